This is an optimization exercise on Yosys and OpenROAD, whose aim is small area, not a production implementation. Where RTL was checked, it was by simulation tests only, not by an equivalence proof against the original. Order is by start time. A run may have started before the one above it ended, and the first run may already hold edits. Not every run is shown, and edits may drop behaviour that the tests do not exercise. For runs 18 to 21, only the layout was checked, not whether the RTL still works. Power is estimated from default activity; no workload was simulated.

==> flow/design.v <==
module uart_rx #(parameter CLKS_PER_BIT = 2813)
                (input clock,
                 input i_rst,
                 input i_rx,
                 output [7:0] o_data_byte,
                 output o_data_avail);
    localparam IDLE_STATE    = 2'b00;
    localparam START_STATE   = 2'b01;
    localparam GET_BIT_STATE = 2'b10;
    localparam STOP_STATE    = 2'b11;
    reg rx_buffer;
    reg rx;
    reg [1:0] state;
    reg [15:0] counter;
    reg [2:0] bit_index;
    reg [7:0] data_byte;
    reg data_avail;
    assign o_data_avail = data_avail;
    assign o_data_byte  = data_byte;
    always @(posedge clock)
    begin
        if (i_rst)
        begin
            rx_buffer <= 1'b1;
            rx        <= 1'b1;
        end
        else
        begin
            rx_buffer <= i_rx;
            rx        <= rx_buffer;
        end
    end
    always @(posedge clock)
    begin
        if (i_rst)
        begin
            state      <= IDLE_STATE;
            counter    <= 0;
            bit_index  <= 0;
            data_byte  <= 0;
            data_avail <= 0;
        end
        else
        case (state)
            IDLE_STATE:
            begin
                data_avail <= 0;
                counter    <= 0;
                bit_index  <= 0;
                if (rx == 0)  
                    state <= START_STATE;
                else
                    state <= IDLE_STATE;
            end
            START_STATE:
            begin
                if (counter == (CLKS_PER_BIT - 1) / 2)
                begin
                    if (rx == 0)  
                    begin
                        counter <= 0;
                        state   <= GET_BIT_STATE;
                    end
                    else
                    begin
                        state <= IDLE_STATE;
                    end
                end
                else
                begin
                    counter <= counter + 16'b1;
                    state   <= START_STATE;
                end
            end
            GET_BIT_STATE:
            begin
                if (counter < CLKS_PER_BIT - 1)
                begin
                    counter <= counter + 16'b1;
                    state   <= GET_BIT_STATE;
                end
                else
                begin
                    counter              <= 0;
                    data_byte[bit_index] <= rx;
                    if (bit_index < 7)
                    begin
                        bit_index <= bit_index + 3'b1;
                        state     <= GET_BIT_STATE;
                    end
                    else
                    begin
                        bit_index <= 0;
                        state     <= STOP_STATE;
                    end
                end
            end
            STOP_STATE:
            begin
                if (counter < CLKS_PER_BIT - 1)
                begin
                    counter <= counter + 16'b1;
                    state   <= STOP_STATE;
                end
                else
                begin
                    data_avail <= 1;
                    counter    <= 0;
                    state      <= IDLE_STATE;
                end
            end
            default:
            state <= IDLE_STATE;
        endcase
    end
endmodule
module filter (input wire clock,
               input wire i_rst,
               input wire i_data_avail,
               input wire [7:0] i_data_byte,
               output reg [7:0] o_data_byte,
               output reg o_data_avail);
    parameter N = 50;
    reg [7:0] shift_reg [0:N-1];   
    reg [15:0] sum;                
    integer i;
    always @(posedge clock) begin
        if (i_rst) begin
            sum = 16'd0;
            for (i = 0; i < N; i = i + 1) begin
                shift_reg[i] <= 8'd0;
            end
            o_data_byte  <= 8'd0;
            o_data_avail <= 1'b0;
        end else if (i_data_avail) begin
            sum = sum - shift_reg[N-1] + i_data_byte;
            for (i = N-1; i > 0; i = i - 1) begin
                shift_reg[i] <= shift_reg[i-1];
            end
            shift_reg[0] <= i_data_byte;
            o_data_byte <= sum / N;
            o_data_avail <= 1'b1;
            end else begin
            o_data_avail <= 1'b0;
        end
    end
endmodule
module uart_tx #(parameter CLKS_PER_BIT = 2813)
                (input clock,
                 input i_rst,
                 input i_data_avail,
                 input [7:0] i_data_byte,
                 output reg o_active,
                 output reg o_tx,
                 output reg o_done);
    localparam IDLE_STATE     = 2'b00;
    localparam START_STATE    = 2'b01;
    localparam SEND_BIT_STATE = 2'b10;
    localparam STOP_STATE     = 2'b11;
    reg [1:0] state;
    reg [15:0] counter;
    reg [2:0] bit_index;
    reg [7:0] data_byte;
	 reg tx;
    always @(posedge clock)
    begin
        if (i_rst)
        begin
            state     <= IDLE_STATE;
            counter   <= 0;
            bit_index <= 0;
            data_byte <= 0;
            o_tx      <= 1;
            o_done    <= 0;
            o_active  <= 0;
        end
        else
        case(state)
            IDLE_STATE:
            begin
                o_tx      <= 1;
                o_done    <= 0;
                counter   <= 0;
                bit_index <= 0;
                if (i_data_avail == 1)
                begin
                    o_active  <= 1;
                    data_byte <= i_data_byte;
                    state     <= START_STATE;
                end
                else
                begin
                    state    <= IDLE_STATE;
                    o_active <= 0;
                end
            end
            START_STATE:
            begin
                o_tx <= 0;
                if (counter < CLKS_PER_BIT - 1)
                begin
                    counter <= counter + 16'b1;
                    state   <= START_STATE;
                end
                else
                begin
                    counter <= 0;
                    state   <= SEND_BIT_STATE;
                end
            end
            SEND_BIT_STATE:
            begin
                o_tx <= data_byte[bit_index];
                if (counter < CLKS_PER_BIT - 1)
                begin
                    counter <= counter + 16'b1;
                    state   <= SEND_BIT_STATE;
                end
                else
                begin
                    counter <= 0;
                    if (bit_index < 7)
                    begin
                        bit_index <= bit_index + 3'b1;
                        state     <= SEND_BIT_STATE;
                    end
                    else
                    begin
                        bit_index <= 0;
                        state     <= STOP_STATE;
                    end
                end
            end
            STOP_STATE:
            begin
                o_tx <= 1;
                if (counter < CLKS_PER_BIT - 1)
                begin
                    counter <= counter + 16'b1;
                    state   <= STOP_STATE;
                end
                else
                begin
                    o_done   <= 1;
                    state    <= IDLE_STATE;
                    o_active <= 0;
                end
            end
            default: state <= IDLE_STATE;
        endcase
    end
endmodule
module uart_top(
	input clk,
	input wire rst,
	input wire uart_rx,
	output wire uart_tx,
	output wire[3:0] led
    );
wire [7:0] data8;
wire data8_avail;
wire filter_data_avail;
reg [7:0] led_reg;
wire [7:0] filter_data; 
wire active;
wire done;
uart_rx#(.CLKS_PER_BIT(2813))  UART_RX (
	.clock (clk),
	.i_rst (rst),
	.i_rx (uart_rx),
	.o_data_byte (data8),
	.o_data_avail(data8_avail)
	);
filter LPF (
 .clock(clk),
 .i_rst(rst),
 .i_data_avail(data8_avail),
 .i_data_byte(data8),
 .o_data_byte(filter_data),
 .o_data_avail(filter_data_avail)
);
uart_tx# (.CLKS_PER_BIT(2813)) UART_TX (
	.clock(clk),
	.i_rst(rst),
	.i_data_avail(filter_data_avail),
	.i_data_byte(filter_data),
	.o_active (active),
	.o_tx (uart_tx),
	.o_done (done)
);
assign led = led_reg;
always @ (posedge clk)
begin
if (rst)
 led_reg <= 8'd0;
else if (filter_data_avail)
 led_reg <= filter_data[3:0];
 end
endmodule
==> flow/run.sh <==
#!/bin/bash
# synth_recipe.tcl (not shown) runs the flow's synth.tcl, then flattens the netlist and writes it again
# the make line also repeats each setting of config.mk as NAME=value (left out here)
make -C /OpenROAD-flow-scripts/flow DESIGN_CONFIG=/design/flow/config.mk WORK_HOME=/design/flow/orfs CLKGATE_MAP_FILE= SYNTH_SCRIPT=/design/flow/synth_recipe.tcl finish
==> flow/config.mk <==
export PLATFORM = sky130hd
export DESIGN_NAME = uart_top
export DESIGN_NICKNAME = uart_top
export VERILOG_FILES = /design/flow/design.v
export SDC_FILE = /design/flow/constraint.sdc
export NUM_CORES = 4
export LEC_CHECK = 0
export CAP_MARGIN = 20
export CORE_MARGIN = 2
export CORE_UTILIZATION = 40
export SLEW_MARGIN = 20
==> flow/constraint.sdc <==
create_clock -name core_clock -period 20.0 [get_ports {clk}]
set_input_delay 4.0000 -clock core_clock [delete_from_list [all_inputs] [get_ports {clk}]]
set_output_delay 4.0000 -clock core_clock [all_outputs]
set_load 0.01 [all_outputs]
==> results.txt, run 1 <==
Synthesized Nets = 2278
Area grow syn2layout = 10.6%
Vias = 14742
Util after Layout = 44.8%
Max Slew Vio Count = 0
Mapped Area = 0.0213 mm²
Post-DP Area = 0.0219 mm²
Max FO, Critical Path = 13
Slowest cell delay on critical path = 630 ps
Clk slew on worst S/H paths = 60 ps
Initial Utilization = 40.5%
Number of synthesized flops with an enable pin = 0
Clock Path Buffers = 3
CP endpoint kind = flop
Worst skew pair latency = 580 ps
Worst Setup SP = UART_RX.data_byte[4]
# nets final = 2220
Antenna cell count = 0
Main synth FF type = dfxtp_1
Final Worst Setup Slack = 9860 ps
Max reg flops = 400
Share of layout cells above drive strength 1 = 7.12%
Tightest Pin Transition = 1210 ps
Seq/Total Area, Yosys = 46.1%
GRT Overall Usage = 13.5%
Routed len/inst = 13.0 µm
Routed vias/inst = 5.07
Fin. Hold Viols = 0
Pin count of the biggest net entering global routing = 252
Seq cells post-synth = 491
Final wirelength = 37800 µm
Crit Path Category = flop to flop
H-tree Lvls = 2
Final setup viols = 0
Synth unique cells = 106
Slowest CP cell = xor2_1
Tmin final = 10140 ps
DRT iter0 DRCs = 899
CTS tree = done
Layout Skew = 14.1 ps
Most common cell after layout, fill and taps aside = nor2_1
RSZ-0062 raised after global routing = no
HPWL Detailed = 23900 µm
First-pass GRT wire length = 66100 µm
# clock sinks = 491
Ys async rst share = 0%
Max-slew headroom = 19.0%
Chip height = 235 µm
Final cycle utilization of the critical path = 50.7%
Most frequent cells in the layout = nor2_1, dfxtp_1, mux2i_1, nand2_1, a21oi_1
Req. time, crit path = 20490 ps
Syn Area/Cell = 9.54 µm²
Cells after Synth = 2236
R2R Path Start = UART_RX.data_byte[4]
Root buffer cell = clkbuf_16
Crit path DAT = 10640 ps
Critical path's top delay family = compound AO/OA/AOI/OAI gates
Routability cong. = 0.815
Core Region = 0.0527 mm²
Number of routed nets with antenna violations = 0
Overflow left after global routing = 0
Max cap viols = 0
Yosys warning total = 5
Dpl ws = 9960 ps
Fill count = 4992
Most area-hungry cell type in the Yosys netlist = dfxtp_1
Buffers & Inverters on Critical Path = 2
Antenna violations before repair = 0
Input/output buffers = 7
Setup Fix Bufs, Post-CTS = 0
Drt first pass iters = 6
CTS Hold Buffers Added = 0
Die ar. = 0.0552 mm²
Vias in the first global route = 14050
Post-route cell area = 0.0236 mm²
Achievable frequency = 98.6 MHz
Area contributors post-synth = dfxtp_1, mux2i_1, nor2_1
Num ports = 8
Critical path launch point type = flop
Post-CTS Resized = 0
CTS Buf Count = 51
Hold Path Class = flop to flop
Status = complete, no violations
R2R setup slack = 9860 ps
TNS Setup = 0 ps
Worst Min Path Start = UART_RX.rx_buffer
Top-area cell type share of the netlist area = 46.1%
DRC = 0
Die width = 235 µm
# rows = 84
Yosys cell counts, drive strengths merged, types with 7 or more instances:
library cell	instances
nand2	79
a21oi	66
a211oi	21
nand4	13
dfxtp	491
xor2	28
nor2	526
o21ai	43
a21o	8
buf	58
nor4	9
and3	7
and2	16
and4	7
or3	8
o211ai	11
nand2b	10
mux2i	431
nand3	34
xnor2	31
a31oi	21
inv	53
ha	31
clkbuf	71
or2	16
fa	8
nor3	23
path summary, 6_finish.rpt:
kind / cells past startpoint / end
worst min-delay path: 1 / UART_RX.rx
worst max register to register: 33 / LPF.o_data_byte[0]
worst max-delay path: 33 / LPF.o_data_byte[0]
worst min register to register: 1 / UART_RX.rx
cell type report:
| type | instances | area [µm²] | area share (%) |
|---|---|---|---|
| Tap cell | 688 | 861 | 3.65 |
| Sequential cell | 491 | 9830 | 41.7 |
| Multi-Input combinational cell | 1563 | 10800 | 45.8 |
| Inverter | 53 | 199 | 0.843 |
| Clock buffer | 73 | 1450 | 6.14 |
| Timing Repair Buffer | 18 | 183 | 0.774 |
| Clock inverter | 21 | 268 | 1.13 |
cells by family (layout without fill, tap and decap cells):
group,after synthesis,in the layout,synth area share (%)
and+or+nand+nor,771,771,15.7
DFF,491,491,46.1
muxes,439,439,20.8
AOI/OAI and AO/OA,249,249,8.63
buffers and inverters,182,165,3.29
xor gates and xnor gates,59,59,2.60
adders and majority gates,45,45,2.86
metrics by stage:
stage	hold slack [ps]	cells
after global routing	449	2907
after global placement	398	2813
after detailed placement	401	2813
final	416	2907
after CTS	416	2907
after floorplan	389	2236
layer usage:
metal  share of wire [%]  track usage [%]  vias up
met5                   0                0        -
met4                 2.4             4.28        0
met3                 3.6             2.57       75
met2                  45             22.1      185
met1                  49             18.0     6875
li1                    -                -     7607
worst reg2reg max path, delay by kind of cell, from the launching register on:
family | cells | cell delay, ps
buf+inv | 2 | 100
fa+ha+maj | 5 | 1930
xor+xnor | 3 | 1190
mux | 2 | 880
flops | 1 | 350
compound gates | 15 | 3800
simple gates | 6 | 1790
Power of run 1 is not shown: the default activity estimate is doubtful for this run.
==> inputs of run 2 (changes only) <==
==> flow/design.v (replaced) <==
module uart_rx (input clock,
                input i_rst,
                input i_rx,
                output reg [11:0] o_cnt,
                output reg [4:0] o_rc,
                output o_sample,
                output o_txstart);
    wire tick0 = (o_cnt == 12'd0);
    wire tick  = tick0 | (o_cnt == 12'd1407);
    always @(posedge clock)
        if (i_rst | (o_cnt == 12'd2812))
            o_cnt <= 12'd0;
        else
            o_cnt <= o_cnt + 12'd1;
    always @(posedge clock)
        if (i_rst)
            o_rc <= 5'd0;
        else if (o_rc == 5'd0) begin
            if (!i_rx)
                o_rc <= tick ? 5'd2 : 5'd1;
        end
        else if (o_rc <= 5'd2 && i_rx)
            o_rc <= 5'd0;
        else if (tick)
            o_rc <= (o_rc == 5'd20) ? 5'd0 : o_rc + 5'd1;
    assign o_sample  = tick & ~o_rc[0] & (o_rc >= 5'd4) & (o_rc <= 5'd18);
    assign o_txstart = tick0 & (o_rc == 5'd19 || o_rc == 5'd20);
endmodule
module filter (input wire clock,
               input wire i_rst,
               input wire i_rx,
               input wire [11:0] i_cnt,
               input wire [4:0] i_rc,
               input wire i_sample,
               output reg [7:0] o_q);
    reg [399:0] ring;
    reg [8:0]   x;
    reg         clr;
    reg         pend;
    reg         nb;         
    reg         ob;         
    reg [5:0]   r;
    wire wr   = pend & (x == 9'd0);
    wire act  = (i_rc >= 5'd5) & (i_rc <= 5'd20);    
    wire win  = act & (i_cnt[11:7] == 5'b10000);
    wire [2:0] bi = (i_rc - 5'd5) >> 1;
    wire step = win & ((i_cnt[6:0] >> bi) == 7'd0);
    wire up   = step & nb & ~ob;
    wire dn   = step & ob & ~nb;
    wire hold = win & (i_cnt[6:0] < 7'd13);
    always @(posedge clock)
        ring <= {ring[398:0], clr ? 1'b0 : (wr ? nb : ring[399])};
    always @(posedge clock) begin
        if (i_rst)
            clr <= 1'b1;
        else if (i_cnt[9])
            clr <= 1'b0;
        if (i_rst | (!hold & x == 9'd399))
            x <= 9'd0;
        else if (!hold)
            x <= x + 9'd1;
        if (i_rst)
            pend <= 1'b0;
        else if (i_sample)
            pend <= 1'b1;
        else if (wr)
            pend <= 1'b0;
        if (i_sample)
            nb <= i_rx;
        if (wr)
            ob <= ring[399];
        if (i_rst) begin
            o_q <= 8'd0;
            r   <= 6'd0;
        end
        else if (up) begin
            if (r == 6'd49) begin
                r   <= 6'd0;
                o_q <= o_q + 8'd1;
            end
            else
                r <= r + 6'd1;
        end
        else if (dn) begin
            if (r == 6'd0) begin
                r   <= 6'd49;
                o_q <= o_q - 8'd1;
            end
            else
                r <= r - 6'd1;
        end
    end
endmodule
module uart_tx (input clock,
                input i_rst,
                input i_tick,
                input i_start,
                input [7:0] i_data,
                output o_tx,
                output [3:0] o_led);
    reg [3:0] s;
    reg [7:0] data;
    always @(posedge clock)
        if (i_rst) begin
            s    <= 4'd0;
            data <= 8'd0;
        end
        else if (i_start) begin
            s    <= 4'd1;
            data <= i_data;
        end
        else if (i_tick && s != 4'd0)
            s <= (s == 4'd9) ? 4'd0 : s + 4'd1;
    wire [2:0] bi = s[2:0] - 3'd2;
    assign o_tx  = (s == 4'd0) | (s != 4'd1 && data[bi]);
    assign o_led = data[3:0];
endmodule
module uart_top(
	input clk,
	input wire rst,
	input wire uart_rx,
	output wire uart_tx,
	output wire[3:0] led
    );
wire [11:0] cnt;
wire [4:0]  rc;
wire        sample;
wire        txstart;
wire [7:0]  q;
uart_rx UART_RX (
	.clock   (clk),
	.i_rst   (rst),
	.i_rx    (uart_rx),
	.o_cnt   (cnt),
	.o_rc    (rc),
	.o_sample(sample),
	.o_txstart(txstart)
	);
filter LPF (
	.clock   (clk),
	.i_rst   (rst),
	.i_rx    (uart_rx),
	.i_cnt   (cnt),
	.i_rc    (rc),
	.i_sample(sample),
	.o_q     (q)
	);
uart_tx UART_TX (
	.clock    (clk),
	.i_rst    (rst),
	.i_tick   (cnt == 12'd0),
	.i_start  (txstart),
	.i_data   (q),
	.o_tx     (uart_tx),
	.o_led    (led)
	);
endmodule
==> results.txt, run 2 <==
CTS Buf Count = 42 (was 51)
Layout Skew = 32.6 ps (was 14.1 ps)
Most frequent cells in the layout = dfxtp_1, nor2_1, clkbuf_16, o21ai_0, nand2_1 (was nor2_1, dfxtp_1, mux2i_1, nand2_1, a21oi_1)
Mux share of post-synthesis cell area = 1.71% (was 20.8%)
Fin. Hold Viols = 0 (unchanged)
Setup Fix Bufs, Post-CTS = 0 (unchanged)
Seq/Total Area, Yosys = 80.2% (was 46.1%)
Root buffer cell = clkbuf_16 (unchanged)
Clock Path Buffers = 3 (unchanged)
Worst Min Path Start = LPF.ring[78] (was UART_RX.rx_buffer)
DRT iter0 DRCs = 276 (was 899)
Chip height = 173 µm (was 235 µm)
XOR/XNOR Fraction of Synth Area = 2.23% (was 2.60%)
Area contributors post-synth = dfxtp_1, ha_1, nor2_1 (was dfxtp_1, mux2i_1, nor2_1)
WHS Path Cells = 0 (was 1)
Antenna cell count = 0 (unchanged)
Worst flop-to-flop path endpoint = LPF.o_q[7] (was LPF.o_data_byte[0])
CP endpoint kind = primary output (was flop)
R2R depth = 14 (was 33)
# clock sinks = 456 (was 491)
Peak VDD IR = 0.0000577 V
Number of synthesized flops with an enable pin = 2 (was 0)
Routed vias/inst = 4.27 (was 5.07)
Dpl ws = 14110 ps (was 9960 ps)
Post-Synth Simple-Gate Area = 6.92% (was 15.7%)
Top-area cell type share of the netlist area = 79.6% (was 46.1%)
Yosys warning total = 3 (was 5)
Top-count cell post-synth = dfxtp_1 (was nor2_1)
Achievable frequency = 156 MHz (was 98.6 MHz)
Routability cong. = 0.763 (was 0.815)
Mapped Area = 0.0114 mm² (was 0.0213 mm²)
Num ports = 8 (unchanged)
Most area-hungry cell type in the Yosys netlist = dfxtp_1 (unchanged)
RSZ-0062 raised after global routing = no (unchanged)
Crit path DAT = 2410 ps (was 10640 ps)
Synthesized Nets = 825 (was 2278)
GRT Overall Usage = 9.98% (was 13.5%)
Hold Path Class = flop to flop (unchanged)
Adder-Cell Fraction of Synth Area = 2.48% (was 2.86%)
Max cap viols = 0 (unchanged)
Final cycle utilization of the critical path = 32.0% (was 50.7%)
Syn Area/Cell = 14.3 µm² (was 9.54 µm²)
Hold endpoint = LPF.ring[79] (was UART_RX.rx)
Tmin final = 6410 ps (was 10140 ps)
Die ar. = 0.0299 mm² (was 0.0552 mm²)
Largest family of logic cells by synthesized area = simple AND/OR/NAND/NOR gates (was multiplexers)
H-tree Lvls = 2 (unchanged)
Most common cell after layout, fill and taps aside = dfxtp_1 (was nor2_1)
Status = complete, no violations (unchanged)
HPWL Detailed = 7600 µm (was 23900 µm)
Synth unique cells = 61 (was 106)
Cells after Synth = 800 (was 2236)
DRC = 0 (unchanged)
# nets final = 854 (was 2220)
Clk slew on worst S/H paths = 60 ps (about the same)
First-pass GRT wire length = 25100 µm (was 66100 µm)
Tightest Pin Transition = 689 ps (was 1210 ps)
Ys async rst share = 0% (unchanged)
Synth top cells by count = dfxtp_1, nor2_1, o21ai_0 (was nor2_1, dfxtp_1, mux2i_1)
Post-CTS Resized = 0 (unchanged)
Antenna violations before repair = 0 (unchanged)
Max-slew headroom = 53.8% (was 19.0%)
Input/output buffers = 7 (unchanged)
Req. time, crit path = 16000 ps (was 20490 ps)
Critical path launch point type = flop (unchanged)
Number of routed nets with antenna violations = 0 (unchanged)
Final setup viols = 0 (unchanged)
Crit Path Category = flop to primary output (was flop to flop)
Largest regs = LPF.ring x400, UART_RX.o_cnt x12, LPF.x x9
R2R setup slack = 15940 ps (was 9860 ps)
R2R Path Start = UART_RX.o_rc[1] (was UART_RX.data_byte[4])
Main synth FF type = dfxtp_1 (unchanged)
Share of layout cells above drive strength 1 = 9.33% (was 7.12%)
Max Slew Vio Count = 0 (unchanged)
Util after Layout = 47.4% (was 44.8%)
CTS tree = done (unchanged)
Final wirelength = 14700 µm (was 37800 µm)
Compound-gate portion of the synthesized area = 4.67% (was 8.63%)
# rows = 61 (was 84)
Initial Utilization = 40.8% (was 40.5%)
Vias = 5274 (was 14742)
Final Worst Setup Slack = 13590 ps (was 9860 ps)
Post-route cell area = 0.0132 mm² (was 0.0236 mm²)
TNS Setup = 0 ps (unchanged)
Die width = 173 µm (was 235 µm)
Worst skew pair latency = 540 ps (was 580 ps)
Max reg flops = 400 (unchanged)
Overflow left after global routing = 0 (unchanged)
Area grow syn2layout = 16.0% (was 10.6%)
Pin count of the biggest net entering global routing = 32 (was 252)
Seq cells post-synth = 456 (was 491)
Drt first pass iters = 4 (was 6)
Core Region = 0.0279 mm² (was 0.0527 mm²)
CTS Hold Buffers Added = 0 (unchanged)
Post-DP Area = 0.0118 mm² (was 0.0219 mm²)
PwrDens = 132 mW/mm²
Vias in the first global route = 5115 (was 14050)
Routed len/inst = 11.9 µm (was 13.0 µm)
Max FO, Critical Path = 8 (was 13)
Leakage = 0.00518 µW
[run 2: cell families (layout without fill, tap and decap cells)]
group	count (synthesis)	in the layout
muxes	17	17
AOI/OAI and AO/OA	81	81
buffers and inverters	41	98
and+or+nand+nor	154	154
adders and majority gates	22	22
xor gates and xnor gates	29	29
DFF	456	456
[run 2: worst max-delay path, cell delays in order, from the launching register on]
cell and delay [ps]:
dfxtp_1 480, mux4_2 530, nor2b_1 140, a211oi_1 190
a21oi_1 60, clkdlybuf4s50_1 490
[run 2: through the flow]
step                std cells  hold slack [ps]  power (µW)
global placement         1163              311         974
global route             1235              295        1810
floorplan                 800              310         967
detailed placement       1163              312         974
CTS                      1235              290        1770
finish                   1235              300        1750
[run 2: worst max path at each step]
stage	startpoint	endpoint	slack [ps]	cells after the start
after global placement	UART_TX.s[1]	uart_tx	14070	5
after CTS	UART_TX.s[1]	uart_tx	13560	5
after detailed placement	UART_TX.s[1]	uart_tx	14110	5
after global routing	UART_TX.s[1]	uart_tx	13470	5
after floorplan	UART_TX.s[1]	uart_tx	14520	5
final	UART_TX.s[1]	uart_tx	13590	5
[run 2: per-layer routing]
layer / vias up / wire (µm) / global-route usage [%]
li1: 2705 / - / -
met1: 2465 / 7970 / 14.9
met2: 72 / 5760 / 13.4
met3: 32 / 621 / 2.88
met4: 0 / 319 / 4.06
met5: - / 0 / 0
[run 2: report_power, final]
group	internal [µW]	total [µW]	leakage (µW)	switching (µW)
clock network	470	793	0.000685	323
registers	912	920	0.00367	7.61
logic	14.1	35.0	0.000823	20.9
[run 2: cell type report]
type	instances	area, µm²
clock buffer	61	1190
clock inverter	11	210
fill	2433	14700
inverter	17	63.8
multi-input combinational	303	2070
sequential	456	9150
tap	378	473
timing repair buffer	9	85.1
==> inputs of run 3 (changes only) <==
--- a/flow/config.mk
+++ b/flow/config.mk
@@ -8,4 +8,6 @@
 export CAP_MARGIN = 20
 export CORE_MARGIN = 2
 export CORE_UTILIZATION = 40
+export CTS_BUF_LIST = sky130_fd_sc_hd__clkbuf_2 sky130_fd_sc_hd__clkbuf_4 sky130_fd_sc_hd__clkbuf_8
+export CTS_CLUSTER_SIZE = 30
 export SLEW_MARGIN = 20
==> results.txt, run 3 <==
Hold Path Class = flop to flop (unchanged)
CTS Hold Buffers Added = 0 (unchanged)
Critical path's top delay family = multiplexers (unchanged)
Vias = 5449 (was 5274)
Max reg flops = 400 (unchanged)
Pin count of the biggest net entering global routing = 32 (unchanged)
DRT iter0 DRCs = 248 (was 276)
Critical path launch point type = flop (unchanged)
Ys async rst share = 0% (unchanged)
Post-route cell area = 0.0134 mm² (was 0.0132 mm²)
TNS Setup = 0 ps (unchanged)
PwrDens = 131 mW/mm² (was 132 mW/mm²)
Layout Skew = 17.2 ps (was 32.6 ps)
Initial Utilization = 40.8% (unchanged)
H-tree Lvls = 3 (was 2)
Mapped Area = 0.0114 mm² (unchanged)
Tightest Pin Transition = 692 ps (was 689 ps)
Post-DP Area = 0.0118 mm² (unchanged)
Top-area cell type share of the netlist area = 79.6% (unchanged)
Peak VDD IR = 0.0000608 V (was 0.0000577 V)
Synth unique cells = 61 (unchanged)
Post-CTS Resized = 0 (unchanged)
Status = complete, no violations (unchanged)
Routability cong. = 0.763 (unchanged)
DRC = 0 (unchanged)
Most frequent cells in the layout = dfxtp_1, clkbuf_8, nor2_1, o21ai_0, nand2_1 (was dfxtp_1, nor2_1, clkbuf_16, o21ai_0, nand2_1)
Crit Path Category = flop to primary output (unchanged)
Routed len/inst = 11.5 µm (was 11.9 µm)
Cells after Synth = 800 (unchanged)
Leakage = 0.00530 µW (was 0.00518 µW)
Post-Layout Cell Count = 1288 (was 1235)
# rows = 61 (unchanged)
Chip height = 173 µm (unchanged)
Number of synthesized flops with an enable pin = 2 (unchanged)
CTS tree = done (unchanged)
Drt first pass iters = 5 (was 4)
Synth top cells by count = dfxtp_1, nor2_1, o21ai_0 (unchanged)
Placed cells = 1163 (unchanged)
HPWL Detailed = 7600 µm (unchanged)
Syn Area/Cell = 14.3 µm² (unchanged)
First-pass GRT wire length = 25600 µm (was 25100 µm)
Core Region = 0.0279 mm² (unchanged)
Main synth FF type = dfxtp_1 (unchanged)
Final setup viols = 0 (unchanged)
Seq cells post-synth = 456 (unchanged)
Root buffer cell = clkbuf_8 (was clkbuf_16)
Overflow left after global routing = 0 (unchanged)
GRT Overall Usage = 10.3% (was 9.98%)
Clk slew on worst S/H paths = 60 ps (about the same)
Largest regs = LPF.ring x400, UART_RX.o_cnt x12, LPF.x x9 (unchanged)
Max-slew headroom = 53.6% (was 53.8%)
Routed vias/inst = 4.23 (was 4.27)
Crit path cell chain = mux4_2 -> nor2b_1 -> a211oi_1 -> a21oi_1 -> clkdlybuf4s50_1 (unchanged)
RSZ-0062 raised after global routing = no (unchanged)
Area contributors post-synth = dfxtp_1, ha_1, nor2_1 (unchanged)
Antenna violations before repair = 0 (unchanged)
Buffers & Inverters on Critical Path = 1 (unchanged)
Crit path DAT = 2460 ps (was 2410 ps)
Most area-hungry cell type in the Yosys netlist = dfxtp_1 (unchanged)
Synthesized Nets = 825 (unchanged)
# nets final = 882 (was 854)
Area grow syn2layout = 17.1% (was 16.0%)
Final cycle utilization of the critical path = 32.3% (was 32.0%)
CP endpoint kind = primary output (unchanged)
Seq/Total Area, Yosys = 80.2% (unchanged)
Die ar. = 0.0299 mm² (unchanged)
Tmin final = 6460 ps (was 6410 ps)
Most common cell after layout, fill and taps aside = dfxtp_1 (unchanged)
Setup Fix Bufs, Post-CTS = 0 (unchanged)
Vias in the first global route = 5361 (was 5115)
CTS Buf Count = 70 (was 42)
Slowest CP cell = mux4_2 (unchanged)
Clock Path Buffers = 3 (unchanged)
Max FO, Critical Path = 8 (unchanged)
Yosys warning total = 3 (unchanged)
Worst skew pair latency = 570 ps (was 540 ps)
# clock sinks = 456 (unchanged)
Num ports = 8 (unchanged)
Max cap viols = 0 (unchanged)
Fin. Hold Viols = 0 (unchanged)
Number of routed nets with antenna violations = 0 (unchanged)
Max Slew Vio Count = 0 (unchanged)
Req. time, crit path = 16000 ps (about the same)
Achievable frequency = 155 MHz (was 156 MHz)
Slowest cell delay on critical path = 530 ps (about the same)
Top-count cell post-synth = dfxtp_1 (unchanged)
Die width = 173 µm (unchanged)
Final wirelength = 14800 µm (was 14700 µm)
Antenna cell count = 0 (unchanged)
Share of layout cells above drive strength 1 = 15.9% (was 9.33%)
Input/output buffers = 7 (unchanged)
[run 3: cell counts after synthesis]
Identical to the previous run, type by type.
[run 3: metrics by stage]
stage	hold slack, ps	util, %	worst slack [ps]	power [µW]
after floorplan	310	-	14520	967
after global placement	311	42.4	14070	974
after detailed placement	312	42.4	14110	974
after CTS	311	47.8	13470	1780
after global routing	308	47.9	13390	1830
final	314	47.9	13540	1750
[run 3: final timing paths]
check / startpoint / to / slack (ps) / depth (start not counted)
worst max-delay path: UART_TX.s[1] / uart_tx / 13540 / 5
worst min-delay path: LPF.ring[213] / LPF.ring[214] / 310 / 0
worst max register to register: UART_RX.o_rc[1] / LPF.o_q[7] / 15930 / 14
worst min register to register: LPF.ring[213] / LPF.ring[214] / 310 / 0
[run 3: where the power goes]
part	internal [µW]	switching, µW	leakage (µW)
clock	457	339	0.000801
combinational	14.1	20.9	0.000823
sequential	912	7.50	0.00367
total	1380	368	0.00530
[run 3: cell families after synthesis]
family / share of synthesized area [%]
AO/OA/AOI/OAI: 4.67
XOR/XNOR: 2.23
adder cells (fa/ha/maj): 2.48
buffers and inverters: 1.82
flip-flops: 80.2
multiplexers: 1.71
AND/OR/NAND/NOR: 6.92
[run 3: final cells by class]
type,count,area [µm²]
Inverter,17,63.8
Timing Repair Buffer,9,85.1
Clock buffer,106,1370
Fill cell,2445,14600
Sequential cell,456,9150
Multi-Input combinational cell,303,2070
Tap cell,378,473
Clock inverter,19,159
[run 3: metal layers]
layer | share of wire [%] | up-vias | GRT usage [%] | wire length [µm]
li1 | - | 2772 | - | -
met1 | 53 | 2538 | 14.7 | 7900
met2 | 39 | 94 | 13.3 | 5710
met3 | 4.7 | 45 | 3.96 | 687
met4 | 3.2 | 0 | 5.76 | 466
met5 | 0 | - | 0 | 0
==> inputs of run 4 (changes only) <==
--- a/flow/config.mk
+++ b/flow/config.mk
@@ -8,6 +8,5 @@
 export CAP_MARGIN = 20
 export CORE_MARGIN = 2
 export CORE_UTILIZATION = 40
-export CTS_BUF_LIST = sky130_fd_sc_hd__clkbuf_2 sky130_fd_sc_hd__clkbuf_4 sky130_fd_sc_hd__clkbuf_8
-export CTS_CLUSTER_SIZE = 30
+export CTS_BUF_LIST = sky130_fd_sc_hd__clkbuf_4
 export SLEW_MARGIN = 20
==> results.txt, run 4 <==
Antenna violations before repair = 1 (was 0)
Clk slew on worst S/H paths = 70 ps (was 60 ps)
Post-Layout Cell Count = 1347 (was 1288)
Ys async rst share = 0% (unchanged)
CTS tree = done (unchanged)
Status = complete, no violations (unchanged)
Most frequent cells in the layout = dfxtp_1, clkbuf_4, nor2_1, o21ai_0, nand2_1 (was dfxtp_1, clkbuf_8, nor2_1, o21ai_0, nand2_1)
Main synth FF type = dfxtp_1 (unchanged)
# nets final = 914 (was 882)
Vias in the first global route = 5659 (was 5361)
DRC = 0 (unchanged)
Syn Area/Cell = 14.3 µm² (unchanged)
Cells after Synth = 800 (unchanged)
PwrDens = 127 mW/mm² (was 131 mW/mm²)
# rows = 61 (unchanged)
CTS Hold Buffers Added = 0 (unchanged)
Req. time, crit path = 16000 ps (about the same)
Mapped Area = 0.0114 mm² (unchanged)
Power share of the sequential group = 54.9% (was 52.5%)
Overflow left after global routing = 0 (unchanged)
Fin. Hold Viols = 0 (unchanged)
Max Slew Vio Count = 0 (unchanged)
Most common cell after layout, fill and taps aside = dfxtp_1 (unchanged)
P_int = 1320 µW (was 1380 µW)
Max FO, Critical Path = 8 (unchanged)
Routability cong. = 0.763 (unchanged)
Share of layout cells above drive strength 1 = 18.7% (was 15.9%)
Number of routed nets with antenna violations = 0 (unchanged)
Tightest Pin Transition = 715 ps (was 692 ps)
Die width = 173 µm (unchanged)
Synthesized Nets = 825 (unchanged)
Final Worst Setup Slack = 13430 ps (was 13540 ps)
Most area-hungry cell type in the Yosys netlist = dfxtp_1 (unchanged)
Worst skew pair latency = 690 ps (was 570 ps)
H-tree Lvls = 3 (unchanged)
Clock Path Buffers = 3 (unchanged)
HPWL Detailed = 7600 µm (unchanged)
Logic pwr share = 2.1% (was 2.0%)
Dpl ws = 14110 ps (unchanged)
Crit path DAT = 2570 ps (was 2460 ps)
Area grow syn2layout = 15.8% (was 17.1%)
Initial Utilization = 40.8% (unchanged)
RSZ-0062 raised after global routing = no (unchanged)
Root buffer cell = clkbuf_4 (was clkbuf_8)
Tmin final = 6570 ps (was 6460 ps)
TNS Setup = 0 ps (unchanged)
Vias = 5633 (was 5449)
Max-slew headroom = 52.0% (was 53.6%)
Top-area cell type share of the netlist area = 79.6% (unchanged)
Routed len/inst = 11.0 µm (was 11.5 µm)
CP endpoint kind = primary output (unchanged)
Leakage = 0.00530 µW (about the same)
Final hold slack = 304 ps (was 314 ps)
Achievable frequency = 152 MHz (was 155 MHz)
Final cycle utilization of the critical path = 32.8% (was 32.3%)
Drt first pass iters = 4 (was 5)
Final setup viols = 0 (unchanged)
Post-CTS Resized = 0 (unchanged)
CTS Buf Count = 102 (was 70)
# clock sinks = 456 (unchanged)
Synth top cells by count = dfxtp_1, nor2_1, o21ai_0 (unchanged)
Chip height = 173 µm (unchanged)
Final wirelength = 14800 µm (about the same)
Seq/Total Area, Yosys = 80.2% (unchanged)
Routed vias/inst = 4.18 (was 4.23)
First-pass GRT wire length = 26000 µm (was 25600 µm)
Switching part of the total power = 21.0% (about the same)
Layout Skew = 23.3 ps (was 17.2 ps)
Placed cells = 1163 (unchanged)
Critical path launch point type = flop (unchanged)
Yosys warning total = 3 (unchanged)
Crit Path Category = flop to primary output (unchanged)
Input/output buffers = 7 (unchanged)
Tot Pwr = 1680 µW (was 1750 µW)
Pin count of the biggest net entering global routing = 32 (unchanged)
Seq cells post-synth = 456 (unchanged)
Number of synthesized flops with an enable pin = 2 (unchanged)
DRT iter0 DRCs = 203 (was 248)
Core Region = 0.0279 mm² (unchanged)
Switch Pwr = 352 µW (was 368 µW)
Clock share of power = 43.0% (was 45.5%)
Hold Path Class = flop to flop (unchanged)
Largest regs = LPF.ring x400, UART_RX.o_cnt x12, LPF.x x9 (unchanged)
Area contributors post-synth = dfxtp_1, ha_1, nor2_1 (unchanged)
Top-count cell post-synth = dfxtp_1 (unchanged)
Peak VDD IR = 0.0000507 V (was 0.0000608 V)
Setup Fix Bufs, Post-CTS = 0 (unchanged)
Num ports = 8 (unchanged)
Max reg flops = 400 (unchanged)
Synth unique cells = 61 (unchanged)
Max cap viols = 0 (unchanged)
GRT Overall Usage = 10.4% (was 10.3%)
Die ar. = 0.0299 mm² (unchanged)
==> run 4: cell types whose count changed in the layout (fill, tap and decap cells not counted), sizes merged <==
cell and change:
bufinv +3, clkbuf +44, clkinv +18, clkinvlp -3, diode +2, inv -5
==> run 4: final timing paths <==
check / start / end / slack [ps] / cells past startpoint
hold / removal: LPF.ring[190] / LPF.ring[191] / 300 / 0
setup / recovery: UART_TX.s[1] / uart_tx / 13430 / 5
setup reg to reg: UART_RX.o_rc[1] / LPF.o_q[7] / 15910 / 14
hold reg to reg: LPF.ring[190] / LPF.ring[191] / 300 / 0
==> run 4: metal layers <==
| layer | up-vias | global-route usage (%) | part of all wire, % | wire length (µm) |
|---|---|---|---|---|
| met5 | - | 0 | 0 | 0 |
| met4 | 0 | 6.39 | 3.1 | 461 |
| met3 | 43 | 3.67 | 3.4 | 501 |
| met2 | 85 | 13.5 | 40 | 5930 |
| met1 | 2621 | 14.6 | 54 | 7950 |
| li1 | 2884 | - | - | - |
==> run 4: cells by family (layout without fill, tap and decap cells) <==
kind of cell	count (synthesis)	in the layout	synth area share, %
flip-flops	456	456	80.2
AND/OR/NAND/NOR	154	154	6.92
AO/OA/AOI/OAI	81	81	4.67
buffers and inverters	41	208	1.82
XOR/XNOR	29	29	2.23
adder cells (fa/ha/maj)	22	22	2.48
multiplexers	17	17	1.71
other	0	2	0
==> run 4: layout make-up <==
type	count	area (µm²)
flip-flops and latches	456	9150
fillers	2530	14700
diodes	2	5.00
well taps	378	473
clock buffers	150	1130
multi-input cells	303	2070
repair buffers	9	85.1
inverters	17	63.8
clock inverters	32	244
==> run 4: stage by stage <==
step / instance area, µm² / util (%)
floorplan: 11400 / -
global placement: 11800 / 42.4
detailed placement: 11800 / 42.4
CTS: 13200 / 47.3
global route: 13200 / 47.3
finish: 13200 / 47.3
==> run 4: power by group through the flow <==
| stage | Combinational (µW) | Clock [µW] | Sequential [µW] |
|---|---|---|---|
| after CTS | 34.8 | 755 | 919 |
| after global routing | 39.8 | 804 | 919 |
| after global placement | 34.2 | 0 | 940 |
| after floorplan | 32.9 | 0 | 935 |
| after detailed placement | 34.5 | 0 | 940 |
| final | 35.0 | 721 | 919 |
==> run 4: worst max-delay path: stages, from the launching register on <==
cell	delay, ps
dfxtp_1	480
mux4_2	530
nor2b_1	140
a211oi_1	190
a21oi_1	60
clkdlybuf4s50_1	490
==> inputs of run 5 (changes only) <==
==> flow/config.mk (replaced) <==
export PLATFORM = sky130hd
export DESIGN_NAME = uart_top
export DESIGN_NICKNAME = uart_top
export VERILOG_FILES = /design/flow/design.v
export SDC_FILE = /design/flow/constraint.sdc
export NUM_CORES = 4
export LEC_CHECK = 0
export ABC_AREA = 1
export CAP_MARGIN = 20
export CORE_MARGIN = 2
export CORE_UTILIZATION = 65
export CTS_CLUSTER_DIAMETER = 100
export CTS_CLUSTER_SIZE = 30
export SLEW_MARGIN = 20
==> results.txt, run 5 <==
Routed vias/inst = 4.92 (was 4.18)
Worst skew pair latency = 530 ps (was 690 ps)
Fin. Hold Viols = 0 (unchanged)
R2R Path Start = UART_RX.o_rc[0] (was UART_RX.o_rc[1])
# rows = 48 (was 61)
CTS Hold Buffers Added = 0 (unchanged)
CP endpoint kind = primary output (unchanged)
Die width = 138 µm (was 173 µm)
GRT Overall Usage = 19.3% (was 10.4%)
Synthesized Nets = 922 (was 825)
Synth unique cells = 48 (was 61)
Vias in the first global route = 5702 (was 5659)
Mux share of post-synthesis cell area = 0% (was 1.71%)
# clock sinks = 456 (unchanged)
R2R setup slack = 16480 ps (was 15910 ps)
Fill count = 1082 (was 2530)
Clock Path Buffers = 3 (unchanged)
Power share of the sequential group = 65.4% (was 54.9%)
Critical Path End = uart_tx (unchanged)
PwrDens = 113 mW/mm² (was 127 mW/mm²)
Req. time, crit path = 16000 ps (about the same)
Max FO, Critical Path = 6 (was 8)
Status = complete, no violations (unchanged)
Max reg flops = 400 (unchanged)
Buffers & Inverters on Critical Path = 2 (was 1)
Number of synthesized flops with an enable pin = 2 (unchanged)
Top-count cell post-synth = dfxtp_1 (unchanged)
Worst flop-to-flop path endpoint = LPF.o_q[7] (unchanged)
CTS tree = done (unchanged)
Top Metal Used = met4 (unchanged)
Num ports = 8 (unchanged)
Number of routed nets with antenna violations = 0 (unchanged)
Routability cong. = 0.772 (was 0.763)
HPWL Detailed = 9740 µm (was 7600 µm)
Antenna cell count = 0 (was 2)
Overflow left after global routing = 0 (unchanged)
Seq cells post-synth = 456 (unchanged)
P_int = 1100 µW (was 1320 µW)
CTS Buf Count = 19 (was 102)
# nets final = 939 (was 914)
Achievable frequency = 161 MHz (was 152 MHz)
Final wirelength = 17700 µm (was 14800 µm)
Crit Path Category = flop to primary output (unchanged)
Slowest CP cell = clkdlybuf4s50_1 (was mux4_2)
Most area-hungry cell type in the Yosys netlist = dfxtp_1 (unchanged)
H-tree Lvls = 1 (was 3)
Die ar. = 0.0189 mm² (was 0.0299 mm²)
Post-route cell area = 0.0124 mm² (was 0.0132 mm²)
Setup Fix Bufs, Post-CTS = 0 (unchanged)
Main synth FF type = dfxtp_1 (unchanged)
Compound-gate portion of the synthesized area = 4.91% (was 4.67%)
Post-Synth Simple-Gate Area = 9.10% (was 6.92%)
Critical path launch point type = flop (unchanged)
Tmin final = 6190 ps (was 6570 ps)
Initial Utilization = 66.9% (was 40.8%)
Input/output buffers = 7 (unchanged)
Met1 wire length = 8640 µm (was 7950 µm)
Hold Path Class = flop to flop (unchanged)
Chip height = 138 µm (was 173 µm)
Largest regs = LPF.ring x400, UART_RX.o_cnt x12, LPF.x x9 (unchanged)
Core Region = 0.0174 mm² (was 0.0279 mm²)
Logic pwr share = 3.2% (was 2.1%)
Slowest cell delay on critical path = 520 ps (was 530 ps)
Ys async rst share = 0% (unchanged)
Met2 wire len = 8200 µm (was 5930 µm)
XOR/XNOR Fraction of Synth Area = 1.51% (was 2.23%)
Max Slew Vio Count = 0 (unchanged)
Leakage = 0.00499 µW (was 0.00530 µW)
First-pass GRT wire length = 28600 µm (was 26000 µm)
Switching part of the total power = 21.2% (was 21.0%)
Drt first pass iters = 5 (was 4)
DRT iter0 DRCs = 312 (was 203)
Clk slew on worst S/H paths = 110 ps (was 70 ps)
Seq/Total Area, Yosys = 78.8% (was 80.2%)
Layout Skew = 24.7 ps (was 23.3 ps)
Area grow syn2layout = 6.89% (was 15.8%)
Area contributors post-synth = dfxtp_1, nand2_1, inv_1 (was dfxtp_1, ha_1, nor2_1)
Syn Area/Cell = 12.9 µm² (was 14.3 µm²)
Adder-Cell Fraction of Synth Area = 2.44% (was 2.48%)
Worst Setup SP = UART_TX.s[0] (was UART_TX.s[1])
Routed wl met3 = 478 µm (was 501 µm)
Vias = 5619 (was 5633)
Pin count of the biggest net entering global routing = 32 (unchanged)
Crit path depth = 5 (unchanged)
Share of layout cells above drive strength 1 = 6.11% (was 18.7%)
RSZ-0062 raised after global routing = no (unchanged)
Most frequent cells in the layout = dfxtp_1, nand2_1, inv_1, nor2_1, a21oi_1 (was dfxtp_1, clkbuf_4, nor2_1, o21ai_0, nand2_1)
Critical path's top delay family = buffers and inverters (was multiplexers)
Max cap viols = 0 (unchanged)
Synth top cells by count = dfxtp_1, nand2_1, inv_1 (was dfxtp_1, nor2_1, o21ai_0)
Final setup viols = 0 (unchanged)
Antenna violations before repair = 0 (was 1)
Cells after Synth = 897 (was 800)
Final cycle utilization of the critical path = 31.0% (was 32.8%)
Post-CTS Resized = 0 (unchanged)
Crit path DAT = 2190 ps (was 2570 ps)
Top-area cell type share of the netlist area = 78.3% (was 79.6%)
Final hold slack = 323 ps (was 304 ps)
Tightest Pin Transition = 809 ps (was 715 ps)
Routed len/inst = 15.5 µm (was 11.0 µm)
Peak VDD IR = 0.000104 V (was 0.0000507 V)
Yosys warning total = 3 (unchanged)
Max-slew headroom = 46.0% (was 52.0%)
Post-DP Area = 0.0119 mm² (was 0.0118 mm²)
R2R depth = 17 (was 14)
Switch Pwr = 296 µW (was 352 µW)
TNS Setup = 0 ps (unchanged)
DRC = 0 (unchanged)
Root buffer cell = clkbuf_16 (was clkbuf_4)
Largest family of logic cells by synthesized area = simple AND/OR/NAND/NOR gates (unchanged)
Mapped Area = 0.0116 mm² (was 0.0114 mm²)
Crit path cell chain = nor2_1 -> inv_1 -> nor3_1 -> a31o_2 -> clkdlybuf4s50_1 (was mux4_2 -> nor2b_1 -> a211oi_1 -> a21oi_1 -> clkdlybuf4s50_1)
Clock share of power = 31.3% (was 43.0%)
Most common cell after layout, fill and taps aside = dfxtp_1 (unchanged)
run 5: cell count changes after synthesis, sizes merged, moves of 6 or more:
| cell | previous run | this run |
|---|---|---|
| o21ai | 23 | 37 |
| a21oi | 19 | 46 |
| mux2i | 15 | 0 |
| nand4 | 7 | 17 |
| and3 | 6 | 0 |
| buf | 13 | 7 |
| xnor2 | 15 | 9 |
| clkbuf | 11 | 4 |
| inv | 17 | 79 |
| nand2 | 22 | 79 |
| nand3 | 16 | 32 |
run 5: kinds of logic (layout without fill, tap and decap cells):
logic type | Yosys count | in the layout
AOI/OAI and AO/OA | 100 | 100
xor gates and xnor gates | 20 | 20
adders and majority gates | 22 | 22
buffers and inverters | 91 | 110
DFF | 456 | 456
and+or+nand+nor | 208 | 208
run 5: worst reg2reg max path, cell delays in order, from the launching register on:
cell,delay (ps)
dfxtp_1,430
inv_1,170
ha_1,400
nand2_1,100
inv_1,40
o21ai_1,140
inv_1,70
a21oi_2,210
nand3_4,290
ha_1,450
a21oi_1,160
nand2_1,130
a31oi_1,400
inv_1,100
nand2_1,100
nand4_1,120
nand2_1,90
nor2_1,50
run 5: how the worst min path moves through the flow:
stage	slack [ps]	cells past startpoint	start	to
2_1_floorplan	310	0	LPF.ring[99]	LPF.ring[100]
3_3_place_gp	310	0	LPF.ring[370]	LPF.ring[371]
3_5_place_dp	310	0	LPF.ring[129]	LPF.ring[130]
4_1_cts	320	0	LPF.ring[396]	LPF.ring[397]
5_1_grt	330	0	LPF.ring[23]	LPF.ring[24]
6_report	320	0	LPF.ring[23]	LPF.ring[24]
run 5: per-layer routing:
metal / up-vias / global-route usage, %
met2: 89 / 32.1
met1: 2628 / 26.9
met5: - / 0
met3: 25 / 2.69
met4: 0 / 5.21
li1: 2877 / -
run 5: cell type report:
class | count | area, µm² | share of cell area, %
Clock buffer | 20 | 479 | 3.86
Clock inverter | 3 | 41.3 | 0.333
Inverter | 80 | 303 | 2.44
Multi-Input combinational cell | 350 | 2080 | 16.8
Sequential cell | 456 | 9150 | 73.7
Tap cell | 225 | 282 | 2.27
Timing Repair Buffer | 7 | 70.1 | 0.565
run 5: metrics by stage:
step	std cells	setup WS, ps	power, µW	util (%)
after global routing	1141	13600	1440	71.5
after floorplan	897	14930	971	-
after global placement	1118	13850	979	68.5
final	1141	13810	1400	71.5
after detailed placement	1118	13810	982	68.5
after CTS	1141	13800	1410	71.5
run 5: power groups by stage:
stage,Clock (µW),Sequential [µW],Combinational [µW]
after floorplan,0,936,35.2
after global placement,0,937,42.2
after detailed placement,0,937,44.5
after CTS,447,916,45.1
after global routing,471,917,51.2
final,438,916,45.5
==> inputs of run 6 (changes only) <==
--- a/flow/config.mk
+++ b/flow/config.mk
@@ -5,7 +5,6 @@
 export SDC_FILE = /design/flow/constraint.sdc
 export NUM_CORES = 4
 export LEC_CHECK = 0
-export ABC_AREA = 1
 export CAP_MARGIN = 20
 export CORE_MARGIN = 2
 export CORE_UTILIZATION = 65
==> results.txt, run 6 <==
GRT Overall Usage = 18.5% (was 19.3%)
Cells after Synth = 800 (was 897)
Layout Skew = 26.2 ps (was 24.7 ps)
Util after Layout = 70.6% (was 71.5%)
Leakage = 0.00475 µW (was 0.00499 µW)
Yosys warning total = 3 (unchanged)
Worst skew pair latency = 540 ps (was 530 ps)
Logic pwr share = 2.6% (was 3.2%)
Main synth FF type = dfxtp_1 (unchanged)
Area contributors post-synth = dfxtp_1, ha_1, nor2_1 (was dfxtp_1, nand2_1, inv_1)
P_int = 1100 µW (about the same)
Power share of the sequential group = 66.0% (was 65.4%)
Slowest cell delay on critical path = 550 ps (was 520 ps)
Most frequent cells in the layout = dfxtp_1, nor2_1, o21ai_0, nand2_1, ha_1 (was dfxtp_1, nand2_1, inv_1, nor2_1, a21oi_1)
Overflow left after global routing = 0 (unchanged)
RSZ-0062 raised after global routing = no (unchanged)
Most area-hungry cell type in the Yosys netlist = dfxtp_1 (unchanged)
Num ports = 8 (unchanged)
HPWL Detailed = 9030 µm (was 9740 µm)
Crit Path Category = flop to primary output (unchanged)
Number of synthesized flops with an enable pin = 2 (unchanged)
# nets final = 831 (was 939)
Root buffer cell = clkbuf_16 (unchanged)
Die width = 136 µm (was 138 µm)
Status = complete, no violations (unchanged)
CTS tree = done (unchanged)
Tmin final = 6520 ps (was 6190 ps)
Chip height = 136 µm (was 138 µm)
Clock Path Buffers = 3 (unchanged)
Number of routed nets with antenna violations = 0 (unchanged)
Clk slew on worst S/H paths = 120 ps (was 110 ps)
Final cycle utilization of the critical path = 32.6% (was 31.0%)
Top-area cell type share of the netlist area = 79.6% (was 78.3%)
Fin. Hold Viols = 0 (unchanged)
CP endpoint kind = primary output (unchanged)
Vias in the first global route = 5324 (was 5702)
# clock sinks = 456 (unchanged)
Seq cells post-synth = 456 (unchanged)
CTS Buf Count = 19 (unchanged)
DRC = 0 (unchanged)
Routability cong. = 0.772 (about the same)
Syn Area/Cell = 14.3 µm² (was 12.9 µm²)
Max reg flops = 400 (unchanged)
Drt first pass iters = 4 (was 5)
Final setup viols = 0 (unchanged)
Final wirelength = 16400 µm (was 17700 µm)
Synthesized Nets = 825 (was 922)
Largest regs = LPF.ring x400, UART_RX.o_cnt x12, LPF.x x9 (unchanged)
Critical path launch point type = flop (unchanged)
Input/output buffers = 7 (unchanged)
Switching part of the total power = 20.8% (was 21.2%)
Max-slew headroom = 53.2% (was 46.0%)
Tightest Pin Transition = 697 ps (was 809 ps)
Area grow syn2layout = 6.59% (was 6.89%)
Routed vias/inst = 5.01 (was 4.92)
Switch Pwr = 290 µW (was 296 µW)
Setup Fix Bufs, Post-CTS = 0 (unchanged)
Clock share of power = 31.4% (was 31.3%)
# rows = 48 (unchanged)
Post-CTS Resized = 0 (unchanged)
First-pass GRT wire length = 27200 µm (was 28600 µm)
Antenna violations before repair = 0 (unchanged)
Achievable frequency = 153 MHz (was 161 MHz)
Req. time, crit path = 16000 ps (about the same)
Antenna cell count = 0 (unchanged)
Share of layout cells above drive strength 1 = 5.08% (was 6.11%)
Synth top cells by count = dfxtp_1, nor2_1, o21ai_0 (was dfxtp_1, nand2_1, inv_1)
Die ar. = 0.0186 mm² (was 0.0189 mm²)
Core Region = 0.0172 mm² (was 0.0174 mm²)
Seq/Total Area, Yosys = 80.2% (was 78.8%)
DRT iter0 DRCs = 237 (was 312)
PwrDens = 114 mW/mm² (was 113 mW/mm²)
Ys async rst share = 0% (unchanged)
TNS Setup = 0 ps (unchanged)
Top-count cell post-synth = dfxtp_1 (unchanged)
Met1 wire length = 8180 µm (was 8640 µm)
Most common cell after layout, fill and taps aside = dfxtp_1 (unchanged)
Crit path cell chain = mux4_2 -> nor2b_1 -> a211oi_1 -> a21oi_1 -> clkdlybuf4s50_1 (was nor2_1 -> inv_1 -> nor3_1 -> a31o_2 -> clkdlybuf4s50_1)
Routed wl met3 = 452 µm (was 478 µm)
Hold Path Class = flop to flop (unchanged)
Max cap viols = 0 (unchanged)
Routed len/inst = 15.9 µm (was 15.5 µm)
Vias = 5167 (was 5619)
Synth unique cells = 61 (was 48)
Crit path DAT = 2520 ps (was 2190 ps)
Initial Utilization = 66.2% (was 66.9%)
Pin count of the biggest net entering global routing = 32 (unchanged)
Mapped Area = 0.0114 mm² (was 0.0116 mm²)
CTS Hold Buffers Added = 0 (unchanged)
Peak VDD IR = 0.000121 V (was 0.000104 V)
Max FO, Critical Path = 8 (was 6)
Slowest CP cell = mux4_2 (was clkdlybuf4s50_1)
Met2 wire len = 7430 µm (was 8200 µm)
Top Metal Used = met4 (unchanged)
Max Slew Vio Count = 0 (unchanged)
H-tree Lvls = 1 (unchanged)
-- run 6: changes by cell type after synthesis, moves of 9 or more --
| cell | previous run | this run |
|---|---|---|
| a21oi_1 | 45 | 17 |
| o21ai_1 | 9 | 0 |
| nand3_1 | 26 | 16 |
| mux2i_1 | 0 | 15 |
| nand2_1 | 75 | 22 |
| nand4_1 | 17 | 7 |
| inv_1 | 73 | 17 |
-- run 6: cells by family (layout without fill, tap and decap cells) --
| family | Yosys count | count (layout) | synth area share [%] |
|---|---|---|---|
| multiplexers | 17 | 17 | 1.71 |
| AND/OR/NAND/NOR | 154 | 154 | 6.92 |
| AO/OA/AOI/OAI | 81 | 81 | 4.67 |
| XOR/XNOR | 29 | 29 | 2.23 |
| flip-flops | 456 | 456 | 80.2 |
| buffers and inverters | 41 | 48 | 1.82 |
| adder cells (fa/ha/maj) | 22 | 22 | 2.48 |
-- run 6: power groups by stage --
stage | Clock, µW | Combinational, µW | Sequential [µW]
6_report | 437 | 36.5 | 919
3_5_place_dp | 0 | 35.4 | 940
5_1_grt | 474 | 40.5 | 921
3_3_place_gp | 0 | 33.3 | 939
4_1_cts | 446 | 35.6 | 919
2_1_floorplan | 0 | 32.9 | 935
-- run 6: path summary, 6_finish.rpt --
path / start / end / slack (ps) / cells after the start
max: UART_TX.s[1] / uart_tx / 13480 / 5
min: LPF.ring[103] / LPF.ring[104] / 310 / 0
max reg2reg: UART_RX.o_rc[0] / LPF.o_q[7] / 15670 / 14
min reg2reg: LPF.ring[103] / LPF.ring[104] / 310 / 0
-- run 6: per-layer routing --
| layer | track usage (%) | up-vias |
|---|---|---|
| met2 | 30.0 | 64 |
| met4 | 4.98 | 0 |
| met1 | 26.0 | 2455 |
| met5 | 0 | - |
| li1 | - | 2629 |
| met3 | 2.96 | 19 |
-- run 6: metrics by stage --
stage / setup slack, ps / hold WS [ps] / power (µW) / cell area [µm²] / cells
2_1_floorplan: 14520 / 310 / 967 / 11400 / 800
3_3_place_gp: 14070 / 311 / 973 / 11600 / 1010
3_5_place_dp: 14050 / 312 / 975 / 11600 / 1010
4_1_cts: 13450 / 315 / 1400 / 12200 / 1032
5_1_grt: 13380 / 321 / 1440 / 12200 / 1032
6_report: 13480 / 306 / 1390 / 12200 / 1032
-- run 6: critical path, delay by kind of cell, from the launching register on --
family / cells / cell delay [ps]
and+or+nand+nor: 1 / 140
AOI/OAI and AO/OA: 2 / 290
buffers and inverters: 1 / 500
DFF: 1 / 500
muxes: 1 / 550
-- run 6: final cells by class --
cell class / count / area (µm²)
Clock inverter: 2 / 38.8
Timing Repair Buffer: 9 / 85.1
Tap cell: 225 / 282
Fill cell: 1088 / 5070
Multi-Input combinational cell: 303 / 2070
Inverter: 17 / 63.8
Sequential cell: 456 / 9150
Clock buffer: 20 / 479
==> inputs of run 7 (changes only) <==
==> flow/design.v (replaced) <==
module uart_rx (input clock,
                input i_rst,
                input i_rx,
                output reg [11:0] o_cnt,
                output o_tick,
                output o_tick0,
                output reg [4:0] o_u,
                output o_sample,
                output o_txstart);
    wire [12:0] c;
    assign c[0] = 1'b1;
    genvar k;
    generate for (k = 0; k < 12; k = k + 1) begin : g_inc
        assign c[k+1] = c[k] & o_cnt[k];
    end endgenerate
    assign o_tick  = c[11];
    assign o_tick0 = c[12];
    always @(posedge clock)
        if (i_rst | c[12])
            o_cnt <= 12'd1283;
        else
            o_cnt <= o_cnt ^ c[11:0];
    wire idle  = ~o_u[4] & ~o_u[3];
    wire check = ~o_u[4] & o_u[3] & ~o_u[1];
    always @(posedge clock)
        if (i_rst)
            o_u <= 5'd0;
        else if (idle) begin
            if (!i_rx)
                o_u <= {4'b0110, o_tick};
        end
        else if (check & i_rx)
            o_u <= 5'd0;
        else
            o_u <= o_u + {4'd0, o_tick};
    assign o_sample  = o_tick & o_u[0] & (o_u[4] ^ (o_u[3] & o_u[2] & o_u[1]));
    assign o_txstart = o_tick0 & (&o_u[4:1]);
endmodule
module filter (input wire clock,
               input wire i_rst,
               input wire i_rx,
               input wire i_clr,
               input wire [11:0] i_cnt,
               input wire [4:0] i_u,
               input wire i_sample,
               output reg [7:0] o_q);
    reg [399:0] ring;
    reg [8:0]   x;
    reg         pend;
    reg         nb;         
    reg         ob;         
    reg [5:0]   r;
    wire wr   = pend & (x == 9'd0);
    wire win  = i_u[4] & (i_cnt[11:7] == 5'b11000);
    wire [2:0] bi = i_u[3:1];
    wire step = win & ((i_cnt[6:0] >> bi) == 7'd0);
    wire up   = step & nb & ~ob;
    wire dn   = step & ob & ~nb;
    wire hold = win & (i_cnt[6:0] < 7'd13);
    always @(posedge clock)
        ring <= {ring[398:0], ~i_clr & (wr ? nb : ring[399])};
    wire [9:0] xc;
    assign xc[0] = ~hold;
    genvar k;
    generate for (k = 0; k < 9; k = k + 1) begin : g_x
        assign xc[k+1] = xc[k] & x[k];
    end endgenerate
    wire xwrap = xc[4] & x[7] & x[8];      
    always @(posedge clock) begin
        if (i_rst | xwrap)
            x <= 9'd0;
        else
            x <= x ^ xc[8:0];
        if (i_rst)
            pend <= 1'b0;
        else if (i_sample)
            pend <= 1'b1;
        else if (wr)
            pend <= 1'b0;
        if (i_sample)
            nb <= i_rx;
        if (wr)
            ob <= ring[399];
    end
    wire [6:0] rt;
    wire [8:0] qt;
    assign rt[0] = up | dn;
    generate for (k = 0; k < 6; k = k + 1) begin : g_r
        assign rt[k+1] = rt[k] & (r[k] ^ dn);
    end endgenerate
    wire r49 = r[5] & r[4] & r[0] & ~r[3] & ~r[2] & ~r[1];
    assign qt[0] = (up & r49) | (dn & rt[6]);
    generate for (k = 0; k < 8; k = k + 1) begin : g_q
        assign qt[k+1] = qt[k] & (o_q[k] ^ dn);
    end endgenerate
    always @(posedge clock)
        if (i_rst) begin
            o_q <= 8'd0;
            r   <= 6'd0;
        end
        else begin
            o_q <= o_q ^ qt[7:0];
            if (qt[0])
                r <= {dn, dn, 3'b000, dn};
            else
                r <= r ^ rt[5:0];
        end
endmodule
module uart_tx (input clock,
                input i_rst,
                input i_tick,
                input i_tick0,
                input i_start,
                input [7:0] i_data,
                output o_tx,
                output [3:0] o_led,
                output o_clr);
    reg [3:0] s;
    reg [7:0] data;
    assign o_clr = ~s[3] & ~s[1] & s[0];
    always @(posedge clock)
        if (i_rst)
            s <= 4'd1;
        else if (i_start)
            s <= 4'd7;
        else if (o_clr)
            s <= {3'd0, ~i_tick};
        else
            s <= s + {3'd0, i_tick0 & (s[3] | s[0])};
    always @(posedge clock)
        if (i_rst)
            data <= 8'd0;
        else if (i_start)
            data <= i_data;
    assign o_tx  = s[3] ? data[s[2:0]] : ~(s[1] & s[0]);
    assign o_led = data[3:0];
endmodule
module uart_top(
	input clk,
	input wire rst,
	input wire uart_rx,
	output wire uart_tx,
	output wire[3:0] led
    );
wire [11:0] cnt;
wire        tick;
wire        tick0;
wire [4:0]  u;
wire        sample;
wire        txstart;
wire        clr;
wire [7:0]  q;
uart_rx UART_RX (
	.clock    (clk),
	.i_rst    (rst),
	.i_rx     (uart_rx),
	.o_cnt    (cnt),
	.o_tick   (tick),
	.o_tick0  (tick0),
	.o_u      (u),
	.o_sample (sample),
	.o_txstart(txstart)
	);
filter LPF (
	.clock   (clk),
	.i_rst   (rst),
	.i_rx    (uart_rx),
	.i_clr   (clr),
	.i_cnt   (cnt),
	.i_u     (u),
	.i_sample(sample),
	.o_q     (q)
	);
uart_tx UART_TX (
	.clock    (clk),
	.i_rst    (rst),
	.i_tick   (tick),
	.i_tick0  (tick0),
	.i_start  (txstart),
	.i_data   (q),
	.o_tx     (uart_tx),
	.o_led    (led),
	.o_clr    (clr)
	);
endmodule
--- a/flow/config.mk
+++ b/flow/config.mk
@@ -8,6 +8,7 @@
 export CAP_MARGIN = 20
 export CORE_MARGIN = 2
 export CORE_UTILIZATION = 65
-export CTS_CLUSTER_DIAMETER = 100
-export CTS_CLUSTER_SIZE = 30
+export CTS_BUF_LIST = sky130_fd_sc_hd__clkbuf_8
+export CTS_CLUSTER_DIAMETER = 60
+export CTS_CLUSTER_SIZE = 20
 export SLEW_MARGIN = 20
==> results.txt, run 7 <==
Area contributors post-synth = dfxtp_1, ha_1, and2_1 (was dfxtp_1, ha_1, nor2_1)
# clock sinks = 455 (was 456)
Final cycle utilization of the critical path = 31.4% (was 32.6%)
Max-slew headroom = 61.4% (was 53.2%)
Die ar. = 0.0177 mm² (was 0.0186 mm²)
Post-Layout Cell Count = 947 (was 1032)
Core Region = 0.0164 mm² (was 0.0172 mm²)
CTS Buf Count = 27 (was 19)
Routed len/inst = 13.2 µm (was 15.9 µm)
Share of layout cells above drive strength 1 = 5.78% (was 5.08%)
Syn Area/Cell = 15.4 µm² (was 14.3 µm²)
Top-count cell post-synth = dfxtp_1 (unchanged)
Root buffer cell = clkbuf_8 (was clkbuf_16)
Final hold slack = 324 ps (was 306 ps)
TNS Setup = 0 ps (unchanged)
Post-CTS Resized = 0 (unchanged)
Tightest Pin Transition = 576 ps (was 697 ps)
Max cap viols = 0 (unchanged)
Area grow syn2layout = 6.32% (was 6.59%)
Tot Pwr = 1290 µW (was 1390 µW)
Antenna violations before repair = 0 (unchanged)
PwrDens = 113 mW/mm² (was 114 mW/mm²)
Initial Utilization = 65.9% (was 66.2%)
WHS Path Cells = 0 (unchanged)
Seq cells post-synth = 455 (was 456)
Routed vias/inst = 4.70 (was 5.01)
Top-area cell type share of the netlist area = 83.8% (was 79.6%)
Tmin final = 6270 ps (was 6520 ps)
Overflow left after global routing = 0 (unchanged)
DRT iter0 DRCs = 176 (was 237)
Status = complete, no violations (unchanged)
Clock Path Buffers = 3 (unchanged)
Max reg flops = 400 (unchanged)
Routability cong. = 0.749 (was 0.772)
CP endpoint kind = primary output (unchanged)
Input/output buffers = 7 (unchanged)
Crit path DAT = 2270 ps (was 2520 ps)
Antenna cell count = 0 (unchanged)
Num ports = 8 (unchanged)
Most frequent cells in the layout = dfxtp_1, nor2_1, clkbuf_8, nand2_1, ha_1 (was dfxtp_1, nor2_1, o21ai_0, nand2_1, ha_1)
Seq/Total Area, Yosys = 84.4% (was 80.2%)
Die width = 133 µm (was 136 µm)
Leakage = 0.00457 µW (was 0.00475 µW)
Fin. Hold Viols = 0 (unchanged)
Critical path launch point type = flop (unchanged)
Synth top cells by count = dfxtp_1, nor2_1, nand2_1 (was dfxtp_1, nor2_1, o21ai_0)
Number of routed nets with antenna violations = 0 (unchanged)
Req. time, crit path = 16000 ps (about the same)
Setup Fix Bufs, Post-CTS = 0 (unchanged)
Clk slew on worst S/H paths = 120 ps (about the same)
Chip height = 133 µm (was 136 µm)
Peak VDD IR = 0.0000900 V (was 0.000121 V)
Yosys warning total = 3 (unchanged)
Number of synthesized flops with an enable pin = 2 (unchanged)
HPWL Detailed = 7030 µm (was 9030 µm)
# rows = 47 (was 48)
Synth unique cells = 50 (was 61)
Worst skew pair latency = 580 ps (was 540 ps)
Final setup viols = 0 (unchanged)
GRT Overall Usage = 14.8% (was 18.5%)
Vias = 4448 (was 5167)
Achievable frequency = 159 MHz (was 153 MHz)
Largest regs = LPF.ring x400, UART_RX.o_cnt x12, LPF.x x9 (unchanged)
Most common cell after layout, fill and taps aside = dfxtp_1 (unchanged)
Max Slew Vio Count = 0 (unchanged)
Crit Path Category = flop to primary output (unchanged)
H-tree Lvls = 1 (unchanged)
Max FO, Critical Path = 6 (was 8)
CTS tree = done (unchanged)
Ys async rst share = 0% (unchanged)
# nets final = 750 (was 831)
Mapped Area = 0.0108 mm² (was 0.0114 mm²)
Hold Path Class = flop to flop (unchanged)
CTS Hold Buffers Added = 0 (unchanged)
Drt first pass iters = 4 (unchanged)
Vias in the first global route = 4547 (was 5324)
Util after Layout = 70.1% (was 70.6%)
DRC = 0 (unchanged)
Placed cells = 915 (was 1010)
Main synth FF type = dfxtp_1 (unchanged)
Most area-hungry cell type in the Yosys netlist = dfxtp_1 (unchanged)
Synthesized Nets = 729 (was 825)
R2R depth = 17 (was 14)
First-pass GRT wire length = 21600 µm (was 27200 µm)
Final wirelength = 12500 µm (was 16400 µm)
Fill count = 1057 (was 1088)
Layout Skew = 26.2 ps (about the same)
Pin count of the biggest net entering global routing = 38 (was 32)
RSZ-0062 raised after global routing = no (unchanged)
Cells after Synth = 703 (was 800)
-- run 7: cell types whose count changed after synthesis, sizes merged, moves of 5 or more --
cell / previous run / this run
mux2i: 15 / 10
and2: 3 / 19
a21o: 5 / 0
inv: 17 / 4
o21ai: 23 / 8
or3: 2 / 7
nand3: 16 / 5
nor2: 56 / 28
xnor2: 15 / 4
xor2: 14 / 7
-- run 7: cell type report --
class	instances	area (µm²)	area share, %
multi-input cells	228	1590	13.8
repair buffers	8	77.6	0.675
inverters	4	15.0	0.131
clock buffers	27	372	3.23
well taps	220	275	2.39
flip-flops and latches	455	9130	79.4
clock inverters	5	46.3	0.403
-- run 7: metrics by stage --
stage / setup slack (ps) / instance area [µm²]
after CTS: 13700 / 11500
after global routing: 13630 / 11500
final: 13730 / 11500
after floorplan: 14870 / 10800
after detailed placement: 14310 / 11100
after global placement: 14360 / 11100
-- run 7: cells by family (layout without fill, tap and decap cells) --
group | count (synthesis) | count (layout) | share of synthesized area [%]
buf+inv | 20 | 44 | 0.949
compound gates | 51 | 51 | 3.03
mux | 12 | 12 | 1.24
xor+xnor | 11 | 11 | 0.891
flops | 455 | 455 | 84.4
simple gates | 131 | 131 | 6.84
fa+ha+maj | 23 | 23 | 2.66
-- run 7: metal layers --
layer / wire (µm) / GRT usage, % / vias up / share of wire (%)
met2: 5080 / 21.7 / 37 / 41
met5: 0 / 0 / - / 0
met3: 406 / 3.10 / 19 / 3.3
met1: 6750 / 22.4 / 2074 / 54
li1: - / - / 2318 / -
met4: 251 / 4.30 / 0 / 2.0
-- run 7: worst paths after layout --
kind,slack [ps],endpoint,from
max,13730,uart_tx,UART_TX.s[0]
min,320,LPF.ring[186],LPF.ring[185]
max reg2reg,16440,UART_TX.s[2],UART_RX.o_cnt[0]
min reg2reg,320,LPF.ring[186],LPF.ring[185]
-- run 7: power by group --
group	switching (µW)	leakage [µW]	internal (µW)
Combinational	4.62	0.000678	4.36
Clock	247	0.000222	127
Sequential	2.32	0.00367	908
Total	254	0.00457	1040
-- run 7: critical path, stage by stage, from the launching register on --
cell and delay (ps):
dfxtp_1 460, mux4_2 540, o21ai_0 170, a32oi_1 70, clkdlybuf4s50_1 490
==> inputs of run 8 (changes only) <==
--- a/flow/config.mk
+++ b/flow/config.mk
@@ -8,7 +8,6 @@
 export CAP_MARGIN = 20
 export CORE_MARGIN = 2
 export CORE_UTILIZATION = 65
-export CTS_BUF_LIST = sky130_fd_sc_hd__clkbuf_8
-export CTS_CLUSTER_DIAMETER = 60
-export CTS_CLUSTER_SIZE = 20
+export CTS_CLUSTER_DIAMETER = 100
+export CTS_CLUSTER_SIZE = 30
 export SLEW_MARGIN = 20
==> results.txt, run 8 <==
Synth unique cells = 50 (unchanged)
HPWL Detailed = 7030 µm (unchanged)
TNS Setup = 0 ps (unchanged)
Seq cells post-synth = 455 (unchanged)
Drt first pass iters = 4 (unchanged)
Max reg flops = 400 (unchanged)
Top-area cell type share of the netlist area = 83.8% (unchanged)
PwrDens = 116 mW/mm² (was 113 mW/mm²)
Ys async rst share = 0% (unchanged)
Post-CTS Resized = 0 (unchanged)
Most common cell after layout, fill and taps aside = dfxtp_1 (unchanged)
Synthesized Nets = 729 (unchanged)
Seq/Total Area, Yosys = 84.4% (unchanged)
Dpl ws = 14310 ps (unchanged)
Post-route cell area = 0.0116 mm² (was 0.0115 mm²)
Largest regs = LPF.ring x400, UART_RX.o_cnt x12, LPF.x x9 (unchanged)
Vias in the first global route = 4525 (was 4547)
Routed len/inst = 13.8 µm (was 13.2 µm)
Critical path's top delay family = multiplexers (unchanged)
Final cycle utilization of the critical path = 31.2% (was 31.4%)
Core Region = 0.0164 mm² (unchanged)
Overflow left after global routing = 0 (unchanged)
Most frequent cells in the layout = dfxtp_1, nor2_1, nand2_1, ha_1, a21oi_1 (was dfxtp_1, nor2_1, clkbuf_8, nand2_1, ha_1)
Post-Synth Simple-Gate Area = 6.84% (unchanged)
Num ports = 8 (unchanged)
Main synth FF type = dfxtp_1 (unchanged)
Root buffer cell = clkbuf_16 (was clkbuf_8)
First-pass GRT wire length = 22100 µm (was 21600 µm)
Fin. Hold Viols = 0 (unchanged)
Slowest CP cell = mux4_2 (unchanged)
Number of routed nets with antenna violations = 0 (unchanged)
Adder-Cell Fraction of Synth Area = 2.66% (unchanged)
CTS tree = done (unchanged)
Critical path launch point type = flop (unchanged)
Yosys warning total = 3 (unchanged)
Cells after Synth = 703 (unchanged)
Max FO, Critical Path = 6 (unchanged)
Antenna violations before repair = 0 (unchanged)
Post-DP Area = 0.0111 mm² (unchanged)
Max Slew Vio Count = 0 (unchanged)
H-tree Lvls = 1 (unchanged)
# clock sinks = 455 (unchanged)
Antenna cell count = 0 (unchanged)
Area grow syn2layout = 7.24% (was 6.32%)
Mapped Area = 0.0108 mm² (unchanged)
Syn Area/Cell = 15.4 µm² (unchanged)
Hold Path Class = flop to flop (unchanged)
Max cap viols = 0 (unchanged)
RSZ-0062 raised after global routing = no (unchanged)
Crit path depth = 4 (unchanged)
CTS Buf Count = 19 (was 27)
DRT iter0 DRCs = 179 (was 176)
Top-count cell post-synth = dfxtp_1 (unchanged)
Chip height = 133 µm (unchanged)
Share of layout cells above drive strength 1 = 4.46% (was 5.78%)
Tmin final = 6250 ps (was 6270 ps)
CP endpoint kind = primary output (unchanged)
Crit Path Category = flop to primary output (unchanged)
Req. time, crit path = 16000 ps (about the same)
Final wirelength = 13000 µm (was 12500 µm)
Leakage = 0.00460 µW (was 0.00457 µW)
Area contributors post-synth = dfxtp_1, ha_1, and2_1 (unchanged)
WHS Path Cells = 0 (unchanged)
Die ar. = 0.0177 mm² (unchanged)
Pin count of the biggest net entering global routing = 38 (unchanged)
CTS Hold Buffers Added = 0 (unchanged)
Compound-gate portion of the synthesized area = 3.03% (unchanged)
# nets final = 742 (was 750)
Input/output buffers = 7 (unchanged)
Slowest cell delay on critical path = 540 ps (about the same)
Synth top cells by count = dfxtp_1, nor2_1, nand2_1 (unchanged)
Buffers & Inverters on Critical Path = 1 (unchanged)
Final Worst Setup Slack = 13750 ps (was 13730 ps)
DRC = 0 (unchanged)
XOR/XNOR Fraction of Synth Area = 0.891% (unchanged)
Peak VDD IR = 0.0000838 V (was 0.0000900 V)
Tightest Pin Transition = 577 ps (was 576 ps)
Status = complete, no violations (unchanged)
Max-slew headroom = 61.4% (about the same)
Clk slew on worst S/H paths = 120 ps (about the same)
Layout Skew = 22.0 ps (was 26.2 ps)
Final setup viols = 0 (unchanged)
Crit path cell chain = mux4_2 -> o21ai_0 -> a32oi_1 -> clkdlybuf4s50_1 (unchanged)
Most area-hungry cell type in the Yosys netlist = dfxtp_1 (unchanged)
Die width = 133 µm (unchanged)
Crit path DAT = 2250 ps (was 2270 ps)
Routed vias/inst = 4.69 (was 4.70)
R2R depth = 17 (unchanged)
GRT Overall Usage = 15.3% (was 14.8%)
Worst skew pair latency = 510 ps (was 580 ps)
Clock Path Buffers = 3 (unchanged)
Final hold slack = 307 ps (was 324 ps)
Mux share of post-synthesis cell area = 1.24% (unchanged)
Vias = 4392 (was 4448)
Initial Utilization = 65.9% (unchanged)
Achievable frequency = 160 MHz (was 159 MHz)
Routability cong. = 0.749 (unchanged)
Largest family of logic cells by synthesized area = simple AND/OR/NAND/NOR gates (unchanged)
# rows = 47 (unchanged)
Number of synthesized flops with an enable pin = 2 (unchanged)
Setup Fix Bufs, Post-CTS = 0 (unchanged)
-- run 8: worst paths after layout --
path / slack (ps) / startpoint / to
setup / recovery: 13750 / UART_TX.s[0] / uart_tx
hold / removal: 310 / LPF.ring[200] / LPF.ring[201]
setup reg to reg: 16460 / UART_RX.o_cnt[0] / UART_TX.s[2]
hold reg to reg: 310 / LPF.ring[200] / LPF.ring[201]
-- run 8: kinds of logic after synthesis --
logic type      after synthesis
compound gates               51
xor+xnor                     11
fa+ha+maj                    23
buf+inv                      20
flops                       455
mux                          12
simple gates                131
-- run 8: metal layers --
metal	GRT usage (%)	up-vias	share of wire, %
met3	2.53	23	2.9
li1	-	2301	-
met4	4.60	0	1.9
met5	0	-	0
met2	23.1	37	42
met1	23.0	2031	54
-- run 8: area by class of cell --
| class | instances | area (µm²) |
|---|---|---|
| flip-flops and latches | 455 | 9130 |
| inverters | 4 | 15.0 |
| clock buffers | 20 | 479 |
| repair buffers | 8 | 77.6 |
| fillers | 1031 | 4810 |
| multi-input cells | 228 | 1590 |
| clock inverters | 2 | 38.8 |
| well taps | 220 | 275 |
-- run 8: worst register-to-register path, stage by stage, from the launching register on --
cell	delay (ps)
dfxtp_1	360
ha_1	200
ha_1	180
ha_1	170
ha_1	170
ha_1	180
ha_1	180
ha_1	180
ha_1	190
ha_1	200
ha_1	260
ha_1	310
o21a_1	150
ha_1	210
ha_1	190
xor2_1	140
nand2_1	70
a21oi_1	140
-- run 8: stage by stage --
stage,total power [µW],utilization (%),instances
4_1_cts,1360,70.7,937
3_5_place_dp,940,67.5,915
2_1_floorplan,938,-,703
6_report,1350,70.7,937
3_3_place_gp,940,67.5,915
5_1_grt,1390,70.7,937
-- run 8: power by group --
part	internal (µW)	switching (µW)
clock	177	252
sequential	908	2.31
combinational	4.36	4.57
total	1090	259
==> inputs of run 9 (changes only) <==
--- a/flow/config.mk
+++ b/flow/config.mk
@@ -8,6 +8,7 @@
 export CAP_MARGIN = 20
 export CORE_MARGIN = 2
 export CORE_UTILIZATION = 65
-export CTS_CLUSTER_DIAMETER = 100
-export CTS_CLUSTER_SIZE = 30
+export CTS_BUF_LIST = sky130_fd_sc_hd__clkbuf_4
+export CTS_CLUSTER_DIAMETER = 40
+export CTS_CLUSTER_SIZE = 12
 export SLEW_MARGIN = 20
==> results.txt, run 9 <==
Status = complete, no violations (unchanged)
Crit path DAT = 2360 ps (was 2250 ps)
TNS Setup = 0 ps (unchanged)
Req. time, crit path = 16000 ps (about the same)
Max Slew Vio Count = 0 (unchanged)
Mapped Area = 0.0108 mm² (unchanged)
Routed len/inst = 13.0 µm (was 13.8 µm)
Achievable frequency = 157 MHz (was 160 MHz)
Switch Pwr = 262 µW (was 259 µW)
Final cycle utilization of the critical path = 31.8% (was 31.2%)
Routed vias/inst = 4.71 (was 4.69)
Main synth FF type = dfxtp_1 (unchanged)
Setup Fix Bufs, Post-CTS = 0 (unchanged)
Slowest CP cell = mux4_2 (unchanged)
Seq/Total Area, Yosys = 84.4% (unchanged)
Peak VDD IR = 0.0000744 V (was 0.0000838 V)
Antenna violations before repair = 1 (was 0)
Routability cong. = 0.749 (unchanged)
Seq cells post-synth = 455 (unchanged)
Num ports = 8 (unchanged)
Root buffer cell = clkbuf_4 (was clkbuf_16)
Final wirelength = 12700 µm (was 13000 µm)
Number of synthesized flops with an enable pin = 2 (unchanged)
Crit Path Category = flop to primary output (unchanged)
Leakage = 0.00461 µW (was 0.00460 µW)
Syn Area/Cell = 15.4 µm² (unchanged)
Initial Utilization = 65.9% (unchanged)
# nets final = 769 (was 742)
Worst skew pair latency = 630 ps (was 510 ps)
Most common cell after layout, fill and taps aside = dfxtp_1 (unchanged)
Area grow syn2layout = 6.51% (was 7.24%)
Power share of the sequential group = 70.2% (was 67.5%)
Dpl ws = 14310 ps (unchanged)
Most area-hungry cell type in the Yosys netlist = dfxtp_1 (unchanged)
Ys async rst share = 0% (unchanged)
Crit path cell chain = mux4_2 -> o21ai_0 -> a32oi_1 -> clkdlybuf4s50_1 (unchanged)
Number of routed nets with antenna violations = 0 (unchanged)
Tightest Pin Transition = 544 ps (was 577 ps)
Cells after Synth = 703 (unchanged)
Synth top cells by count = dfxtp_1, nor2_1, nand2_1 (unchanged)
Overflow left after global routing = 0 (unchanged)
Layout Skew = 19.2 ps (was 22.0 ps)
Input/output buffers = 7 (unchanged)
H-tree Lvls = 2 (was 1)
Largest regs = LPF.ring x400, UART_RX.o_cnt x12, LPF.x x9 (unchanged)
DRC = 0 (unchanged)
Yosys warning total = 3 (unchanged)
Vias in the first global route = 4750 (was 4525)
Critical path launch point type = flop (unchanged)
Logic pwr share = 0.7% (about the same)
CP endpoint kind = primary output (unchanged)
PwrDens = 113 mW/mm² (was 116 mW/mm²)
First-pass GRT wire length = 22100 µm (about the same)
Area contributors post-synth = dfxtp_1, ha_1, and2_1 (unchanged)
CTS tree = done (unchanged)
Max-slew headroom = 63.5% (was 61.4%)
Synth unique cells = 50 (unchanged)
Max FO, Critical Path = 6 (unchanged)
# rows = 47 (unchanged)
RSZ-0062 raised after global routing = no (unchanged)
CTS Hold Buffers Added = 0 (unchanged)
Share of layout cells above drive strength 1 = 9.02% (was 4.46%)
Max reg flops = 400 (unchanged)
P_int = 1040 µW (was 1090 µW)
R2R setup slack = 16470 ps (was 16460 ps)
Tmin final = 6360 ps (was 6250 ps)
Core Region = 0.0164 mm² (unchanged)
Clock share of power = 29.1% (was 31.8%)
HPWL Detailed = 7030 µm (unchanged)
Top-count cell post-synth = dfxtp_1 (unchanged)
DRT iter0 DRCs = 156 (was 179)
GRT Overall Usage = 15.3% (about the same)
Die width = 133 µm (unchanged)
Die ar. = 0.0177 mm² (unchanged)
Hold Path Class = flop to flop (unchanged)
Fin. Hold Viols = 0 (unchanged)
Slowest cell delay on critical path = 540 ps (about the same)
Tot Pwr = 1300 µW (was 1350 µW)
Post-CTS Resized = 0 (unchanged)
Final Worst Setup Slack = 13640 ps (was 13750 ps)
Drt first pass iters = 4 (unchanged)
Vias = 4591 (was 4392)
Pin count of the biggest net entering global routing = 38 (unchanged)
# clock sinks = 455 (unchanged)
Clock Path Buffers = 3 (unchanged)
Max cap viols = 0 (unchanged)
Chip height = 133 µm (unchanged)
Final setup viols = 0 (unchanged)
Clk slew on worst S/H paths = 110 ps (was 120 ps)
CTS Buf Count = 46 (was 19)
Switching part of the total power = 20.2% (was 19.2%)
Most frequent cells in the layout = dfxtp_1, clkbuf_4, nor2_1, nand2_1, ha_1 (was dfxtp_1, nor2_1, nand2_1, ha_1, a21oi_1)
Top-area cell type share of the netlist area = 83.8% (unchanged)
Synthesized Nets = 729 (unchanged)
-- run 9: cell types whose count changed in the layout (fill, tap and decap cells not counted), sizes merged --
cell      previous run  this run
diode                0         1
inv                  5         8
clkinvlp             0         1
clkinv               1         3
clkbuf              20        51
-- run 9: cell families (layout without fill, tap and decap cells) --
group / count (synthesis) / after routing / share of synthesized area, %
xor+xnor: 11 / 11 / 0.891
buf+inv: 20 / 71 / 0.949
mux: 12 / 12 / 1.24
other cells: 0 / 1 / 0
fa+ha+maj: 23 / 23 / 2.66
compound gates: 51 / 51 / 3.03
simple gates: 131 / 131 / 6.84
flops: 455 / 455 / 84.4
-- run 9: through the flow --
step | cell area [µm²] | hold WS (ps) | utilization [%] | instances
after detailed placement | 11100 | 312 | 67.5 | 915
final | 11500 | 325 | 70.2 | 975
after global placement | 11100 | 313 | 67.5 | 915
after global routing | 11500 | 336 | 70.2 | 975
after CTS | 11500 | 332 | 70.2 | 974
after floorplan | 10800 | 310 | - | 703
-- run 9: power groups by stage --
stage / registers [µW] / clock network, µW / logic [µW]
2_1_floorplan: 930 / 0 / 7.59
4_1_cts: 911 / 394 / 9.06
5_1_grt: 911 / 426 / 10.2
3_5_place_dp: 931 / 0 / 8.99
6_report: 911 / 378 / 8.99
3_3_place_gp: 931 / 0 / 8.59
-- run 9: critical path: cells and delay by family, from the launching register on --
family,cells,cell delay (ps)
multiplexers,1,540
buffers and inverters,1,490
AO/OA/AOI/OAI,2,240
flip-flops,1,460
-- run 9: final timing paths --
kind                    startpoint             to  cells past startpoint
setup reg to reg  UART_RX.o_cnt[0]   UART_TX.s[2]                     17
setup / recovery      UART_TX.s[0]        uart_tx                      4
hold / removal       LPF.ring[209]  LPF.ring[210]                      0
hold reg to reg      LPF.ring[209]  LPF.ring[210]                      0
-- run 9: final cells by class --
type / instances / area [µm²]
fill: 1093 / 4890
multi-input combinational: 228 / 1590
timing repair buffer: 8 / 77.6
inverter: 4 / 15.0
sequential: 455 / 9130
clock buffer: 51 / 383
clock inverter: 8 / 53.8
tap: 220 / 275
antenna: 1 / 2.50
-- run 9: routing by layer --
metal  GRT usage (%)  vias to the layer above  part of all wire (%)
li1                -                     2384                     -
met1            22.2                     2122                    53
met2            21.8                       59                    41
met3            4.37                       26                   4.1
met4            6.09                        0                   1.8
met5               0                        -                     0
==> inputs of run 10 (changes only) <==
==> flow/flow/run.sh (new file) <==
#!/bin/bash
# The standard layout with two changes:
#  - synthesis is the standard synthesis script with ABC mapping for area
#    (flow/abc_area.tcl); registers are mapped before ABC and are unchanged;
#  - clock tree synthesis adds no dummy loads.
# Each tool's log is under orfs/logs/; this script's own output goes to
# standard.log.
set -euo pipefail
{ head -n 1 synth_recipe.tcl; cat flow/abc_area.tcl; tail -n +2 synth_recipe.tcl; } > flow_synth.tcl
sed "s#SYNTH_SCRIPT=[^ ]*synth_recipe.tcl#SYNTH_SCRIPT=$PWD/flow_synth.tcl#" standard.sh > flow_standard.sh
grep -q "SYNTH_SCRIPT=$PWD/flow_synth.tcl" flow_standard.sh
export CTS_ARGS="-sink_clustering_enable -repair_clock_nets -dont_use_dummy_load -buf_list sky130_fd_sc_hd__clkbuf_8 -sink_clustering_size 20 -sink_clustering_max_diameter 60"
bash flow_standard.sh > standard.log 2>&1
==> flow/flow/abc_area.tcl (new file) <==
# Map with ABC's own default script for the library instead of ORFS's
# delay-driven script (and without its -D target), which trades area for depth.
proc abc {args} {
  set out {}
  set skip 0
  foreach a $args {
    if {$skip} { set skip 0; continue }
    if {$a eq "-script" || $a eq "-D"} { set skip 1; continue }
    lappend out $a
  }
  yosys abc {*}$out
}
==> flow/standard.sh (new file) <==
#!/bin/bash
# synth_recipe.tcl (not shown) runs the flow's synth.tcl, then flattens the netlist and writes it again
# the make line also repeats each setting of config.mk as NAME=value (left out here)
make -C /OpenROAD-flow-scripts/flow DESIGN_CONFIG=/design/flow/config.mk WORK_HOME=/design/flow/orfs CLKGATE_MAP_FILE= SYNTH_SCRIPT=/design/flow/synth_recipe.tcl "${@:-finish}"
--- a/flow/config.mk
+++ b/flow/config.mk
@@ -8,7 +8,7 @@
 export CAP_MARGIN = 20
 export CORE_MARGIN = 2
 export CORE_UTILIZATION = 65
-export CTS_BUF_LIST = sky130_fd_sc_hd__clkbuf_4
-export CTS_CLUSTER_DIAMETER = 40
-export CTS_CLUSTER_SIZE = 12
+export CTS_BUF_LIST = sky130_fd_sc_hd__clkbuf_8
+export CTS_CLUSTER_DIAMETER = 60
+export CTS_CLUSTER_SIZE = 20
 export SLEW_MARGIN = 20
removed: flow/run.sh
==> results.txt, run 10 <==
Number of routed nets with antenna violations = 0 (unchanged)
Req. time, crit path = 16000 ps (about the same)
Root buffer cell = clkbuf_8 (was clkbuf_4)
Layout Skew = 54.8 ps (was 19.2 ps)
Ys async rst share = 0% (unchanged)
Mux share of post-synthesis cell area = 0.580% (was 1.24%)
Final setup viols = 0 (unchanged)
Post-Synth Simple-Gate Area = 6.82% (was 6.84%)
Tightest Pin Transition = 485 ps (was 544 ps)
# nets final = 747 (was 769)
Most area-hungry cell type in the Yosys netlist = dfxtp_1 (unchanged)
Routed vias/inst = 4.71 (about the same)
Syn Area/Cell = 15.4 µm² (about the same)
Number of synthesized flops with an enable pin = 2 (unchanged)
Main synth FF type = dfxtp_1 (unchanged)
GRT Overall Usage = 14.7% (was 15.3%)
Chip height = 133 µm (about the same)
Seq cells post-synth = 455 (unchanged)
Mapped Area = 0.0108 mm² (about the same)
Fin. Hold Viols = 0 (unchanged)
Die width = 133 µm (about the same)
First-pass GRT wire length = 21100 µm (was 22100 µm)
Most common cell after layout, fill and taps aside = dfxtp_1 (unchanged)
HPWL Detailed = 6820 µm (was 7030 µm)
Synth unique cells = 54 (was 50)
H-tree Lvls = 1 (was 2)
DRC = 0 (unchanged)
Hold Path Class = flop to flop (unchanged)
Pin count of the biggest net entering global routing = 38 (unchanged)
PwrDens = 112 mW/mm² (was 113 mW/mm²)
# clock sinks = 455 (unchanged)
Placed cells = 912 (was 915)
Antenna cell count = 0 (was 1)
Share of layout cells above drive strength 1 = 5.84% (was 9.02%)
Post-CTS Resized = 0 (unchanged)
CTS Hold Buffers Added = 0 (unchanged)
Max Slew Vio Count = 0 (unchanged)
Power share of the sequential group = 71.2% (was 70.2%)
Tmin final = 6280 ps (was 6360 ps)
Area grow syn2layout = 6.03% (was 6.51%)
Final wirelength = 12200 µm (was 12700 µm)
RSZ-0062 raised after global routing = no (unchanged)
Max FO, Critical Path = 7 (was 6)
Worst skew pair latency = 570 ps (was 630 ps)
Seq/Total Area, Yosys = 84.7% (was 84.4%)
Crit path DAT = 2280 ps (was 2360 ps)
Vias = 4426 (was 4591)
CP endpoint kind = primary output (unchanged)
P_int = 1030 µW (was 1040 µW)
Critical path launch point type = flop (unchanged)
Largest regs = LPF.ring x400, UART_RX.o_cnt x12, LPF.x x9 (unchanged)
Status = complete, no violations (unchanged)
Max cap viols = 0 (unchanged)
Fill count = 1082 (was 1093)
DRT iter0 DRCs = 127 (was 156)
Leakage = 0.00452 µW (was 0.00461 µW)
Initial Utilization = 65.7% (was 65.9%)
Logic pwr share = 0.8% (was 0.7%)
Post-Layout Cell Count = 939 (was 975)
Synthesized Nets = 724 (was 729)
Synth top cells by count = dfxtp_1, nand2_1, ha_1 (was dfxtp_1, nor2_1, nand2_1)
Switch Pwr = 244 µW (was 262 µW)
Antenna violations before repair = 0 (was 1)
Cells after Synth = 698 (was 703)
XOR/XNOR Fraction of Synth Area = 1.38% (was 0.891%)
Top-area cell type share of the netlist area = 84.1% (was 83.8%)
Routability cong. = 0.761 (was 0.749)
Clock share of power = 27.9% (was 29.1%)
# rows = 47 (unchanged)
Peak VDD IR = 0.000102 V (was 0.0000744 V)
Achievable frequency = 159 MHz (was 157 MHz)
Area contributors post-synth = dfxtp_1, ha_1, and2_1 (unchanged)
Max-slew headroom = 66.7% (was 63.5%)
Clock Path Buffers = 3 (unchanged)
Compound-gate portion of the synthesized area = 3.10% (was 3.03%)
Num ports = 8 (unchanged)
Die ar. = 0.0176 mm² (was 0.0177 mm²)
Overflow left after global routing = 0 (unchanged)
Core Region = 0.0164 mm² (unchanged)
Routed len/inst = 13.0 µm (about the same)
Vias in the first global route = 4351 (was 4750)
Adder-Cell Fraction of Synth Area = 2.67% (was 2.66%)
Clk slew on worst S/H paths = 120 ps (was 110 ps)
Yosys warning total = 3 (unchanged)
Input/output buffers = 7 (unchanged)
Crit Path Category = flop to primary output (unchanged)
TNS Setup = 0 ps (unchanged)
Max reg flops = 400 (unchanged)
CTS tree = done (unchanged)
Drt first pass iters = 4 (unchanged)
Switching part of the total power = 19.1% (was 20.2%)
CTS Buf Count = 27 (was 46)
Largest family of logic cells by synthesized area = simple AND/OR/NAND/NOR gates (unchanged)
Setup Fix Bufs, Post-CTS = 0 (unchanged)
Top-count cell post-synth = dfxtp_1 (unchanged)
Most frequent cells in the layout = dfxtp_1, clkbuf_8, nand2_1, ha_1, a21oi_1 (was dfxtp_1, clkbuf_4, nor2_1, nand2_1, ha_1)
Final cycle utilization of the critical path = 31.4% (was 31.8%)
run 10: critical path: stages, from the launching register on:
cell,delay [ps]
dfxtp_1,480
mux4_2,530
o21ai_0,160
a32oi_1,70
clkdlybuf4s50_1,490
run 10: stage by stage:
step / hold WS, ps / instance area [µm²] / utilization [%] / total power [µW] / setup WS [ps]
floorplan: 310 / 10800 / - / 939 / 14850
global placement: 312 / 11100 / 67.4 / 941 / 14340
detailed placement: 312 / 11100 / 67.4 / 942 / 14330
CTS: 291 / 11400 / 69.7 / 1290 / 13670
global route: 288 / 11400 / 69.7 / 1330 / 13570
finish: 288 / 11400 / 69.7 / 1280 / 13720
run 10: power by group through the flow:
stage	combinational, µW	clock (µW)	sequential (µW)
floorplan	8.86	0	930
global placement	9.74	0	931
detailed placement	10.5	0	932
CTS	10.6	371	911
global route	12.3	402	912
finish	10.6	357	911
run 10: path summary, 6_finish.rpt:
kind / cells after the start / end / from / slack, ps
max: 4 / uart_tx / UART_TX.s[1] / 13720
min: 0 / LPF.ring[44] / LPF.ring[43] / 290
max reg2reg: 17 / UART_TX.s[2] / UART_RX.o_cnt[0] / 16450
min reg2reg: 0 / LPF.ring[44] / LPF.ring[43] / 290
run 10: area by class of cell:
cell class | count | area [µm²] | area share (%)
Inverter | 3 | 11.3 | 0.0985
Tap cell | 220 | 275 | 2.41
Clock buffer | 27 | 372 | 3.25
Timing Repair Buffer | 8 | 77.6 | 0.678
Multi-Input combinational cell | 226 | 1570 | 13.7
Sequential cell | 455 | 9130 | 79.8
run 10: cells by family (layout without fill, tap and decap cells):
family	Yosys count	in the layout
xor gates and xnor gates	17	17
muxes	5	5
DFF	455	455
AOI/OAI and AO/OA	51	51
adders and majority gates	23	23
and+or+nand+nor	130	130
buffers and inverters	17	38
run 10: metal layers:
metal	GRT usage, %	wire [µm]	part of all wire, %	up-vias
met2	20.9	4840	40	46
li1	-	-	-	2302
met4	5.32	295	2.4	0
met3	3.07	451	3.7	22
met5	0	0	0	-
met1	22.4	6660	54	2056
==> inputs of run 11 (changes only) <==
==> flow/flow/run.sh (replaced) <==
#!/bin/bash
# Standard layout, with clock tree synthesis told not to add dummy loads.
set -euo pipefail
export CTS_ARGS="-sink_clustering_enable -repair_clock_nets -dont_use_dummy_load -buf_list sky130_fd_sc_hd__clkbuf_8 -sink_clustering_size 20 -sink_clustering_max_diameter 60"
bash standard.sh > standard.log 2>&1
removed: flow/flow/abc_area.tcl
==> results.txt, run 11 <==
Mapped Area = 0.0108 mm² (about the same)
# rows = 47 (unchanged)
Most area-hungry cell type in the Yosys netlist = dfxtp_1 (unchanged)
HPWL Detailed = 7030 µm (was 6820 µm)
CTS tree = done (unchanged)
Setup Fix Bufs, Post-CTS = 0 (unchanged)
Max cap viols = 0 (unchanged)
Most frequent cells in the layout = dfxtp_1, nor2_1, clkbuf_8, nand2_1, ha_1 (was dfxtp_1, clkbuf_8, nand2_1, ha_1, a21oi_1)
Core Region = 0.0164 mm² (unchanged)
Crit path DAT = 2210 ps (was 2280 ps)
Worst skew pair latency = 570 ps (about the same)
Pin count of the biggest net entering global routing = 38 (unchanged)
Switching part of the total power = 19.0% (was 19.1%)
CP endpoint kind = primary output (unchanged)
Syn Area/Cell = 15.4 µm² (about the same)
Status = complete, no violations (unchanged)
Placed cells = 915 (was 912)
Dpl ws = 14310 ps (was 14330 ps)
Antenna violations before repair = 0 (unchanged)
# clock sinks = 455 (unchanged)
Root buffer cell = clkbuf_8 (unchanged)
Max Slew Vio Count = 0 (unchanged)
Max-slew headroom = 63.6% (was 66.7%)
Top-count cell post-synth = dfxtp_1 (unchanged)
Clk slew on worst S/H paths = 110 ps (was 120 ps)
Max FO, Critical Path = 6 (was 7)
Achievable frequency = 161 MHz (was 159 MHz)
Yosys warning total = 3 (unchanged)
Layout Skew = 75.9 ps (was 54.8 ps)
Area grow syn2layout = 5.89% (was 6.03%)
Num ports = 8 (unchanged)
Util after Layout = 69.8% (was 69.7%)
H-tree Lvls = 1 (unchanged)
# nets final = 750 (was 747)
Top-area cell type share of the netlist area = 83.8% (was 84.1%)
R2R depth = 17 (unchanged)
Ys async rst share = 0% (unchanged)
Final Worst Setup Slack = 13790 ps (was 13720 ps)
Fin. Hold Viols = 0 (unchanged)
Final cycle utilization of the critical path = 31.0% (was 31.4%)
Synthesized Nets = 729 (was 724)
First-pass GRT wire length = 21500 µm (was 21100 µm)
Synth top cells by count = dfxtp_1, nor2_1, nand2_1 (was dfxtp_1, nand2_1, ha_1)
Share of layout cells above drive strength 1 = 5.26% (was 5.84%)
Seq cells post-synth = 455 (unchanged)
Vias in the first global route = 4542 (was 4351)
R2R setup slack = 16450 ps (about the same)
Overflow left after global routing = 0 (unchanged)
CTS Buf Count = 27 (unchanged)
Worst flop-to-flop path endpoint = UART_TX.s[2] (unchanged)
Routed vias/inst = 4.70 (was 4.71)
Routability cong. = 0.749 (was 0.761)
Power share of the sequential group = 71.3% (was 71.2%)
Clock Path Buffers = 3 (unchanged)
Crit Path Category = flop to primary output (unchanged)
Critical path launch point type = flop (unchanged)
Tmin final = 6210 ps (was 6280 ps)
Max reg flops = 400 (unchanged)
DRC = 0 (unchanged)
Hold Path Class = flop to flop (unchanged)
R2R Path Start = UART_RX.o_cnt[0] (unchanged)
Final wirelength = 12500 µm (was 12200 µm)
Leakage = 0.00454 µW (was 0.00452 µW)
Post-Layout Cell Count = 942 (was 939)
Cells after Synth = 703 (was 698)
Synth unique cells = 50 (was 54)
Drt first pass iters = 4 (unchanged)
Peak VDD IR = 0.0000900 V (was 0.000102 V)
Fill count = 1062 (was 1082)
TNS Setup = 0 ps (unchanged)
Number of routed nets with antenna violations = 0 (unchanged)
Tightest Pin Transition = 544 ps (was 485 ps)
PwrDens = 112 mW/mm² (about the same)
P_int = 1030 µW (about the same)
Worst Setup SP = UART_TX.s[0] (was UART_TX.s[1])
Initial Utilization = 65.9% (was 65.7%)
Input/output buffers = 7 (unchanged)
Largest regs = LPF.ring x400, UART_RX.o_cnt x12, LPF.x x9 (unchanged)
Chip height = 133 µm (about the same)
Die width = 133 µm (about the same)
Number of synthesized flops with an enable pin = 2 (unchanged)
Area contributors post-synth = dfxtp_1, ha_1, and2_1 (unchanged)
Main synth FF type = dfxtp_1 (unchanged)
Logic pwr share = 0.7% (was 0.8%)
Critical Path End = uart_tx (unchanged)
Die ar. = 0.0177 mm² (was 0.0176 mm²)
CTS Hold Buffers Added = 0 (unchanged)
Final hold slack = 307 ps (was 288 ps)
Vias = 4426 (unchanged)
Routed len/inst = 13.2 µm (was 13.0 µm)
Post-CTS Resized = 0 (unchanged)
Antenna cell count = 0 (unchanged)
Most common cell after layout, fill and taps aside = dfxtp_1 (unchanged)
DRT iter0 DRCs = 205 (was 127)
Req. time, crit path = 16000 ps (about the same)
Seq/Total Area, Yosys = 84.4% (was 84.7%)
GRT Overall Usage = 14.8% (was 14.7%)
Switch Pwr = 243 µW (was 244 µW)
Clock share of power = 28.0% (was 27.9%)
RSZ-0062 raised after global routing = no (unchanged)
Final setup viols = 0 (unchanged)
[run 11: changes by cell type after synthesis, sizes merged, moves of 3 or more]
cell	before	now
nand3b	1	4
nor2	20	28
mux2i	4	10
nand3	16	5
o21ba	1	4
xnor2	10	4
nor3b	4	1
or4	0	4
[run 11: metal layers]
layer,part of all wire (%),vias up,track usage [%]
li1,-,2311,-
met1,54,2053,22.5
met2,40,44,21.6
met3,3.2,18,3.10
met4,2.1,0,4.30
met5,0,-,0
[run 11: critical path: stages, from the launching register on]
cell	delay (ps)
dfxtp_1	450
mux4_2	530
o21ai_0	170
a32oi_1	70
clkdlybuf4s50_1	490
[run 11: final cells by class]
| cell class | count | area [µm²] | area share, % |
|---|---|---|---|
| clock buffers | 27 | 372 | 3.24 |
| multi-input cells | 228 | 1590 | 13.8 |
| flip-flops and latches | 455 | 9130 | 79.7 |
| well taps | 220 | 275 | 2.40 |
| inverters | 4 | 15.0 | 0.131 |
| repair buffers | 8 | 77.6 | 0.677 |
[run 11: cell families after synthesis]
group | count (synthesis) | synth area share, %
XOR/XNOR | 11 | 0.891
flip-flops | 455 | 84.4
buffers and inverters | 20 | 0.949
AO/OA/AOI/OAI | 51 | 3.03
AND/OR/NAND/NOR | 131 | 6.84
adder cells (fa/ha/maj) | 23 | 2.66
multiplexers | 12 | 1.24
[run 11: how the worst min path moves through the flow]
stage                              from       endpoint  depth (start not counted)
after global routing      LPF.ring[240]  LPF.ring[241]                          0
after floorplan            LPF.ring[99]  LPF.ring[100]                          0
final                      LPF.ring[35]   LPF.ring[36]                          0
after CTS                 LPF.ring[103]  LPF.ring[104]                          0
after global placement    LPF.ring[370]  LPF.ring[371]                          0
after detailed placement  LPF.ring[140]  LPF.ring[141]                          0
[run 11: through the flow]
stage	cell area (µm²)	total power, µW
floorplan	10800	938
global placement	11100	940
detailed placement	11100	940
CTS	11500	1290
global route	11500	1320
finish	11500	1280
[run 11: power groups by stage]
stage / clock (µW) / sequential [µW] / combinational (µW)
6_report: 358 / 910 / 8.99
5_1_grt: 398 / 911 / 10.2
4_1_cts: 370 / 910 / 9.06
3_5_place_dp: 0 / 931 / 8.99
3_3_place_gp: 0 / 931 / 8.59
2_1_floorplan: 0 / 930 / 7.59
==> inputs of run 12 (changes only) <==
--- a/flow/design.v
+++ b/flow/design.v
@@ -5,7 +5,6 @@
                 output o_tick,
                 output o_tick0,
                 output reg [4:0] o_u,
-                output o_sample,
                 output o_txstart);
     wire [12:0] c;
     assign c[0] = 1'b1;
@@ -33,7 +32,6 @@
             o_u <= 5'd0;
         else
             o_u <= o_u + {4'd0, o_tick};
-    assign o_sample  = o_tick & o_u[0] & (o_u[4] ^ (o_u[3] & o_u[2] & o_u[1]));
     assign o_txstart = o_tick0 & (&o_u[4:1]);
 endmodule
 module filter (input wire clock,
@@ -42,23 +40,20 @@
                input wire i_clr,
                input wire [11:0] i_cnt,
                input wire [4:0] i_u,
-               input wire i_sample,
                output reg [7:0] o_q);
     reg [399:0] ring;
     reg [8:0]   x;
-    reg         pend;
-    reg         nb;         
-    reg         ob;         
+    reg         up;         
+    reg         dn;         
     reg [5:0]   r;
-    wire wr   = pend & (x == 9'd0);
-    wire win  = i_u[4] & (i_cnt[11:7] == 5'b11000);
+    wire rdbit = i_u[0] & (i_u[4] ^ (i_u[3] & i_u[2] & i_u[1]));
+    wire wr    = rdbit & i_cnt[10] & i_cnt[9] & (x == 9'd0);
+    wire win   = i_u[4] & (i_cnt[11:7] == 5'b11000);
     wire [2:0] bi = i_u[3:1];
-    wire step = win & ((i_cnt[6:0] >> bi) == 7'd0);
-    wire up   = step & nb & ~ob;
-    wire dn   = step & ob & ~nb;
-    wire hold = win & (i_cnt[6:0] < 7'd13);
+    wire step  = win & ((i_cnt[6:0] >> bi) == 7'd0);
+    wire hold  = win & (i_cnt[6:0] < 7'd13);
     always @(posedge clock)
-        ring <= {ring[398:0], ~i_clr & (wr ? nb : ring[399])};
+        ring <= {ring[398:0], ~i_clr & (wr ? i_rx : ring[399])};
     wire [9:0] xc;
     assign xc[0] = ~hold;
     genvar k;
@@ -67,31 +62,31 @@
     end endgenerate
     wire xwrap = xc[4] & x[7] & x[8];      
     always @(posedge clock) begin
-        if (i_rst | xwrap)
+        if (xwrap)
             x <= 9'd0;
         else
             x <= x ^ xc[8:0];
-        if (i_rst)
-            pend <= 1'b0;
-        else if (i_sample)
-            pend <= 1'b1;
-        else if (wr)
-            pend <= 1'b0;
-        if (i_sample)
-            nb <= i_rx;
-        if (wr)
-            ob <= ring[399];
+        if (i_cnt[11:7] == 5'b11001) begin
+            up <= 1'b0;
+            dn <= 1'b0;
+        end
+        else if (wr) begin
+            up <= up | (i_rx & ~ring[399]);
+            dn <= dn | (~i_rx & ring[399]);
+        end
     end
     wire [6:0] rt;
     wire [8:0] qt;
-    assign rt[0] = up | dn;
+    wire sup = step & up;
+    wire sdn = step & dn;
+    assign rt[0] = sup | sdn;
     generate for (k = 0; k < 6; k = k + 1) begin : g_r
-        assign rt[k+1] = rt[k] & (r[k] ^ dn);
+        assign rt[k+1] = rt[k] & (r[k] ^ sdn);
     end endgenerate
     wire r49 = r[5] & r[4] & r[0] & ~r[3] & ~r[2] & ~r[1];
-    assign qt[0] = (up & r49) | (dn & rt[6]);
+    assign qt[0] = (sup & r49) | (sdn & rt[6]);
     generate for (k = 0; k < 8; k = k + 1) begin : g_q
-        assign qt[k+1] = qt[k] & (o_q[k] ^ dn);
+        assign qt[k+1] = qt[k] & (o_q[k] ^ sdn);
     end endgenerate
     always @(posedge clock)
         if (i_rst) begin
@@ -101,7 +96,7 @@
         else begin
             o_q <= o_q ^ qt[7:0];
             if (qt[0])
-                r <= {dn, dn, 3'b000, dn};
+                r <= {sdn, sdn, 3'b000, sdn};
             else
                 r <= r ^ rt[5:0];
         end
@@ -129,9 +124,12 @@
             s <= s + {3'd0, i_tick0 & (s[3] | s[0])};
     always @(posedge clock)
         if (i_rst)
-            data <= 8'd0;
+            data[3:0] <= 4'd0;
         else if (i_start)
-            data <= i_data;
+            data[3:0] <= i_data[3:0];
+    always @(posedge clock)
+        if (i_start)
+            data[7:4] <= i_data[7:4];
     assign o_tx  = s[3] ? data[s[2:0]] : ~(s[1] & s[0]);
     assign o_led = data[3:0];
 endmodule
@@ -146,7 +144,6 @@
 wire        tick;
 wire        tick0;
 wire [4:0]  u;
-wire        sample;
 wire        txstart;
 wire        clr;
 wire [7:0]  q;
@@ -158,7 +155,6 @@
 	.o_tick   (tick),
 	.o_tick0  (tick0),
 	.o_u      (u),
-	.o_sample (sample),
 	.o_txstart(txstart)
 	);
 filter LPF (
@@ -168,7 +164,6 @@
 	.i_clr   (clr),
 	.i_cnt   (cnt),
 	.i_u     (u),
-	.i_sample(sample),
 	.o_q     (q)
 	);
 uart_tx UART_TX (
==> flow/flow/run.sh (replaced) <==
#!/bin/bash
# The standard layout with two changes:
#  - synthesis is the standard synthesis script with ABC mapping for area
#    (flow/abc_area.tcl); registers are mapped before ABC and are unchanged;
#  - clock tree synthesis adds no dummy loads.
# Each tool's log is under orfs/logs/; this script's own output goes to
# standard.log.
set -euo pipefail
{ head -n 1 synth_recipe.tcl; cat flow/abc_area.tcl; tail -n +2 synth_recipe.tcl; } > flow_synth.tcl
sed "s#SYNTH_SCRIPT=[^ ]*synth_recipe.tcl#SYNTH_SCRIPT=$PWD/flow_synth.tcl#" standard.sh > flow_standard.sh
grep -q "SYNTH_SCRIPT=$PWD/flow_synth.tcl" flow_standard.sh
export CTS_ARGS="-sink_clustering_enable -repair_clock_nets -dont_use_dummy_load -buf_list sky130_fd_sc_hd__clkbuf_8 -sink_clustering_size 24 -sink_clustering_max_diameter 50"
bash flow_standard.sh > standard.log 2>&1
==> flow/flow/abc_area.tcl (new file) <==
# Map with ABC's own default script for the library instead of ORFS's
# delay-driven script (and without its -D target), which trades area for depth.
proc abc {args} {
  set out {}
  set skip 0
  foreach a $args {
    if {$skip} { set skip 0; continue }
    if {$a eq "-script" || $a eq "-D"} { set skip 1; continue }
    lappend out $a
  }
  yosys abc {*}$out
}
--- a/flow/config.mk
+++ b/flow/config.mk
@@ -8,7 +8,4 @@
 export CAP_MARGIN = 20
 export CORE_MARGIN = 2
 export CORE_UTILIZATION = 65
-export CTS_BUF_LIST = sky130_fd_sc_hd__clkbuf_8
-export CTS_CLUSTER_DIAMETER = 60
-export CTS_CLUSTER_SIZE = 20
 export SLEW_MARGIN = 20
==> results.txt, run 12 <==
Status = complete, no violations (unchanged)
Yosys warning total = 3 (unchanged)
Seq/Total Area, Yosys = 85.5% (was 84.4%)
Peak VDD IR = 0.0000845 V (was 0.0000900 V)
Clock share of power = 28.5% (was 28.0%)
Die ar. = 0.0175 mm² (was 0.0177 mm²)
DRC = 0 (unchanged)
Final cycle utilization of the critical path = 31.1% (was 31.0%)
RSZ-0062 raised after global routing = no (unchanged)
Mapped Area = 0.0107 mm² (was 0.0108 mm²)
Crit path DAT = 2220 ps (was 2210 ps)
Final setup viols = 0 (unchanged)
Max FO, Critical Path = 5 (was 6)
Routed vias/inst = 4.84 (was 4.70)
Hold Path Class = flop to flop (unchanged)
Synthesized Nets = 699 (was 729)
Switch Pwr = 242 µW (was 243 µW)
Post-route cell area = 0.0114 mm² (was 0.0115 mm²)
CTS Hold Buffers Added = 0 (unchanged)
Syn Area/Cell = 15.9 µm² (was 15.4 µm²)
Tot Pwr = 1280 µW (about the same)
Main synth FF type = dfxtp_1 (unchanged)
Post-Layout Cell Count = 917 (was 942)
Root buffer cell = clkbuf_8 (unchanged)
CP endpoint kind = primary output (unchanged)
Largest regs = LPF.ring x400, UART_RX.o_cnt x12, LPF.x x9 (unchanged)
Leakage = 0.00449 µW (was 0.00454 µW)
P_int = 1040 µW (was 1030 µW)
Layout Skew = 55.4 ps (was 75.9 ps)
Switching part of the total power = 18.9% (was 19.0%)
Overflow left after global routing = 0 (unchanged)
Vias = 4438 (was 4426)
Most area-hungry cell type in the Yosys netlist = dfxtp_1 (unchanged)
Power share of the sequential group = 70.9% (was 71.3%)
GRT Overall Usage = 14.9% (was 14.8%)
Input/output buffers = 7 (unchanged)
CTS tree = done (unchanged)
Logic pwr share = 0.6% (was 0.7%)
Cells after Synth = 673 (was 703)
First-pass GRT wire length = 21600 µm (was 21500 µm)
# clock sinks = 454 (was 455)
Synth unique cells = 51 (was 50)
# rows = 46 (was 47)
Synth top cells by count = dfxtp_1, a21oi_1, ha_1 (was dfxtp_1, nor2_1, nand2_1)
Chip height = 132 µm (was 133 µm)
Worst skew pair latency = 570 ps (about the same)
Reg area = 0.00913 mm² (unchanged)
H-tree Lvls = 1 (unchanged)
Area of the multi-input gates = 0.00149 mm² (was 0.00159 mm²)
Tmin final = 6220 ps (was 6210 ps)
Most common cell after layout, fill and taps aside = dfxtp_1 (unchanged)
DRT iter0 DRCs = 145 (was 205)
Max cap viols = 0 (unchanged)
Area contributors post-synth = dfxtp_1, ha_1, a21oi_1 (was dfxtp_1, ha_1, and2_1)
# nets final = 729 (was 750)
Ys async rst share = 0% (unchanged)
Critical path launch point type = flop (unchanged)
Util after Layout = 71.1% (was 69.8%)
Die width = 132 µm (was 133 µm)
Post-CTS Resized = 0 (unchanged)
Area grow syn2layout = 6.46% (was 5.89%)
Drt first pass iters = 4 (unchanged)
Share of layout cells above drive strength 1 = 7.13% (was 5.26%)
Routed len/inst = 13.6 µm (was 13.2 µm)
Vias in the first global route = 4539 (was 4542)
Max reg flops = 400 (unchanged)
Top-count cell post-synth = dfxtp_1 (unchanged)
Max Slew Vio Count = 0 (unchanged)
Post-DP Area = 0.0110 mm² (was 0.0111 mm²)
Placed cells = 888 (was 915)
Top-area cell type share of the netlist area = 84.3% (was 83.8%)
Most frequent cells in the layout = dfxtp_1, clkbuf_8, a21oi_1, ha_1, nand2_1 (was dfxtp_1, nor2_1, clkbuf_8, nand2_1, ha_1)
TNS Setup = 0 ps (unchanged)
Crit Path Category = flop to primary output (unchanged)
Fill count = 1058 (was 1062)
Antenna cell count = 0 (unchanged)
HPWL Detailed = 7330 µm (was 7030 µm)
Initial Utilization = 66.8% (was 65.9%)
Clock Path Buffers = 3 (unchanged)
Req. time, crit path = 16000 ps (about the same)
Clk slew on worst S/H paths = 120 ps (was 110 ps)
Achievable frequency = 161 MHz (about the same)
Fin. Hold Viols = 0 (unchanged)
Tightest Pin Transition = 589 ps (was 544 ps)
Setup Fix Bufs, Post-CTS = 0 (unchanged)
Seq cells post-synth = 454 (was 455)
Number of routed nets with antenna violations = 0 (unchanged)
Core Region = 0.0160 mm² (was 0.0164 mm²)
PwrDens = 113 mW/mm² (was 112 mW/mm²)
Antenna violations before repair = 0 (unchanged)
Final wirelength = 12500 µm (about the same)
Number of synthesized flops with an enable pin = 4 (was 2)
Pin count of the biggest net entering global routing = 33 (was 38)
Num ports = 8 (unchanged)
CTS Buf Count = 29 (was 27)
Max-slew headroom = 60.8% (was 63.6%)
Routability cong. = 0.759 (was 0.749)
run 12: worst paths after layout:
kind | start | end | slack [ps] | cells after the start
setup / recovery | UART_TX.s[1] | uart_tx | 13780 | 4
hold / removal | LPF.ring[244] | LPF.ring[245] | 290 | 0
setup reg to reg | UART_RX.o_cnt[0] | UART_TX.s[2] | 16340 | 17
hold reg to reg | LPF.ring[244] | LPF.ring[245] | 290 | 0
run 12: kinds of logic after synthesis:
kind of cell	synth area share (%)
DFF	85.5
muxes	0.715
xor gates and xnor gates	1.07
buffers and inverters	0.597
and+or+nand+nor	5.59
adders and majority gates	2.69
AOI/OAI and AO/OA	3.87
run 12: layer usage:
metal,vias to the layer above,track usage [%],part of all wire (%)
met4,0,4.60,2.6
met3,33,3.00,3.3
met5,-,0,0
li1,2246,-,-
met2,74,22.5,42
met1,2085,22.0,52
run 12: power by group through the flow:
stage / clock (µW) / combinational (µW) / sequential (µW)
final: 365 / 7.50 / 908
after global routing: 411 / 8.48 / 909
after CTS: 379 / 7.61 / 908
after detailed placement: 0 / 7.53 / 929
after global placement: 0 / 7.18 / 929
after floorplan: 0 / 5.50 / 928
run 12: critical path: stages (launching register included):
cell and delay (ps):
dfxtp_1 430, mux4_2 510, o22ai_1 160, a32oi_1 70, clkdlybuf4s50_1 490
run 12: layout make-up:
class | count | share of cell area [%]
multi-input cells | 206 | 13.1
well taps | 216 | 2.38
clock buffers | 29 | 3.51
flip-flops and latches | 454 | 80.3
inverters | 5 | 0.165
repair buffers | 7 | 0.572
run 12: per-stage QoR:
stage | setup WS (ps) | hold slack [ps]
floorplan | 14880 | 310
global placement | 14140 | 313
detailed placement | 14050 | 312
CTS | 13750 | 294
global route | 13630 | 295
finish | 13780 | 288
==> inputs of run 13 (changes only) <==
--- a/flow/flow/run.sh
+++ b/flow/flow/run.sh
@@ -9,5 +9,5 @@
 { head -n 1 synth_recipe.tcl; cat flow/abc_area.tcl; tail -n +2 synth_recipe.tcl; } > flow_synth.tcl
 sed "s#SYNTH_SCRIPT=[^ ]*synth_recipe.tcl#SYNTH_SCRIPT=$PWD/flow_synth.tcl#" standard.sh > flow_standard.sh
 grep -q "SYNTH_SCRIPT=$PWD/flow_synth.tcl" flow_standard.sh
-export CTS_ARGS="-sink_clustering_enable -repair_clock_nets -dont_use_dummy_load -buf_list sky130_fd_sc_hd__clkbuf_8 -sink_clustering_size 24 -sink_clustering_max_diameter 50"
+export CTS_ARGS="-sink_clustering_enable -repair_clock_nets -dont_use_dummy_load -buf_list sky130_fd_sc_hd__clkbuf_4 -sink_clustering_size 12 -sink_clustering_max_diameter 40"
 bash flow_standard.sh > standard.log 2>&1
==> results.txt, run 13 <==
Status = complete, no violations (unchanged)
CTS tree = done (unchanged)
Post-Synth Simple-Gate Area = 5.59% (unchanged)
Yosys warning total = 3 (unchanged)
Largest family of logic cells by synthesized area = simple AND/OR/NAND/NOR gates (unchanged)
Fill count = 1064 (was 1058)
Clock Path Buffers = 3 (unchanged)
Drt first pass iters = 4 (unchanged)
XOR/XNOR Fraction of Synth Area = 1.07% (unchanged)
Buffers & Inverters on Critical Path = 1 (unchanged)
Critical path's top delay family = multiplexers (unchanged)
Share of layout cells above drive strength 1 = 9.46% (was 7.13%)
Num ports = 8 (unchanged)
Hold Path Class = flop to flop (unchanged)
DRT iter0 DRCs = 176 (was 145)
PwrDens = 112 mW/mm² (was 113 mW/mm²)
Peak VDD IR = 0.0000769 V (was 0.0000845 V)
Chip height = 132 µm (unchanged)
Crit Path Category = flop to primary output (unchanged)
Final cycle utilization of the critical path = 31.5% (was 31.1%)
Vias = 4487 (was 4438)
Core Region = 0.0160 mm² (unchanged)
Achievable frequency = 159 MHz (was 161 MHz)
Synth top cells by count = dfxtp_1, a21oi_1, ha_1 (unchanged)
Final wirelength = 12800 µm (was 12500 µm)
Main synth FF type = dfxtp_1 (unchanged)
Antenna violations before repair = 1 (was 0)
Max-slew headroom = 60.6% (was 60.8%)
Setup Fix Bufs, Post-CTS = 0 (unchanged)
Most common cell after layout, fill and taps aside = dfxtp_1 (unchanged)
Area grow syn2layout = 6.05% (was 6.46%)
Initial Utilization = 66.8% (unchanged)
Tmin final = 6310 ps (was 6220 ps)
Adder-Cell Fraction of Synth Area = 2.69% (unchanged)
Root buffer cell = clkbuf_4 (was clkbuf_8)
Seq cells post-synth = 454 (unchanged)
Dpl ws = 14050 ps (unchanged)
Clk slew on worst S/H paths = 110 ps (was 120 ps)
Top-area cell type share of the netlist area = 84.3% (unchanged)
HPWL Detailed = 7330 µm (unchanged)
Area of the multi-input gates = 0.00149 mm² (unchanged)
Max cap viols = 0 (unchanged)
Most area-hungry cell type in the Yosys netlist = dfxtp_1 (unchanged)
Post-route cell area = 0.0113 mm² (was 0.0114 mm²)
Number of routed nets with antenna violations = 0 (unchanged)
Syn Area/Cell = 15.9 µm² (unchanged)
Top-count cell post-synth = dfxtp_1 (unchanged)
CTS Hold Buffers Added = 0 (unchanged)
Seq/Total Area, Yosys = 85.5% (unchanged)
Largest regs = LPF.ring x400, UART_RX.o_cnt x12, LPF.x x9 (unchanged)
Fin. Hold Viols = 0 (unchanged)
Synth unique cells = 51 (unchanged)
Tightest Pin Transition = 591 ps (was 589 ps)
Crit path cell chain = mux4_2 -> o22ai_1 -> a32oi_1 -> clkdlybuf4s50_1 (unchanged)
Die width = 132 µm (unchanged)
Crit path DAT = 2310 ps (was 2220 ps)
Routed len/inst = 13.7 µm (was 13.6 µm)
Ys async rst share = 0% (unchanged)
H-tree Lvls = 2 (was 1)
Leakage = 0.00450 µW (was 0.00449 µW)
Slowest cell delay on critical path = 510 ps (about the same)
Layout Skew = 53.3 ps (was 55.4 ps)
# clock sinks = 454 (unchanged)
Worst skew pair latency = 640 ps (was 570 ps)
Number of synthesized flops with an enable pin = 4 (unchanged)
Mux share of post-synthesis cell area = 0.715% (unchanged)
Compound-gate portion of the synthesized area = 3.87% (unchanged)
Max reg flops = 400 (unchanged)
CTS Buf Count = 47 (was 29)
Vias in the first global route = 4738 (was 4539)
Die ar. = 0.0175 mm² (unchanged)
Input/output buffers = 7 (unchanged)
First-pass GRT wire length = 22100 µm (was 21600 µm)
Post-CTS Resized = 0 (unchanged)
Req. time, crit path = 16000 ps (about the same)
TNS Setup = 0 ps (unchanged)
Reg area = 0.00913 mm² (unchanged)
Area contributors post-synth = dfxtp_1, ha_1, a21oi_1 (unchanged)
GRT Overall Usage = 15.6% (was 14.9%)
# nets final = 747 (was 729)
Mapped Area = 0.0107 mm² (unchanged)
Most frequent cells in the layout = dfxtp_1, clkbuf_4, a21oi_1, ha_1, nand2_1 (was dfxtp_1, clkbuf_8, a21oi_1, ha_1, nand2_1)
Routability cong. = 0.759 (unchanged)
Final Worst Setup Slack = 13690 ps (was 13780 ps)
Cells after Synth = 673 (unchanged)
Final setup viols = 0 (unchanged)
Max Slew Vio Count = 0 (unchanged)
DRC = 0 (unchanged)
# rows = 46 (unchanged)
Overflow left after global routing = 0 (unchanged)
Pin count of the biggest net entering global routing = 33 (unchanged)
Critical path launch point type = flop (unchanged)
Final hold slack = 261 ps (was 288 ps)
Max FO, Critical Path = 5 (unchanged)
CP endpoint kind = primary output (unchanged)
Synthesized Nets = 699 (unchanged)
RSZ-0062 raised after global routing = no (unchanged)
Slowest CP cell = mux4_2 (unchanged)
Post-DP Area = 0.0110 mm² (unchanged)
Routed vias/inst = 4.79 (was 4.84)
run 13: cell counts after synthesis:
Identical to the previous run, type by type.
run 13: final cells by class:
type,instances,area share [%]
Sequential cell,454,80.6
Multi-Input combinational cell,206,13.1
Clock buffer,47,3.12
Tap cell,216,2.39
Timing Repair Buffer,7,0.574
Inverter,5,0.166
Antenna cell,1,0.0221
run 13: report_power, final:
group          switching (µW)  internal (µW)
Sequential               2.02            906
Combinational            4.68           2.86
Clock                     242            109
Total                     248           1020
run 13: worst reg2reg max path, delay by kind of cell, from the launching register on:
kind	cells	cell delay (ps)
DFF	1	370
adders and majority gates	13	2640
AOI/OAI and AO/OA	4	600
run 13: metrics by stage:
stage | power (µW) | cells | utilization, %
after detailed placement | 936 | 888 | 68.6
after floorplan | 934 | 673 | -
after global routing | 1320 | 936 | 70.8
final | 1270 | 936 | 70.8
after global placement | 936 | 888 | 68.6
after CTS | 1280 | 935 | 70.8
run 13: metal layers:
metal / track usage, % / vias up / wire [µm]
met4: 8.18 / 0 / 392
met5: 0 / - / 0
met2: 22.5 / 87 / 5370
met3: 4.15 / 36 / 543
li1: - / 2295 / -
met1: 21.7 / 2069 / 6480
run 13: cells by family after synthesis:
logic type,after synthesis
xor+xnor,13
flops,454
fa+ha+maj,23
mux,6
simple gates,108
buf+inv,13
compound gates,56
run 13: final timing paths:
| kind | from | endpoint | slack [ps] | cells after the start |
|---|---|---|---|---|
| worst max-delay path | UART_TX.s[1] | uart_tx | 13690 | 4 |
| worst min-delay path | LPF.ring[48] | LPF.ring[49] | 260 | 0 |
| worst max register to register | UART_RX.o_cnt[0] | UART_TX.s[2] | 16300 | 17 |
| worst min register to register | LPF.ring[48] | LPF.ring[49] | 260 | 0 |
==> inputs of run 14 (changes only) <==
--- a/flow/flow/run.sh
+++ b/flow/flow/run.sh
@@ -10,4 +10,5 @@
 sed "s#SYNTH_SCRIPT=[^ ]*synth_recipe.tcl#SYNTH_SCRIPT=$PWD/flow_synth.tcl#" standard.sh > flow_standard.sh
 grep -q "SYNTH_SCRIPT=$PWD/flow_synth.tcl" flow_standard.sh
 export CTS_ARGS="-sink_clustering_enable -repair_clock_nets -dont_use_dummy_load -buf_list sky130_fd_sc_hd__clkbuf_4 -sink_clustering_size 12 -sink_clustering_max_diameter 40"
+export BUFFER_PORTS_ARGS="-buffer_cell sky130_fd_sc_hd__buf_1"
 bash flow_standard.sh > standard.log 2>&1
==> results.txt, run 14 <==
Status = complete, no violations (unchanged)
Clock Path Buffers = 3 (unchanged)
First-pass GRT wire length = 21000 µm (was 22100 µm)
Share of layout cells above drive strength 1 = 9.44% (was 9.46%)
Overflow left after global routing = 0 (unchanged)
Logic pwr share = 0.6% (about the same)
Crit Path Category = flop to primary output (unchanged)
Root buffer cell = clkbuf_4 (unchanged)
Syn Area/Cell = 15.9 µm² (unchanged)
Fin. Hold Viols = 0 (unchanged)
Crit path DAT = 1980 ps (was 2310 ps)
Post-route cell area = 0.0113 mm² (about the same)
Final hold slack = 307 ps (was 261 ps)
Leakage = 0.00448 µW (was 0.00450 µW)
Layout Skew = 38.6 ps (was 53.3 ps)
Max reg flops = 400 (unchanged)
Worst skew pair latency = 640 ps (about the same)
Critical path launch point type = flop (unchanged)
Seq cells post-synth = 454 (unchanged)
Switching part of the total power = 19.6% (about the same)
Crit path cell chain = mux4_2 -> o22ai_1 -> a32oi_1 -> buf_1 (was mux4_2 -> o22ai_1 -> a32oi_1 -> clkdlybuf4s50_1)
H-tree Lvls = 2 (unchanged)
PwrDens = 112 mW/mm² (about the same)
Clock share of power = 27.7% (about the same)
Most frequent cells in the layout = dfxtp_1, clkbuf_4, a21oi_1, ha_1, nand2_1 (unchanged)
GRT Overall Usage = 14.8% (was 15.6%)
Vias = 4522 (was 4487)
Area grow syn2layout = 5.75% (was 6.05%)
Routability cong. = 0.751 (was 0.759)
Drt first pass iters = 4 (unchanged)
DRC = 0 (unchanged)
Req. time, crit path = 16000 ps (about the same)
Post-DP Area = 0.0109 mm² (was 0.0110 mm²)
Setup Fix Bufs, Post-CTS = 0 (unchanged)
Top-count cell post-synth = dfxtp_1 (unchanged)
Number of synthesized flops with an enable pin = 4 (unchanged)
Power share of the sequential group = 71.8% (was 71.7%)
Seq/Total Area, Yosys = 85.5% (unchanged)
Max cap viols = 0 (unchanged)
Slowest CP cell = mux4_2 (unchanged)
HPWL Detailed = 6940 µm (was 7330 µm)
Die width = 132 µm (unchanged)
Vias in the first global route = 4510 (was 4738)
Max Slew Vio Count = 0 (unchanged)
CTS Hold Buffers Added = 0 (unchanged)
Max FO, Critical Path = 5 (unchanged)
R2R depth = 17 (unchanged)
Most common cell after layout, fill and taps aside = dfxtp_1 (unchanged)
RSZ-0062 raised after global routing = no (unchanged)
Ys async rst share = 0% (unchanged)
Peak VDD IR = 0.0000722 V (was 0.0000769 V)
CP endpoint kind = primary output (unchanged)
Mapped Area = 0.0107 mm² (unchanged)
Clk slew on worst S/H paths = 110 ps (about the same)
Synthesized Nets = 699 (unchanged)
Final cycle utilization of the critical path = 29.9% (was 31.5%)
Cells after Synth = 673 (unchanged)
Area contributors post-synth = dfxtp_1, ha_1, a21oi_1 (unchanged)
# clock sinks = 454 (unchanged)
TNS Setup = 0 ps (unchanged)
Tmin final = 5980 ps (was 6310 ps)
DRT iter0 DRCs = 149 (was 176)
Num ports = 8 (unchanged)
# nets final = 748 (was 747)
Final setup viols = 0 (unchanged)
Synth unique cells = 51 (unchanged)
Routed vias/inst = 4.83 (was 4.79)
Antenna violations before repair = 1 (unchanged)
Slowest cell delay on critical path = 510 ps (about the same)
CTS tree = done (unchanged)
Fill count = 1120 (was 1064)
Most area-hungry cell type in the Yosys netlist = dfxtp_1 (unchanged)
Pin count of the biggest net entering global routing = 33 (unchanged)
WHS Path Cells = 0 (unchanged)
Number of routed nets with antenna violations = 0 (unchanged)
Top-area cell type share of the netlist area = 84.3% (unchanged)
Initial Utilization = 66.8% (unchanged)
Final wirelength = 12300 µm (was 12800 µm)
Achievable frequency = 167 MHz (was 159 MHz)
Main synth FF type = dfxtp_1 (unchanged)
CTS Buf Count = 47 (unchanged)
Tightest Pin Transition = 579 ps (was 591 ps)
Max-slew headroom = 61.0% (was 60.6%)
Switch Pwr = 247 µW (was 248 µW)
Routed len/inst = 13.2 µm (was 13.7 µm)
P_int = 1020 µW (about the same)
Synth top cells by count = dfxtp_1, a21oi_1, ha_1 (unchanged)
Largest regs = LPF.ring x400, UART_RX.o_cnt x12, LPF.x x9 (unchanged)
Yosys warning total = 3 (unchanged)
Core Region = 0.0160 mm² (unchanged)
Hold Path Class = flop to flop (unchanged)
Chip height = 132 µm (unchanged)
Die ar. = 0.0175 mm² (unchanged)
Post-CTS Resized = 0 (unchanged)
# rows = 46 (unchanged)
Input/output buffers = 7 (unchanged)
## run 14: cells by family after synthesis
family,after synthesis,synth area share [%]
compound gates,56,3.87
simple gates,108,5.59
xor+xnor,13,1.07
mux,6,0.715
fa+ha+maj,23,2.69
flops,454,85.5
buf+inv,13,0.597
## run 14: layout make-up
type                            count  area, µm²  area share (%)
Sequential cell                   454       9130            80.8
Multi-Input combinational cell    206       1490            13.2
Clock buffer                       47        353            3.12
Tap cell                          216        270            2.39
Timing Repair Buffer                8       33.8           0.299
Inverter                            5       18.8           0.166
Antenna cell                        1       2.50          0.0222
## run 14: final timing paths
| kind | from | end | slack, ps |
|---|---|---|---|
| worst max-delay path | UART_TX.s[1] | uart_tx | 14020 |
| worst min-delay path | LPF.ring[153] | LPF.ring[154] | 310 |
| worst max register to register | UART_RX.o_cnt[0] | UART_TX.s[2] | 16450 |
| worst min register to register | LPF.ring[153] | LPF.ring[154] | 310 |
## run 14: worst max-delay path, delay by kind of cell, from the launching register on
kind / cells / cell delay, ps
DFF: 1 / 430
buffers and inverters: 1 / 150
muxes: 1 / 510
AOI/OAI and AO/OA: 2 / 250
## run 14: per-layer routing
layer  vias up  wire [µm]  GRT usage, %
met3        34        449          3.77
met1      2117       6430          21.0
met2        69       5120          21.4
li1       2302          -             -
met4         0        341          7.29
met5         -          0             0
## run 14: power by group through the flow
stage               clock network, µW  registers [µW]  logic [µW]
finish                            350             908        7.47
global placement                    0             929        6.98
global route                      397             909        8.45
CTS                               365             908        7.46
detailed placement                  0             929        7.34
floorplan                           0             928        5.50
## run 14: through the flow
step / instances / utilization, % / power, µW / worst slack (ps)
detailed placement: 889 / 68.4 / 936 / 14690
CTS: 936 / 70.6 / 1280 / 13990
global placement: 889 / 68.4 / 936 / 14730
floorplan: 673 / - / 934 / 14880
global route: 937 / 70.6 / 1310 / 13910
finish: 937 / 70.6 / 1270 / 14020
==> inputs of run 15 (changes only) <==
--- a/flow/flow/run.sh
+++ b/flow/flow/run.sh
@@ -9,6 +9,6 @@
 { head -n 1 synth_recipe.tcl; cat flow/abc_area.tcl; tail -n +2 synth_recipe.tcl; } > flow_synth.tcl
 sed "s#SYNTH_SCRIPT=[^ ]*synth_recipe.tcl#SYNTH_SCRIPT=$PWD/flow_synth.tcl#" standard.sh > flow_standard.sh
 grep -q "SYNTH_SCRIPT=$PWD/flow_synth.tcl" flow_standard.sh
-export CTS_ARGS="-sink_clustering_enable -repair_clock_nets -dont_use_dummy_load -buf_list sky130_fd_sc_hd__clkbuf_4 -sink_clustering_size 12 -sink_clustering_max_diameter 40"
+export CTS_ARGS="-sink_clustering_enable -repair_clock_nets -dont_use_dummy_load -buf_list {sky130_fd_sc_hd__clkbuf_4 sky130_fd_sc_hd__clkbuf_8} -root_buf sky130_fd_sc_hd__clkbuf_8 -sink_clustering_buffer sky130_fd_sc_hd__clkbuf_4 -sink_clustering_size 14 -sink_clustering_max_diameter 40"
 export BUFFER_PORTS_ARGS="-buffer_cell sky130_fd_sc_hd__buf_1"
 bash flow_standard.sh > standard.log 2>&1
==> results.txt, run 15 <==
PwrDens = 112 mW/mm² (about the same)
Syn Area/Cell = 15.9 µm² (unchanged)
Final cycle utilization of the critical path = 29.3% (was 29.9%)
Most frequent cells in the layout = dfxtp_1, clkbuf_4, a21oi_1, ha_1, nand2_1 (unchanged)
Overflow left after global routing = 0 (unchanged)
Antenna cell count = 0 (was 1)
Hold Path Class = flop to flop (unchanged)
Main synth FF type = dfxtp_1 (unchanged)
Die width = 132 µm (unchanged)
Req. time, crit path = 16000 ps (about the same)
CP endpoint kind = primary output (unchanged)
Number of routed nets with antenna violations = 0 (unchanged)
Cells after Synth = 673 (unchanged)
Tightest Pin Transition = 584 ps (was 579 ps)
Synth top cells by count = dfxtp_1, a21oi_1, ha_1 (unchanged)
Placed cells = 889 (unchanged)
DRC = 0 (unchanged)
# nets final = 744 (was 748)
Hold endpoint = LPF.ring[40] (was LPF.ring[154])
Crit Path Category = flop to primary output (unchanged)
Area of the multi-input gates = 0.00149 mm² (unchanged)
Clk slew on worst S/H paths = 120 ps (was 110 ps)
Chip height = 132 µm (unchanged)
Critical path launch point type = flop (unchanged)
Seq/Total Area, Yosys = 85.5% (unchanged)
Routed len/inst = 13.2 µm (about the same)
Synthesized Nets = 699 (unchanged)
Drt first pass iters = 4 (unchanged)
Peak VDD IR = 0.0000686 V (was 0.0000722 V)
Post-CTS Resized = 0 (unchanged)
Root buffer cell = clkbuf_8 (was clkbuf_4)
Area grow syn2layout = 5.74% (was 5.75%)
Crit path DAT = 1860 ps (was 1980 ps)
Num ports = 8 (unchanged)
Die ar. = 0.0175 mm² (unchanged)
Seq cells post-synth = 454 (unchanged)
Top-count cell post-synth = dfxtp_1 (unchanged)
Clock Path Buffers = 3 (unchanged)
HPWL Detailed = 6940 µm (unchanged)
Max FO, Critical Path = 5 (unchanged)
Initial Utilization = 66.8% (unchanged)
Number of synthesized flops with an enable pin = 4 (unchanged)
Layout Skew = 48.2 ps (was 38.6 ps)
Vias in the first global route = 4537 (was 4510)
Setup Fix Bufs, Post-CTS = 0 (unchanged)
Area contributors post-synth = dfxtp_1, ha_1, a21oi_1 (unchanged)
Max cap viols = 0 (unchanged)
R2R depth = 17 (unchanged)
GRT Overall Usage = 14.8% (about the same)
Share of layout cells above drive strength 1 = 8.94% (was 9.44%)
H-tree Lvls = 2 (unchanged)
Most area-hungry cell type in the Yosys netlist = dfxtp_1 (unchanged)
Max reg flops = 400 (unchanged)
Reg area = 0.00913 mm² (unchanged)
DRT iter0 DRCs = 190 (was 149)
R2R setup slack = 16450 ps (about the same)
Fin. Hold Viols = 0 (unchanged)
Routed vias/inst = 4.82 (was 4.83)
Worst skew pair latency = 520 ps (was 640 ps)
Worst Min Path Start = LPF.ring[39] (was LPF.ring[153])
Routability cong. = 0.751 (unchanged)
Yosys warning total = 3 (unchanged)
Final hold slack = 300 ps (was 307 ps)
Synth unique cells = 51 (unchanged)
First-pass GRT wire length = 21100 µm (was 21000 µm)
CTS Hold Buffers Added = 0 (unchanged)
Top-area cell type share of the netlist area = 84.3% (unchanged)
Input/output buffers = 7 (unchanged)
Core Region = 0.0160 mm² (unchanged)
WHS Path Cells = 0 (unchanged)
Post-Layout Cell Count = 932 (was 937)
Mapped Area = 0.0107 mm² (unchanged)
Largest regs = LPF.ring x400, UART_RX.o_cnt x12, LPF.x x9 (unchanged)
Max-slew headroom = 60.7% (was 61.0%)
Ys async rst share = 0% (unchanged)
RSZ-0062 raised after global routing = no (unchanged)
Pin count of the biggest net entering global routing = 33 (unchanged)
Vias = 4496 (was 4522)
Achievable frequency = 171 MHz (was 167 MHz)
Antenna violations before repair = 0 (was 1)
TNS Setup = 0 ps (unchanged)
CTS tree = done (unchanged)
Final wirelength = 12300 µm (about the same)
# rows = 46 (unchanged)
# clock sinks = 454 (unchanged)
Tmin final = 5860 ps (was 5980 ps)
Fill count = 1103 (was 1120)
CTS Buf Count = 43 (was 47)
Worst flop-to-flop path endpoint = UART_TX.s[2] (unchanged)
Most common cell after layout, fill and taps aside = dfxtp_1 (unchanged)
Leakage = 0.00448 µW (about the same)
R2R Path Start = UART_RX.o_cnt[0] (unchanged)
Final setup viols = 0 (unchanged)
Max Slew Vio Count = 0 (unchanged)
Status = complete, no violations (unchanged)
==> run 15: cell counts after synthesis <==
Identical to the previous run, type by type.
==> run 15: how the worst max path moves through the flow <==
stage                             from      end  slack, ps  cells after the start
after global routing      UART_TX.s[1]  uart_tx      14050                      4
after detailed placement  UART_TX.s[1]  uart_tx      14690                      4
after CTS                 UART_TX.s[1]  uart_tx      14120                      4
final                     UART_TX.s[1]  uart_tx      14140                      4
after global placement    UART_TX.s[1]  uart_tx      14730                      4
after floorplan           UART_TX.s[1]  uart_tx      14880                      3
==> run 15: power by group <==
part / switching (µW) / total (µW) / internal [µW]
registers: 1.82 / 908 / 906
clock network: 240 / 352 / 112
logic: 4.63 / 7.47 / 2.84
total: 246 / 1270 / 1020
==> run 15: cell type report <==
class | count | share of cell area (%)
multi-input cells | 206 | 13.2
clock buffers | 43 | 3.14
repair buffers | 8 | 0.299
flip-flops and latches | 454 | 80.8
well taps | 216 | 2.39
inverters | 5 | 0.166
==> run 15: metrics by stage <==
stage          total power (µW)  util [%]  area (µm²)  setup slack, ps
2_1_floorplan               934         -       10700            14880
3_5_place_dp                936      68.4       10900            14690
6_report                   1270      70.6       11300            14140
3_3_place_gp                936      68.4       10900            14730
4_1_cts                    1280      70.6       11300            14120
5_1_grt                    1320      70.6       11300            14050
==> run 15: kinds of logic (layout without fill, tap and decap cells) <==
logic type	count (synthesis)	in the layout	synth area share (%)
fa+ha+maj	23	23	2.69
mux	6	6	0.715
simple gates	108	108	5.59
buf+inv	13	56	0.597
flops	454	454	85.5
xor+xnor	13	13	1.07
compound gates	56	56	3.87
==> run 15: layer usage <==
metal,vias up,track usage (%),part of all wire (%)
met2,64,21.6,42
met3,21,4.04,4.0
met4,0,6.51,2.0
met5,-,0,0
met1,2122,21.0,52
li1,2289,-,-
==> run 15: critical path, stage by stage, from the launching register on <==
cell     delay, ps
dfxtp_1        430
mux4_2         510
o22ai_1        170
a32oi_1         80
buf_1          150
==> inputs of run 16 (changes only) <==
==> flow/flow/run.sh (replaced) <==
#!/bin/bash
# The standard layout with two changes:
#  - synthesis is the standard synthesis script with ABC mapping for area
#    (flow/abc_area.tcl); registers are mapped before ABC and are unchanged;
#  - clock tree synthesis adds no dummy loads.
# Each tool's log is under orfs/logs/; this script's own output goes to
# standard.log.
set -euo pipefail
{ head -n 1 synth_recipe.tcl; cat flow/abc_area.tcl; tail -n +2 synth_recipe.tcl; } > flow_synth.tcl
sed "s#SYNTH_SCRIPT=[^ ]*synth_recipe.tcl#SYNTH_SCRIPT=$PWD/flow_synth.tcl#" standard.sh > flow_standard.sh
grep -q "SYNTH_SCRIPT=$PWD/flow_synth.tcl" flow_standard.sh
export CTS_ARGS="-sink_clustering_enable -repair_clock_nets -dont_use_dummy_load -buf_list sky130_fd_sc_hd__clkbuf_4 -sink_clustering_size 13 -sink_clustering_max_diameter 40"
export BUFFER_PORTS_ARGS="-buffer_cell sky130_fd_sc_hd__buf_1"
bash flow_standard.sh > standard.log 2>&1
==> results.txt, run 16 <==
Tmin final = 5970 ps (was 5860 ps)
Compound-gate portion of the synthesized area = 3.87% (unchanged)
GRT Overall Usage = 14.8% (about the same)
Routed vias/inst = 4.81 (was 4.82)
Dpl ws = 14690 ps (unchanged)
CP endpoint kind = primary output (unchanged)
CTS tree = done (unchanged)
Critical path launch point type = flop (unchanged)
Share of layout cells above drive strength 1 = 9.19% (was 8.94%)
Peak VDD IR = 0.0000702 V (was 0.0000686 V)
Switching part of the total power = 19.4% (about the same)
Seq cells post-synth = 454 (unchanged)
Most frequent cells in the layout = dfxtp_1, clkbuf_4, a21oi_1, ha_1, nand2_1 (unchanged)
Achievable frequency = 168 MHz (was 171 MHz)
R2R depth = 17 (unchanged)
Final wirelength = 12300 µm (about the same)
Power share of the sequential group = 72.2% (was 71.7%)
Synth top cells by count = dfxtp_1, a21oi_1, ha_1 (unchanged)
Util after Layout = 70.5% (was 70.6%)
Clock Path Buffers = 3 (unchanged)
Yosys warning total = 3 (unchanged)
Max cap viols = 0 (unchanged)
Max FO, Critical Path = 5 (unchanged)
Vias = 4497 (was 4496)
Die width = 132 µm (unchanged)
Input/output buffers = 7 (unchanged)
H-tree Lvls = 2 (unchanged)
Req. time, crit path = 16000 ps (about the same)
Hold Path Class = flop to flop (unchanged)
Worst skew pair latency = 640 ps (was 520 ps)
Die ar. = 0.0175 mm² (unchanged)
Overflow left after global routing = 0 (unchanged)
Antenna violations before repair = 1 (was 0)
Layout Skew = 51.9 ps (was 48.2 ps)
Synth unique cells = 51 (unchanged)
DRC = 0 (unchanged)
Synthesized Nets = 699 (unchanged)
Largest family of logic cells by synthesized area = simple AND/OR/NAND/NOR gates (unchanged)
Routability cong. = 0.751 (unchanged)
Tightest Pin Transition = 583 ps (was 584 ps)
Routed len/inst = 13.1 µm (was 13.2 µm)
Fin. Hold Viols = 0 (unchanged)
Status = complete, no violations (unchanged)
# clock sinks = 454 (unchanged)
CTS Buf Count = 45 (was 43)
First-pass GRT wire length = 21000 µm (was 21100 µm)
Post-Synth Simple-Gate Area = 5.59% (unchanged)
# nets final = 746 (was 744)
Ys async rst share = 0% (unchanged)
Num ports = 8 (unchanged)
Initial Utilization = 66.8% (unchanged)
Mapped Area = 0.0107 mm² (unchanged)
Area contributors post-synth = dfxtp_1, ha_1, a21oi_1 (unchanged)
HPWL Detailed = 6940 µm (unchanged)
XOR/XNOR Fraction of Synth Area = 1.07% (unchanged)
DRT iter0 DRCs = 186 (was 190)
TNS Setup = 0 ps (unchanged)
Max reg flops = 400 (unchanged)
Most area-hungry cell type in the Yosys netlist = dfxtp_1 (unchanged)
Final setup viols = 0 (unchanged)
Seq/Total Area, Yosys = 85.5% (unchanged)
Drt first pass iters = 4 (unchanged)
Leakage = 0.00447 µW (was 0.00448 µW)
PwrDens = 112 mW/mm² (about the same)
Max Slew Vio Count = 0 (unchanged)
RSZ-0062 raised after global routing = no (unchanged)
Top-area cell type share of the netlist area = 84.3% (unchanged)
Syn Area/Cell = 15.9 µm² (unchanged)
# rows = 46 (unchanged)
Chip height = 132 µm (unchanged)
Crit Path Category = flop to primary output (unchanged)
Adder-Cell Fraction of Synth Area = 2.69% (unchanged)
Clock share of power = 27.2% (was 27.8%)
Logic pwr share = 0.6% (about the same)
Post-CTS Resized = 0 (unchanged)
WHS Path Cells = 0 (unchanged)
CTS Hold Buffers Added = 0 (unchanged)
Vias in the first global route = 4532 (was 4537)
Number of synthesized flops with an enable pin = 4 (unchanged)
Cells after Synth = 673 (unchanged)
Max-slew headroom = 60.7% (about the same)
Mux share of post-synthesis cell area = 0.715% (unchanged)
Clk slew on worst S/H paths = 120 ps (about the same)
Crit path DAT = 1970 ps (was 1860 ps)
Setup Fix Bufs, Post-CTS = 0 (unchanged)
Top-count cell post-synth = dfxtp_1 (unchanged)
Final cycle utilization of the critical path = 29.8% (was 29.3%)
Area grow syn2layout = 5.61% (was 5.74%)
P_int = 1010 µW (was 1020 µW)
Core Region = 0.0160 mm² (unchanged)
Largest regs = LPF.ring x400, UART_RX.o_cnt x12, LPF.x x9 (unchanged)
Final Worst Setup Slack = 14030 ps (was 14140 ps)
Most common cell after layout, fill and taps aside = dfxtp_1 (unchanged)
Number of routed nets with antenna violations = 0 (unchanged)
Main synth FF type = dfxtp_1 (unchanged)
Root buffer cell = clkbuf_4 (was clkbuf_8)
Switch Pwr = 244 µW (was 246 µW)
Pin count of the biggest net entering global routing = 33 (unchanged)
==> run 16: cell types whose count changed in the layout (fill, tap and decap cells not counted), sizes merged <==
cell    before  now
diode        0    1
clkbuf      43   45
==> run 16: layer usage <==
layer / GRT usage, % / vias up / share of wire (%)
li1: - / 2298 / -
met1: 20.7 / 2107 / 51
met2: 21.6 / 71 / 42
met3: 3.96 / 21 / 4.3
met4: 7.35 / 0 / 2.3
met5: 0 / - / 0
==> run 16: stage by stage <==
stage	instances	cell area (µm²)	power (µW)	hold WS [ps]
floorplan	673	10700	934	310
global placement	889	10900	936	312
detailed placement	889	10900	936	312
CTS	934	11300	1270	277
global route	935	11300	1310	272
finish	935	11300	1260	278
==> run 16: cell type report <==
| class | count | area [µm²] |
|---|---|---|
| Antenna cell | 1 | 2.50 |
| Timing Repair Buffer | 8 | 33.8 |
| Multi-Input combinational cell | 206 | 1490 |
| Clock buffer | 45 | 338 |
| Tap cell | 216 | 270 |
| Fill cell | 1126 | 4720 |
| Sequential cell | 454 | 9130 |
| Inverter | 5 | 18.8 |
==> run 16: logic make-up after synthesis <==
family	count (synthesis)
adders and majority gates	23
xor gates and xnor gates	13
DFF	454
buffers and inverters	13
and+or+nand+nor	108
AOI/OAI and AO/OA	56
muxes	6
==> run 16: worst max-delay path, stage by stage, from the launching register on <==
cell	delay (ps)
dfxtp_1	430
mux4_2	510
o22ai_1	170
a32oi_1	80
buf_1	150
==> run 16: final timing paths <==
kind	startpoint	end	slack, ps
max reg2reg	UART_RX.o_cnt[0]	UART_TX.s[2]	16440
max	UART_TX.s[1]	uart_tx	14030
min reg2reg	LPF.ring[31]	LPF.ring[32]	280
min	LPF.ring[31]	LPF.ring[32]	280
==> run 16: power groups by stage <==
stage | clock network [µW] | logic [µW] | registers, µW
2_1_floorplan | 0 | 5.50 | 928
3_3_place_gp | 0 | 6.98 | 929
3_5_place_dp | 0 | 7.34 | 929
4_1_cts | 358 | 7.46 | 908
5_1_grt | 392 | 8.45 | 909
6_report | 342 | 7.47 | 908
==> inputs of run 17 (changes only) <==
==> flow/flow/run.sh (replaced) <==
#!/bin/bash
# The standard layout (standard.sh) with these changes:
#  - synthesis is the standard synthesis script, with ABC mapping for area
#    (flow/abc_area.tcl, flow/abc.script); registers are mapped before ABC and
#    are unchanged;
#  - clock tree synthesis uses clkbuf_4 in small clusters and adds no dummy
#    loads;
#  - port buffers are buf_1.
# Each tool's log is under orfs/logs/; this script's own output goes to
# standard.log.
set -euo pipefail
{ head -n 1 synth_recipe.tcl; sed "s#@ABC_SCRIPT@#$PWD/flow/abc.script#" flow/abc_area.tcl; tail -n +2 synth_recipe.tcl; } > flow_synth.tcl
sed "s#SYNTH_SCRIPT=[^ ]*synth_recipe.tcl#SYNTH_SCRIPT=$PWD/flow_synth.tcl#" standard.sh > flow_standard.sh
grep -q "SYNTH_SCRIPT=$PWD/flow_synth.tcl" flow_standard.sh
export CTS_ARGS="-sink_clustering_enable -repair_clock_nets -dont_use_dummy_load -buf_list sky130_fd_sc_hd__clkbuf_4 -sink_clustering_size 13 -sink_clustering_max_diameter 40"
export BUFFER_PORTS_ARGS="-buffer_cell sky130_fd_sc_hd__buf_1"
bash flow_standard.sh > standard.log 2>&1
==> flow/flow/abc.script (new file) <==
strash
&get -n
&fraig -x
&put
scorr
dc2
strash
&get -n
&dch -f
&nf -R 1000
&put
topo
==> flow/flow/abc_area.tcl (replaced) <==
# Map with an area-oriented ABC script (flow/abc.script, whose path run.sh
# puts in place of @ABC_SCRIPT@) instead of ORFS's delay-driven script and its
# -D target.
proc abc {args} {
  set out {}
  set skip 0
  foreach a $args {
    if {$skip} { set skip 0; continue }
    if {$a eq "-script" || $a eq "-D"} { set skip 1; continue }
    lappend out $a
  }
  yosys abc {*}$out -script @ABC_SCRIPT@
}
==> results.txt, run 17 <==
Routed vias/inst = 4.74 (was 4.81)
# nets final = 743 (was 746)
Synth top cells by count = dfxtp_1, a21oi_1, ha_1, nand2_1, and2_0 (was dfxtp_1, a21oi_1, ha_1)
Routability cong. = 0.776 (was 0.751)
Clock share of power = 27.1% (was 27.2%)
Seq cells post-synth = 454 (unchanged)
Clock Path Buffers = 3 (unchanged)
Max Slew Vio Count = 0 (unchanged)
Logic pwr share = 0.5% (was 0.6%)
Chip height = 131 µm (was 132 µm)
Top-count cell post-synth = dfxtp_1 (unchanged)
Final wirelength = 12400 µm (was 12300 µm)
Dpl ws = 14630 ps (was 14690 ps)
Ys async rst share = 0% (unchanged)
HPWL Detailed = 7090 µm (was 6940 µm)
Hold Path Class = flop to flop (unchanged)
DRT iter0 DRCs = 160 (was 186)
Max FO, Critical Path = 5 (unchanged)
Fill count = 1043 (was 1126)
Util after Layout = 70.3% (was 70.5%)
Final Worst Setup Slack = 13980 ps (was 14030 ps)
Layout Skew = 47.4 ps (was 51.9 ps)
Achievable frequency = 166 MHz (was 168 MHz)
Fin. Hold Viols = 0 (unchanged)
DRC = 0 (unchanged)
Crit Path Category = flop to primary output (unchanged)
Power share of the sequential group = 72.4% (was 72.2%)
Crit path cell chain = mux4_2 -> o22ai_1 -> a32oi_1 -> buf_1 (unchanged)
First-pass GRT wire length = 21600 µm (was 21000 µm)
Area contributors post-synth = dfxtp_1, ha_1, a21oi_1 (unchanged)
Post-DP Area = 0.0108 mm² (was 0.0109 mm²)
Core Region = 0.0159 mm² (was 0.0160 mm²)
Synth unique cells = 36 (was 51)
Top Metal Used = met4 (unchanged)
Switching part of the total power = 19.4% (about the same)
P_int = 1010 µW (about the same)
Leakage = 0.00441 µW (was 0.00447 µW)
Final setup viols = 0 (unchanged)
Tmin final = 6020 ps (was 5970 ps)
Peak VDD IR = 0.0000764 V (was 0.0000702 V)
Worst skew pair latency = 630 ps (was 640 ps)
Die ar. = 0.0173 mm² (was 0.0175 mm²)
Number of synthesized flops with an enable pin = 4 (unchanged)
Number of routed nets with antenna violations = 0 (unchanged)
Initial Utilization = 66.4% (was 66.8%)
Post-route cell area = 0.0112 mm² (was 0.0113 mm²)
Tot Pwr = 1250 µW (was 1260 µW)
Die width = 131 µm (was 132 µm)
Input/output buffers = 7 (unchanged)
Most common cell after layout, fill and taps aside = dfxtp_1 (unchanged)
RSZ-0062 raised after global routing = no (unchanged)
Num ports = 8 (unchanged)
Met1 wire length = 6280 µm (was 6300 µm)
Req. time, crit path = 16000 ps (about the same)
Met2 wire len = 5120 µm (was 5140 µm)
Overflow left after global routing = 0 (unchanged)
Slowest cell delay on critical path = 530 ps (was 510 ps)
CTS Hold Buffers Added = 0 (unchanged)
Seq/Total Area, Yosys = 86.6% (was 85.5%)
Drt first pass iters = 4 (unchanged)
PwrDens = 112 mW/mm² (about the same)
Slowest CP cell = mux4_2 (unchanged)
# clock sinks = 454 (unchanged)
GRT Overall Usage = 15.4% (was 14.8%)
Root buffer cell = clkbuf_4 (unchanged)
Top-area cell type share of the netlist area = 85.4% (was 84.3%)
Cells after Synth = 666 (was 673)
Max-slew headroom = 59.3% (was 60.7%)
Largest regs = LPF.ring x400, UART_RX.o_cnt x12, LPF.x x9 (unchanged)
Setup Fix Bufs, Post-CTS = 0 (unchanged)
Share of layout cells above drive strength 1 = 6.57% (was 9.19%)
Main synth FF type = dfxtp_1 (unchanged)
Most area-hungry cell type in the Yosys netlist = dfxtp_1 (unchanged)
CTS Buf Count = 44 (was 45)
Yosys warning total = 3 (unchanged)
Status = complete, no violations (unchanged)
Critical path launch point type = flop (unchanged)
Final cycle utilization of the critical path = 30.1% (was 29.8%)
Antenna violations before repair = 1 (unchanged)
H-tree Lvls = 2 (unchanged)
CTS tree = done (unchanged)
Area of the multi-input gates = 0.00137 mm² (was 0.00149 mm²)
Pin count of the biggest net entering global routing = 33 (unchanged)
Syn Area/Cell = 15.8 µm² (was 15.9 µm²)
CP endpoint kind = primary output (unchanged)
R2R depth = 18 (was 17)
Post-CTS Resized = 0 (unchanged)
TNS Setup = 0 ps (unchanged)
Vias = 4421 (was 4497)
Routed len/inst = 13.3 µm (was 13.1 µm)
Crit path DAT = 2020 ps (was 1970 ps)
Vias in the first global route = 4583 (was 4532)
Tightest Pin Transition = 609 ps (was 583 ps)
Switch Pwr = 244 µW (about the same)
WHS Path Cells = 0 (unchanged)
Reg area = 0.00913 mm² (unchanged)
Mapped Area = 0.0105 mm² (was 0.0107 mm²)
Max cap viols = 0 (unchanged)
Area grow syn2layout = 5.85% (was 5.61%)
Most frequent cells in the layout = dfxtp_1, clkbuf_4, a21oi_1, nand2_1, ha_1 (was dfxtp_1, clkbuf_4, a21oi_1, ha_1, nand2_1)
# rows = 46 (unchanged)
Max reg flops = 400 (unchanged)
Clk slew on worst S/H paths = 120 ps (about the same)
Synthesized Nets = 692 (was 699)
Routed wl met3 = 550 µm (was 526 µm)
==> run 17: cell count changes after synthesis, sizes merged, moves of 3 or more <==
| cell | delta |
|---|---|
| inv | -5 |
| and2 | +4 |
| clkbuf | -4 |
| clkinv | +4 |
| nor3 | -4 |
| nand3 | -3 |
==> run 17: cell type report <==
type	count	share of cell area, %
Sequential cell	454	81.8
Multi-Input combinational cell	204	12.3
Clock buffer	44	2.96
Tap cell	216	2.42
Timing Repair Buffer	9	0.370
Inverter	4	0.135
Antenna cell	2	0.0448
==> run 17: worst paths after layout <==
check	from	to	slack, ps
hold / removal	LPF.ring[202]	LPF.ring[203]	290
setup / recovery	UART_TX.s[1]	uart_tx	13980
hold reg to reg	LPF.ring[202]	LPF.ring[203]	290
setup reg to reg	UART_RX.o_u[1]	LPF.o_q[7]	15500
==> run 17: power by group through the flow <==
stage / Combinational [µW] / Sequential (µW) / Clock (µW)
floorplan: 4.19 / 928 / 0
global placement: 6.04 / 928 / 0
detailed placement: 6.61 / 929 / 0
CTS: 6.78 / 908 / 356
global route: 7.68 / 909 / 389
finish: 6.70 / 908 / 340
==> run 17: cells by family (layout without fill, tap and decap cells) <==
group	after synthesis	after routing	synth area share [%]
XOR/XNOR	15	15	1.25
AND/OR/NAND/NOR	105	105	5.21
buffers and inverters	8	57	0.427
AO/OA/AOI/OAI	57	57	3.30
flip-flops	454	454	86.6
multiplexers	4	4	0.522
adder cells (fa/ha/maj)	23	23	2.73
other	0	2	0
==> run 17: stage by stage <==
stage / hold slack, ps / instances
2_1_floorplan: 310 / 666
3_3_place_gp: 312 / 887
3_5_place_dp: 312 / 887
4_1_cts: 298 / 931
5_1_grt: 288 / 933
6_report: 289 / 933
==> run 17: critical path: cells and delay by family, from the launching register on <==
| family | cells | cell delay (ps) |
|---|---|---|
| multiplexers | 1 | 530 |
| flip-flops | 1 | 430 |
| AO/OA/AOI/OAI | 2 | 290 |
| buffers and inverters | 1 | 150 |
==> run 17: layer usage <==
layer,GRT usage [%],vias up
met1,22.0,2015
met4,7.73,0
li1,-,2278
met3,4.05,45
met5,0,-
met2,22.0,83
==> inputs of run 18 (changes only) <==
--- a/flow/design.v
+++ b/flow/design.v
@@ -37,48 +37,40 @@
 module filter (input wire clock,
                input wire i_rst,
                input wire i_rx,
+               input wire i_tick,
                input wire i_clr,
                input wire [11:0] i_cnt,
                input wire [4:0] i_u,
                output reg [7:0] o_q);
     reg [399:0] ring;
     reg [8:0]   x;
-    reg         up;         
-    reg         dn;         
+    reg         d;          
     reg [5:0]   r;
     wire rdbit = i_u[0] & (i_u[4] ^ (i_u[3] & i_u[2] & i_u[1]));
-    wire wr    = rdbit & i_cnt[10] & i_cnt[9] & (x == 9'd0);
-    wire win   = i_u[4] & (i_cnt[11:7] == 5'b11000);
-    wire [2:0] bi = i_u[3:1];
-    wire step  = win & ((i_cnt[6:0] >> bi) == 7'd0);
-    wire hold  = win & (i_cnt[6:0] < 7'd13);
+    wire ivl   = i_cnt[10] & (i_cnt[9] ^ (i_cnt[8] & i_cnt[7]));
+    wire wr    = rdbit & ivl & (x == 9'd0);
+    wire win   = rdbit & (&i_cnt[10:7]);
+    wire [2:0] bi = i_u[3:1] + 3'd1;
+    wire step  = win & d & ((i_cnt[6:0] >> bi) == 7'd0);
+    wire hold  = i_tick & rdbit;
     always @(posedge clock)
         ring <= {ring[398:0], ~i_clr & (wr ? i_rx : ring[399])};
-    wire [9:0] xc;
-    assign xc[0] = ~hold;
+    wire xwrap = ~hold & (x == 9'd399);
     genvar k;
-    generate for (k = 0; k < 9; k = k + 1) begin : g_x
-        assign xc[k+1] = xc[k] & x[k];
-    end endgenerate
-    wire xwrap = xc[4] & x[7] & x[8];      
     always @(posedge clock) begin
         if (xwrap)
             x <= 9'd0;
         else
-            x <= x ^ xc[8:0];
-        if (i_cnt[11:7] == 5'b11001) begin
-            up <= 1'b0;
-            dn <= 1'b0;
-        end
-        else if (wr) begin
-            up <= up | (i_rx & ~ring[399]);
-            dn <= dn | (~i_rx & ring[399]);
-        end
+            x <= x + {8'd0, ~hold};
+        if (i_tick)
+            d <= 1'b0;
+        else if (wr)
+            d <= d | (i_rx ^ ring[399]);
     end
     wire [6:0] rt;
     wire [8:0] qt;
-    wire sup = step & up;
-    wire sdn = step & dn;
+    wire sup = step & i_rx;
+    wire sdn = step & ~i_rx;
     assign rt[0] = sup | sdn;
     generate for (k = 0; k < 6; k = k + 1) begin : g_r
         assign rt[k+1] = rt[k] & (r[k] ^ sdn);
@@ -161,6 +153,7 @@
 	.clock   (clk),
 	.i_rst   (rst),
 	.i_rx    (uart_rx),
+	.i_tick  (tick),
 	.i_clr   (clr),
 	.i_cnt   (cnt),
 	.i_u     (u),
==> results.txt, run 18 <==
Switching part of the total power = 19.4% (about the same)
Number of synthesized flops with an enable pin = 4 (unchanged)
Req. time, crit path = 20500 ps (was 16000 ps)
Hold Path Class = flop to flop (unchanged)
Reg area = 0.00911 mm² (was 0.00913 mm²)
Drt first pass iters = 5 (was 4)
Vias in the first global route = 4562 (was 4583)
Routed vias/inst = 4.79 (was 4.74)
CP most frequent cell = a21oi_1
Share of layout cells above drive strength 1 = 6.50% (was 6.57%)
Number of routed nets with antenna violations = 0 (unchanged)
Most common cell after layout, fill and taps aside = dfxtp_1 (unchanged)
Max FO, Critical Path = 16 (was 5)
TNS Setup = 0 ps (unchanged)
CP endpoint kind = flop (was primary output)
Ys async rst share = 0% (unchanged)
Top-area cell type share of the netlist area = 84.9% (was 85.4%)
Max reg flops = 400 (unchanged)
Synthesized Nets = 696 (was 692)
HPWL Detailed = 6920 µm (was 7090 µm)
Mapped Area = 0.0106 mm² (was 0.0105 mm²)
R2R Path Start = UART_RX.o_cnt[0] (was UART_RX.o_u[1])
PwrDens = 112 mW/mm² (about the same)
Worst skew pair latency = 650 ps (was 630 ps)
Input/output buffers = 7 (unchanged)
Tightest Pin Transition = 828 ps (was 609 ps)
Area grow syn2layout = 5.87% (was 5.85%)
Setup Fix Bufs, Post-CTS = 0 (unchanged)
Logic pwr share = 0.7% (was 0.5%)
CTS Hold Buffers Added = 0 (unchanged)
Yosys warning total = 3 (unchanged)
DRT iter0 DRCs = 208 (was 160)
# nets final = 746 (was 743)
Syn Area/Cell = 15.7 µm² (was 15.8 µm²)
Routability cong. = 0.758 (was 0.776)
Clk slew on worst S/H paths = 110 ps (was 120 ps)
Most area-hungry cell type in the Yosys netlist = dfxtp_1 (unchanged)
Status = complete, no violations (unchanged)
Synth unique cells = 42 (was 36)
RSZ-0062 raised after global routing = no (unchanged)
Layout Skew = 54.5 ps (was 47.4 ps)
Power share of the sequential group = 72.5% (was 72.4%)
Antenna violations before repair = 1 (unchanged)
Main synth FF type = dfxtp_1 (unchanged)
Critical path launch point type = input pin (was flop)
Leakage = 0.00444 µW (was 0.00441 µW)
CTS Buf Count = 43 (was 44)
Achievable frequency = 157 MHz (was 166 MHz)
Clock Path Buffers = 3 (unchanged)
Area of the multi-input gates = 0.00146 mm² (was 0.00137 mm²)
R2R depth = 15 (was 18)
Max Slew Vio Count = 0 (unchanged)
Root buffer cell = clkbuf_4 (unchanged)
Max cap viols = 0 (unchanged)
Tot Pwr = 1250 µW (about the same)
Final cycle utilization of the critical path = 31.9% (was 30.1%)
Worst flop-to-flop path endpoint = UART_TX.s[0] (was LPF.o_q[7])
Initial Utilization = 66.7% (was 66.4%)
WHS Path Cells = 0 (unchanged)
Fill count = 1087 (was 1043)
Slowest cell delay on critical path = 840 ps (was 530 ps)
Pin count of the biggest net entering global routing = 31 (was 33)
DRC = 0 (unchanged)
Final wirelength = 12300 µm (was 12400 µm)
Post-CTS Resized = 0 (unchanged)
Seq/Total Area, Yosys = 86.0% (was 86.6%)
Seq cells post-synth = 453 (was 454)
Peak VDD IR = 0.0000779 V (was 0.0000764 V)
Crit path cell chain = buf_1 -> nor4_4 -> nor3b_1 -> a21oi_1 -> nor4_1 -> a21oi_1 -> or4b_1 -> nor2_1 -> a21oi_1 -> o21a_1 (was mux4_2 -> o22ai_1 -> a32oi_1 -> buf_1)
Tmin final = 6390 ps (was 6020 ps)
Top-count cell post-synth = dfxtp_1 (unchanged)
Chip height = 132 µm (was 131 µm)
Vias = 4506 (was 4421)
Hold endpoint = LPF.ring[380] (was LPF.ring[203])
Synth top cells by count = dfxtp_1, nor2_1, a21oi_1 (was dfxtp_1, a21oi_1, ha_1, nand2_1, and2_0)
Clock share of power = 26.8% (was 27.1%)
CTS tree = done (unchanged)
Area contributors post-synth = dfxtp_1, ha_1, xor2_1 (was dfxtp_1, ha_1, a21oi_1)
Switch Pwr = 242 µW (was 244 µW)
H-tree Lvls = 2 (unchanged)
Slowest CP cell = nor4_4 (was mux4_2)
Crit Path Category = input pin to flop (was flop to primary output)
Die ar. = 0.0173 mm² (about the same)
# clock sinks = 453 (was 454)
R2R setup slack = 16140 ps (was 15500 ps)
Util after Layout = 70.6% (was 70.3%)
Largest regs = LPF.ring x400, UART_RX.o_cnt x12, LPF.x x9 (unchanged)
Max-slew headroom = 44.4% (was 59.3%)
Die width = 132 µm (was 131 µm)
Worst Min Path Start = LPF.ring[379] (was LPF.ring[202])
Fin. Hold Viols = 0 (unchanged)
Num ports = 8 (unchanged)
Cells after Synth = 675 (was 666)
P_int = 1010 µW (about the same)
First-pass GRT wire length = 21600 µm (unchanged)
# rows = 46 (unchanged)
GRT Overall Usage = 15.3% (was 15.4%)
Most frequent cells in the layout = dfxtp_1, clkbuf_4, nor2_1, a21oi_1, ha_1 (was dfxtp_1, clkbuf_4, a21oi_1, nand2_1, ha_1)
Overflow left after global routing = 0 (unchanged)
Routed len/inst = 13.1 µm (was 13.3 µm)
Crit path DAT = 6890 ps (was 2020 ps)
Final setup viols = 0 (unchanged)
Core Region = 0.0159 mm² (unchanged)
==> run 18: worst max path at each step <==
stage,start,endpoint,slack (ps)
2_1_floorplan,uart_rx,LPF.o_q[7],12940
3_3_place_gp,uart_rx,LPF.o_q[7],12840
3_5_place_dp,uart_rx,LPF.o_q[7],13090
4_1_cts,uart_rx,LPF.o_q[7],13760
5_1_grt,uart_rx,LPF.o_q[7],13390
6_report,uart_rx,LPF.o_q[7],13610
==> run 18: through the flow <==
stage | worst slack [ps] | instances | cell area (µm²) | hold WS, ps
3_3_place_gp | 12840 | 896 | 10900 | 311
6_report | 13610 | 940 | 11200 | 279
5_1_grt | 13390 | 940 | 11200 | 247
4_1_cts | 13760 | 939 | 11200 | 261
2_1_floorplan | 12940 | 675 | 10600 | 310
3_5_place_dp | 13090 | 896 | 10900 | 312
==> run 18: worst max-delay path, delay by kind of cell <==
kind            cells  cell delay, ps
simple gates        5            2120
compound gates      4             460
buf+inv             1             290
==> run 18: logic make-up (layout without fill, tap and decap cells) <==
family	after synthesis	in the layout	synth area share, %
and+or+nand+nor	120	120	5.96
AOI/OAI and AO/OA	46	46	2.71
other	0	1	0
buffers and inverters	6	54	0.355
adders and majority gates	18	18	2.13
xor gates and xnor gates	28	28	2.32
muxes	4	4	0.508
DFF	453	453	86.0
==> run 18: area by class of cell <==
| class | instances | area share, % |
|---|---|---|
| Tap cell | 216 | 2.41 |
| Multi-Input combinational cell | 216 | 13.0 |
| Antenna cell | 1 | 0.0223 |
| Inverter | 2 | 0.0670 |
| Sequential cell | 453 | 81.3 |
| Timing Repair Buffer | 9 | 0.368 |
| Clock buffer | 43 | 2.88 |
==> run 18: routing by layer <==
metal	global-route usage, %	up-vias	part of all wire (%)
met1	21.7	2095	51
met2	22.0	77	42
met4	6.70	0	2.4
met3	4.44	25	4.3
li1	-	2309	-
met5	0	-	0
==> run 18: power by group through the flow <==
| stage | clock network, µW | logic [µW] | registers, µW |
|---|---|---|---|
| detailed placement | 0 | 8.56 | 926 |
| floorplan | 0 | 5.35 | 926 |
| global route | 389 | 9.93 | 907 |
| global placement | 0 | 7.93 | 926 |
| CTS | 354 | 8.49 | 906 |
| finish | 336 | 8.46 | 906 |
==> inputs of run 19 (changes only) <==
--- a/flow/design.v
+++ b/flow/design.v
@@ -37,22 +37,21 @@
 module filter (input wire clock,
                input wire i_rst,
                input wire i_rx,
-               input wire i_tick,
                input wire i_clr,
                input wire [11:0] i_cnt,
                input wire [4:0] i_u,
                output reg [7:0] o_q);
     reg [399:0] ring;
     reg [8:0]   x;
-    reg         d;          
+    reg         up;         
+    reg         dn;         
     reg [5:0]   r;
     wire rdbit = i_u[0] & (i_u[4] ^ (i_u[3] & i_u[2] & i_u[1]));
-    wire ivl   = i_cnt[10] & (i_cnt[9] ^ (i_cnt[8] & i_cnt[7]));
-    wire wr    = rdbit & ivl & (x == 9'd0);
-    wire win   = rdbit & (&i_cnt[10:7]);
-    wire [2:0] bi = i_u[3:1] + 3'd1;
-    wire step  = win & d & ((i_cnt[6:0] >> bi) == 7'd0);
-    wire hold  = i_tick & rdbit;
+    wire wr    = rdbit & i_cnt[10] & i_cnt[9] & (x == 9'd0);
+    wire win   = i_u[4] & (i_cnt[11:7] == 5'b11000);
+    wire [2:0] bi = i_u[3:1];
+    wire step  = win & ((i_cnt[6:0] >> bi) == 7'd0);
+    wire hold  = win & (i_cnt[6:0] < 7'd13);
     always @(posedge clock)
         ring <= {ring[398:0], ~i_clr & (wr ? i_rx : ring[399])};
     wire xwrap = ~hold & (x == 9'd399);
@@ -62,15 +61,19 @@
             x <= 9'd0;
         else
             x <= x + {8'd0, ~hold};
-        if (i_tick)
-            d <= 1'b0;
-        else if (wr)
-            d <= d | (i_rx ^ ring[399]);
+        if (i_cnt[11:7] == 5'b11001) begin
+            up <= 1'b0;
+            dn <= 1'b0;
+        end
+        else if (wr) begin
+            up <= up | (i_rx & ~ring[399]);
+            dn <= dn | (~i_rx & ring[399]);
+        end
     end
     wire [6:0] rt;
     wire [8:0] qt;
-    wire sup = step & i_rx;
-    wire sdn = step & ~i_rx;
+    wire sup = step & up;
+    wire sdn = step & dn;
     assign rt[0] = sup | sdn;
     generate for (k = 0; k < 6; k = k + 1) begin : g_r
         assign rt[k+1] = rt[k] & (r[k] ^ sdn);
@@ -153,7 +156,6 @@
 	.clock   (clk),
 	.i_rst   (rst),
 	.i_rx    (uart_rx),
-	.i_tick  (tick),
 	.i_clr   (clr),
 	.i_cnt   (cnt),
 	.i_u     (u),
--- a/flow/flow/run.sh
+++ b/flow/flow/run.sh
@@ -12,6 +12,6 @@
 { head -n 1 synth_recipe.tcl; sed "s#@ABC_SCRIPT@#$PWD/flow/abc.script#" flow/abc_area.tcl; tail -n +2 synth_recipe.tcl; } > flow_synth.tcl
 sed "s#SYNTH_SCRIPT=[^ ]*synth_recipe.tcl#SYNTH_SCRIPT=$PWD/flow_synth.tcl#" standard.sh > flow_standard.sh
 grep -q "SYNTH_SCRIPT=$PWD/flow_synth.tcl" flow_standard.sh
-export CTS_ARGS="-sink_clustering_enable -repair_clock_nets -dont_use_dummy_load -buf_list sky130_fd_sc_hd__clkbuf_4 -sink_clustering_size 13 -sink_clustering_max_diameter 40"
+export CTS_ARGS="-sink_clustering_enable -repair_clock_nets -dont_use_dummy_load -buf_list sky130_fd_sc_hd__clkbuf_4 -sink_clustering_size 13 -sink_clustering_max_diameter 35"
 export BUFFER_PORTS_ARGS="-buffer_cell sky130_fd_sc_hd__buf_1"
 bash flow_standard.sh > standard.log 2>&1
==> results.txt, run 19 <==
Number of synthesized flops with an enable pin = 4 (unchanged)
Num ports = 8 (unchanged)
Synthesized Nets = 699 (was 696)
Largest regs = LPF.ring x400, UART_RX.o_cnt x12, LPF.x x9 (unchanged)
Area of the multi-input gates = 0.00135 mm² (was 0.00146 mm²)
Fin. Hold Viols = 0 (unchanged)
Synth unique cells = 35 (was 42)
Logic pwr share = 0.5% (was 0.7%)
Syn Area/Cell = 15.5 µm² (was 15.7 µm²)
Achievable frequency = 169 MHz (was 157 MHz)
Peak VDD IR = 0.0000809 V (was 0.0000779 V)
GRT Overall Usage = 15.1% (was 15.3%)
WHS Path Cells = 0 (unchanged)
Antenna violations before repair = 1 (unchanged)
Root buffer cell = clkbuf_4 (unchanged)
Seq/Total Area, Yosys = 86.6% (was 86.0%)
Largest family of logic cells by synthesized area = simple AND/OR/NAND/NOR gates (unchanged)
Max-slew headroom = 53.6% (was 44.4%)
R2R setup slack = 15620 ps (was 16140 ps)
Leakage = 0.00445 µW (was 0.00444 µW)
Tmin final = 5910 ps (was 6390 ps)
Mux share of post-synthesis cell area = 0.309% (was 0.508%)
Status = complete, no violations (unchanged)
Max reg flops = 400 (unchanged)
CTS Hold Buffers Added = 0 (unchanged)
Hold endpoint = LPF.ring[199] (was LPF.ring[380])
# rows = 46 (unchanged)
Power share of the sequential group = 72.1% (was 72.5%)
Chip height = 131 µm (was 132 µm)
Die ar. = 0.0172 mm² (was 0.0173 mm²)
Vias = 4448 (was 4506)
Worst skew pair latency = 640 ps (was 650 ps)
Switch Pwr = 245 µW (was 242 µW)
Worst Min Path Start = LPF.ring[198] (was LPF.ring[379])
Drt first pass iters = 4 (was 5)
Pin count of the biggest net entering global routing = 31 (unchanged)
Routability cong. = 0.788 (was 0.758)
Clock Path Buffers = 3 (unchanged)
Util after Layout = 70.2% (was 70.6%)
Max FO, Critical Path = 6 (was 16)
Ys async rst share = 0% (unchanged)
HPWL Detailed = 6750 µm (was 6920 µm)
R2R Path Start = UART_RX.o_cnt[10] (was UART_RX.o_cnt[0])
Post-Synth Simple-Gate Area = 5.47% (was 5.96%)
Critical path launch point type = flop (was input pin)
Fill count = 1056 (was 1087)
Top-count cell post-synth = dfxtp_1 (unchanged)
RSZ-0062 raised after global routing = no (unchanged)
Req. time, crit path = 16000 ps (was 20500 ps)
Mapped Area = 0.0105 mm² (was 0.0106 mm²)
CP endpoint kind = primary output (was flop)
Area contributors post-synth = dfxtp_1, ha_1, a21oi_1 (was dfxtp_1, ha_1, xor2_1)
CTS Buf Count = 46 (was 43)
Tightest Pin Transition = 694 ps (was 828 ps)
Vias in the first global route = 4586 (was 4562)
Clk slew on worst S/H paths = 100 ps (was 110 ps)
Input/output buffers = 7 (unchanged)
Max Slew Vio Count = 0 (unchanged)
Cells after Synth = 679 (was 675)
R2R depth = 17 (was 15)
Max cap viols = 0 (unchanged)
Number of routed nets with antenna violations = 0 (unchanged)
Top-area cell type share of the netlist area = 85.5% (was 84.9%)
P_int = 1020 µW (was 1010 µW)
Final cycle utilization of the critical path = 29.6% (was 31.9%)
# clock sinks = 454 (was 453)
Seq cells post-synth = 454 (was 453)
Worst flop-to-flop path endpoint = LPF.o_q[7] (was UART_TX.s[0])
GR Util met2 = 20.8% (was 22.0%)
Most frequent cells in the layout = dfxtp_1, clkbuf_4, nor2_1, a21oi_1, nand2_1 (was dfxtp_1, clkbuf_4, nor2_1, a21oi_1, ha_1)
Main synth FF type = dfxtp_1 (unchanged)
Area grow syn2layout = 5.90% (was 5.87%)
Share of layout cells above drive strength 1 = 6.73% (was 6.50%)
Hold Path Class = flop to flop (unchanged)
Most common cell after layout, fill and taps aside = dfxtp_1 (unchanged)
Synth top cells by count = dfxtp_1, a21oi_1, nor2_1 (was dfxtp_1, nor2_1, a21oi_1)
# nets final = 750 (was 746)
Initial Utilization = 66.3% (was 66.7%)
Overflow left after global routing = 0 (unchanged)
XOR/XNOR Fraction of Synth Area = 1.75% (was 2.32%)
Routed vias/inst = 4.71 (was 4.79)
Final setup viols = 0 (unchanged)
Met3 usage = 4.51% (was 4.44%)
Crit Path Category = flop to primary output (was input pin to flop)
TNS Setup = 0 ps (unchanged)
Compound-gate portion of the synthesized area = 3.21% (was 2.71%)
First-pass GRT wire length = 21400 µm (was 21600 µm)
Setup Fix Bufs, Post-CTS = 0 (unchanged)
Adder-Cell Fraction of Synth Area = 2.02% (was 2.13%)
Gr busiest metal = met1 (was met2)
Die width = 131 µm (was 132 µm)
Most area-hungry cell type in the Yosys netlist = dfxtp_1 (unchanged)
H-tree Lvls = 2 (unchanged)
Routed len/inst = 13.0 µm (was 13.1 µm)
Clock share of power = 27.4% (was 26.8%)
Post-CTS Resized = 0 (unchanged)
Switching part of the total power = 19.4% (about the same)
Core Region = 0.0159 mm² (unchanged)
Reg area = 0.00913 mm² (was 0.00911 mm²)
Yosys warning total = 3 (unchanged)
GR Util met1 = 22.6% (was 21.7%)
CTS tree = done (unchanged)
DRT iter0 DRCs = 126 (was 208)
Crit path DAT = 1910 ps (was 6890 ps)
DRC = 0 (unchanged)
PwrDens = 113 mW/mm² (was 112 mW/mm²)
Final wirelength = 12300 µm (about the same)
Layout Skew = 77.8 ps (was 54.5 ps)
-- run 19: changes by cell type in the layout (fill, tap and decap cells not counted), moves of 4 or more --
| cell | before | now |
|---|---|---|
| nor2b_1 | 8 | 2 |
| nand2_1 | 14 | 21 |
| nand2b_1 | 8 | 1 |
| xor2_1 | 17 | 9 |
| clkinv_1 | 2 | 9 |
| a21oi_1 | 22 | 29 |
| a31oi_1 | 0 | 4 |
-- run 19: area by class of cell --
class	instances	share of cell area [%]
Inverter	9	0.303
Timing Repair Buffer	7	0.247
Clock buffer	46	3.09
Tap cell	216	2.42
Sequential cell	454	81.8
Multi-Input combinational cell	212	12.1
Antenna cell	1	0.0224
-- run 19: worst max-delay path by stage --
stage | from | to | cells past startpoint
after floorplan | UART_TX.s[1] | uart_tx | 3
after global placement | rst | UART_RX.o_cnt[11] | 3
after detailed placement | UART_TX.s[1] | uart_tx | 4
after CTS | UART_TX.s[1] | uart_tx | 4
after global routing | UART_TX.s[1] | uart_tx | 4
final | UART_TX.s[1] | uart_tx | 4
-- run 19: power groups by stage --
stage,sequential (µW),combinational [µW],clock [µW]
after CTS,909,6.81,360
final,909,6.83,345
after global placement,929,6.28,0
after global routing,910,7.87,395
after floorplan,929,4.50,0
after detailed placement,929,6.77,0
-- run 19: logic make-up after synthesis --
| kind of cell | after synthesis |
|---|---|
| compound gates | 58 |
| xor+xnor | 21 |
| buf+inv | 13 |
| flops | 454 |
| simple gates | 114 |
| mux | 2 |
| fa+ha+maj | 17 |
-- run 19: through the flow --
stage / std cells / instance area, µm² / power [µW] / hold WS [ps] / setup slack [ps]
finish: 945 / 11200 / 1260 / 256 / 14090
global route: 945 / 11200 / 1310 / 263 / 13890
CTS: 944 / 11100 / 1280 / 257 / 14030
detailed placement: 898 / 10800 / 936 / 312 / 14710
global placement: 898 / 10800 / 935 / 312 / 14460
floorplan: 679 / 10500 / 933 / 310 / 14870
-- run 19: metal layers --
metal,vias up,wire length (µm)
li1,2311,-
met1,2061,6640
met2,55,4930
met3,21,488
met4,0,240
met5,-,0
-- run 19: worst max-delay path, cell delays in order, from the launching register on --
cell     delay, ps
dfxtp_1        440
mux4_2         510
o21ai_0        150
a32oi_1         70
buf_1          140
==> inputs of run 20 (changes only) <==
--- a/flow/flow/run.sh
+++ b/flow/flow/run.sh
@@ -12,6 +12,6 @@
 { head -n 1 synth_recipe.tcl; sed "s#@ABC_SCRIPT@#$PWD/flow/abc.script#" flow/abc_area.tcl; tail -n +2 synth_recipe.tcl; } > flow_synth.tcl
 sed "s#SYNTH_SCRIPT=[^ ]*synth_recipe.tcl#SYNTH_SCRIPT=$PWD/flow_synth.tcl#" standard.sh > flow_standard.sh
 grep -q "SYNTH_SCRIPT=$PWD/flow_synth.tcl" flow_standard.sh
-export CTS_ARGS="-sink_clustering_enable -repair_clock_nets -dont_use_dummy_load -buf_list sky130_fd_sc_hd__clkbuf_4 -sink_clustering_size 13 -sink_clustering_max_diameter 35"
+export CTS_ARGS="-sink_clustering_enable -repair_clock_nets -dont_use_dummy_load -buf_list sky130_fd_sc_hd__clkbuf_4 -sink_clustering_size 13 -sink_clustering_max_diameter 40"
 export BUFFER_PORTS_ARGS="-buffer_cell sky130_fd_sc_hd__buf_1"
 bash flow_standard.sh > standard.log 2>&1
--- a/flow/config.mk
+++ b/flow/config.mk
@@ -7,5 +7,5 @@
 export LEC_CHECK = 0
 export CAP_MARGIN = 20
 export CORE_MARGIN = 2
-export CORE_UTILIZATION = 65
+export CORE_UTILIZATION = 55
 export SLEW_MARGIN = 20
==> results.txt, run 20 <==
Most frequent cells in the layout = dfxtp_1, clkbuf_4, nor2_1, a21oi_1, nand2_1 (unchanged)
Chip height = 142 µm (was 131 µm)
Hold Path Class = flop to flop (unchanged)
Placed cells = 917 (was 898)
P_int = 1010 µW (was 1020 µW)
Max cap viols = 0 (unchanged)
GRT Overall Usage = 12.7% (was 15.1%)
Yosys warning total = 3 (unchanged)
Largest family of logic cells by synthesized area = simple AND/OR/NAND/NOR gates (unchanged)
Max FO, Critical Path = 6 (unchanged)
Die width = 142 µm (was 131 µm)
Die ar. = 0.0203 mm² (was 0.0172 mm²)
Top-count cell post-synth = dfxtp_1 (unchanged)
Synth unique cells = 35 (unchanged)
Most area-hungry cell type in the Yosys netlist = dfxtp_1 (unchanged)
Antenna violations before repair = 1 (unchanged)
Num ports = 8 (unchanged)
TNS Setup = 0 ps (unchanged)
Ys async rst share = 0% (unchanged)
Post-Synth Simple-Gate Area = 5.47% (unchanged)
Mux share of post-synthesis cell area = 0.309% (unchanged)
CTS tree = done (unchanged)
Fill count = 1469 (was 1056)
Power share of the sequential group = 72.1% (about the same)
Max Slew Vio Count = 0 (unchanged)
Req. time, crit path = 16000 ps (about the same)
Final setup viols = 0 (unchanged)
H-tree Lvls = 2 (unchanged)
Input/output buffers = 7 (unchanged)
Achievable frequency = 169 MHz (about the same)
Tmin final = 5920 ps (was 5910 ps)
CP endpoint kind = primary output (unchanged)
Core Region = 0.0188 mm² (was 0.0159 mm²)
Max reg flops = 400 (unchanged)
Logic pwr share = 0.5% (about the same)
Synth top cells by count = dfxtp_1, a21oi_1, nor2_1 (unchanged)
# clock sinks = 454 (unchanged)
Largest regs = LPF.ring x400, UART_RX.o_cnt x12, LPF.x x9 (unchanged)
Worst skew pair latency = 650 ps (was 640 ps)
Vias = 4566 (was 4448)
Syn Area/Cell = 15.5 µm² (unchanged)
Final wirelength = 12100 µm (was 12300 µm)
XOR/XNOR Fraction of Synth Area = 1.75% (unchanged)
Peak VDD IR = 0.0000671 V (was 0.0000809 V)
Routability cong. = 0.735 (was 0.788)
Critical path launch point type = flop (unchanged)
Drt first pass iters = 4 (unchanged)
Fin. Hold Viols = 0 (unchanged)
Most common cell after layout, fill and taps aside = dfxtp_1 (unchanged)
Final cycle utilization of the critical path = 29.6% (about the same)
Switch Pwr = 246 µW (was 245 µW)
Clock share of power = 27.4% (about the same)
Number of synthesized flops with an enable pin = 4 (unchanged)
Overflow left after global routing = 0 (unchanged)
Crit Path Category = flop to primary output (unchanged)
Cells after Synth = 679 (unchanged)
Share of layout cells above drive strength 1 = 6.59% (was 6.73%)
Number of routed nets with antenna violations = 0 (unchanged)
HPWL Detailed = 6430 µm (was 6750 µm)
Synthesized Nets = 699 (unchanged)
Routed vias/inst = 4.74 (was 4.71)
CTS Buf Count = 45 (was 46)
Tot Pwr = 1260 µW (about the same)
Clock Path Buffers = 3 (unchanged)
Main synth FF type = dfxtp_1 (unchanged)
Root buffer cell = clkbuf_4 (unchanged)
Compound-gate portion of the synthesized area = 3.21% (unchanged)
PwrDens = 113 mW/mm² (about the same)
Area grow syn2layout = 6.10% (was 5.90%)
Seq/Total Area, Yosys = 86.6% (unchanged)
CTS Hold Buffers Added = 0 (unchanged)
Setup Fix Bufs, Post-CTS = 0 (unchanged)
Area of the multi-input gates = 0.00135 mm² (unchanged)
Top-area cell type share of the netlist area = 85.5% (unchanged)
Clk slew on worst S/H paths = 110 ps (was 100 ps)
Switching part of the total power = 19.5% (was 19.4%)
DRT iter0 DRCs = 202 (was 126)
Area contributors post-synth = dfxtp_1, ha_1, a21oi_1 (unchanged)
Status = complete, no violations (unchanged)
DRC = 0 (unchanged)
# nets final = 750 (unchanged)
Adder-Cell Fraction of Synth Area = 2.02% (unchanged)
Post-Layout Cell Count = 963 (was 945)
Crit path DAT = 1920 ps (was 1910 ps)
Reg area = 0.00913 mm² (unchanged)
Post-CTS Resized = 0 (unchanged)
Tightest Pin Transition = 679 ps (was 694 ps)
# rows = 50 (was 46)
Mapped Area = 0.0105 mm² (unchanged)
Layout Skew = 58.8 ps (was 77.8 ps)
Routed len/inst = 12.5 µm (was 13.0 µm)
Seq cells post-synth = 454 (unchanged)
RSZ-0062 raised after global routing = no (unchanged)
Vias in the first global route = 4554 (was 4586)
Pin count of the biggest net entering global routing = 31 (unchanged)
Initial Utilization = 56.1% (was 66.3%)
Max-slew headroom = 54.6% (was 53.6%)
First-pass GRT wire length = 20800 µm (was 21400 µm)
Leakage = 0.00444 µW (was 0.00445 µW)
-- run 20: cell counts after synthesis --
No cell type changed its count.
-- run 20: stage by stage --
step           utilization [%]  cell area [µm²]  worst slack [ps]  hold slack, ps
6_report                  59.6            11200             14080             281
5_1_grt                   59.6            11200             13960             274
4_1_cts                   59.5            11200             14010             275
3_5_place_dp              57.7            10800             14690             312
3_3_place_gp              57.7            10800             14710             312
2_1_floorplan                -            10500             14870             310
-- run 20: cell families (layout without fill, tap and decap cells) --
kind of cell | after synthesis | count (layout)
xor+xnor | 21 | 21
flops | 454 | 454
mux | 2 | 2
simple gates | 114 | 114
fa+ha+maj | 17 | 17
buf+inv | 13 | 62
compound gates | 58 | 58
other cells | 0 | 1
-- run 20: critical path, stage by stage, from the launching register on --
cell and delay (ps):
dfxtp_1 430, mux4_2 520, o21ai_0 160, a32oi_1 70
buf_1 140
-- run 20: path summary, 6_finish.rpt --
| check | start | endpoint | slack, ps | cells past startpoint |
|---|---|---|---|---|
| setup / recovery | UART_TX.s[1] | uart_tx | 14080 | 4 |
| hold / removal | LPF.ring[2] | LPF.ring[3] | 280 | 0 |
| setup reg to reg | UART_RX.o_u[2] | LPF.o_q[7] | 15620 | 19 |
| hold reg to reg | LPF.ring[2] | LPF.ring[3] | 280 | 0 |
-- run 20: layout make-up --
cell class,instances,share of cell area (%)
Timing Repair Buffer,8,0.302
Clock buffer,45,3.02
Multi-Input combinational cell,212,12.1
Tap cell,234,2.62
Inverter,9,0.302
Antenna cell,1,0.0224
Sequential cell,454,81.7
-- run 20: power by group through the flow --
stage	Combinational, µW	Sequential (µW)	Clock [µW]
after floorplan	4.50	929	0
after global placement	6.31	929	0
after detailed placement	6.53	929	0
after CTS	6.61	909	363
after global routing	7.84	910	399
final	6.70	909	345
-- run 20: per-layer routing --
layer / vias to the layer above / share of wire [%] / GRT usage [%]
li1: 2309 / - / -
met1: 2148 / 52 / 17.9
met2: 69 / 40 / 17.7
met3: 40 / 4.6 / 3.63
met4: 0 / 3.3 / 6.93
met5: - / 0 / 0
==> inputs of run 21 (changes only) <==
==> flow/config.mk (replaced) <==
export PLATFORM = sky130hd
export DESIGN_NAME = uart_top
export DESIGN_NICKNAME = uart_top
export VERILOG_FILES = /design/flow/design.v
export SDC_FILE = /design/flow/constraint.sdc
export NUM_CORES = 4
export LEC_CHECK = 0
export CAP_MARGIN = 0
export CORE_MARGIN = 2
export CORE_UTILIZATION = 65
export GPL_TIMING_DRIVEN = 0
export SLEW_MARGIN = 0
==> results.txt, run 21 <==
Mapped Area = 0.0105 mm² (unchanged)
TNS Setup = 0 ps (unchanged)
Most common cell after layout, fill and taps aside = dfxtp_1 (unchanged)
DRT iter0 DRCs = 168 (was 202)
Pin count of the biggest net entering global routing = 31 (unchanged)
Seq cells post-synth = 454 (unchanged)
Drt first pass iters = 7 (was 4)
Vias in the first global route = 4614 (was 4554)
# nets final = 752 (was 750)
Final setup viols = 0 (unchanged)
Synth unique cells = 35 (unchanged)
Switch Pwr = 244 µW (was 246 µW)
Hold Path Class = flop to flop (unchanged)
Share of layout cells above drive strength 1 = 6.71% (was 6.59%)
Final cycle utilization of the critical path = 29.5% (was 29.6%)
Logic pwr share = 0.6% (was 0.5%)
Clk slew on worst S/H paths = 120 ps (was 110 ps)
Largest regs = LPF.ring x400, UART_RX.o_cnt x12, LPF.x x9 (unchanged)
First-pass GRT wire length = 21600 µm (was 20800 µm)
P_int = 1010 µW (about the same)
Max FO, Critical Path = 6 (unchanged)
Main synth FF type = dfxtp_1 (unchanged)
Initial Utilization = 66.3% (was 56.1%)
Die width = 131 µm (was 142 µm)
Switching part of the total power = 19.4% (was 19.5%)
Input/output buffers = 7 (unchanged)
Post-CTS Resized = 0 (unchanged)
Tmin final = 5890 ps (was 5920 ps)
Synthesized Nets = 699 (unchanged)
Chip height = 131 µm (was 142 µm)
Leakage = 0.00445 µW (was 0.00444 µW)
Top-count cell post-synth = dfxtp_1 (unchanged)
Most frequent cells in the layout = dfxtp_1, clkbuf_4, nor2_1, a21oi_1, nand2_1 (unchanged)
H-tree Lvls = 2 (unchanged)
Cells after Synth = 679 (unchanged)
Top-area cell type share of the netlist area = 85.5% (unchanged)
Final wirelength = 12300 µm (was 12100 µm)
Max cap viols = 0 (unchanged)
Area contributors post-synth = dfxtp_1, ha_1, a21oi_1 (unchanged)
Yosys warning total = 3 (unchanged)
Max reg flops = 400 (unchanged)
Routability cong. = 0.765 (was 0.735)
Crit path cell chain = mux4_2 -> o21ai_0 -> a32oi_1 -> buf_1 (unchanged)
Clock Path Buffers = 3 (unchanged)
Number of routed nets with antenna violations = 0 (unchanged)
Routed vias/inst = 4.84 (was 4.74)
Seq/Total Area, Yosys = 86.6% (unchanged)
Slowest CP cell = mux4_2 (unchanged)
Status = complete, no violations (unchanged)
# rows = 46 (was 50)
Power share of the sequential group = 72.4% (was 72.1%)
Achievable frequency = 170 MHz (was 169 MHz)
Die ar. = 0.0172 mm² (was 0.0203 mm²)
Vias = 4581 (was 4566)
Fin. Hold Viols = 0 (unchanged)
Routed len/inst = 13.0 µm (was 12.5 µm)
CTS Buf Count = 44 (was 45)
Max-slew headroom = 14.4% (was 54.6%)
Crit path DAT = 1890 ps (was 1920 ps)
Fill count = 1090 (was 1469)
CP endpoint kind = primary output (unchanged)
Area grow syn2layout = 5.97% (was 6.10%)
Synth top cells by count = dfxtp_1, a21oi_1, nor2_1 (unchanged)
Core Region = 0.0159 mm² (was 0.0188 mm²)
Root buffer cell = clkbuf_4 (unchanged)
DRC = 0 (unchanged)
CTS Hold Buffers Added = 0 (unchanged)
Critical path launch point type = flop (unchanged)
Tightest Pin Transition = 1280 ps (was 679 ps)
Number of synthesized flops with an enable pin = 4 (unchanged)
Max Slew Vio Count = 0 (unchanged)
HPWL Detailed = 6900 µm (was 6430 µm)
Tot Pwr = 1260 µW (about the same)
Peak VDD IR = 0.0000941 V (was 0.0000671 V)
Crit Path Category = flop to primary output (unchanged)
Clock share of power = 27.0% (was 27.4%)
Overflow left after global routing = 0 (unchanged)
Slowest cell delay on critical path = 520 ps (about the same)
Ys async rst share = 0% (unchanged)
GRT Overall Usage = 15.2% (was 12.7%)
Antenna violations before repair = 1 (unchanged)
Syn Area/Cell = 15.5 µm² (unchanged)
# clock sinks = 454 (unchanged)
Layout Skew = 81.4 ps (was 58.8 ps)
CTS tree = done (unchanged)
Most area-hungry cell type in the Yosys netlist = dfxtp_1 (unchanged)
PwrDens = 112 mW/mm² (was 113 mW/mm²)
Setup Fix Bufs, Post-CTS = 0 (unchanged)
Req. time, crit path = 16000 ps (about the same)
RSZ-0062 raised after global routing = no (unchanged)
Num ports = 8 (unchanged)
Worst skew pair latency = 640 ps (was 650 ps)
## run 21: changes by cell type in the layout (fill, tap and decap cells not counted), sizes merged
cell,delta
clkbuf,-1
buf,+3
## run 21: kinds of logic (layout without fill, tap and decap cells)
family	count (synthesis)	after routing	share of synthesized area (%)
AO/OA/AOI/OAI	58	58	3.21
XOR/XNOR	21	21	1.75
adder cells (fa/ha/maj)	17	17	2.02
buffers and inverters	13	64	0.606
flip-flops	454	454	86.6
multiplexers	2	2	0.309
other	0	1	0
AND/OR/NAND/NOR	114	114	5.47
## run 21: final timing paths
| kind | start | end | slack [ps] | cells past startpoint |
|---|---|---|---|---|
| setup / recovery | UART_TX.s[1] | uart_tx | 14110 | 4 |
| hold / removal | LPF.ring[48] | LPF.ring[49] | 270 | 0 |
| setup reg to reg | UART_RX.o_cnt[10] | LPF.o_q[7] | 15590 | 17 |
| hold reg to reg | LPF.ring[48] | LPF.ring[49] | 270 | 0 |
## run 21: area by class of cell
class                   instances  area (µm²)  share of cell area (%)
multi-input cells             212        1340                    12.0
plain buffers                   4        30.0                   0.269
well taps                     216         270                    2.42
inverters                       9        33.8                   0.303
flip-flops and latches        454        9130                    81.8
repair buffers                  7        26.3                   0.235
clock buffers                  44         330                    2.96
diodes                          1        2.50                  0.0224
## run 21: per-stage QoR
step	hold slack (ps)	setup slack (ps)	area, µm²	util (%)	cells
detailed placement	312	14380	10800	68.2	902
floorplan	310	14870	10500	-	679
finish	275	14110	11200	70.3	947
global route	256	13990	11200	70.3	947
global placement	310	14400	10800	68.2	902
CTS	255	14070	11200	70.3	946
## run 21: power groups by stage
stage / logic, µW / clock network [µW] / registers (µW)
6_report: 6.92 / 339 / 909
5_1_grt: 7.64 / 393 / 910
4_1_cts: 6.77 / 355 / 909
3_5_place_dp: 6.62 / 0 / 929
3_3_place_gp: 6.22 / 0 / 929
2_1_floorplan: 4.50 / 0 / 929
## run 21: per-layer routing
layer,global-route usage [%],routed length [µm]
met1,21.6,6320
met2,21.9,4970
met3,4.36,619
met4,6.64,354
met5,0,0
## run 21: critical path, delay by kind of cell, from the launching register on
family / cells / cell delay [ps]
mux: 1 / 520
compound gates: 2 / 230
flops: 1 / 440
buf+inv: 1 / 140
==> inputs of run 22 (changes only) <==
--- a/flow/design.v
+++ b/flow/design.v
@@ -54,13 +54,18 @@
     wire hold  = win & (i_cnt[6:0] < 7'd13);
     always @(posedge clock)
         ring <= {ring[398:0], ~i_clr & (wr ? i_rx : ring[399])};
-    wire xwrap = ~hold & (x == 9'd399);
+    wire [9:0] xc;
+    assign xc[0] = ~hold;
     genvar k;
+    generate for (k = 0; k < 9; k = k + 1) begin : g_x
+        assign xc[k+1] = xc[k] & x[k];
+    end endgenerate
+    wire xwrap = xc[4] & x[7] & x[8];      
     always @(posedge clock) begin
         if (xwrap)
             x <= 9'd0;
         else
-            x <= x + {8'd0, ~hold};
+            x <= x ^ xc[8:0];
         if (i_cnt[11:7] == 5'b11001) begin
             up <= 1'b0;
             dn <= 1'b0;
==> flow/config.mk (replaced) <==
export PLATFORM = sky130hd
export DESIGN_NAME = uart_top
export DESIGN_NICKNAME = uart_top
export VERILOG_FILES = /design/flow/design.v
export SDC_FILE = /design/flow/constraint.sdc
export NUM_CORES = 4
export LEC_CHECK = 0
export CAP_MARGIN = 20
export CORE_MARGIN = 2
export CORE_UTILIZATION = 65
export PLACE_DENSITY = 0.8
export SLEW_MARGIN = 20
==> results.txt, run 22 <==
PwrDens = 112 mW/mm² (about the same)
Ys async rst share = 0% (unchanged)
Number of routed nets with antenna violations = 0 (unchanged)
Synthesized Nets = 692 (was 699)
Root buffer cell = clkbuf_4 (unchanged)
Max cap viols = 0 (unchanged)
# clock sinks = 454 (unchanged)
Req. time, crit path = 16000 ps (about the same)
Worst skew pair latency = 630 ps (was 640 ps)
Top-area cell type share of the netlist area = 85.4% (was 85.5%)
Drt first pass iters = 4 (was 7)
Met2 wire len = 5300 µm (was 4970 µm)
R2R Path Start = UART_RX.o_u[1] (was UART_RX.o_cnt[10])
Vias = 4448 (was 4581)
Largest regs = LPF.ring x400, UART_RX.o_cnt x12, LPF.x x9 (unchanged)
Crit path DAT = 1960 ps (was 1890 ps)
Most common cell after layout, fill and taps aside = dfxtp_1 (unchanged)
Critical path launch point type = flop (unchanged)
Syn Area/Cell = 15.8 µm² (was 15.5 µm²)
Synth top cells by count = dfxtp_1, a21oi_1, ha_1, nand2_1, and2_0 (was dfxtp_1, a21oi_1, nor2_1)
Seq cells post-synth = 454 (unchanged)
Final setup viols = 0 (unchanged)
Tmin final = 5960 ps (was 5890 ps)
Top-count cell post-synth = dfxtp_1 (unchanged)
Tightest Pin Transition = 581 ps (was 1280 ps)
Die width = 131 µm (about the same)
WHS Path Cells = 0 (unchanged)
Num ports = 8 (unchanged)
Routed vias/inst = 4.79 (was 4.84)
Share of layout cells above drive strength 1 = 6.18% (was 6.71%)
Mapped Area = 0.0105 mm² (about the same)
Number of synthesized flops with an enable pin = 4 (unchanged)
Chip height = 131 µm (about the same)
Crit path cell chain = mux4_2 -> o22ai_1 -> a32oi_1 -> buf_1 (was mux4_2 -> o21ai_0 -> a32oi_1 -> buf_1)
R2R setup slack = 15570 ps (was 15590 ps)
Routed len/inst = 13.4 µm (was 13.0 µm)
Slowest CP cell = mux4_2 (unchanged)
CP endpoint kind = primary output (unchanged)
TNS Setup = 0 ps (unchanged)
Post-Layout Cell Count = 928 (was 947)
Top Metal Used = met4 (unchanged)
HPWL Detailed = 7150 µm (was 6900 µm)
# rows = 46 (unchanged)
DRC = 0 (unchanged)
Synth unique cells = 36 (was 35)
Clk slew on worst S/H paths = 120 ps (about the same)
Slowest cell delay on critical path = 530 ps (was 520 ps)
Setup Fix Bufs, Post-CTS = 0 (unchanged)
Pin count of the biggest net entering global routing = 33 (was 31)
Met1 wire length = 6360 µm (was 6320 µm)
Most frequent cells in the layout = dfxtp_1, clkbuf_4, a21oi_1, nand2_1, ha_1 (was dfxtp_1, clkbuf_4, nor2_1, a21oi_1, nand2_1)
Routed wl met3 = 495 µm (was 619 µm)
Antenna cell count = 0 (was 1)
Most area-hungry cell type in the Yosys netlist = dfxtp_1 (unchanged)
H-tree Lvls = 2 (unchanged)
Routability cong. = 0.763 (was 0.765)
Cells after Synth = 666 (was 679)
Max reg flops = 400 (unchanged)
CTS Buf Count = 41 (was 44)
Hold endpoint = LPF.ring[37] (was LPF.ring[49])
Max-slew headroom = 61.1% (was 14.4%)
Input/output buffers = 7 (unchanged)
Peak VDD IR = 0.0000659 V (was 0.0000941 V)
Seq/Total Area, Yosys = 86.6% (about the same)
Max Slew Vio Count = 0 (unchanged)
Final cycle utilization of the critical path = 29.8% (was 29.5%)
Vias in the first global route = 4643 (was 4614)
Antenna violations before repair = 0 (was 1)
Max FO, Critical Path = 5 (was 6)
Final wirelength = 12500 µm (was 12300 µm)
Main synth FF type = dfxtp_1 (unchanged)
Layout Skew = 34.7 ps (was 81.4 ps)
CTS tree = done (unchanged)
Crit Path Category = flop to primary output (unchanged)
Overflow left after global routing = 0 (unchanged)
Status = complete, no violations (unchanged)
Placed cells = 887 (was 902)
Area grow syn2layout = 5.59% (was 5.97%)
Fin. Hold Viols = 0 (unchanged)
Hold Path Class = flop to flop (unchanged)
Post-CTS Resized = 0 (unchanged)
Leakage = 0.00440 µW (was 0.00445 µW)
Die ar. = 0.0173 mm² (was 0.0172 mm²)
R2R depth = 18 (was 17)
Initial Utilization = 66.4% (was 66.3%)
GRT Overall Usage = 15.6% (was 15.2%)
# nets final = 740 (was 752)
Core Region = 0.0159 mm² (unchanged)
Worst Min Path Start = LPF.ring[36] (was LPF.ring[48])
Clock Path Buffers = 3 (unchanged)
Area contributors post-synth = dfxtp_1, ha_1, a21oi_1 (unchanged)
RSZ-0062 raised after global routing = no (unchanged)
DRT iter0 DRCs = 193 (was 168)
Worst flop-to-flop path endpoint = LPF.o_q[7] (unchanged)
First-pass GRT wire length = 22200 µm (was 21600 µm)
CTS Hold Buffers Added = 0 (unchanged)
Yosys warning total = 3 (unchanged)
Achievable frequency = 168 MHz (was 170 MHz)
==> run 22: changes by cell type after synthesis, sizes merged, moves of 3 or more <==
cell	delta
nand2b	+4
nor2	-14
clkinv	-5
ha	+6
nand4	-3
o21ai	-5
xnor2	-3
and2	+11
xor2	-3
==> run 22: critical path: cells and delay by family (launching register included) <==
family          cells  cell delay [ps]
compound gates      2              250
flops               1              440
mux                 1              530
buf+inv             1              140
==> run 22: metal layers <==
metal,global-route usage [%],vias to the layer above
met2,23.4,78
met1,22.2,2073
met3,3.94,30
met5,0,-
met4,6.16,0
li1,-,2267
==> run 22: area by class of cell <==
type,count,area [µm²]
flip-flops and latches,454,9130
fillers,1080,4750
multi-input cells,204,1370
clock buffers,41,308
well taps,216,270
repair buffers,9,41.3
inverters,4,15.0
==> run 22: per-stage QoR <==
stage	total power [µW]	setup slack [ps]	area (µm²)	hold slack (ps)	util, %
after floorplan	932	14880	10500	310	-
after global placement	934	14750	10800	314	68.2
after detailed placement	935	14720	10800	312	68.2
after CTS	1260	14000	11100	299	70.1
after global routing	1300	13940	11100	312	70.1
final	1240	14040	11100	310	70.1
==> run 22: kinds of logic after synthesis <==
group           count (synthesis)  synth area share [%]
compound gates                 57                  3.30
xor+xnor                       15                  1.25
fa+ha+maj                      23                  2.73
buf+inv                         8                 0.427
flops                         454                  86.6
mux                             4                 0.522
simple gates                  105                  5.21
==> run 22: how the worst max path moves through the flow <==
| stage | startpoint | to | slack, ps |
|---|---|---|---|
| final | UART_TX.s[1] | uart_tx | 14040 |
| after global routing | UART_TX.s[1] | uart_tx | 13940 |
| after CTS | UART_TX.s[1] | uart_tx | 14000 |
| after detailed placement | UART_TX.s[1] | uart_tx | 14720 |
| after global placement | UART_TX.s[1] | uart_tx | 14750 |
| after floorplan | UART_TX.s[1] | uart_tx | 14880 |
==> run 22: report_power, final <==
group	total, µW	switching (µW)	internal [µW]
sequential	908	1.73	906
combinational	6.86	4.12	2.74
clock	329	233	95.6
total	1240	239	1000

-- re-timing with driven ports --
Ports are ideal in the flow. The routed layouts listed here were re-timed in OpenROAD. Step 1, drivers: a clkbuf_16 drives clk and a buf_2 each remaining input, both assumed. Step 2 also shifts input and output timing later by t, the mid clock arrival at the registers, as if the neighbouring blocks saw the same clock. Slacks: no drivers / after step 1 / after step 2; pairs: no drivers / after step 1.
run	shift t [ns]	slack for setup (ns)	latest minus earliest clock arrival (ns)	slew at the worst register clock pin (ns)
run 1	0.629	9.858 / 9.858 / 9.858	0.020 / 0.021	0.07 / 0.07
run 2	0.571	13.593 / 13.549 / 14.120	0.036 / 0.036	0.07 / 0.07
run 3	0.601	13.542 / 13.500 / 14.102	0.025 / 0.025	0.06 / 0.06
run 4	0.705	13.433 / 13.396 / 14.101	0.039 / 0.039	0.07 / 0.07
run 5	0.560	13.807 / 13.762 / 13.798	0.026 / 0.026	0.12 / 0.12
run 6	0.559	13.475 / 13.430 / 13.989	0.043 / 0.042	0.12 / 0.12
run 7	0.601	13.726 / 13.689 / 14.290	0.027 / 0.026	0.12 / 0.12
run 8	0.544	13.753 / 13.711 / 14.256	0.032 / 0.033	0.12 / 0.12
run 9	0.661	13.635 / 13.599 / 14.259	0.027 / 0.027	0.11 / 0.11
run 10	0.579	13.717 / 13.678 / 14.257	0.060 / 0.061	0.12 / 0.12
run 11	0.572	13.792 / 13.755 / 14.327	0.076 / 0.076	0.12 / 0.12
run 12	0.582	13.782 / 13.746 / 14.327	0.067 / 0.067	0.12 / 0.12
run 13	0.653	13.694 / 13.656 / 14.309	0.062 / 0.062	0.12 / 0.12
run 14	0.646	14.024 / 13.991 / 14.637	0.052 / 0.052	0.11 / 0.11
run 15	0.544	14.140 / 14.103 / 14.647	0.065 / 0.066	0.13 / 0.13
run 16	0.647	14.035 / 13.998 / 14.645	0.067 / 0.067	0.12 / 0.12
run 17	0.647	13.980 / 13.946 / 14.592	0.055 / 0.055	0.12 / 0.12
run 18	0.651	13.612 / 13.620 / 12.969	0.072 / 0.073	0.12 / 0.12
run 19	0.642	14.088 / 14.052 / 14.694	0.092 / 0.092	0.12 / 0.12
run 20	0.660	14.083 / 14.044 / 14.704	0.070 / 0.069	0.13 / 0.13
run 21	0.634	14.109 / 14.071 / 14.273	0.082 / 0.082	0.12 / 0.12
run 22	0.641	14.039 / 14.007 / 14.648	0.052 / 0.051	0.12 / 0.12
After both steps setup and hold are still met in every run listed. For run 18, which loses most, drivers alone change the setup slack by +0.008 ns; drivers and shift together by -0.643 ns.
